Source: an optimization exercise on an open RTL-to-GDS flow (aim: small area, a short achievable clock period and few clock cycles per item). Production flows keep margins and buffers that such runs may drop.
Where RTL was checked, it was by simulation tests only, not by an equivalence proof against the original.
The runs stand in the order in which they began. Some may have run side by side, so a run need not build on the results above it, and the first need not be the original design.
Not every run is shown, and edits may drop behaviour that the tests do not exercise.
The RTL of runs 2 to 5, 11, 18 to 20 and 25 was laid out without a check of its function.

### flow/run.sh
#!/bin/bash
# synth_recipe.tcl (not shown) runs the flow's synth.tcl, then flattens the netlist and writes it again
# the make line also repeats each setting of config.mk as NAME=value (left out here)
make -C /OpenROAD-flow-scripts/flow DESIGN_CONFIG=/design/flow/config.mk WORK_HOME=/design/flow/orfs CLKGATE_MAP_FILE= SYNTH_SCRIPT=/design/flow/synth_recipe.tcl finish
### flow/config.mk
export PLATFORM = sky130hd
export DESIGN_NAME = SNN
export DESIGN_NICKNAME = SNN
export VERILOG_FILES = /design/flow/design.v
export SDC_FILE = /design/flow/constraint.sdc
export NUM_CORES = 4
export LEC_CHECK = 0
export CAP_MARGIN = 20
export CORE_MARGIN = 2
export CORE_UTILIZATION = 40
export SLEW_MARGIN = 20
### flow/constraint.sdc
create_clock -name core_clock -period 16.0 [get_ports {clk}]
set_input_delay 3.2000 -clock core_clock [delete_from_list [all_inputs] [get_ports {clk}]]
set_output_delay 3.2000 -clock core_clock [all_outputs]
set_load 0.01 [all_outputs]
### flow/design.v
module SNN(
	clk,
	rst_n,
	in_valid,
	img,
	ker,
	weight,
	out_valid,
	out_data
);
input clk;
input rst_n;
input in_valid;
input [7:0] img;
input [7:0] ker;
input [7:0] weight;
output reg out_valid;
output reg [9:0] out_data;
reg[7:0] image[0:2][0:5];
reg[7:0] kernel[0:8];
reg[7:0] wgt[0:3];
reg[2:0] img_x;
reg[1:0] img_y;
reg[1:0] img_flag;
reg out_valid_conv;
reg[19:0] conv_data;
reg[7:0] mcand[0:8];
reg[15:0] product[0:8];
always @(posedge clk or negedge rst_n) begin
	if(!rst_n) img_x <= 3'b0;
	else if(in_valid) img_x <= (img_x[2] & img_x[0])? 3'b0:img_x + 1'b1;
	else img_x <= img_x;
end
always @(posedge clk or negedge rst_n) begin
	if(!rst_n) img_y <= 2'b0;
	else if(img_x[2] & img_x[0]) img_y <= (img_y[1])? 2'b0:img_y + 1'b1;
	else img_y <= img_y;
end
always @(posedge clk or negedge rst_n) begin
	if(!rst_n) img_flag <= 2'b0;
	else if(img_y[1] & img_x[2] & img_x[0]) img_flag <= img_flag + 1'b1;
	else img_flag <= img_flag;
end
generate
	for(genvar j = 0; j < 3; j = j + 1)begin
		for(genvar i = 0; i < 6; i = i + 1)begin
			always @(posedge clk) begin
				if(j == img_y && i == img_x) image[j][i] <= img;
				else image[j][i] <= image[j][i];
			end
		end
	end
endgenerate
generate
	for(genvar i = 1; i < 6; i = i + 1)begin
		always @(posedge clk) begin
			if(~|img_flag && ~|img_y && i == img_x) kernel[i] <= ker;
			else kernel[i] <= kernel[i];
		end
	end
endgenerate
always @(posedge clk) begin
	if(~|img_flag && img_y[0] && ~|img_x) kernel[6] <= ker;
	else kernel[6] <= kernel[6];
end
always @(posedge clk) begin
	if(~|img_flag && img_y[0] && img_x == 3'd1) kernel[7] <= ker;
	else kernel[7] <= kernel[7];
end
always @(posedge clk) begin
	if(~|img_flag & img_y[0] & img_x[1] & ~img_x[0]) kernel[8] <= ker;
	else kernel[8] <= kernel[8];
end
generate
	for(genvar i = 1; i < 4; i = i + 1)begin
		always @(posedge clk) begin
			if(~|img_flag && ~|img_y && i == img_x) wgt[i] <= weight;
			else wgt[i] <= wgt[i];
		end
	end
endgenerate
always @(posedge clk) begin
	if(in_valid && ~|img_flag && ~|img_y && ~|img_x)begin
		kernel[0] <= ker;
		wgt[0] <= weight;
	end
end
always @(posedge clk or negedge rst_n) begin
	if(!rst_n) out_valid_conv <= 1'b0;
	else out_valid_conv <= (img_x[2:1] && (img_flag[0] | img_y[1]));
end
always @(*) begin
	if(img_x[2:1] && (img_flag[0] | img_y[1]))begin
		mcand[0] = image[(1+img_y)%3][img_x-2];
		mcand[1] = image[(1+img_y)%3][img_x-1];
		mcand[2] = image[(1+img_y)%3][img_x];
		mcand[3] = image[(2+img_y)%3][img_x-2];
		mcand[4] = image[(2+img_y)%3][img_x-1];
		mcand[5] = image[(2+img_y)%3][img_x];
		mcand[6] = image[img_y][img_x-2];
		mcand[7] = image[img_y][img_x-1];
		mcand[8] = img;
	end else begin
		for(integer i = 0; i < 9; i = i + 1) mcand[i] = 8'b0;
	end
end
always @(*) begin
	for(integer i = 0; i < 9; i = i + 1)
		product[i] = mcand[i] * kernel[i];
end
always @(posedge clk) begin
	conv_data <= (product[0] + product[1] + product[2]) + (product[3] + product[4] + product[5]) + (product[6] + product[7] + product[8]);
end
wire[7:0]conv_q1 = conv_data / 12'd2295;
reg[2:0] cnt_mp;
reg[7:0] max[0:1];
reg[7:0] compare;
reg[7:0] opA, opB;
reg out_valid_mp;
always @(posedge clk or negedge rst_n) begin
	if(!rst_n) cnt_mp <= 3'b0;
	else if(out_valid_conv) cnt_mp <= cnt_mp + 1'b1;
end
always @(posedge clk) begin
	if(out_valid_conv)begin
		case (cnt_mp)
			3'd0: max[0] <= conv_q1;
			3'd1,3'd4,3'd5: max[0] <= compare;
			default:  max[0] <=  max[0];
		endcase
	end
end
always @(posedge clk) begin
	if(out_valid_conv)begin
		case (cnt_mp)
			3'd2: max[1] <= conv_q1;
			3'd3,3'd6,3'd7: max[1] <= compare;
			default: max[1] <=  max[1];
		endcase
	end
end
always @(*) begin
	opA = conv_q1;
end
always @(*) begin
	if(cnt_mp[1]) opB = max[1];
	else opB = max[0];
end
always @(*) begin
	if(opA < opB) compare = opB;
	else compare = opA;
end
always @(posedge clk or negedge rst_n) begin
	if(!rst_n) out_valid_mp <= 1'b0;
	else out_valid_mp <= cnt_mp[2] & cnt_mp[0];
end
reg cnt_fc;
reg[15:0] fc_data[0:1];
reg[15:0] product_fc[0:1];
reg [7:0] wgt_src[0:1];
reg [7:0] input_src;
always @(posedge clk or negedge rst_n) begin
	if(!rst_n) cnt_fc <= 1'b0;
	else if(out_valid_mp) cnt_fc <= ~cnt_fc;
end
always @(*) begin
	if(cnt_fc)begin
		input_src  = max[1];
		wgt_src[0] = wgt[2];
		wgt_src[1] = wgt[3];
	end else  begin
		input_src  = max[0];
		wgt_src[0] = wgt[0];
		wgt_src[1] = wgt[1];
	end
end
always @(*) begin
	product_fc[0] = input_src * wgt_src[0];
	product_fc[1] = input_src * wgt_src[1];
end
always @(posedge clk) begin
	if(out_valid_mp & ~cnt_fc)begin
		fc_data[0] <= product_fc[0];
		fc_data[1] <= product_fc[1];
	end
end
wire[16:0]  sum[0:1];
wire[7:0] fc_q2[0:1];
assign sum[0] = fc_data[0] + product_fc[0];
assign sum[1] = fc_data[1] + product_fc[1];
assign fc_q2[0] = sum[0] / 9'd510;
assign fc_q2[1] = sum[1] / 9'd510;
reg[1:0] cnt_L1;
reg[7:0] L1_data[0:3];
reg [9:0] out_data_reg;
reg [7:0] abs_add[0:1];
always @(posedge clk or negedge rst_n) begin
	if(!rst_n) cnt_L1 <= 2'b0;
	else if(out_valid_mp & cnt_fc) cnt_L1 <= cnt_L1 + 1'b1;
end
always @(posedge clk) begin
	if(out_valid_mp && cnt_fc && ~cnt_L1[0])begin
		L1_data[0] <= (cnt_L1[1])? abs_add[0]:fc_q2[0];
		L1_data[1] <= (cnt_L1[1])? abs_add[1]:fc_q2[1];
	end
end
always @(posedge clk) begin
	if(out_valid_mp && cnt_fc && cnt_L1[0])begin
		L1_data[2] <= (cnt_L1[1])? abs_add[0]:fc_q2[0];
		L1_data[3] <= (cnt_L1[1])? abs_add[1]:fc_q2[1];
	end
end
always @(*) begin
	if(cnt_L1[0])begin
		abs_add[0] = (L1_data[2] < fc_q2[0])? fc_q2[0] - L1_data[2]:L1_data[2] - fc_q2[0];
		abs_add[1] = (L1_data[3] < fc_q2[1])? fc_q2[1] - L1_data[3]:L1_data[3] - fc_q2[1];
	end else begin
		abs_add[0] = (L1_data[0] < fc_q2[0])? fc_q2[0] - L1_data[0]:L1_data[0] - fc_q2[0];
		abs_add[1] = (L1_data[1] < fc_q2[1])? fc_q2[1] - L1_data[1]:L1_data[1] - fc_q2[1];
	end
end
always @(*) begin
	out_data_reg = (L1_data[0] + L1_data[1]) + (L1_data[2] + L1_data[3]);
end
always @(posedge clk or negedge rst_n) begin
	if(!rst_n) out_valid <= 1'b0;
	else out_valid <= out_valid_mp && cnt_fc && cnt_L1 == 2'd3;
end
always @(*) begin
	if(out_valid && out_data_reg[9:4]) out_data = out_data_reg;
	else out_data = 10'b0;
end
endmodule
==> impl_metrics.csv, run 1 <==
group,metric,value,unit
status,status,"no timing/DRC/antenna violations",
global_routing,grt_max_degree,47,
cells_and_area,final_cell_mix,"inv_1 (874), fa_1 (649), ha_1 (494)",
route,viasPerCell,6.14,
synthesis,synth_seq_cells,364,
setup_path,startpoint_type,"register",
die,core-area,139000,µm²
route,dr.pass1.iters,10,
synthesis,syn_inst,6055,
sta,skew,33.3,ps
global_routing,grt_pass1_vias,49700,
route,wl,228000,µm
synthesis,synthesis.area,56100,µm²
sta,drv_slew,0,
setup_path,endpoint,"conv_data[19]$_DFF_P_",
synthesis,synthArstFlopShare,4.40,%
synthesis,seq_area_frac_synth,19.0,%
setup_path,crit_path_frequent_cell,"fa_1",
cts,cts_buffers,47,
placed_design,hpwl,172000,µm
placed_design,dp_slack,-320,ps
setup_path,crit_required,16490,ps
synthesis,yosys.area_share.simple,15.7,%
cells_and_area,layout_commonest_cell,"inv_1",
setup_path,r2r_end,"conv_data[19]$_DFF_P_",
cts,clock_sink_count,364,
route,ant_nets,0,
setup_path,crit_buf_inv,7,
synthesis,synth-edff-count,328,
cts,h-tree-depth,2,
setup_path,path_delay_family,"adder cells",
synthesis,synth_area_per_cell,9.26,µm²
job,cap_violations,0,
setup_path,crit_start,"img_y[0]$_DFFE_PN0P_",
sta,fin_ws,588,ps
cells_and_area,finalNonFillerCells,8040,
cts,clk_latency,660,ps
sta,relSlewSlack,15.6,%
setup_path,crit_arrival,15900,ps
cts,holdBufCountCts,0,
setup_path,critPathMaxStageDelay,880,ps
setup_path,reg2reg_depth,48,
cts,cts_buffer_depth,3,
cts,cts_tree,"done",
route,wire_per_inst,28.3,µm
synthesis,syn-num-nets,7225,
cells_and_area,drive_gt1_share,7.81,%
cells_and_area,final_nets,7280,
setup_path,r2r_start,"img_y[0]$_DFFE_PN0P_",
cts,cts_root_buf,"clkbuf_16",
die,die-area,143000,µm²
sta,fin_crit,15410,ps
setup_path,worstPathMaxFanout,18,
die,start_util,40.2,%
synthesis,synthAdderAreaFrac,34.3,%
global_routing,antenna_found_initial,22,
synthesis,synth_xor_area_share,2.97,%
placed_design,gp_congestion,1.06,
setup_path,endpoint_kind,"register",
route,drc,0,
setup_path,slowest_stage,"a31oi_1",
sta,fmax,0.0649,GHz
cells_and_area,syn_to_final_growth,9.52,%
die,rows,137,
synthesis,ys_types,123,
die,die_height,378,µm
cells_and_area,fill_cells,13500,
sta,worst_pin_slew,1270,ps
setup_path,crit_cells,48,
sta,finalHoldViolCount,0,
worst_hold_path,holdPathStages,1,
placed_design,placed_cells,7921,
sta,timing.final.crit_share,96.3,%
global_routing,grt-ovfl-total,0,
cells_and_area,final_util,44.1,%
route,vias,49400,
route,first_iter_violations,5435,
die,io_pins,38,
sta,setup_viol,0,
placed_design,port_buffers,37,
global_routing,grt_pass1_wl,333000,µm
synthesis,synthFlopType,"edfxtp_1",
global_routing,grt.total_usage,31.7,%
setup_path,reg2reg_slack,590,ps
die,dieWidth,378,µm
setup_path,path_class,"register to register",
synthesis,synth_top_family_by_area,"adder cells",
worst_hold_path,hp-class,"register to register",
synthesis,synth_mux_area_share,3.68,%
synthesis,yosysWarnings,12,
cts,cts.clk_slew.worst_paths,70,ps
synthesis,synth_compound_area_share,16.9,%
-- final cells by class --
| type | count | area, µm² | area share (%) |
|---|---|---|---|
| diodes | 16 | 40.0 | 0.0652 |
| clock inverters | 33 | 439 | 0.715 |
| inverters | 878 | 3300 | 5.38 |
| multi-input cells | 4575 | 41500 | 67.5 |
| clock buffers | 54 | 1220 | 1.99 |
| well taps | 1876 | 2350 | 3.82 |
| repair buffers | 244 | 1930 | 3.15 |
| flip-flops and latches | 364 | 10700 | 17.4 |
-- logic make-up after synthesis --
| logic type | Yosys count |
|---|---|
| xor+xnor | 190 |
| buf+inv | 1116 |
| compound gates | 1289 |
| flops | 364 |
| mux | 187 |
| simple gates | 1762 |
| fa+ha+maj | 1147 |
-- layer usage --
metal	wire, µm	global-route usage, %	vias up
met5	213	1.03	-
met4	13700	15.8	7
met3	21400	8.18	699
met2	100000	49.6	2534
met1	92100	40.4	24800
li1	-	-	21300
-- worst register-to-register path: cells and delay by family (launching register included) --
kind | cells | cell delay, ps
adders and majority gates | 13 | 6710
xor gates and xnor gates | 3 | 1470
and+or+nand+nor | 6 | 1540
DFF | 1 | 550
AOI/OAI and AO/OA | 19 | 4070
buffers and inverters | 7 | 910
-- cell usage after synthesis, types with 41 or more instances --
library cell / instances / area share, %
nand4_1: 51 / 0.57
or2_2: 45 / 0.50
fa_1: 649 / 23
a21o_1: 73 / 0.98
and2_1: 309 / 3.4
nand2_1: 488 / 3.3
a221oi_1: 102 / 1.6
a31oi_1: 56 / 0.62
mux2i_1: 148 / 2.6
a22oi_1: 142 / 1.9
ha_1: 494 / 11
nand3_1: 112 / 1.0
xor2_1: 51 / 0.80
clkbuf_1: 109 / 0.73
and3_1: 77 / 0.86
o21ai_0: 176 / 1.6
inv_1: 875 / 5.9
edfxtp_1: 328 / 18
a222oi_1: 73 / 1.3
nor2_1: 414 / 2.8
a22o_1: 75 / 1.2
a21oi_1: 210 / 1.9
nor3_1: 69 / 0.62
o21a_1: 41 / 0.55
xnor2_1: 139 / 2.2
buf_1: 111 / 0.74
-- repair_timing --
item	4_1_cts	5_1_grt
pin swaps	0	6
setup endpoints to repair	6	28
gates resized for setup	4	53
buffers inserted	0	14
-- through the flow --
stage	hold slack (ps)	cell area (µm²)	TNS, ps
floorplan	468	56100	0
global placement	492	59300	-163
detailed placement	517	59300	-1000
CTS	533	61000	0
global route	548	61400	-159
finish	526	61400	0
-- worst min path at each step --
stage	slack [ps]	from	endpoint
floorplan	470	img_flag[0]$_DFFE_PN0P_	img_flag[0]$_DFFE_PN0P_
global placement	490	img_flag[1]$_DFFE_PN0P_	img_flag[1]$_DFFE_PN0P_
detailed placement	520	img_flag[1]$_DFFE_PN0P_	img_flag[1]$_DFFE_PN0P_
CTS	530	img_flag[1]$_DFFE_PN0P_	img_flag[1]$_DFFE_PN0P_
global route	550	img_flag[0]$_DFFE_PN0P_	img_flag[0]$_DFFE_PN0P_
finish	530	img_flag[1]$_DFFE_PN0P_	img_flag[1]$_DFFE_PN0P_
-- registers in the layout, indices dropped and copies added, names as in the netlist, 2 cells and up --
register and flops:
max 16, img_x 3, cnt_L1 2, kernel 72, img_flag 2, img_y 2
conv_data 20, cnt_mp 3, L1_data 32, fc_data 32, wgt 32, image 144
Testbench counts, summed over its fixed seeds: cycles 36,000, items 480.
Power of run 1 is left out: the tool's default activity adds up to more than one toggle a clock period on the data nets, which glitch-free logic cannot reach.
==> run 2: too many edits to list; what changed since run 1 <==
flow/design.v: 233 -> 3559 lines; modules unchanged: 0
  SNN: edited, 233 -> 3559 lines, shown in part
==> module SNN, changes in run 2, first 62 of 3749 lines <==
@@ -16,218 +16,3544 @@
 input [7:0] weight;
 output reg out_valid;
 output reg [9:0] out_data;
-reg[7:0] image[0:2][0:5];
-reg[7:0] kernel[0:8];
-reg[7:0] wgt[0:3];
-reg[2:0] img_x;
-reg[1:0] img_y;
-reg[1:0] img_flag;
-reg out_valid_conv;
-reg[19:0] conv_data;
-reg[7:0] mcand[0:8];
-reg[15:0] product[0:8];
+reg v_r;
+reg [2:0] x, ym;
+reg im;
+reg [7:0] img_r, sr0, sr1, sr2, sr3, sr4, sr5, sr6, sr7, sr8, sr9, sr10, sr11, sr12;
+reg [7:0] k0, k1, k2, k3, k4, k5, k6, k7, k8;
+reg [7:0] w0, w1, w2, w3;
 always @(posedge clk or negedge rst_n) begin
-	if(!rst_n) img_x <= 3'b0;
-	else if(in_valid) img_x <= (img_x[2] & img_x[0])? 3'b0:img_x + 1'b1;
-	else img_x <= img_x;
-end
-always @(posedge clk or negedge rst_n) begin
-	if(!rst_n) img_y <= 2'b0;
-	else if(img_x[2] & img_x[0]) img_y <= (img_y[1])? 2'b0:img_y + 1'b1;
-	else img_y <= img_y;
-end
-always @(posedge clk or negedge rst_n) begin
-	if(!rst_n) img_flag <= 2'b0;
-	else if(img_y[1] & img_x[2] & img_x[0]) img_flag <= img_flag + 1'b1;
-	else img_flag <= img_flag;
-end
-generate
-	for(genvar j = 0; j < 3; j = j + 1)begin
-		for(genvar i = 0; i < 6; i = i + 1)begin
-			always @(posedge clk) begin
-				if(j == img_y && i == img_x) image[j][i] <= img;
-				else image[j][i] <= image[j][i];
-			end
-		end
-	end
-endgenerate
-generate
-	for(genvar i = 1; i < 6; i = i + 1)begin
-		always @(posedge clk) begin
-			if(~|img_flag && ~|img_y && i == img_x) kernel[i] <= ker;
-			else kernel[i] <= kernel[i];
-		end
-	end
-endgenerate
-always @(posedge clk) begin
-	if(~|img_flag && img_y[0] && ~|img_x) kernel[6] <= ker;
-	else kernel[6] <= kernel[6];
-end
-always @(posedge clk) begin
-	if(~|img_flag && img_y[0] && img_x == 3'd1) kernel[7] <= ker;
-	else kernel[7] <= kernel[7];
-end
-always @(posedge clk) begin
==> run 2 against run 1 <==
Compared with the run above:
- critical path type unchanged
- non-clock buffer count shrank 193
- largest cell class unchanged
- sequential share of layout area increased by 7.8 points
- critical endpoint is now acc0[16]$_DFFE_PP_
- die area decreased by 26%
- count of clock-buffer cells in the layout up 19
==> impl_metrics.csv, run 2 <==
group,metric,value,unit
status,status,"no timing/DRC/antenna violations",
worst_hold_path,holdPathStages,0,
route,wl,101000,µm
setup_path,crit_buf_inv,3,
cts,clk_latency,660,ps
synthesis,synth_top_area_share,35.9,%
synthesis,synth_most_common_cell,"inv_1",
cts,cts_resized,0,
placed_design,port_buffers,37,
cells_and_area,final_nets,4871,
cells_and_area,largest_reg_flops,20,
global_routing,antenna_found_initial,2,
setup_path,crit_start,"f2$_DFF_PN0_",
route,ant_nets,0,
cts,cts_buffer_depth,3,
setup_path,worstPathMaxFanout,40,
synthesis,syn_inst,3755,
global_routing,gr-usage-met3,3.18,%
setup_path,crit_required,16520,ps
die,io_pins,38,
cts,cts_tree,"done",
setup_path,crit_arrival,6260,ps
setup_path,startpoint_type,"register",
setup_path,crit_chain,"buf_4 > mux2i_1 > nor2_1 > ha_1 > fa_1 > inv_1 > fa_1 > inv_1 > fa_1 > ha_1 > and3_1 > a211oi_2 > o21bai_1 > or4_1 > nand3_1",
sta,relSlewSlack,28.5,%
setup_path,path_class,"register to register",
cells_and_area,layout_top_registers,"conv (20), acc0 (17), acc1 (17)",
job,cap_violations,0,
setup_path,crit_path_frequent_cell,"fa_1",
synthesis,synthArstFlopShare,3.92,%
die,rows,118,
global_routing,grt_pass1_wl,159000,µm
sta,rsz0062_at_grt,"false",
sta,finalHoldViolCount,0,
cells_and_area,syn_to_final_growth,9.88,%
route,dr.pass1.iters,5,
synthesis,synthTopCellsByArea,"fa_1 (36%), edfxtp_1 (16%), dfxtp_1 (11%), ha_1 (8.0%), inv_1 (7.8%)",
die,dieWidth,326,µm
cells_and_area,num_antenna_cells,0,
die,core-area,103000,µm²
placed_design,gp_congestion,0.884,
synthesis,synth_area_per_cell,11.0,µm²
synthesis,synth_common_cells,"inv_1 (867), fa_1 (744), and2_1 (459)",
setup_path,slowest_stage,"dfrtp_2",
synthesis,seq_area_frac_synth,27.6,%
route,viasPerCell,4.82,
global_routing,grt.total_usage,19.6,%
die,die_height,326,µm
synthesis,synthFlopType,"dfxtp_1",
sta,setup_viol,0,
setup_path,path_delay_family,"adder cells",
sta,timing.final.crit_share,35.9,%
placed_design,hpwl,83100,µm
setup_path,endpoint_kind,"register",
die,start_util,40.2,%
global_routing,busiest_layer,"met2",
sta,worst_pin_slew,1070,ps
synthesis,synth_seq_cells,459,
worst_hold_path,hp-class,"register to register",
cells_and_area,drive_gt1_share,4.22,%
synthesis,ys_types,68,
cells_and_area,fill_cells,9631,
cts,h-tree-depth,2,
synthesis,synth-edff-count,218,
setup_path,r2r_start,"f2$_DFF_PN0_",
cells_and_area,regMostFlops,"conv",
synthesis,yosysWarnings,1,
setup_path,reg2reg_slack,10260,ps
route,wire_per_inst,19.1,µm
sta,tns,0,ps
global_routing,grtUsageMet1,26.2,%
sta,skew,21.2,ps
global_routing,grt_pass1_vias,27500,
synthesis,synthesis.area,41500,µm²
cts,cts.clk_slew.worst_paths,60,ps
cts,cts_root_buf,"clkbuf_16",
synthesis,yosys.area.top_type,"fa_1",
worst_hold_path,min-delay-start,"sr9[4]$_DFF_P_",
setup_path,r2r_end,"acc0[16]$_DFFE_PP_",
sta,drv_slew,0,
cts,cts_buffers,55,
global_routing,grtUsageMet2,32.3,%
global_routing,grt_max_degree,41,
sta,fmax,0.174,GHz
setup_path,critPathMaxStageDelay,840,ps
route,first_iter_violations,1465,
setup_path,reg2reg_depth,15,
synthesis,syn-num-nets,4791,
cells_and_area,layout_commonest_cell,"inv_1",
global_routing,grt-ovfl-total,0,
route,vias,25400,
cells_and_area,final_cell_mix,"inv_1 (867), fa_1 (744), and2_1 (459)",
sta,fin_crit,5740,ps
cts,clock_sink_count,459,
worst_hold_path,hold_end,"sr10[4]$_DFF_P_",
cts,holdBufCountCts,0,
route,drc,0,
die,die-area,106000,µm²
cts,post_cts.repair.setup_buffers,0,
-- run 2: cell count changes after synthesis, sizes merged, moves of 141 or more --
cell   before  now
a22oi     142    1
ha        494  265
and2      312  460
nor2      416  143
nand2     490  194
dfxtp      20  223
-- run 2: logic make-up (layout without fill, tap and decap cells) --
logic type                 after synthesis  in the layout  share of synthesized area, %
and+or+nand+nor                        976            976                          12.7
DFF                                    459            459                          27.6
buffers and inverters                  895           1022                          8.13
muxes                                   55             55                          1.36
xor gates and xnor gates                99             99                          2.09
adders and majority gates             1009           1009                          43.9
AOI/OAI and AO/OA                      262            262                          4.19
-- run 2: worst max-delay path by stage --
stage / endpoint / slack [ps] / cells past startpoint
after global routing: acc1[16]$_DFFE_PP_ / 9930 / 18
after global placement: acc0[16]$_DFFE_PP_ / 10400 / 15
after floorplan: acc0[16]$_DFFE_PP_ / 10580 / 17
after CTS: acc0[16]$_DFFE_PP_ / 10280 / 15
after detailed placement: acc0[16]$_DFFE_PP_ / 10330 / 15
final: acc0[16]$_DFFE_PP_ / 10260 / 15
-- run 2: cell type report --
cell class	instances	area (µm²)	share of cell area [%]
clock inverter	31	425	0.934
sequential	459	11500	25.2
clock buffer	73	1570	3.44
tap	1380	1730	3.79
inverter	867	3250	7.14
multi-input combinational	2401	26600	58.5
timing repair buffer	51	475	1.04
-- run 2: routing by layer --
metal,vias up,wire length [µm]
li1,11600,-
met1,12900,43000
met2,641,48200
met3,162,5620
met4,2,3800
met5,-,7
-- run 2: stage by stage --
stage | std cells | hold WS, ps | area, µm² | utilization [%] | setup slack (ps)
after floorplan | 3755 | 310 | 41500 | - | 10580
after global placement | 5158 | 310 | 43600 | 42.2 | 10400
after detailed placement | 5158 | 312 | 43600 | 42.2 | 10330
after CTS | 5262 | 318 | 45600 | 44.1 | 10280
after global routing | 5262 | 325 | 45600 | 44.1 | 9930
final | 5262 | 317 | 45600 | 44.1 | 10260
Power of run 2 is not shown: the default activity estimate is doubtful for this run.
--- run 3: outline of the changes from run 2 ---
flow/design.v: 3559 -> 3271 lines; modules unchanged: 0
  SNN: edited, 3559 -> 3271 lines, shown in part
==> module SNN, changes in run 3, first 56 of 2329 lines <==
@@ -20,8 +20,9 @@
 reg [2:0] x, ym;
 reg im;
 reg [7:0] img_r, sr0, sr1, sr2, sr3, sr4, sr5, sr6, sr7, sr8, sr9, sr10, sr11, sr12;
+reg [7:0] img_b;
 reg [7:0] k0, k1, k2, k3, k4, k5, k6, k7, k8;
-reg [7:0] w0, w1, w2, w3;
+reg [7:0] w_in, wr0, wr1, wr2, wr3;
 always @(posedge clk or negedge rst_n) begin
   if (!rst_n) v_r <= 1'b0;
   else v_r <= in_valid;
@@ -36,8 +37,13 @@
     end else x <= x + 3'd1;
   end
 end
+always @(posedge clk or negedge rst_n) begin
+  if (!rst_n) img_b <= 8'd0;
+  else img_b <= img;
+end
 always @(posedge clk) begin
     img_r <= img;
+    w_in <= weight;
     sr0 <= img_r;
     sr1 <= sr0;
     sr2 <= sr1;
@@ -55,406 +61,414 @@
 wire first = in_valid & ~v_r;
 wire row0 = v_r & ~im & (ym == 3'd0);
 wire row1 = v_r & ~im & (ym == 3'd1);
+reg op0, op1, op2, op3, e2, e3, g;
+wire wshift = (row0 & (x <= 3'd3)) | op0 | op1 | op2 | op3;
 always @(posedge clk) begin
-  if (first) begin k0 <= ker; w0 <= weight; end
-  if (row0 && x == 3'd0) begin k1 <= ker; w1 <= weight; end
-  if (row0 && x == 3'd1) begin k2 <= ker; w2 <= weight; end
-  if (row0 && x == 3'd2) begin k3 <= ker; w3 <= weight; end
+  if (first) k0 <= ker;
+  if (row0 && x == 3'd0) k1 <= ker;
+  if (row0 && x == 3'd1) k2 <= ker;
+  if (row0 && x == 3'd2) k3 <= ker;
   if (row0 && x == 3'd3) k4 <= ker;
   if (row0 && x == 3'd4) k5 <= ker;
   if (row0 && x == 3'd5) k6 <= ker;
   if (row1 && x == 3'd0) k7 <= ker;
   if (row1 && x == 3'd1) k8 <= ker;
+  if (wshift) begin
+    wr0 <= wr1; wr1 <= wr2; wr2 <= wr3;
+    wr3 <= (op0 | op1 | op2 | op3) ? wr0 : w_in;
+  end
 end
-reg cv, qv, f1, f2, g3, g4;
+reg cv, qv;
 reg [1:0] cr, cc, qr, qc;
-reg cim, qim, fpr, fim, g3pr, g3im, g4pr;
+reg cim, qim, opr, oim, epr, eim, ek, gpr, gk;
 always @(posedge clk or negedge rst_n) begin
==> run 3 against run 2 <==
Compared with the run above:
- still clean
- critical path depth rose by 1
- maximum frequency rose by 1.6%
- count of clock-buffer cells in the layout rose by 6
- die area fell by 10%
- design area fell by 10%
- flip-flop and latch count rose by 13
- core utilization rose by 0.45 points
- synthesized cell count fell by 13%
- routed wire length fell by 10%
- hold slack improved by 5.0 ps
- critical endpoint is now mr[16]$_DFF_P_
==> impl_metrics.csv, run 3 <==
group,metric,value,unit
status,status,"no timing/DRC/antenna violations",
global_routing,antenna_found_initial,1,
setup_path,crit_path_frequent_cell,"fa_1",
cells_and_area,layout_top_registers,"conv (20), m2 (17), mr (17)",
synthesis,synth_area_per_cell,11.4,µm²
cts,holdBufCountCts,0,
route,viasPerCell,4.78,
worst_hold_path,hp-class,"register to register",
synthesis,synth_most_common_cell,"inv_1",
cts,cts_resized,0,
global_routing,grt_pass1_wl,144000,µm
synthesis,ys_types,60,
setup_path,crit_chain,"nor2_1 > mux2i_1 > nor2b_1 > fa_1 > inv_1 > fa_1 > fa_1 > inv_1 > fa_1 > ha_1 > a41oi_1 > o21ai_0 > a221oi_1 > o21ai_0 > a21oi_1 > xor2_1",
cells_and_area,drive_gt1_share,3.61,%
global_routing,grt_pass1_vias,24400,
route,first_iter_violations,1382,
synthesis,synthTopCellsByArea,"fa_1 (37%), dfxtp_1 (15%), edfxtp_1 (14%), inv_1 (7.4%), and2_1 (7.0%)",
synthesis,synthesis.area,37200,µm²
die,io_pins,38,
die,core-area,91900,µm²
job,cap_violations,0,
die,die-area,95400,µm²
placed_design,hpwl,74800,µm
cells_and_area,final_cell_mix,"inv_1 (729), fa_1 (684), and2_1 (416)",
die,rows,111,
route,ant_nets,0,
synthesis,synth-edff-count,171,
synthesis,synth_seq_cells,472,
setup_path,worstPathMaxFanout,10,
cells_and_area,regMostFlops,"conv",
setup_path,crit_start,"e2$_DFF_PN0_",
die,dieWidth,309,µm
sta,rsz0062_at_grt,"false",
cells_and_area,layout_commonest_cell,"inv_1",
setup_path,path_class,"register to register",
placed_design,port_buffers,37,
synthesis,syn_inst,3267,
route,wire_per_inst,19.5,µm
synthesis,synth_top_area_share,36.8,%
cts,cts_tree,"done",
die,start_util,40.4,%
setup_path,critPathMaxStageDelay,640,ps
sta,timing.final.crit_share,35.3,%
cells_and_area,num_antenna_cells,0,
setup_path,endpoint_kind,"register",
setup_path,endpoint,"mr[16]$_DFF_P_",
cts,cts_root_buf,"clkbuf_16",
setup_path,crit_arrival,6190,ps
placed_design,gp_congestion,0.940,
cts,clk_latency,630,ps
sta,skew,25.7,ps
sta,hold_ws,322,ps
global_routing,grt.total_usage,20.0,%
synthesis,seq_area_frac_synth,30.4,%
route,drc,0,
global_routing,grt_max_degree,34,
sta,relSlewSlack,37.0,%
sta,drv_slew,0,
setup_path,reg2reg_depth,16,
cells_and_area,largest_reg_flops,20,
setup_path,r2r_start,"e2$_DFF_PN0_",
setup_path,crit_required,16550,ps
setup_path,r2r_end,"mr[16]$_DFF_P_",
synthesis,synthFlopType,"dfxtp_1",
cts,cts_buffer_depth,3,
sta,setup_viol,0,
cts,h-tree-depth,2,
sta,worst_pin_slew,945,ps
cells_and_area,syn_to_final_growth,10.3,%
synthesis,yosys.area.top_type,"fa_1",
sta,finalHoldViolCount,0,
sta,tns,0,ps
route,dr.pass1.iters,5,
synthesis,syn-num-nets,4185,
cts,post_cts.repair.setup_buffers,0,
cts,clock_sink_count,472,
setup_path,slowest_stage,"mux2i_1",
route,wl,90600,µm
sta,fmax,0.177,GHz
synthesis,yosysWarnings,1,
setup_path,reg2reg_slack,10350,ps
setup_path,startpoint_type,"register",
die,die_height,309,µm
synthesis,synth_common_cells,"inv_1 (729), fa_1 (684), and2_1 (416)",
route,vias,22200,
global_routing,grt-ovfl-total,0,
sta,fin_crit,5650,ps
synthesis,synthArstFlopShare,5.93,%
cts,cts.clk_slew.worst_paths,60,ps
cells_and_area,final_nets,4276,
cts,cts_buffers,55,
run 3: cells by family (layout without fill, tap and decap cells):
logic type,after synthesis,in the layout,synth area share [%]
adder cells (fa/ha/maj),891,891,43.8
AND/OR/NAND/NOR,854,854,12.2
buffers and inverters,737,874,7.45
flip-flops,472,472,30.4
multiplexers,19,19,0.549
AO/OA/AOI/OAI,226,226,3.95
XOR/XNOR,68,68,1.60
run 3: cell type report:
cell class	count	area (µm²)
Clock buffer	79	1590
Clock inverter	24	302
Fill cell	8667	50900
Inverter	729	2740
Multi-Input combinational cell	2058	23100
Sequential cell	472	11300
Tap cell	1243	1560
Timing Repair Buffer	42	403
run 3: layer usage:
layer	wire length [µm]	part of all wire, %	vias up	global-route usage [%]
met5	0	0	-	0
met4	2140	2.4	0	4.99
met3	5380	5.9	152	3.85
met2	43200	48	544	33.6
met1	39900	44	11400	26.6
li1	-	-	10100	-
run 3: worst max-delay path: cells and delay by family, from the launching register on:
family,cells,cell delay (ps)
muxes,1,640
AOI/OAI and AO/OA,5,1260
xor gates and xnor gates,1,150
DFF,1,410
buffers and inverters,2,100
adders and majority gates,5,2330
and+or+nand+nor,2,670
run 3: stage by stage:
stage	setup WS (ps)	area [µm²]	utilization [%]	instances
6_report	10350	41000	44.6	4647
5_1_grt	9890	41000	44.6	4647
3_3_place_gp	10480	39100	42.5	4544
4_1_cts	10330	41000	44.6	4647
3_5_place_dp	10360	39100	42.5	4544
2_1_floorplan	10980	37200	-	3267
run 3: worst min-delay path by stage:
stage / start / to / slack (ps) / cells after the start
final: sr7[7]$_DFF_P_ / sr8[7]$_DFF_P_ / 320 / 0
after global routing: sr3[0]$_DFF_P_ / sr4[0]$_DFF_P_ / 330 / 0
after CTS: sr3[0]$_DFF_P_ / sr4[0]$_DFF_P_ / 320 / 0
after detailed placement: sr3[2]$_DFF_P_ / sr4[2]$_DFF_P_ / 310 / 0
after global placement: cim$_DFF_P_ / qim$_DFF_P_ / 310 / 0
after floorplan: ek$_DFF_P_ / gk$_DFF_P_ / 310 / 0
Power of run 3 is not shown: default switching activity piles up to over one toggle a cycle in this logic, so the estimate is an artifact.
==> run 4: too many edits to list; what changed since run 3 <==
flow/design.v: 3271 -> 3094 lines; modules unchanged: 0
  SNN: edited, 3271 -> 3094 lines, shown in part
==> module SNN, changes in run 4, first 59 of 1776 lines <==
@@ -20,7 +20,6 @@
 reg [2:0] x, ym;
 reg im;
 reg [7:0] img_r, sr0, sr1, sr2, sr3, sr4, sr5, sr6, sr7, sr8, sr9, sr10, sr11, sr12;
-reg [7:0] img_b;
 reg [7:0] k0, k1, k2, k3, k4, k5, k6, k7, k8;
 reg [7:0] w_in, wr0, wr1, wr2, wr3;
 always @(posedge clk or negedge rst_n) begin
@@ -37,10 +36,6 @@
     end else x <= x + 3'd1;
   end
 end
-always @(posedge clk or negedge rst_n) begin
-  if (!rst_n) img_b <= 8'd0;
-  else img_b <= img;
-end
 always @(posedge clk) begin
     img_r <= img;
     w_in <= weight;
@@ -61,8 +56,9 @@
 wire first = in_valid & ~v_r;
 wire row0 = v_r & ~im & (ym == 3'd0);
 wire row1 = v_r & ~im & (ym == 3'd1);
-reg op0, op1, op2, op3, e2, e3, g;
-wire wshift = (row0 & (x <= 3'd3)) | op0 | op1 | op2 | op3;
+reg op0, op1, op2, op3, e2, e3;
+wire opany = op0 | op1 | op2 | op3;
+wire wshift = (row0 & (x <= 3'd3)) | opany;
 always @(posedge clk) begin
   if (first) k0 <= ker;
   if (row0 && x == 3'd0) k1 <= ker;
@@ -75,15 +71,15 @@
   if (row1 && x == 3'd1) k8 <= ker;
   if (wshift) begin
     wr0 <= wr1; wr1 <= wr2; wr2 <= wr3;
-    wr3 <= (op0 | op1 | op2 | op3) ? wr0 : w_in;
+    wr3 <= opany ? wr0 : w_in;
   end
 end
 reg cv, qv;
 reg [1:0] cr, cc, qr, qc;
-reg cim, qim, opr, oim, epr, eim, ek, gpr, gk;
+reg cim, qim, opr, oim, epr, eim;
 always @(posedge clk or negedge rst_n) begin
   if (!rst_n) begin cv <= 1'b0; qv <= 1'b0; op0 <= 1'b0; op1 <= 1'b0; op2 <= 1'b0; op3 <= 1'b0;
-    e2 <= 1'b0; e3 <= 1'b0; g <= 1'b0; end
+    e2 <= 1'b0; e3 <= 1'b0; end
   else begin
     cv <= v_r & (x >= 3'd2) & (ym >= 3'd2);
     qv <= cv;
@@ -93,26 +89,20 @@
     op3 <= op2;
     e2 <= op2;
     e3 <= op3;
-    g <= (e2 | e3) & eim;
   end
 end
 always @(posedge clk) begin
   cr <= ym[1:0] - 2'd2; cc <= x[1:0] - 2'd2; cim <= im;
==> run 4 against run 3 <==
Compared with the run above:
- non-clock buffer count is the same
- highest routed layer is now met5
- maximum frequency grew 5.6%
- hold slack lost 8.2 ps
- area after synthesis shrank 2.7%
- die area shrank 2.7%
- critical path depth grew 8
- routed wire length shrank 2.6%
- critical endpoint is now out_data[0]$_DFF_PN0_
- still clean
- worst setup slack gained 300 ps
- first-iteration DRC count shrank 18%
- clock skew grew 2.2 ps
- core utilization shrank 0.19 points
- count of clock-buffer cells in the layout shrank 6
==> impl_metrics.csv, run 4 <==
group,metric,value,unit
cts,holdBufCountCts,0,
global_routing,grt_pass1_vias,23600,
placed_design,dp_slack,10610,ps
synthesis,syn-num-nets,3936,
sta,setup_viol,0,
cells_and_area,drive_gt1_share,3.75,%
sta,fin_crit,5350,ps
sta,drv_slew,0,
synthesis,synthFlopType,"dfxtp_1",
route,drc,0,
cells_and_area,final_cell_mix,"fa_1 (651), inv_1 (618), and2_1 (495)",
setup_path,r2r_end,"out_data[0]$_DFF_PN0_",
cells_and_area,final_nets,4022,
die,dieWidth,305,µm
route,wl,88300,µm
cts,cts_buffers,56,
worst_hold_path,hold_end,"sr3[2]$_DFF_P_",
setup_path,worstPathMaxFanout,9,
die,core-area,89900,µm²
cells_and_area,final_area,39900,µm²
synthesis,seq_area_frac_synth,32.7,%
cts,cts_tree,"done",
cells_and_area,regMostFlops,"conv",
setup_path,endpoint_kind,"register",
job,cap_violations,0,
synthesis,synth_common_cells,"fa_1 (651), inv_1 (618), and2_1 (495)",
global_routing,grt.total_usage,19.8,%
synthesis,synth_seq_cells,501,
global_routing,antenna_found_initial,2,
cells_and_area,largest_reg_flops,20,
cells_and_area,layout_commonest_cell,"fa_1",
placed_design,placed_area,38000,µm²
synthesis,synthTopCellsByArea,"fa_1 (36%), dfxtp_1 (17%), edfxtp_1 (14%), and2_1 (8.6%), inv_1 (6.4%)",
cells_and_area,multi_input_area,22000,µm²
placed_design,port_buffers,37,
sta,relSlewSlack,42.0,%
global_routing,grt_max_degree,34,
global_routing,grt_pass1_wl,139000,µm
synthesis,synthArstFlopShare,3.79,%
cts,cts_resized,0,
cells_and_area,syn_to_final_growth,10.3,%
cells_and_area,fill_cells,8329,
status,status,"no timing/DRC/antenna violations",
synthesis,synth_top_area_share,36.0,%
worst_hold_path,holdPathStages,0,
route,first_iter_violations,1132,
die,start_util,40.2,%
worst_hold_path,min-delay-start,"sr2[2]$_DFF_P_",
cts,cts.clk_slew.worst_paths,60,ps
die,die-area,92900,µm²
route,wire_per_inst,20.1,µm
cells_and_area,layout_top_registers,"conv (20), m2 (17), mr (17)",
cts,h-tree-depth,2,
die,rows,110,
route,vias,21200,
setup_path,path_class,"register to register",
worst_hold_path,hp-class,"register to register",
synthesis,yosys.area.top_type,"fa_1",
sta,skew,27.9,ps
setup_path,crit_arrival,5880,ps
synthesis,synth-edff-count,171,
sta,tns,0,ps
die,io_pins,38,
setup_path,reg2reg_depth,24,
die,die_height,305,µm
placed_design,gp_congestion,0.915,
cts,post_cts.repair.setup_buffers,0,
setup_path,reg2reg_slack,10650,ps
cts,clk_latency,660,ps
route,viasPerCell,4.82,
placed_design,hpwl,72100,µm
global_routing,grt-ovfl-total,0,
setup_path,crit_required,16540,ps
sta,fin_ws,10650,ps
route,ant_nets,0,
cts,cts_buffer_depth,3,
synthesis,synth_area_per_cell,11.7,µm²
sta,timing.final.crit_share,33.4,%
sta,rsz0062_at_grt,"false",
route,dr.pass1.iters,5,
setup_path,r2r_start,"mr[11]$_DFF_P_",
synthesis,ys_types,63,
synthesis,synthesis.area,36200,µm²
synthesis,synth_most_common_cell,"fa_1",
sta,hold_ws,314,ps
cells_and_area,register_area,11800,µm²
sta,worst_pin_slew,867,ps
synthesis,yosysWarnings,1,
sta,fmax,0.187,GHz
synthesis,syn_inst,3092,
sta,finalHoldViolCount,0,
setup_path,startpoint_type,"register",
cts,cts_root_buf,"clkbuf_16",
cts,clock_sink_count,501,
## run 4: changes by cell type in the layout (fill, tap and decap cells not counted), sizes merged, moves of 9 or more
| cell | previous run | this run |
|---|---|---|
| nand2 | 257 | 189 |
| and2 | 416 | 495 |
| dfxtp | 273 | 311 |
| a21o | 37 | 27 |
| ha | 207 | 166 |
| o211ai | 4 | 15 |
| clkinv | 10 | 19 |
| o21ai | 46 | 33 |
| inv | 735 | 624 |
| dfrtp | 28 | 19 |
| o21a | 6 | 19 |
| a21oi | 73 | 52 |
| fa | 684 | 651 |
| o21bai | 15 | 4 |
## run 4: routing by layer
layer | track usage (%) | part of all wire, % | vias to the layer above
met1 | 26.6 | 44 | 10900
met4 | 5.49 | 2.6 | 4
met5 | 0 | 0.028 | -
met3 | 4.14 | 6.2 | 159
met2 | 32.5 | 47 | 506
li1 | - | - | 9612
## run 4: stage by stage
| stage | instances | util (%) |
|---|---|---|
| CTS | 4399 | 44.4 |
| global route | 4400 | 44.4 |
| finish | 4401 | 44.4 |
| floorplan | 3092 | - |
| global placement | 4295 | 42.3 |
| detailed placement | 4295 | 42.3 |
## run 4: cell type report
class                   instances  area share (%)
diodes                          1         0.00627
clock inverters                31           0.815
inverters                     618            5.81
clock buffers                  73            3.91
multi-input cells            1959            55.1
well taps                    1176            3.69
repair buffers                 42            1.04
flip-flops and latches        501            29.7
## run 4: worst max-delay path: stages (launching register included)
cell and delay [ps]:
dfxtp_1 460, ha_1 290, a21oi_1 120, a21boi_0 100
a2111oi_2 390, nor2_1 80, o21ai_0 150, nand2b_1 110
xor2_1 170, ha_1 220, fa_1 400, nand3b_1 190
a21oi_1 240, o21ai_4 150, a211oi_1 230, a21oi_1 70
xor2_1 170, ha_1 350, o21ai_0 130, o21ai_0 260
nand2_1 90, a21oi_1 170, mux2i_1 280, and4b_1 330
nor2_1 70
## run 4: kinds of logic after synthesis
| group | after synthesis | synth area share, % |
|---|---|---|
| buffers and inverters | 632 | 6.56 |
| adders and majority gates | 817 | 41.8 |
| DFF | 501 | 32.7 |
| xor gates and xnor gates | 62 | 1.50 |
| and+or+nand+nor | 865 | 13.3 |
| AOI/OAI and AO/OA | 198 | 3.69 |
| muxes | 17 | 0.502 |
## run 4: worst max path at each step
stage | slack [ps] | end | startpoint
after floorplan | 11230 | out_data[0]$_DFF_PN0_ | mr[11]$_DFF_P_
after global placement | 10600 | out_data[0]$_DFF_PN0_ | mr[11]$_DFF_P_
after detailed placement | 10610 | out_data[2]$_DFF_PN0_ | mr[11]$_DFF_P_
after CTS | 10580 | out_data[0]$_DFF_PN0_ | mr[11]$_DFF_P_
after global routing | 10100 | out_data[0]$_DFF_PN0_ | mr[11]$_DFF_P_
final | 10650 | out_data[0]$_DFF_PN0_ | mr[11]$_DFF_P_
Power of run 4 is not shown: the default activity estimate is doubtful for this run.
==> run 5, diff against run 4 <==
--- a/flow/config.mk
+++ b/flow/config.mk
@@ -8,4 +8,5 @@
 export CAP_MARGIN = 20
 export CORE_MARGIN = 2
 export CORE_UTILIZATION = 40
+export CTS_BUF_LIST = sky130_fd_sc_hd__clkbuf_4 sky130_fd_sc_hd__clkbuf_8
 export SLEW_MARGIN = 20
==> run 5 against run 4 <==
Compared with the run above:
- synthesized cell count did not move
- critical path depth unchanged
- clock skew up 11 ps
- area after synthesis is the same
- flip-flop and latch count unchanged
- die area is the same
- sequential share of layout area down 0.12 points
- maximum frequency is essentially flat
- hold slack hardly changed
- count of clock-buffer cells in the layout increased by 55
- global-route usage is 0.14 points higher
- still clean on timing, DRC and antenna
==> impl_metrics.csv, run 5 <==
group,metric,value,unit
status,status,"no timing/DRC/antenna violations",
synthesis,yosys.area_share.simple,13.3,%
die,core-area,89900,µm²
cells_and_area,final_util,44.6,%
route,wire_per_inst,19.9,µm
cells_and_area,layout_top_registers,"conv (20), m2 (17), mr (17)",
synthesis,syn_inst,3092,
synthesis,synth_compound_area_share,3.69,%
sta,hold_ws,314,ps
sta,worst_pin_slew,867,ps
synthesis,synth-edff-count,171,
synthesis,synth_seq_cells,501,
sta,finalHoldViolCount,0,
placed_design,hpwl,72100,µm
sta,rsz0062_at_grt,"false",
cts,post_cts.repair.setup_buffers,0,
synthesis,synthTopCellsByArea,"fa_1 (36%), dfxtp_1 (17%), edfxtp_1 (14%), and2_1 (8.6%), inv_1 (6.4%)",
sta,relSlewSlack,42.0,%
worst_hold_path,hp-class,"register to register",
cts,h-tree-depth,3,
sta,fin_crit,5340,ps
route,vias,21500,
cells_and_area,finalNonFillerCells,4464,
cells_and_area,final_cell_mix,"fa_1 (651), inv_1 (618), and2_1 (495)",
route,ant_nets,0,
cts,cts_root_buf,"clkbuf_8",
synthesis,yosysWarnings,1,
sta,fmax,0.187,GHz
synthesis,synthesis.area,36200,µm²
synthesis,synth_area_per_cell,11.7,µm²
cts,cts_resized,0,
job,cap_violations,0,
global_routing,busiest_layer,"met2",
sta,timing.final.crit_share,33.4,%
global_routing,grtUsageMet1,26.7,%
global_routing,grt.total_usage,19.9,%
route,viasPerCell,4.81,
placed_design,port_buffers,37,
die,rows,110,
cells_and_area,drive_gt1_share,5.81,%
sta,skew,39.1,ps
setup_path,worstPathMaxFanout,9,
global_routing,gr-usage-met3,4.14,%
cts,cts.clk_slew.worst_paths,60,ps
cts,cts_tree,"done",
setup_path,startpoint_type,"register",
route,dr.pass1.iters,5,
synthesis,synthAdderAreaFrac,41.8,%
cts,holdBufCountCts,0,
die,io_pins,38,
cells_and_area,largest_reg_flops,20,
synthesis,synthFlopType,"dfxtp_1",
die,die_height,305,µm
setup_path,crit_required,16620,ps
synthesis,synth_mux_area_share,0.502,%
setup_path,crit_arrival,5960,ps
die,dieWidth,305,µm
cts,clk_latency,730,ps
cts,clock_sink_count,501,
synthesis,syn-num-nets,3936,
global_routing,grt_max_degree,34,
synthesis,synth_xor_area_share,1.50,%
setup_path,path_class,"register to register",
synthesis,synth_common_cells,"fa_1 (651), inv_1 (618), and2_1 (495)",
placed_design,placed_cells,4295,
sta,setup_viol,0,
synthesis,ys_types,63,
cells_and_area,layout_commonest_cell,"fa_1",
route,wl,89000,µm
global_routing,grt_pass1_wl,140000,µm
route,drc,0,
global_routing,grtUsageMet2,32.6,%
cells_and_area,syn_to_final_growth,10.8,%
cells_and_area,regMostFlops,"conv",
synthesis,yosys.area.top_type,"fa_1",
synthesis,seq_area_frac_synth,32.7,%
global_routing,grt_pass1_vias,23900,
cells_and_area,final_nets,4055,
synthesis,synthArstFlopShare,3.79,%
sta,tns,0,ps
die,start_util,40.2,%
synthesis,synth_top_family_by_area,"adder cells",
synthesis,synth_top_area_share,36.0,%
cts,cts_buffer_depth,3,
placed_design,gp_congestion,0.915,
global_routing,antenna_found_initial,2,
cts,cts_buffers,89,
global_routing,grt-ovfl-total,0,
setup_path,endpoint_kind,"register",
route,first_iter_violations,1084,
synthesis,synth_most_common_cell,"fa_1",
die,die-area,92900,µm²
sta,drv_slew,0,
## run 5: cell counts after synthesis
No cell type changed its count.
## run 5: cells by family (layout without fill, tap and decap cells)
family                     Yosys count  count (layout)
other                                0               3
and+or+nand+nor                    865             865
adders and majority gates          817             817
DFF                                501             501
AOI/OAI and AO/OA                  198             198
buffers and inverters              632             825
muxes                               17              17
xor gates and xnor gates            62              62
## run 5: worst paths after layout
| path | endpoint | startpoint | slack, ps | depth (start not counted) |
|---|---|---|---|---|
| setup / recovery | out_data[2]$_DFF_PN0_ | mr[11]$_DFF_P_ | 10660 | 24 |
| hold / removal | sr10[7]$_DFF_P_ | sr9[7]$_DFF_P_ | 310 | 0 |
| setup reg to reg | out_data[2]$_DFF_PN0_ | mr[11]$_DFF_P_ | 10660 | 24 |
| hold reg to reg | sr10[7]$_DFF_P_ | sr9[7]$_DFF_P_ | 310 | 0 |
| max in group asynchronous | out_data[7]$_DFF_PN0_ | rst_n | 12490 | 1 |
| min in group asynchronous | out_data[2]$_DFF_PN0_ | rst_n | 2960 | 1 |
## run 5: layout make-up
type	instances	area (µm²)
clock inverters	37	453
diodes	3	7.51
clock buffers	128	1590
repair buffers	42	414
multi-input cells	1959	22000
flip-flops and latches	501	11800
fillers	8362	49800
well taps	1176	1470
inverters	618	2320
## run 5: per-layer routing
metal | share of wire (%) | up-vias
li1 | - | 9701
met1 | 45 | 11100
met2 | 47 | 512
met3 | 5.4 | 187
met4 | 2.8 | 2
met5 | 0.011 | -
## run 5: critical path: stages, from the launching register on
cell       delay [ps]
dfxtp_1           470
ha_1              300
a21oi_1           120
a21boi_0          100
a2111oi_2         390
nor2_1             80
o21ai_0           150
nand2b_1          110
xor2_1            170
ha_1              220
fa_1              400
nand3b_1          190
a21oi_1           240
o21ai_4           150
a211oi_1          230
a21oi_1            70
xor2_1            170
ha_1              350
o21ai_0           130
o21ai_0           250
nand2_1            90
a21oi_1           170
mux2i_1           290
and4b_1           320
nor2_1             70
## run 5: per-stage QoR
stage                     cell area, µm²  setup WS (ps)
after detailed placement           38000          10610
after global placement             38000          10600
after CTS                          40000          10600
after global routing               40100          10110
final                              40100          10660
after floorplan                    36200          11230
Power of run 5 is not shown: the default activity estimate is doubtful for this run.
==> run 6, diff against run 5 <==
--- a/flow/design.v
+++ b/flow/design.v
@@ -56,7 +56,7 @@
 wire first = in_valid & ~v_r;
 wire row0 = v_r & ~im & (ym == 3'd0);
 wire row1 = v_r & ~im & (ym == 3'd1);
-reg op0, op1, op2, op3, e2, e3;
+reg op0, op1, op2, op3, e2, e3, h;
 wire opany = op0 | op1 | op2 | op3;
 wire wshift = (row0 & (x <= 3'd3)) | opany;
 always @(posedge clk) begin
@@ -76,10 +76,10 @@
 end
 reg cv, qv;
 reg [1:0] cr, cc, qr, qc;
-reg cim, qim, opr, oim, epr, eim;
+reg cim, qim, opr, oim, epr, eim, hk, hpr;
 always @(posedge clk or negedge rst_n) begin
   if (!rst_n) begin cv <= 1'b0; qv <= 1'b0; op0 <= 1'b0; op1 <= 1'b0; op2 <= 1'b0; op3 <= 1'b0;
-    e2 <= 1'b0; e3 <= 1'b0; end
+    e2 <= 1'b0; e3 <= 1'b0; h <= 1'b0; end
   else begin
     cv <= v_r & (x >= 3'd2) & (ym >= 3'd2);
     qv <= cv;
@@ -89,6 +89,7 @@
     op3 <= op2;
     e2 <= op2;
     e3 <= op3;
+    h <= (e2 | e3) & eim;
   end
 end
 always @(posedge clk) begin
@@ -96,6 +97,7 @@
   qr <= cr; qc <= cc; qim <= cim;
   if (op0) begin opr <= qr[1]; oim <= qim; end
   epr <= opr; eim <= oim;
+  hk <= e3; hpr <= epr;
 end
 reg [19:0] conv;
 reg [7:0] q;
@@ -103,6 +105,7 @@
 reg [16:0] mr, m2;
 reg [7:0] f0, f1, f2, f3;
 reg [9:0] dsum;
+reg [7:0] dif;
 wire hs_1;
 wire hc_2;
 assign hs_1 = ~(~(sr12[0] & k0[7]) ^ ~(sr12[1] & k0[6]));
@@ -3066,9 +3069,8 @@
 wire pfirst = !qr[0] && !qc[0];
 wire [16:0] fsum = {1'b0, mr[16:1]} + {9'd0, mr[16:9]} + 17'd1;
 wire [7:0] fcv = fsum[15:8];
-wire [7:0] dif = (f0 > fcv) ? f0 - fcv : fcv - f0;
-wire last = e3 & eim & epr;
-wire [9:0] tot = ((epr | e3) ? dsum : 10'd0) + {2'd0, dif};
+wire last = h & hpr & hk;
+wire [9:0] tot = ((hpr | hk) ? dsum : 10'd0) + {2'd0, dif};
 always @(posedge clk) begin
   conv <= conv_nx;
   q <= qn;
@@ -3082,7 +3084,8 @@
   if (e2 | e3) begin
     f0 <= f1; f1 <= f2; f2 <= f3; f3 <= fcv;
   end
-  if ((e2 | e3) & eim) dsum <= tot;
+  dif <= (f0 > fcv) ? f0 - fcv : fcv - f0;
+  if (h) dsum <= tot;
 end
 always @(posedge clk or negedge rst_n) begin
   if (!rst_n) begin out_valid <= 1'b0; out_data <= 10'd0; end
--- a/flow/config.mk
+++ b/flow/config.mk
@@ -8,5 +8,4 @@
 export CAP_MARGIN = 20
 export CORE_MARGIN = 2
 export CORE_UTILIZATION = 40
-export CTS_BUF_LIST = sky130_fd_sc_hd__clkbuf_4 sky130_fd_sc_hd__clkbuf_8
 export SLEW_MARGIN = 20
==> run 6 against run 5 <==
Compared with the run above:
- die area grew 1.4%
- still clean
- synthesized cell count is 2.8% higher
- largest cell class unchanged
- cell count increased by 0.85%
- design area increased by 1.4%
==> impl_metrics.csv, run 6 <==
group,metric,value,unit
global_routing,grt_max_degree,34,
route,wl,88600,µm
route,drc,0,
synthesis,seq_area_frac_synth,32.9,%
cts,cts.clk_slew.worst_paths,60,ps
setup_path,r2r_start,"k1[4]$_DFFE_PP_",
synthesis,syn_inst,3179,
sta,setup_viol,0,
setup_path,worstPathMaxFanout,8,
route,wire_per_inst,19.7,µm
synthesis,yosysWarnings,1,
cts,cts_buffer_depth,3,
cells_and_area,final_cell_mix,"inv_1 (689), fa_1 (651), and2_1 (476)",
cts,clk_latency,660,ps
cts,cts_tree,"done",
worst_hold_path,hp-class,"register to register",
die,core-area,91200,µm²
synthesis,synth-edff-count,171,
synthesis,synth_seq_cells,512,
setup_path,r2r_end,"sa_6_0$_DFF_P_",
cells_and_area,final_nets,4112,
sta,finalHoldViolCount,0,
cts,clock_sink_count,512,
cells_and_area,final_util,44.5,%
synthesis,synth_area_per_cell,11.5,µm²
synthesis,synth_top_area_share,35.5,%
sta,relSlewSlack,24.9,%
setup_path,reg2reg_depth,11,
cts,holdBufCountCts,0,
synthesis,syn-num-nets,4024,
sta,tns,0,ps
setup_path,reg2reg_slack,11240,ps
sta,fin_crit,4760,ps
synthesis,synthesis.area,36700,µm²
sta,timing.final.crit_share,29.7,%
synthesis,synthFlopType,"dfxtp_1",
cells_and_area,layout_top_registers,"conv (20), m2 (17), mr (17)",
cts,cts_resized,0,
synthesis,ys_types,64,
worst_hold_path,holdPathStages,0,
cts,cts_root_buf,"clkbuf_16",
cells_and_area,regMostFlops,"conv",
route,viasPerCell,4.81,
die,die_height,307,µm
cells_and_area,largest_reg_flops,20,
synthesis,synthArstFlopShare,3.91,%
sta,skew,42.3,ps
synthesis,yosys.area.top_type,"fa_1",
cells_and_area,layout_commonest_cell,"inv_1",
global_routing,grt_pass1_wl,140000,µm
global_routing,grt.total_usage,19.7,%
setup_path,crit_arrival,5290,ps
die,io_pins,38,
sta,drv_slew,0,
die,dieWidth,307,µm
setup_path,endpoint_kind,"register",
worst_hold_path,hold_end,"sr2[6]$_DFF_P_",
sta,worst_pin_slew,1120,ps
synthesis,synthTopCellsByArea,"fa_1 (36%), dfxtp_1 (18%), edfxtp_1 (14%), and2_1 (8.1%), inv_1 (7.1%)",
route,dr.pass1.iters,7,
cells_and_area,syn_to_final_growth,10.8,%
placed_design,dp_slack,10830,ps
synthesis,synth_common_cells,"inv_1 (689), fa_1 (651), and2_1 (476)",
sta,fin_ws,11240,ps
die,start_util,40.2,%
die,die-area,94100,µm²
sta,fmax,0.210,GHz
die,rows,111,
setup_path,path_class,"register to register",
cts,cts_buffers,58,
global_routing,antenna_found_initial,4,
cells_and_area,num_antenna_cells,0,
placed_design,hpwl,72600,µm
route,first_iter_violations,1301,
job,cap_violations,0,
worst_hold_path,min-delay-start,"sr1[6]$_DFF_P_",
placed_design,port_buffers,37,
cts,h-tree-depth,2,
setup_path,startpoint_type,"register",
route,vias,21700,
synthesis,synth_most_common_cell,"inv_1",
global_routing,grt_pass1_vias,23900,
global_routing,grt-ovfl-total,0,
cells_and_area,drive_gt1_share,4.22,%
setup_path,crit_required,16530,ps
route,ant_nets,0,
cts,post_cts.repair.setup_buffers,0,
placed_design,gp_congestion,0.900,
status,status,"no timing/DRC/antenna violations",
sta,rsz0062_at_grt,"false",
[run 6: per-stage QoR]
step	hold slack, ps	std cells	area (µm²)
floorplan	310	3179	36700
global placement	310	4392	38500
detailed placement	312	4393	38500
CTS	304	4502	40600
global route	314	4502	40600
finish	312	4502	40600
[run 6: worst max-delay path by stage]
stage                     startpoint        endpoint  slack [ps]  cells past startpoint
finish               k1[4]$_DFFE_PP_  sa_6_0$_DFF_P_       11240                     11
global route        conv[17]$_DFF_P_    q[6]$_DFF_P_       11060                     13
CTS                  k1[4]$_DFFE_PP_  sa_6_0$_DFF_P_       11210                     11
detailed placement            img[0]  pb_7_1$_DFF_P_       10830                      5
global placement              img[0]  pb_7_1$_DFF_P_       10850                      5
floorplan                     img[0]  pb_7_1$_DFF_P_       11510                      4
[run 6: metal layers]
layer	GRT usage (%)	share of wire (%)	routed length, µm
met1	25.5	41	36600
met2	33.1	49	43500
met3	3.67	6.2	5510
met4	6.66	3.3	2940
met5	0	0	0
[run 6: worst max-delay path, stage by stage, from the launching register on]
cell      delay [ps]
edfxtp_1         550
and2_1           230
fa_1             530
inv_1             60
fa_1             530
fa_1             550
inv_1             60
fa_1             530
fa_1             590
inv_1             60
fa_1             460
fa_1             480
[run 6: cells by family (layout without fill, tap and decap cells)]
logic type / after synthesis / in the layout / synth area share, %
AO/OA/AOI/OAI: 192 / 192 / 3.52
adder cells (fa/ha/maj): 818 / 818 / 41.2
XOR/XNOR: 60 / 60 / 1.43
flip-flops: 512 / 512 / 32.9
buffers and inverters: 702 / 839 / 7.19
AND/OR/NAND/NOR: 868 / 868 / 12.9
multiplexers: 27 / 27 / 0.798
[run 6: final cells by class]
type	instances	area, µm²
Sequential cell	512	12100
Tap cell	1186	1480
Clock buffer	75	1720
Timing Repair Buffer	40	393
Fill cell	8443	50600
Clock inverter	34	400
Inverter	690	2590
Multi-Input combinational cell	1965	22000
Testbench counts for the RTL of run 6, summed over its fixed seeds: cycles 38,400, items 480.
Power of run 6 is left out: the tool's default activity adds up to more than one toggle a clock period on the data nets, which glitch-free logic cannot reach.
==> run 7, diff against run 6 <==
==> flow/flow/run.sh (new file) <==
#!/bin/bash
# Standard ORFS layout; the only change is the cell used to buffer the ports.
set -euo pipefail
export BUFFER_PORTS_ARGS="-buffer_cell sky130_fd_sc_hd__buf_2"
bash standard.sh > standard.log 2>&1
==> flow/standard.sh (new file) <==
#!/bin/bash
# synth_recipe.tcl (not shown) runs the flow's synth.tcl, then flattens the netlist and writes it again
# the make line also repeats each setting of config.mk as NAME=value (left out here)
make -C /OpenROAD-flow-scripts/flow DESIGN_CONFIG=/design/flow/config.mk WORK_HOME=/design/flow/orfs CLKGATE_MAP_FILE= SYNTH_SCRIPT=/design/flow/synth_recipe.tcl "${@:-finish}"
removed: flow/run.sh
==> run 7 against run 6 <==
Compared with the run above:
- maximum frequency is 1.4% higher
- non-clock buffer count grew 2
- critical endpoint is now q[6]$_DFF_P_
- worst setup slack better by 67 ps
==> impl_metrics.csv, run 7 <==
group,metric,value,unit
route,drc,0,
synthesis,synth_common_cells,"inv_1 (689), fa_1 (651), and2_1 (476)",
cells_and_area,regMostFlops,"conv",
cts,cts_buffers,60,
sta,setup_viol,0,
die,rows,111,
sta,timing.final.crit_share,29.3,%
route,first_iter_violations,1187,
synthesis,synthFlopType,"dfxtp_1",
synthesis,synth_area_per_cell,11.5,µm²
global_routing,grt-ovfl-total,0,
synthesis,synthArstFlopShare,3.91,%
route,ant_nets,0,
status,status,"no timing/DRC/antenna violations",
sta,tns,0,ps
synthesis,synthAdderAreaFrac,41.2,%
global_routing,antenna_found_initial,3,
cts,holdBufCountCts,0,
synthesis,syn-num-nets,4024,
sta,drv_slew,0,
global_routing,grt.total_usage,19.9,%
cts,cts_buffer_depth,3,
cts,cts_resized,0,
synthesis,seq_area_frac_synth,32.9,%
die,die-area,94100,µm²
synthesis,synth_top_family_by_area,"adder cells",
cells_and_area,fill_cells,8436,
synthesis,synthTopCellsByArea,"fa_1 (36%), dfxtp_1 (18%), edfxtp_1 (14%), and2_1 (8.1%), inv_1 (7.1%)",
global_routing,grt_max_degree,34,
setup_path,reg2reg_slack,11310,ps
placed_design,port_buffers,37,
cts,cts.clk_slew.worst_paths,60,ps
cells_and_area,layout_commonest_cell,"inv_1",
worst_hold_path,hp-class,"register to register",
synthesis,synthesis.area,36700,µm²
route,wl,89700,µm
placed_design,gp_congestion,0.966,
cells_and_area,final_cell_mix,"inv_1 (689), fa_1 (651), and2_1 (476)",
synthesis,syn_inst,3179,
sta,fmax,0.213,GHz
synthesis,synth_top_area_share,35.5,%
synthesis,synth_seq_cells,512,
synthesis,yosys.area_share.simple,12.9,%
cts,h-tree-depth,2,
synthesis,synth_mux_area_share,0.798,%
cts,cts_tree,"done",
synthesis,yosys.area.top_type,"fa_1",
sta,finalHoldViolCount,0,
sta,skew,40.6,ps
synthesis,synth_most_common_cell,"inv_1",
cells_and_area,final_nets,4116,
die,die_height,307,µm
cts,cts_root_buf,"clkbuf_16",
synthesis,synth_compound_area_share,3.52,%
cells_and_area,largest_reg_flops,20,
cts,clock_sink_count,512,
setup_path,r2r_start,"conv[15]$_DFF_P_",
placed_design,hpwl,74100,µm
sta,relSlewSlack,44.9,%
synthesis,synth-edff-count,171,
global_routing,grt_pass1_wl,140000,µm
job,cap_violations,0,
setup_path,crit_required,16540,ps
route,viasPerCell,4.81,
cts,post_cts.repair.setup_buffers,0,
sta,fin_crit,4690,ps
synthesis,ys_types,64,
synthesis,synth_xor_area_share,1.43,%
cells_and_area,layout_top_registers,"conv (20), m2 (17), mr (17)",
cts,clk_latency,690,ps
setup_path,startpoint_type,"register",
cells_and_area,syn_to_final_growth,10.3,%
global_routing,grt_pass1_vias,23500,
setup_path,worstPathMaxFanout,4,
setup_path,crit_start,"conv[15]$_DFF_P_",
setup_path,path_class,"register to register",
route,dr.pass1.iters,5,
die,start_util,40.2,%
route,vias,21700,
route,wire_per_inst,19.9,µm
setup_path,endpoint_kind,"register",
die,dieWidth,307,µm
setup_path,crit_arrival,5230,ps
die,core-area,91200,µm²
synthesis,yosysWarnings,1,
cells_and_area,drive_gt1_share,5.33,%
sta,worst_pin_slew,827,ps
sta,rsz0062_at_grt,"false",
worst_hold_path,min-delay-start,"sr1[4]$_DFF_P_",
die,io_pins,38,
-- run 7: layout make-up --
cell class / instances / area [µm²] / area share (%)
multi-input cells: 1965 / 22000 / 54.3
flip-flops and latches: 512 / 12100 / 29.8
inverters: 690 / 2590 / 6.40
clock buffers: 90 / 1860 / 4.59
well taps: 1186 / 1480 / 3.67
clock inverters: 24 / 251 / 0.622
repair buffers: 42 / 223 / 0.551
diodes: 2 / 5.00 / 0.0124
-- run 7: through the flow --
step | hold WS, ps | worst slack [ps] | util (%) | instance area (µm²) | std cells
final | 320 | 11310 | 44.3 | 40500 | 4511
after global routing | 314 | 11100 | 44.3 | 40400 | 4509
after CTS | 313 | 11290 | 44.3 | 40400 | 4509
after detailed placement | 312 | 11290 | 42.0 | 38300 | 4395
after global placement | 310 | 11310 | 42.0 | 38300 | 4394
after floorplan | 310 | 11510 | - | 36700 | 3179
-- run 7: path summary, 6_finish.rpt --
check / endpoint / cells after the start
max in group asynchronous: qv$_DFF_PN0_ / 1
hold reg to reg: sr2[4]$_DFF_P_ / 0
setup reg to reg: q[6]$_DFF_P_ / 13
setup / recovery: q[6]$_DFF_P_ / 13
min in group asynchronous: out_data[3]$_DFF_PN0_ / 1
hold / removal: sr2[4]$_DFF_P_ / 0
-- run 7: per-layer routing --
layer  share of wire (%)  GRT usage [%]  wire, µm  vias up
li1                    -              -         -     9832
met1                  42           25.7     37400    11100
met2                  48           32.6     42900      550
met3                 6.0           4.20      5380      181
met4                 4.4           8.29      3950        2
met5               0.014              0        13        -
-- run 7: logic make-up after synthesis --
group,count (synthesis)
and+or+nand+nor,868
adders and majority gates,818
buffers and inverters,702
DFF,512
AOI/OAI and AO/OA,192
xor gates and xnor gates,60
muxes,27
-- run 7: worst max-delay path, stage by stage, from the launching register on --
cell and delay (ps):
dfxtp_1 450, inv_1 190, fa_1 570, fa_1 550, fa_1 520, inv_1 50
fa_1 450, ha_1 330, nand4_1 130, a211oi_1 320, o311ai_1 260, a211oi_1 430
mux2i_1 240, nand3_1 90
Power of run 7 is not shown: the default activity estimate is doubtful for this run.
==> run 8, diff against run 7 <==
==> flow/run.sh (new file) <==
#!/bin/bash
# synth_recipe.tcl (not shown) runs the flow's synth.tcl, then flattens the netlist and writes it again
# the make line also repeats each setting of config.mk as NAME=value (left out here)
make -C /OpenROAD-flow-scripts/flow DESIGN_CONFIG=/design/flow/config.mk WORK_HOME=/design/flow/orfs CLKGATE_MAP_FILE= SYNTH_SCRIPT=/design/flow/synth_recipe.tcl finish
--- a/flow/config.mk
+++ b/flow/config.mk
@@ -5,6 +5,7 @@
 export SDC_FILE = /design/flow/constraint.sdc
 export NUM_CORES = 4
 export LEC_CHECK = 0
+export ABC_AREA = 1
 export CAP_MARGIN = 20
 export CORE_MARGIN = 2
 export CORE_UTILIZATION = 40
removed: flow/flow/run.sh
removed: flow/standard.sh
==> run 8 against run 7 <==
Compared with the run above:
- critical path type is now register to primary output
- still clean on timing, DRC and antenna
- sequential share of layout area down 1.0 points
- cell count up 20%
- register-to-register slack worse by 30 ps
- count of clock-buffer cells in the layout is 13 lower
- first-iteration DRC count rose by 44%
- hold slack got worse by 3.6 ps
- maximum frequency shrank 0.74%
==> impl_metrics.csv, run 8 <==
group,metric,value,unit
cells_and_area,regMostFlops,"conv",
setup_path,crit_required,12800,ps
sta,relSlewSlack,22.7,%
cells_and_area,final_nets,4922,
synthesis,synth_top_area_share,33.8,%
die,core-area,95200,µm²
cells_and_area,layout_commonest_cell,"inv_1",
cts,clock_sink_count,512,
global_routing,grt_pass1_wl,156000,µm
sta,rsz0062_at_grt,"false",
cells_and_area,final_cell_mix,"inv_1 (1279), nand2_1 (923), fa_1 (651)",
route,ant_nets,0,
global_routing,antenna_found_initial,2,
global_routing,grt_max_degree,33,
global_routing,grt_pass1_vias,26900,
sta,skew,53.8,ps
cts,cts_buffers,58,
synthesis,synthArstFlopShare,3.91,%
global_routing,grt.total_usage,20.9,%
synthesis,synth_area_per_cell,9.30,µm²
cts,cts_buffer_depth,3,
cts,clk_latency,670,ps
setup_path,crit_arrival,1530,ps
route,drc,0,
synthesis,syn_inst,4141,
cts,cts_root_buf,"clkbuf_16",
die,rows,113,
setup_path,crit_chain,"clkdlybuf4s50_1",
synthesis,syn-num-nets,4986,
synthesis,synth_most_common_cell,"inv_1",
sta,finalHoldViolCount,0,
cells_and_area,syn_to_final_growth,8.71,%
cts,h-tree-depth,2,
synthesis,synthTopCellsByArea,"fa_1 (34%), dfxtp_1 (17%), edfxtp_1 (13%), inv_1 (12%), nand2_1 (9.0%)",
synthesis,seq_area_frac_synth,31.3,%
route,dr.pass1.iters,5,
placed_design,port_buffers,37,
cts,cts_resized,0,
die,start_util,40.5,%
synthesis,synth_common_cells,"inv_1 (1279), nand2_1 (923), fa_1 (651)",
route,vias,24800,
sta,fmax,0.212,GHz
sta,worst_pin_slew,1150,ps
route,wl,99400,µm
synthesis,yosys.area.top_type,"fa_1",
cells_and_area,drive_gt1_share,3.01,%
setup_path,endpoint_kind,"primary output",
placed_design,placed_cells,5282,
die,die_height,314,µm
cells_and_area,final_util,44.0,%
cts,cts.clk_slew.worst_paths,70,ps
die,io_pins,38,
placed_design,hpwl,81700,µm
synthesis,synthesis.area,38500,µm²
sta,timing.final.crit_share,29.5,%
worst_hold_path,hp-class,"register to register",
cts,post_cts.repair.setup_buffers,0,
route,wire_per_inst,18.4,µm
cells_and_area,finalNonFillerCells,5391,
setup_path,startpoint_type,"register",
synthesis,synth_seq_cells,512,
sta,fin_crit,4730,ps
global_routing,grt-ovfl-total,0,
setup_path,worstPathMaxFanout,1,
sta,tns,0,ps
cells_and_area,final_area,41900,µm²
synthesis,ys_types,40,
synthesis,synth-edff-count,171,
die,die-area,98800,µm²
synthesis,synthFlopType,"dfxtp_1",
placed_design,gp_congestion,0.954,
cells_and_area,layout_top_registers,"conv (20), m2 (17), mr (17)",
die,dieWidth,314,µm
setup_path,slowest_stage,"clkdlybuf4s50_1",
cts,holdBufCountCts,0,
status,status,"no timing/DRC/antenna violations",
route,first_iter_violations,1708,
job,cap_violations,0,
setup_path,path_delay_family,"buffers and inverters",
route,viasPerCell,4.60,
sta,setup_viol,0,
synthesis,yosysWarnings,1,
sta,drv_slew,0,
setup_path,critPathMaxStageDelay,550,ps
cells_and_area,largest_reg_flops,20,
placed_design,placed_area,39900,µm²
setup_path,crit_buf_inv,1,
cells_and_area,num_antenna_cells,0,
setup_path,path_class,"register to primary output",
cts,cts_tree,"done",
## run 8: cell families after synthesis
kind of cell             share of synthesized area, %
buffers and inverters                            14.2
adder cells (fa/ha/maj)                          39.3
flip-flops                                       31.3
XOR/XNOR                                         1.00
AO/OA/AOI/OAI                                    2.33
AND/OR/NAND/NOR                                  11.9
## run 8: cell type report
type	instances	area [µm²]
clock inverters	32	390
flip-flops and latches	512	12100
inverters	1280	4800
multi-input cells	2183	21000
clock buffers	77	1620
repair buffers	42	403
fillers	9110	53300
well taps	1265	1580
## run 8: final timing paths
kind | slack (ps) | from | to | depth (start not counted)
worst min-delay path | 320 | sr9[0]$_DFF_P_ | sr10[0]$_DFF_P_ | 0
min in group asynchronous | 2510 | rst_n | out_data[2]$_DFF_PN0_ | 1
worst min register to register | 320 | sr9[0]$_DFF_P_ | sr10[0]$_DFF_P_ | 0
worst max register to register | 11280 | sr4[4]$_DFF_P_ | sa_8_0$_DFF_P_ | 10
worst max-delay path | 11270 | out_data[3]$_DFF_PN0_ | out_data[3] | 1
max in group asynchronous | 13100 | rst_n | op2$_DFF_PN0_ | 1
## run 8: worst register-to-register path, delay by kind of cell (launching register included)
kind	cells	cell delay, ps
adder cells (fa/ha/maj)	7	3570
flip-flops	1	710
AND/OR/NAND/NOR	1	160
buffers and inverters	2	150
## run 8: routing by layer
metal  up-vias  global-route usage (%)  routed length, µm
li1      11600                       -                  -
met1     12300                    27.5              41800
met2       737                    35.0              47100
met3       201                    3.68               6940
met4         0                    6.92               3580
met5         -                       0                  0
## run 8: metrics by stage
step                setup WS, ps  hold WS, ps
floorplan                  11390          310
global placement           10830          310
detailed placement         10790          313
CTS                        11200          316
global route               11170          319
finish                     11270          316
Power of run 8 is left out: the tool's default activity adds up to more than one toggle a clock period on the data nets, which glitch-free logic cannot reach.
==> run 9, diff against run 8 <==
==> flow/flow/run.sh (new file) <==
#!/bin/bash
# Standard ORFS layout with two changes: the ports are buffered with buf_2, and
# after the standard synthesis the inverters that extract_fa leaves around
# full adders are removed by choosing each full adder's polarity (invopt.py).
set -euo pipefail
export BUFFER_PORTS_ARGS="-buffer_cell sky130_fd_sc_hd__buf_2"
bash standard.sh synth > synth.log 2>&1
NET=orfs/results/sky130hd/SNN/base/1_2_yosys.v
cp "$NET" synth_netlist_before_invopt.log
python3 flow/invopt.py "$NET" > invopt.log 2>&1
bash standard.sh > standard.log 2>&1
==> flow/flow/invopt.py (new file) <==
#!/usr/bin/env python3
"""Remove inverters around full adders in a flat gate-level netlist.

A full adder is self-dual: FA(~a,~b,~c) = (~cout, ~sum).  Yosys' extract_fa
leaves many inverters between full-adder cells.  This pass chooses, for each
fa cell, whether to implement it in complemented polarity so that the number
of inverters needed is minimal, then rewrites the netlist.  The logic
function of every port and register input is unchanged.

usage: invopt.py netlist.v [out.v]
"""
import re, sys, random, collections

CELL_RE = re.compile(r'^(\s*)(sky130_fd_sc_hd__\w+)\s+(\S+)\s*\((.*?)\);\n', re.M | re.S)
PIN_RE = re.compile(r'\.(\w+)\(\s*((?:\\\S+\s*)|[^()]*?)\s*\)')
OUTPINS = {'X', 'Y', 'Q', 'Q_N', 'SUM', 'COUT', 'HI', 'LO'}
INV_TYPES = {'sky130_fd_sc_hd__inv_1'}


def fmt(net):
    return net + ' ' if net.startswith('\\') else net


def main():
    src = sys.argv[1]
    dst = sys.argv[2] if len(sys.argv) > 2 else src
    txt = open(src).read()
    mod_end = txt.rindex('endmodule')
    ports = set()
    for m in re.finditer(r'^\s*(input|output)\s+(\[[^\]]*\]\s*)?(\S+);', txt, re.M):
        ports.add(m.group(3))

    cells = []   # [type, name, {pin: net}, indent]
    for m in CELL_RE.finditer(txt):
        pins = {p: n.strip() for p, n in PIN_RE.findall(m.group(4))}
        cells.append([m.group(2), m.group(3), pins, m.group(1)])

    def base(net):
        return net.split('[')[0].strip().lstrip('\\')

    drv = {}
    loads = collections.defaultdict(list)
    for i, (t, n, p, _) in enumerate(cells):
        for pin, net in p.items():
            if pin in OUTPINS:
                drv[net] = (i, pin)
            else:
                loads[net].append((i, pin))

    # removable inverters: input and output internal nets
    removable = set()
    for i, (t, n, p, _) in enumerate(cells):
        if t in INV_TYPES:
            a, y = p['A'], p['Y']
            if base(a) in ports or base(y) in ports:
                continue
            removable.add(i)

    # resolve every net to (root net, polarity) through removable inverters
    root = {}
    def resolve(net):
        if net in root:
            return root[net]
        d = drv.get(net)
        if d is not None and d[0] in removable:
            r, pol = resolve(cells[d[0]][2]['A'])
            root[net] = (r, pol ^ 1)
        else:
            root[net] = (net, 0)
        return root[net]

    # load pins (non-removable cells) grouped by root net
    pinreq = collections.defaultdict(list)  # root -> [(cell, pin, pol)]
    for i, (t, n, p, _) in enumerate(cells):
        if i in removable:
            continue
        for pin, net in p.items():
            if pin in OUTPINS:
                continue
            r, pol = resolve(net)
            pinreq[r].append((i, pin, pol))

    isfa = [c[0].startswith('sky130_fd_sc_hd__fa_') for c in cells]
    flip = [0] * len(cells)
    # root nets driven by fa cells
    rootdrv = {}
    for r in pinreq:
        d = drv.get(r)
        rootdrv[r] = d[0] if d is not None else None

    fa_roots = collections.defaultdict(set)   # fa cell -> root nets it touches
    for r, lst in pinreq.items():
        d = rootdrv[r]
        if d is not None and isfa[d]:
            fa_roots[d].add(r)
        for (i, pin, pol) in lst:
            if isfa[i]:
                fa_roots[i].add(r)

    def cost_root(r):
        d = rootdrv[r]
        fd = flip[d] if d is not None else 0
        need = 0
        for (i, pin, pol) in pinreq[r]:
            if pol ^ flip[i] ^ fd:
                need = 1
                break
        # a root whose driver was flipped but which feeds a port directly is handled
        # by the rewrite (it needs an inverter to the port); count it too
        return need

    fas = [i for i in range(len(cells)) if isfa[i]]
    total0 = sum(cost_root(r) for r in pinreq)
    best = total0
    random.seed(1)
    improved = True
    it = 0
    while improved and it < 50:
        improved = False
        it += 1
        random.shuffle(fas)
        for i in fas:
            rs = fa_roots[i]
            before = sum(cost_root(r) for r in rs)
            flip[i] ^= 1
            after = sum(cost_root(r) for r in rs)
            if after < before:
                improved = True
            elif after == before and random.random() < 0.3:
                pass
            else:
                flip[i] ^= 1
    total = sum(cost_root(r) for r in pinreq)

    # nets that are outputs of cells we keep and are connected to ports need care:
    # a flipped fa never drives a port net directly (check)
    for i in fas:
        if flip[i]:
            for pin in ('SUM', 'COUT'):
                net = cells[i][2].get(pin)
                if net is not None and base(net) in ports:
                    flip[i] = 0
    total = sum(cost_root(r) for r in pinreq)

    # rewrite: new inverter per root that needs one
    newcells = []
    newwires = []
    invnet = {}
    k = 0
    for r, lst in pinreq.items():
        d = rootdrv[r]
        fd = flip[d] if d is not None else 0
        for (i, pin, pol) in lst:
            if pol ^ flip[i] ^ fd:
                if r not in invnet:
                    k += 1
                    nn = f'_invopt_n{k}_'
                    invnet[r] = nn
                    newwires.append(nn)
                    newcells.append(('sky130_fd_sc_hd__inv_1', f'_invopt_i{k}_', {'A': r, 'Y': nn}))
                cells[i][2][pin] = invnet[r]
            else:
                cells[i][2][pin] = r
    # removed inverters: drop them
    out = []
    pos = 0
    idx = 0
    pieces = []
    last = 0
    for m, c in zip(CELL_RE.finditer(txt), cells):
        pieces.append(txt[last:m.start()])
        i = idx
        idx += 1
        last = m.end()
        if i in removable:
            continue
        t, n, p, ind = c
        body = ',\n'.join(f'{ind}  .{pin}({fmt(net)})' for pin, net in p.items())
        pieces.append(f'{ind}{t} {n} (\n{body}\n{ind});\n')
    tail = txt[last:]
    body = ''.join(pieces)
    # declare new wires right after the module header port declarations
    decl = ''.join(f'  wire {w};\n' for w in newwires)
    cellsrc = ''.join(f'  {t} {n} (\n' + ',\n'.join(f'    .{pin}({fmt(net)})' for pin, net in p.items()) + '\n  );\n' for t, n, p in newcells)
    ei = tail.rindex('endmodule')
    tail = tail[:ei] + cellsrc + tail[ei:]
    first_cell = body.find('sky130_fd_sc_hd__')
    # insert declarations before the first cell instance line
    line_start = body.rfind('\n', 0, first_cell) + 1
    body = body[:line_start] + decl + body[line_start:]
    open(dst, 'w').write(body + tail)
    print(f'invopt: fa cells {len(fas)}, flipped {sum(flip[i] for i in fas)}, '
          f'removable inverters {len(removable)}, inverters before {total0} after {total}')


if __name__ == '__main__':
    main()
==> flow/standard.sh (new file) <==
#!/bin/bash
# synth_recipe.tcl (not shown) runs the flow's synth.tcl, then flattens the netlist and writes it again
# the make line also repeats each setting of config.mk as NAME=value (left out here)
make -C /OpenROAD-flow-scripts/flow DESIGN_CONFIG=/design/flow/config.mk WORK_HOME=/design/flow/orfs CLKGATE_MAP_FILE= SYNTH_SCRIPT=/design/flow/synth_recipe.tcl "${@:-finish}"
--- a/flow/config.mk
+++ b/flow/config.mk
@@ -5,7 +5,6 @@
 export SDC_FILE = /design/flow/constraint.sdc
 export NUM_CORES = 4
 export LEC_CHECK = 0
-export ABC_AREA = 1
 export CAP_MARGIN = 20
 export CORE_MARGIN = 2
 export CORE_UTILIZATION = 40
removed: flow/run.sh
==> run 9 against run 8 <==
Compared with the run above:
- die area shrank 8.3%
- global-route usage shrank 1.3 points
- maximum frequency shrank 0.35%
- clock skew shrank 9.0 ps
- design area shrank 7.0%
- non-clock buffer count shrank 1
- via count shrank 19%
- core utilization grew 0.66 points
- sequential share of layout area grew 2.2 points
- critical path type is now register to register
- critical endpoint is now q[6]$_DFF_P_
==> impl_metrics.csv, run 9 <==
group,metric,value,unit
status,status,"no timing/DRC/antenna violations",
route,wl,85200,µm
cells_and_area,syn_to_final_growth,10.3,%
cells_and_area,final_cell_mix,"fa_1 (651), and2_1 (476), dfxtp_1 (321)",
cells_and_area,layout_top_registers,"conv (20), m2 (17), mr (17)",
sta,rsz0062_at_grt,"false",
global_routing,grt_max_degree,34,
sta,finalHoldViolCount,0,
sta,tns,0,ps
cts,cts_buffers,57,
route,ant_nets,0,
cts,cts_buffer_depth,3,
sta,setup_viol,0,
route,first_iter_violations,1169,
die,io_pins,38,
cells_and_area,drive_gt1_share,5.80,%
sta,timing.final.crit_share,29.6,%
cells_and_area,final_nets,3743,
setup_path,crit_chain,"inv_1 > fa_1 > fa_1 > inv_1 > fa_1 > fa_1 > inv_1 > ha_1 > nand4_1 > a211oi_1 > o311ai_1 > a211oi_1 > mux2i_1 > nand3_1",
route,drc,0,
sta,fin_crit,4740,ps
cts,cts_root_buf,"clkbuf_16",
route,dr.pass1.iters,5,
cells_and_area,largest_reg_flops,20,
synthesis,syn-num-nets,3655,
cells_and_area,layout_commonest_cell,"fa_1",
placed_design,dp_slack,11260,ps
cts,holdBufCountCts,0,
worst_hold_path,hp-class,"register to register",
synthesis,synthesis.area,35300,µm²
setup_path,crit_arrival,5290,ps
placed_design,hpwl,70400,µm
synthesis,syn_inst,2810,
cells_and_area,regMostFlops,"conv",
setup_path,crit_path_frequent_cell,"fa_1",
cells_and_area,fill_cells,8004,
die,start_util,40.5,%
setup_path,startpoint_type,"register",
die,die_height,301,µm
die,rows,108,
global_routing,grt_pass1_wl,133000,µm
cts,clock_sink_count,512,
placed_design,port_buffers,37,
sta,skew,44.9,ps
synthesis,yosysWarnings,1,
setup_path,crit_required,16550,ps
setup_path,endpoint_kind,"register",
route,viasPerCell,4.91,
sta,worst_pin_slew,1030,ps
sta,fmax,0.211,GHz
setup_path,worstPathMaxFanout,5,
cts,h-tree-depth,2,
cts,cts.clk_slew.worst_paths,60,ps
sta,relSlewSlack,31.1,%
global_routing,grt-ovfl-total,0,
setup_path,critPathMaxStageDelay,530,ps
job,cap_violations,0,
placed_design,gp_congestion,0.925,
setup_path,path_class,"register to register",
cts,cts_tree,"done",
cts,post_cts.repair.setup_buffers,0,
cts,cts_resized,0,
global_routing,grt_pass1_vias,22300,
die,die-area,90600,µm²
setup_path,path_delay_family,"adder cells",
sta,fin_ws,11260,ps
die,core-area,87200,µm²
die,dieWidth,301,µm
setup_path,crit_buf_inv,3,
global_routing,antenna_found_initial,3,
global_routing,grt.total_usage,19.6,%
synthesis,synth_area_per_cell,12.6,µm²
cts,clk_latency,680,ps
sta,drv_slew,0,
route,wire_per_inst,20.8,µm
setup_path,slowest_stage,"dfxtp_1",
route,vias,20200,
## run 9: worst reg2reg max path: cells and delay by family, from the launching register on
kind	cells	cell delay [ps]
multiplexers	1	240
AO/OA/AOI/OAI	3	940
AND/OR/NAND/NOR	2	230
buffers and inverters	3	310
adder cells (fa/ha/maj)	5	2390
flip-flops	1	530
## run 9: per-stage QoR
step,hold slack (ps),instance area (µm²),util (%),cells
after floorplan,310,35300,-,2810
after global placement,310,36900,42.3,3994
after detailed placement,312,36900,42.3,3994
after CTS,293,38900,44.6,4102
after global routing,293,38900,44.6,4102
final,300,38900,44.7,4103
## run 9: routing by layer
| metal | global-route usage, % | part of all wire [%] | vias to the layer above |
|---|---|---|---|
| met3 | 3.92 | 5.9 | 128 |
| met4 | 7.53 | 3.8 | 2 |
| met5 | 0 | 0.021 | - |
| li1 | - | - | 9074 |
| met1 | 25.4 | 42 | 10400 |
| met2 | 32.4 | 48 | 515 |
## run 9: worst paths after layout
path | startpoint | to | slack, ps | cells past startpoint
max in group asynchronous | rst_n | out_data[6]$_DFF_PN0_ | 13210 | 1
hold reg to reg | sr1[0]$_DFF_P_ | sr2[0]$_DFF_P_ | 300 | 0
min in group asynchronous | rst_n | out_data[2]$_DFF_PN0_ | 2470 | 1
setup reg to reg | conv[14]$_DFF_P_ | q[6]$_DFF_P_ | 11260 | 14
setup / recovery | conv[14]$_DFF_P_ | q[6]$_DFF_P_ | 11260 | 14
hold / removal | sr1[0]$_DFF_P_ | sr2[0]$_DFF_P_ | 300 | 0
## run 9: area by class of cell
type | instances | area, µm² | area share, %
Timing Repair Buffer | 41 | 215 | 0.553
Clock inverter | 40 | 438 | 1.13
Sequential cell | 512 | 12100 | 31.0
Tap cell | 1155 | 1450 | 3.71
Multi-Input combinational cell | 1965 | 22000 | 56.5
Antenna cell | 1 | 2.50 | 0.00643
Clock buffer | 68 | 1570 | 4.03
Inverter | 321 | 1200 | 3.10
Power of run 9 is left out for the same reason.
==> run 10, diff against run 9 <==
==> flow/run.sh (new file) <==
#!/bin/bash
# synth_recipe.tcl (not shown) runs the flow's synth.tcl, then flattens the netlist and writes it again
# the make line also repeats each setting of config.mk as NAME=value (left out here)
make -C /OpenROAD-flow-scripts/flow DESIGN_CONFIG=/design/flow/config.mk WORK_HOME=/design/flow/orfs CLKGATE_MAP_FILE= SYNTH_SCRIPT=/design/flow/synth_recipe.tcl finish
--- a/flow/config.mk
+++ b/flow/config.mk
@@ -8,4 +8,6 @@
 export CAP_MARGIN = 20
 export CORE_MARGIN = 2
 export CORE_UTILIZATION = 40
+export CTS_CLUSTER_DIAMETER = 120
+export CTS_CLUSTER_SIZE = 24
 export SLEW_MARGIN = 20
removed: flow/flow/run.sh
removed: flow/flow/invopt.py
removed: flow/standard.sh
==> run 10 against run 9 <==
Compared with the run above:
- die area increased by 3.9%
- routed wire length is 3.0% higher
- first-iteration DRC count grew 13%
- flip-flop and latch count unchanged
- critical endpoint is now sa_6_0$_DFF_P_
- count of clock-buffer cells in the layout decreased by 29
==> impl_metrics.csv, run 10 <==
group,metric,value,unit
status,status,"no timing/DRC/antenna violations",
cts,cts.clk_slew.worst_paths,100,ps
synthesis,yosys.area.top_type,"fa_1",
placed_design,placed_area,38500,µm²
cells_and_area,final_area,39300,µm²
sta,drv_slew,0,
cells_and_area,regMostFlops,"conv",
die,die-area,94100,µm²
sta,rsz0062_at_grt,"false",
global_routing,grt_pass1_vias,23500,
die,die_height,307,µm
cts,cts_resized,0,
setup_path,crit_arrival,5260,ps
route,vias,21400,
synthesis,syn_inst,3179,
sta,finalHoldViolCount,0,
placed_design,hpwl,72600,µm
synthesis,synth_most_common_cell,"inv_1",
placed_design,port_buffers,37,
synthesis,synth-edff-count,171,
route,drc,0,
global_routing,grt_pass1_wl,138000,µm
cts,cts_buffer_depth,3,
sta,relSlewSlack,23.4,%
synthesis,ys_types,64,
synthesis,synthArstFlopShare,3.91,%
die,start_util,40.2,%
cts,post_cts.repair.setup_buffers,0,
die,dieWidth,307,µm
route,wl,87700,µm
setup_path,worstPathMaxFanout,8,
global_routing,antenna_found_initial,4,
setup_path,endpoint_kind,"register",
placed_design,gp_congestion,0.900,
cells_and_area,largest_reg_flops,20,
cts,clock_sink_count,512,
die,core-area,91200,µm²
synthesis,synth_area_per_cell,11.5,µm²
setup_path,path_class,"register to register",
cts,clk_latency,640,ps
synthesis,synth_common_cells,"inv_1 (689), fa_1 (651), and2_1 (476)",
sta,tns,0,ps
cts,cts_tree,"done",
route,dr.pass1.iters,5,
worst_hold_path,hp-class,"register to register",
synthesis,seq_area_frac_synth,32.9,%
synthesis,synthFlopType,"dfxtp_1",
job,cap_violations,0,
cells_and_area,drive_gt1_share,2.21,%
cts,h-tree-depth,1,
synthesis,synthTopCellsByArea,"fa_1 (36%), dfxtp_1 (18%), edfxtp_1 (14%), and2_1 (8.1%), inv_1 (7.1%)",
cells_and_area,syn_to_final_growth,7.26,%
setup_path,startpoint_type,"register",
sta,timing.final.crit_share,29.6,%
setup_path,crit_required,16520,ps
cells_and_area,layout_commonest_cell,"inv_1",
global_routing,grt.total_usage,19.3,%
route,viasPerCell,4.81,
sta,skew,37.3,ps
cells_and_area,layout_top_registers,"conv (20), m2 (17), mr (17)",
cells_and_area,final_cell_mix,"inv_1 (689), fa_1 (651), and2_1 (476)",
sta,setup_viol,0,
die,io_pins,38,
sta,fmax,0.211,GHz
global_routing,grt-ovfl-total,0,
synthesis,synthesis.area,36700,µm²
route,ant_nets,0,
sta,worst_pin_slew,1140,ps
synthesis,synth_seq_cells,512,
route,wire_per_inst,19.7,µm
die,rows,111,
cts,cts_buffers,27,
synthesis,synth_top_area_share,35.5,%
synthesis,syn-num-nets,4024,
cts,cts_root_buf,"clkbuf_16",
cts,holdBufCountCts,0,
global_routing,grt_max_degree,34,
sta,fin_crit,4740,ps
cells_and_area,final_nets,4081,
synthesis,yosysWarnings,1,
route,first_iter_violations,1318,
-- run 10: cell families after synthesis --
family | after synthesis | share of synthesized area (%)
compound gates | 192 | 3.52
buf+inv | 702 | 7.19
fa+ha+maj | 818 | 41.2
simple gates | 868 | 12.9
flops | 512 | 32.9
mux | 27 | 0.798
xor+xnor | 60 | 1.43
-- run 10: per-stage QoR --
| step | std cells | hold slack (ps) | utilization (%) | worst slack (ps) |
|---|---|---|---|---|
| after detailed placement | 4393 | 312 | 42.2 | 10830 |
| after global placement | 4392 | 310 | 42.2 | 10850 |
| after floorplan | 3179 | 310 | - | 11510 |
| after global routing | 4443 | 326 | 43.1 | 11040 |
| final | 4445 | 305 | 43.1 | 11260 |
| after CTS | 4442 | 308 | 43.1 | 11240 |
-- run 10: layout make-up --
| type | instances | area (µm²) |
|---|---|---|
| Sequential cell | 512 | 12100 |
| Antenna cell | 3 | 7.51 |
| Multi-Input combinational cell | 1965 | 22000 |
| Inverter | 690 | 2590 |
| Fill cell | 8552 | 51900 |
| Tap cell | 1186 | 1480 |
| Clock buffer | 39 | 721 |
| Timing Repair Buffer | 40 | 393 |
| Clock inverter | 10 | 101 |
-- run 10: per-layer routing --
metal  share of wire (%)  GRT usage [%]  up-vias
met1                  41           25.1    11000
met3                 6.1           3.51      141
li1                    -              -     9717
met2                  49           32.6      516
met5               0.015              0        -
met4                 3.8           6.74        2
-- run 10: worst max-delay path, stage by stage, from the launching register on --
cell and delay (ps):
edfxtp_1 560, and2_1 230, fa_1 530, inv_1 60, fa_1 530, fa_1 550
inv_1 60, fa_1 530, fa_1 590, inv_1 60, fa_1 460, fa_1 480
-- run 10: worst paths after layout --
check                                     start        endpoint  slack, ps  cells past startpoint
worst min register to register   sr8[2]$_DFF_P_  sr9[2]$_DFF_P_        310                      0
worst max register to register  k1[4]$_DFFE_PP_  sa_6_0$_DFF_P_      11260                     11
worst max-delay path            k1[4]$_DFFE_PP_  sa_6_0$_DFF_P_      11260                     11
worst min-delay path             sr8[2]$_DFF_P_  sr9[2]$_DFF_P_        310                      0
min in group asynchronous                 rst_n    cv$_DFF_PN0_       3090                      1
max in group asynchronous                 rst_n    qv$_DFF_PN0_      12350                      1
Power of run 10 is left out for the same reason.
==> run 11, diff against run 10 <==
--- a/flow/design.v
+++ b/flow/design.v
@@ -21,7 +21,7 @@
 reg im;
 reg [7:0] img_r, sr0, sr1, sr2, sr3, sr4, sr5, sr6, sr7, sr8, sr9, sr10, sr11, sr12;
 reg [7:0] k0, k1, k2, k3, k4, k5, k6, k7, k8;
-reg [7:0] w_in, wr0, wr1, wr2, wr3;
+reg [7:0] wr0, wr1, wr2, wr3;
 always @(posedge clk or negedge rst_n) begin
   if (!rst_n) v_r <= 1'b0;
   else v_r <= in_valid;
@@ -38,7 +38,6 @@
 end
 always @(posedge clk) begin
     img_r <= img;
-    w_in <= weight;
     sr0 <= img_r;
     sr1 <= sr0;
     sr2 <= sr1;
@@ -56,9 +55,9 @@
 wire first = in_valid & ~v_r;
 wire row0 = v_r & ~im & (ym == 3'd0);
 wire row1 = v_r & ~im & (ym == 3'd1);
-reg op0, op1, op2, op3, e2, e3, h;
+reg op0, op1, op2, op3, e2, e3;
 wire opany = op0 | op1 | op2 | op3;
-wire wshift = (row0 & (x <= 3'd3)) | opany;
+wire wshift = first | (row0 & (x <= 3'd2)) | opany;
 always @(posedge clk) begin
   if (first) k0 <= ker;
   if (row0 && x == 3'd0) k1 <= ker;
@@ -71,15 +70,15 @@
   if (row1 && x == 3'd1) k8 <= ker;
   if (wshift) begin
     wr0 <= wr1; wr1 <= wr2; wr2 <= wr3;
-    wr3 <= opany ? wr0 : w_in;
+    wr3 <= opany ? wr0 : weight;
   end
 end
 reg cv, qv;
 reg [1:0] cr, cc, qr, qc;
-reg cim, qim, opr, oim, epr, eim, hk, hpr;
+reg cim, qim, opr, oim, epr, eim;
 always @(posedge clk or negedge rst_n) begin
   if (!rst_n) begin cv <= 1'b0; qv <= 1'b0; op0 <= 1'b0; op1 <= 1'b0; op2 <= 1'b0; op3 <= 1'b0;
-    e2 <= 1'b0; e3 <= 1'b0; h <= 1'b0; end
+    e2 <= 1'b0; e3 <= 1'b0; end
   else begin
     cv <= v_r & (x >= 3'd2) & (ym >= 3'd2);
     qv <= cv;
@@ -89,7 +88,6 @@
     op3 <= op2;
     e2 <= op2;
     e3 <= op3;
-    h <= (e2 | e3) & eim;
   end
 end
 always @(posedge clk) begin
@@ -97,7 +95,6 @@
   qr <= cr; qc <= cc; qim <= cim;
   if (op0) begin opr <= qr[1]; oim <= qim; end
   epr <= opr; eim <= oim;
-  hk <= e3; hpr <= epr;
 end
 reg [19:0] conv;
 reg [7:0] q;
@@ -105,7 +102,6 @@
 reg [16:0] mr, m2;
 reg [7:0] f0, f1, f2, f3;
 reg [9:0] dsum;
-reg [7:0] dif;
 wire hs_1;
 wire hc_2;
 assign hs_1 = ~(~(sr12[0] & k0[7]) ^ ~(sr12[1] & k0[6]));
@@ -3069,8 +3065,11 @@
 wire pfirst = !qr[0] && !qc[0];
 wire [16:0] fsum = {1'b0, mr[16:1]} + {9'd0, mr[16:9]} + 17'd1;
 wire [7:0] fcv = fsum[15:8];
-wire last = h & hpr & hk;
-wire [9:0] tot = ((hpr | hk) ? dsum : 10'd0) + {2'd0, dif};
+wire last = e3 & eim & epr;
+wire [9:0] dbase = (epr | e3) ? dsum : 10'd0;
+wire [9:0] tot_a = dbase + {2'd0, f0} - {2'd0, fcv};
+wire [9:0] tot_b = dbase + {2'd0, fcv} - {2'd0, f0};
+wire [9:0] tot = (f0 >= fcv) ? tot_a : tot_b;
 always @(posedge clk) begin
   conv <= conv_nx;
   q <= qn;
@@ -3084,8 +3083,7 @@
   if (e2 | e3) begin
     f0 <= f1; f1 <= f2; f2 <= f3; f3 <= fcv;
   end
-  dif <= (f0 > fcv) ? f0 - fcv : fcv - f0;
-  if (h) dsum <= tot;
+  if ((e2 | e3) & eim) dsum <= tot;
 end
 always @(posedge clk or negedge rst_n) begin
   if (!rst_n) begin out_valid <= 1'b0; out_data <= 10'd0; end
==> flow/flow/run.sh (new file) <==
#!/bin/bash
# Standard ORFS layout with two changes: the ports are buffered with buf_2, and
# after the standard synthesis the inverters that extract_fa leaves around
# full adders are removed by choosing each full adder's polarity (invopt.py).
set -euo pipefail
export BUFFER_PORTS_ARGS="-buffer_cell sky130_fd_sc_hd__buf_2"
bash standard.sh synth > synth.log 2>&1
NET=orfs/results/sky130hd/SNN/base/1_2_yosys.v
cp "$NET" synth_netlist_before_invopt.log
python3 flow/invopt.py "$NET" > invopt.log 2>&1
bash standard.sh > standard.log 2>&1
==> flow/flow/invopt.py (new file) <==
#!/usr/bin/env python3
"""Remove inverters around full adders in a flat gate-level netlist.

A full adder is self-dual: FA(~a,~b,~c) = (~cout, ~sum).  Yosys' extract_fa
leaves many inverters between full-adder cells.  This pass chooses, for each
fa cell, whether to implement it in complemented polarity so that the number
of inverters needed is minimal, then rewrites the netlist.  The logic
function of every port and register input is unchanged.

usage: invopt.py netlist.v [out.v]
"""
import re, sys, random, collections, os

CELL_RE = re.compile(r'^(\s*)(sky130_fd_sc_hd__\w+)\s+(\S+)\s*\((.*?)\);\n', re.M | re.S)
PIN_RE = re.compile(r'\.(\w+)\(\s*((?:\\\S+\s*)|[^()]*?)\s*\)')
OUTPINS = {'X', 'Y', 'Q', 'Q_N', 'SUM', 'COUT', 'HI', 'LO'}
INV_TYPES = {'sky130_fd_sc_hd__inv_1'}


def fmt(net):
    return net + ' ' if net.startswith('\\') else net


def main():
    src = sys.argv[1]
    dst = sys.argv[2] if len(sys.argv) > 2 else src
    txt = open(src).read()
    mod_end = txt.rindex('endmodule')
    ports = set()
    for m in re.finditer(r'^\s*(input|output)\s+(\[[^\]]*\]\s*)?(\S+);', txt, re.M):
        ports.add(m.group(3))

    cells = []   # [type, name, {pin: net}, indent]
    for m in CELL_RE.finditer(txt):
        pins = {p: n.strip() for p, n in PIN_RE.findall(m.group(4))}
        cells.append([m.group(2), m.group(3), pins, m.group(1)])

    def base(net):
        return net.split('[')[0].strip().lstrip('\\')

    drv = {}
    loads = collections.defaultdict(list)
    for i, (t, n, p, _) in enumerate(cells):
        for pin, net in p.items():
            if pin in OUTPINS:
                drv[net] = (i, pin)
            else:
                loads[net].append((i, pin))

    # removable inverters: input and output internal nets
    removable = set()
    for i, (t, n, p, _) in enumerate(cells):
        if t in INV_TYPES:
            a, y = p['A'], p['Y']
            if base(a) in ports or base(y) in ports:
                continue
            removable.add(i)

    # resolve every net to (root net, polarity) through removable inverters
    root = {}
    def resolve(net):
        if net in root:
            return root[net]
        d = drv.get(net)
        if d is not None and d[0] in removable:
            r, pol = resolve(cells[d[0]][2]['A'])
            root[net] = (r, pol ^ 1)
        else:
            root[net] = (net, 0)
        return root[net]

    # load pins (non-removable cells) grouped by root net
    pinreq = collections.defaultdict(list)  # root -> [(cell, pin, pol)]
    for i, (t, n, p, _) in enumerate(cells):
        if i in removable:
            continue
        for pin, net in p.items():
            if pin in OUTPINS:
                continue
            r, pol = resolve(net)
            pinreq[r].append((i, pin, pol))

    isfa = [c[0].startswith('sky130_fd_sc_hd__fa_') for c in cells]
    # gates whose output polarity may be chosen: type -> (complement type, output pin map)
    PAIRS = [('and2_1', 'nand2_1', 6.256, 3.754), ('or2_1', 'nor2_1', 6.256, 3.754),
             ('xor2_1', 'xnor2_1', 8.758, 8.758), ('a21o_1', 'a21oi_1', 7.507, 5.005),
             ('o21a_1', 'o21ai_0', 7.507, 5.005), ('and3_1', 'nand3_1', 6.256, 5.005),
             ('or3_1', 'nor3_1', 6.256, 5.005), ('a22o_1', 'a22oi_1', 8.758, 7.507),
             ('o22a_1', 'o22ai_1', 8.758, 6.256), ('and4_1', 'nand4_1', 8.758, 6.256),
             ('or4_1', 'nor4_1', 7.507, 6.256), ('a211o_1', 'a211oi_1', 8.758, 7.507),
             ('o211a_1', 'o211ai_1', 10.010, 7.507), ('a31o_1', 'a31oi_1', 8.758, 6.256),
             ('o31a_1', 'o31ai_1', 8.758, 7.507), ('mux2_1', 'mux2i_1', 11.261, 10.010),
             ('or2b_1', 'nor2b_1', 7.507, 6.256), ('and2b_1', 'nand2b_1', 7.507, 6.256)]
    DUAL = {}
    AREA = {}
    for pos, neg, apos, aneg in PAIRS:
        P = 'sky130_fd_sc_hd__' + pos
        N = 'sky130_fd_sc_hd__' + neg
        DUAL[P] = (N, {'X': 'Y'})
        DUAL[N] = (P, {'Y': 'X'})
        AREA[P] = apos
        AREA[N] = aneg
    # o21ai_1 is flipped to o21a_1 (o21a_1 flips back to o21ai_0)
    DUAL['sky130_fd_sc_hd__o21ai_1'] = ('sky130_fd_sc_hd__o21a_1', {'Y': 'X'})
    AREA['sky130_fd_sc_hd__o21ai_1'] = 5.005
    INV_AREA = 3.754
    isgate = [False] * len(cells)
    for i, c in enumerate(cells):
        if c[0] in DUAL and i not in removable:
            outnet = [n for pin, n in c[2].items() if pin in OUTPINS][0]
            if base(outnet) not in ports:
                isgate[i] = True
    flip = [0] * len(cells)
    # root nets driven by fa cells
    rootdrv = {}
    for r in pinreq:
        d = drv.get(r)
        rootdrv[r] = d[0] if d is not None else None

    fa_roots = collections.defaultdict(set)   # flippable cell -> root nets it touches
    for r, lst in pinreq.items():
        d = rootdrv[r]
        if d is not None and (isfa[d] or isgate[d]):
            fa_roots[d].add(r)
        for (i, pin, pol) in lst:
            if isfa[i]:
                fa_roots[i].add(r)

    def gate_area(i):
        t = cells[i][0]
        return AREA[DUAL[t][0]] if flip[i] else AREA[t]

    def cost_root(r):
        d = rootdrv[r]
        fd = flip[d] if d is not None else 0
        need = 0
        for (i, pin, pol) in pinreq[r]:
            if pol ^ (flip[i] if isfa[i] else 0) ^ fd:
                need = 1
                break
        # a root whose driver was flipped but which feeds a port directly is handled
        # by the rewrite (it needs an inverter to the port); count it too
        return need

    fas = [i for i in range(len(cells)) if isfa[i] or isgate[i]]
    def cell_cost(i):
        return gate_area(i) if isgate[i] else 0.0
    def total_cost():
        return INV_AREA * sum(cost_root(r) for r in pinreq) + sum(cell_cost(i) for i in fas)
    area0 = total_cost()
    total0 = sum(cost_root(r) for r in pinreq)
    best = total0
    random.seed(int(os.environ.get('INVOPT_SEED', '1')))
    import math
    def local(i):
        return INV_AREA * sum(cost_root(r) for r in fa_roots[i]) + cell_cost(i)
    if os.environ.get('INVOPT_INIT') == 'inv':
        for i in fas:
            if isfa[i] or cells[i][0] == 'sky130_fd_sc_hd__and2_1':
                flip[i] = 1
    cur = total_cost()
    best_cost = cur
    best_flip = list(flip)
    n = len(fas)
    iters = int(os.environ.get('INVOPT_ITERS', '3000')) * n
    T0, T1 = float(os.environ.get('INVOPT_T0', '3.0')), 0.01
    for k in range(iters):
        T = T0 * (T1 / T0) ** (k / iters)
        i = fas[random.randrange(n)]
        before = local(i)
        flip[i] ^= 1
        after = local(i)
        d = after - before
        if d <= 0 or random.random() < math.exp(-d / T):
            cur += d
            if cur < best_cost - 1e-9:
                best_cost = cur
                best_flip = list(flip)
        else:
            flip[i] ^= 1
    flip[:] = best_flip
    # final greedy clean-up
    improved = True
    while improved:
        improved = False
        for i in fas:
            before = local(i)
            flip[i] ^= 1
            if local(i) < before - 1e-9:
                improved = True
            else:
                flip[i] ^= 1
    total = sum(cost_root(r) for r in pinreq)

    # nets that are outputs of cells we keep and are connected to ports need care:
    # a flipped fa never drives a port net directly (check)
    for i in fas:
        if flip[i] and isfa[i]:
            for pin in ('SUM', 'COUT'):
                net = cells[i][2].get(pin)
                if net is not None and base(net) in ports:
                    flip[i] = 0
    total = sum(cost_root(r) for r in pinreq)

    # rewrite: new inverter per root that needs one
    newcells = []
    newwires = []
    invnet = {}
    k = 0
    for r, lst in pinreq.items():
        d = rootdrv[r]
        fd = flip[d] if d is not None else 0
        for (i, pin, pol) in lst:
            if pol ^ (flip[i] if isfa[i] else 0) ^ fd:
                if r not in invnet:
                    k += 1
                    nn = f'_invopt_n{k}_'
                    invnet[r] = nn
                    newwires.append(nn)
                    newcells.append(('sky130_fd_sc_hd__inv_1', f'_invopt_i{k}_', {'A': r, 'Y': nn}))
                cells[i][2][pin] = invnet[r]
            else:
                cells[i][2][pin] = r
    for i in fas:
        if isgate[i] and flip[i]:
            t = cells[i][0]
            nt, pm = DUAL[t]
            cells[i][0] = nt
            cells[i][2] = {pm.get(pin, pin): net for pin, net in cells[i][2].items()}
    # removed inverters: drop them
    out = []
    pos = 0
    idx = 0
    pieces = []
    last = 0
    for m, c in zip(CELL_RE.finditer(txt), cells):
        pieces.append(txt[last:m.start()])
        i = idx
        idx += 1
        last = m.end()
        if i in removable:
            continue
        t, n, p, ind = c
        body = ',\n'.join(f'{ind}  .{pin}({fmt(net)})' for pin, net in p.items())
        pieces.append(f'{ind}{t} {n} (\n{body}\n{ind});\n')
    tail = txt[last:]
    body = ''.join(pieces)
    # declare new wires right after the module header port declarations
    decl = ''.join(f'  wire {w};\n' for w in newwires)
    cellsrc = ''.join(f'  {t} {n} (\n' + ',\n'.join(f'    .{pin}({fmt(net)})' for pin, net in p.items()) + '\n  );\n' for t, n, p in newcells)
    ei = tail.rindex('endmodule')
    tail = tail[:ei] + cellsrc + tail[ei:]
    first_cell = body.find('sky130_fd_sc_hd__')
    # insert declarations before the first cell instance line
    line_start = body.rfind('\n', 0, first_cell) + 1
    body = body[:line_start] + decl + body[line_start:]
    open(dst, 'w').write(body + tail)
    print(f'invopt: flippable cells {len(fas)}, flipped {sum(flip[i] for i in fas)}, '
          f'removable inverters {len(removable)}, inverters before {total0} after {total}, '
          f'area of inverters+gates {area0:.1f} -> {total_cost():.1f}')


if __name__ == '__main__':
    main()
==> flow/standard.sh (new file) <==
#!/bin/bash
# synth_recipe.tcl (not shown) runs the flow's synth.tcl, then flattens the netlist and writes it again
# the make line also repeats each setting of config.mk as NAME=value (left out here)
make -C /OpenROAD-flow-scripts/flow DESIGN_CONFIG=/design/flow/config.mk WORK_HOME=/design/flow/orfs CLKGATE_MAP_FILE= SYNTH_SCRIPT=/design/flow/synth_recipe.tcl "${@:-finish}"
removed: flow/run.sh
==> run 11 against run 10 <==
Compared with the run above:
- worst setup slack got worse by 470 ps
- maximum frequency fell by 9.0%
- die area decreased by 8.5%
- via count down 8.1%
- cell count shrank 15%
- hold slack improved by 28 ps
- design area is 8.9% lower
- flip-flop and latch count is 19 lower
- non-clock buffer count shrank 1
- clock skew decreased by 11 ps
- highest routed layer is now met4
==> impl_metrics.csv, run 11 <==
group,metric,value,unit
cells_and_area,final_nets,3554,
synthesis,syn_inst,2630,
sta,fmax,0.192,GHz
synthesis,synthesis.area,33500,µm²
sta,setup_viol,0,
die,start_util,40.3,%
route,first_iter_violations,1409,
die,dieWidth,294,µm
setup_path,endpoint_kind,"register",
global_routing,grt_pass1_vias,22500,
route,vias,19700,
placed_design,hpwl,69900,µm
cts,post_cts.repair.setup_buffers,0,
die,core-area,83300,µm²
synthesis,yosysWarnings,1,
route,drc,0,
sta,tns,0,ps
cells_and_area,drive_gt1_share,3.85,%
cts,cts_buffer_depth,3,
cts,cts.clk_slew.worst_paths,100,ps
placed_design,placed_area,35000,µm²
global_routing,antenna_found_initial,2,
setup_path,startpoint_type,"register",
cts,cts_tree,"done",
placed_design,placed_cells,3739,
cells_and_area,largest_reg_flops,20,
global_routing,grt-ovfl-total,0,
cells_and_area,final_util,43.0,%
route,dr.pass1.iters,8,
cells_and_area,final_area,35800,µm²
synthesis,syn-num-nets,3498,
cts,cts_buffers,25,
die,io_pins,38,
cells_and_area,fill_cells,7658,
cts,clock_sink_count,493,
global_routing,grt.total_usage,20.2,%
route,ant_nets,0,
route,wire_per_inst,22.2,µm
cts,clk_latency,610,ps
die,die_height,294,µm
cells_and_area,multi_input_area,21000,µm²
cells_and_area,layout_commonest_cell,"fa_1",
sta,rsz0062_at_grt,"false",
setup_path,reg2reg_slack,10790,ps
sta,fin_crit,5210,ps
sta,worst_pin_slew,842,ps
cells_and_area,layout_top_registers,"conv (20), m2 (17), mr (17)",
cts,cts_root_buf,"clkbuf_16",
cts,holdBufCountCts,0,
job,cap_violations,0,
placed_design,port_buffers,37,
setup_path,worstPathMaxFanout,5,
sta,skew,26.8,ps
setup_path,crit_required,16460,ps
synthesis,synth_area_per_cell,12.7,µm²
sta,drv_slew,0,
route,wl,84000,µm
setup_path,critPathMaxStageDelay,550,ps
route,viasPerCell,5.19,
cts,cts_resized,0,
setup_path,slowest_stage,"or4_1",
global_routing,grt_pass1_wl,132000,µm
cells_and_area,finalNonFillerCells,3785,
global_routing,grt_max_degree,34,
worst_hold_path,hp-class,"register to register",
setup_path,path_class,"register to register",
cells_and_area,regMostFlops,"conv",
cells_and_area,syn_to_final_growth,6.85,%
cells_and_area,final_cell_mix,"fa_1 (663), nand2_1 (594), dfxtp_1 (303)",
sta,finalHoldViolCount,0,
die,die-area,86200,µm²
placed_design,gp_congestion,0.958,
cts,h-tree-depth,1,
sta,relSlewSlack,43.8,%
setup_path,path_delay_family,"simple AND/OR/NAND/NOR gates",
die,rows,106,
setup_path,crit_buf_inv,1,
setup_path,crit_chain,"ha_1 > o21ai_1 > a221oi_2 > o2111ai_2 > a21boi_2 > and2_1 > nand3_1 > nor2_1 > xor2_1 > inv_1 > fa_1 > ha_1 > or3_1 > o22ai_1 > xnor2_1 > or4_1 > nor3_1 > a211o_2 > a21boi_1",
status,status,"no timing/DRC/antenna violations",
cells_and_area,register_area,11700,µm²
setup_path,crit_path_frequent_cell,"ha_1",
sta,timing.final.crit_share,32.6,%
setup_path,crit_arrival,5680,ps
run 11: final cells by class:
class / instances / area share, %
sequential: 493 / 32.6
multi-input combinational: 1917 / 58.7
antenna: 1 / 0.00698
clock inverter: 7 / 0.286
clock buffer: 38 / 1.89
inverter: 210 / 2.20
tap: 1080 / 3.77
timing repair buffer: 39 / 0.559
run 11: routing by layer:
metal	track usage, %	share of wire [%]
met1	25.5	39
met2	35.1	51
met5	0	0
met3	2.66	5.7
met4	8.49	4.9
run 11: path summary, 6_finish.rpt:
| path | from | to | cells past startpoint |
|---|---|---|---|
| max | mr[11]$_DFF_P_ | out_data[0]$_DFF_PN0_ | 19 |
| min | sr2[4]$_DFF_P_ | sr3[4]$_DFF_P_ | 0 |
| max reg2reg | mr[11]$_DFF_P_ | out_data[0]$_DFF_PN0_ | 19 |
| min reg2reg | sr2[4]$_DFF_P_ | sr3[4]$_DFF_P_ | 0 |
| max in group asynchronous | rst_n | cv$_DFF_PN0_ | 1 |
| min in group asynchronous | rst_n | v_r$_DFF_PN0_ | 1 |
run 11: per-stage QoR:
step / hold WS, ps / worst slack [ps]
floorplan: 310 / 11080
global placement: 310 / 11070
detailed placement: 312 / 10820
CTS: 334 / 10790
global route: 340 / 10390
finish: 334 / 10790
run 11: worst reg2reg max path, stage by stage, from the launching register on:
cell	delay (ps)
dfxtp_1	370
ha_1	290
o21ai_1	80
a221oi_2	290
o2111ai_2	150
a21boi_2	250
and2_1	260
nand3_1	140
nor2_1	230
xor2_1	390
inv_1	150
fa_1	520
ha_1	260
or3_1	380
o22ai_1	230
xnor2_1	120
or4_1	550
nor3_1	190
a211o_2	180
a21boi_1	80
Power of run 11 is not shown: the default activity estimate is doubtful for this run.
==> run 12, diff against run 11 <==
==> flow/design.v: back to that of run 6 <==
==> run 12 against run 11 <==
Compared with the run above:
- sequential share of layout area increased by 0.54 points
- via count increased by 2.6%
- flip-flop and latch count increased by 19
- core utilization increased by 0.42 points
- area after synthesis increased by 1.0%
- worst setup slack improved by 450 ps
- hold slack got worse by 25 ps
- die area increased by 1.0%
- maximum frequency increased by 9.5%
- first-iteration DRC count increased by 5.7%
==> impl_metrics.csv, run 12 <==
group,metric,value,unit
setup_path,crit_path_frequent_cell,"fa_1",
status,status,"no timing/DRC/antenna violations",
sta,fin_crit,4760,ps
cts,cts.clk_slew.worst_paths,100,ps
sta,setup_viol,0,
cts,clock_sink_count,512,
route,wire_per_inst,22.4,µm
cells_and_area,regMostFlops,"conv",
route,first_iter_violations,1489,
cts,holdBufCountCts,0,
die,io_pins,38,
die,rows,106,
cells_and_area,drive_gt1_share,4.00,%
synthesis,syn-num-nets,3539,
die,core-area,83800,µm²
sta,finalHoldViolCount,0,
worst_hold_path,hp-class,"register to register",
setup_path,worstPathMaxFanout,7,
setup_path,endpoint_kind,"register",
route,wl,87500,µm
cells_and_area,layout_top_registers,"conv (20), m2 (17), mr (17)",
sta,rsz0062_at_grt,"false",
sta,drv_slew,0,
die,start_util,40.4,%
cells_and_area,final_nets,3598,
cells_and_area,fill_cells,7852,
setup_path,slowest_stage,"fa_1",
die,die-area,87000,µm²
global_routing,grt.total_usage,20.8,%
placed_design,gp_congestion,0.948,
job,cap_violations,0,
synthesis,synthesis.area,33900,µm²
die,die_height,295,µm
route,vias,20200,
sta,worst_pin_slew,897,ps
setup_path,critPathMaxStageDelay,720,ps
global_routing,grt-ovfl-total,0,
setup_path,crit_required,16540,ps
sta,timing.final.crit_share,29.8,%
placed_design,port_buffers,37,
cts,cts_root_buf,"clkbuf_16",
cts,post_cts.repair.setup_buffers,0,
setup_path,crit_chain,"inv_1 > fa_1 > fa_1 > fa_1 > fa_1 > ha_1 > nand4_1 > a211oi_1 > o311ai_1 > a211oi_1 > nor2_1 > mux2i_1",
cts,cts_resized,0,
route,viasPerCell,5.16,
route,dr.pass1.iters,7,
sta,relSlewSlack,40.1,%
cts,cts_buffer_depth,3,
global_routing,grt_max_degree,34,
placed_design,hpwl,72600,µm
setup_path,startpoint_type,"register",
cells_and_area,final_cell_mix,"fa_1 (651), nand2_1 (610), dfxtp_1 (321)",
cells_and_area,largest_reg_flops,20,
cells_and_area,syn_to_final_growth,7.46,%
sta,fmax,0.210,GHz
global_routing,grt_pass1_vias,22800,
setup_path,crit_arrival,5310,ps
sta,skew,51.3,ps
cts,cts_tree,"done",
sta,tns,0,ps
setup_path,path_class,"register to register",
route,ant_nets,0,
cts,clk_latency,650,ps
cts,cts_buffers,28,
synthesis,syn_inst,2694,
global_routing,antenna_found_initial,4,
cts,h-tree-depth,1,
route,drc,0,
cells_and_area,layout_commonest_cell,"fa_1",
die,dieWidth,295,µm
synthesis,yosysWarnings,1,
global_routing,grt_pass1_wl,135000,µm
synthesis,synth_area_per_cell,12.6,µm²
-- run 12: metrics by stage --
| step | utilization, % | hold WS [ps] | worst slack [ps] | cell area [µm²] | std cells |
|---|---|---|---|---|---|
| after floorplan | - | 310 | 11610 | 33900 | 2694 |
| after global placement | 42.3 | 310 | 11280 | 35500 | 3856 |
| after detailed placement | 42.3 | 312 | 11220 | 35500 | 3856 |
| after CTS | 43.4 | 311 | 11180 | 36400 | 3908 |
| after global routing | 43.4 | 311 | 10990 | 36400 | 3909 |
| final | 43.4 | 308 | 11240 | 36400 | 3911 |
-- run 12: path summary, 6_finish.rpt --
| check | cells past startpoint | endpoint | slack [ps] | startpoint |
|---|---|---|---|---|
| min reg2reg | 0 | sr2[4]$_DFF_P_ | 310 | sr1[4]$_DFF_P_ |
| min in group asynchronous | 1 | out_data[3]$_DFF_PN0_ | 2540 | rst_n |
| max | 12 | q[7]$_DFF_P_ | 11240 | conv[18]$_DFF_P_ |
| max in group asynchronous | 1 | h$_DFF_PN0_ | 13140 | rst_n |
| max reg2reg | 12 | q[7]$_DFF_P_ | 11240 | conv[18]$_DFF_P_ |
| min | 0 | sr2[4]$_DFF_P_ | 310 | sr1[4]$_DFF_P_ |
-- run 12: worst max-delay path: cells and delay by family, from the launching register on --
| kind | cells | cell delay, ps |
|---|---|---|
| buffers and inverters | 1 | 140 |
| AOI/OAI and AO/OA | 3 | 870 |
| muxes | 1 | 210 |
| DFF | 1 | 580 |
| adders and majority gates | 5 | 2520 |
| and+or+nand+nor | 2 | 380 |
-- run 12: cell type report --
type,count,area [µm²],share of cell area (%)
antenna,2,5.00,0.0137
timing repair buffer,41,215,0.591
sequential,512,12100,33.1
tap,1134,1420,3.90
inverter,205,769,2.11
clock inverter,8,126,0.347
clock buffer,44,803,2.21
multi-input combinational,1965,21000,57.7
-- run 12: per-layer routing --
metal  part of all wire (%)  global-route usage (%)
met1                     40                    26.8
met2                     48                    34.9
met3                    6.4                    2.93
met4                    5.5                    9.57
met5                      0                       0
Testbench counts for the RTL of run 12, summed over its fixed seeds: cycles 38,400, items 480.
Power of run 12 is not shown: default switching activity piles up to over one toggle a cycle in this logic, so the estimate is an artifact.
==> run 13, diff against run 12 <==
--- a/flow/flow/run.sh
+++ b/flow/flow/run.sh
@@ -4,6 +4,7 @@
 # full adders are removed by choosing each full adder's polarity (invopt.py).
 set -euo pipefail
 export BUFFER_PORTS_ARGS="-buffer_cell sky130_fd_sc_hd__buf_2"
+export SETUP_SLACK_MARGIN=11.6
 bash standard.sh synth > synth.log 2>&1
 NET=orfs/results/sky130hd/SNN/base/1_2_yosys.v
 cp "$NET" synth_netlist_before_invopt.log
==> run 13 against run 12 <==
Compared with the run above:
- still clean
- non-clock buffer count grew 126
- area after synthesis is the same
- register-to-register slack gained 340 ps
- global-route usage grew 0.56 points
- hold slack lost 6.3 ps
- via count grew 2.7%
- flip-flop and latch count is the same
- sequential share of layout area shrank 0.88 points
- critical path type unchanged
- largest cell class unchanged
- highest routed layer unchanged
==> impl_metrics.csv, run 13 <==
group,metric,value,unit
die,rows,106,
setup_path,crit_buf_inv,1,
cells_and_area,layout_commonest_cell,"fa_1",
setup_path,critPathMaxStageDelay,620,ps
job,cap_violations,0,
global_routing,antenna_found_initial,4,
cts,clock_sink_count,512,
cts,cts_tree,"done",
global_routing,grtUsageMet2,35.8,%
sta,timing.final.crit_share,27.6,%
global_routing,grt.total_usage,21.4,%
worst_hold_path,hp-class,"register to register",
setup_path,startpoint_type,"register",
die,dieWidth,295,µm
cells_and_area,regMostFlops,"conv",
cells_and_area,layout_top_registers,"conv (20), m2 (17), mr (17)",
sta,setup_viol,0,
cts,clk_latency,650,ps
synthesis,syn_inst,2694,
cells_and_area,syn_to_final_growth,11.2,%
global_routing,grt_max_degree,34,
sta,fmax,0.226,GHz
setup_path,worstPathMaxFanout,5,
global_routing,grtUsageMet1,27.3,%
sta,tns,0,ps
global_routing,grt_pass1_wl,139000,µm
cts,holdBufCountCts,0,
route,viasPerCell,5.13,
status,status,"no timing/DRC/antenna violations",
die,io_pins,38,
cells_and_area,multi_input_area,21200,µm²
die,core-area,83800,µm²
cells_and_area,drive_gt1_share,11.8,%
sta,relSlewSlack,40.4,%
route,dr.pass1.iters,5,
synthesis,synthesis.area,33900,µm²
sta,fin_crit,4420,ps
route,drc,0,
global_routing,gr-usage-met3,3.52,%
route,vias,20700,
setup_path,crit_chain,"buf_6 > nand2_4 > fa_2 > fa_1 > fa_1 > fa_1 > fa_1 > fa_1 > fa_2",
setup_path,crit_path_frequent_cell,"fa_1",
cts,h-tree-depth,1,
sta,drv_slew,0,
sta,worst_pin_slew,892,ps
route,wire_per_inst,22.4,µm
route,first_iter_violations,1564,
placed_design,port_buffers,37,
cells_and_area,fill_cells,7783,
cts,cts_root_buf,"clkbuf_16",
sta,rsz0062_at_grt,"true",
cts,cts_buffers,28,
setup_path,endpoint_kind,"register",
route,ant_nets,0,
cts,cts_buffer_depth,3,
die,die_height,295,µm
setup_path,crit_arrival,5010,ps
cells_and_area,final_cell_mix,"fa_1 (627), nand2_1 (603), dfxtp_1 (263)",
placed_design,gp_congestion,0.948,
setup_path,path_delay_family,"adder cells",
synthesis,yosysWarnings,1,
global_routing,grt-ovfl-total,0,
setup_path,path_class,"register to register",
die,start_util,40.4,%
cells_and_area,final_nets,3724,
sta,skew,53.1,ps
die,die-area,87000,µm²
cts,cts.clk_slew.worst_paths,110,ps
setup_path,slowest_stage,"fa_2",
cells_and_area,largest_reg_flops,20,
global_routing,grt_pass1_vias,23200,
sta,finalHoldViolCount,0,
setup_path,crit_required,16590,ps
synthesis,synth_area_per_cell,12.6,µm²
cells_and_area,register_area,12100,µm²
route,wl,90500,µm
placed_design,hpwl,72600,µm
global_routing,busiest_layer,"met2",
synthesis,syn-num-nets,3539,
[run 13: layout make-up]
type	count	area share [%]
antenna	3	0.0199
clock inverter	8	0.336
sequential	512	32.2
timing repair buffer	167	3.18
clock buffer	44	2.13
tap	1134	3.77
multi-input combinational	1965	56.3
inverter	205	2.04
[run 13: path summary, 6_finish.rpt]
check	startpoint	end	slack [ps]	cells after the start
max	k0[5]$_DFFE_PP_	sa_10_0$_DFF_P_	11580	9
min	sr3[5]$_DFF_P_	sr4[5]$_DFF_P_	300	0
max reg2reg	k0[5]$_DFFE_PP_	sa_10_0$_DFF_P_	11580	9
min reg2reg	sr3[5]$_DFF_P_	sr4[5]$_DFF_P_	300	0
max in group asynchronous	rst_n	h$_DFF_PN0_	13140	1
min in group asynchronous	rst_n	out_data[3]$_DFF_PN0_	2540	1
[run 13: worst register-to-register path, cell delays in order, from the launching register on]
cell and delay [ps]:
edfxtp_1 510, buf_6 170, nand2_4 50, fa_2 620
fa_1 470, fa_1 540, fa_1 440, fa_1 570
fa_1 460, fa_2 540
[run 13: routing by layer]
metal	wire length, µm	up-vias
met5	0	-
met4	4800	0
met3	6530	199
met2	43800	756
met1	35400	10800
li1	-	8992
[run 13: per-stage QoR]
| step | util, % | area [µm²] | std cells | worst slack, ps | hold slack [ps] |
|---|---|---|---|---|---|
| after floorplan | - | 33900 | 2694 | 11610 | 310 |
| after global placement | 42.3 | 35500 | 3856 | 11280 | 310 |
| after detailed placement | 42.3 | 35500 | 3856 | 11220 | 312 |
| after CTS | 44.3 | 37200 | 3995 | 11560 | 308 |
| after global routing | 44.9 | 37700 | 4035 | 11530 | 307 |
| final | 44.9 | 37700 | 4038 | 11580 | 302 |
[run 13: timing repair]
item / in CTS / in global routing
pin swaps: 16 / 52
resized for setup: 67 / 49
setup endpoints to repair: 33 / 33
buffers inserted: 87 / 39
Power of run 13 is left out for the same reason.
==> run 14, diff against run 13 <==
--- a/flow/flow/run.sh
+++ b/flow/flow/run.sh
@@ -4,7 +4,6 @@
 # full adders are removed by choosing each full adder's polarity (invopt.py).
 set -euo pipefail
 export BUFFER_PORTS_ARGS="-buffer_cell sky130_fd_sc_hd__buf_2"
-export SETUP_SLACK_MARGIN=11.6
 bash standard.sh synth > synth.log 2>&1
 NET=orfs/results/sky130hd/SNN/base/1_2_yosys.v
 cp "$NET" synth_netlist_before_invopt.log
--- a/flow/config.mk
+++ b/flow/config.mk
@@ -8,6 +8,6 @@
 export CAP_MARGIN = 20
 export CORE_MARGIN = 2
 export CORE_UTILIZATION = 40
-export CTS_CLUSTER_DIAMETER = 120
-export CTS_CLUSTER_SIZE = 24
+export CTS_CLUSTER_DIAMETER = 100
+export CTS_CLUSTER_SIZE = 30
 export SLEW_MARGIN = 20
==> run 14 against run 13 <==
Compared with the run above:
- via count fell by 2.8%
- synthesized cell count did not move
- die area did not move
- global-route usage fell by 0.62 points
- cell count fell by 3.1%
- routed wire length fell by 3.8%
- critical path type unchanged
- count of clock-buffer cells in the layout fell by 10
- non-clock buffer count fell by 126
- worst setup slack got worse by 320 ps
- register-to-register slack got worse by 320 ps
==> impl_metrics.csv, run 14 <==
group,metric,value,unit
status,status,"no timing/DRC/antenna violations",
synthesis,yosysWarnings,1,
cts,h-tree-depth,1,
cts,cts.clk_slew.worst_paths,110,ps
route,met3WireLength,5970,µm
sta,timing.final.crit_share,29.7,%
route,vias,20100,
synthesis,syn-num-nets,3539,
route,viasPerCell,5.15,
sta,worst_pin_slew,905,ps
setup_path,reg2reg_depth,12,
setup_path,worstPathMaxFanout,7,
die,die-area,87000,µm²
die,dieWidth,295,µm
route,wire_per_inst,22.3,µm
route,first_iter_violations,1338,
synthesis,synth_area_per_cell,12.6,µm²
cells_and_area,multi_input_area,21000,µm²
cells_and_area,final_nets,3598,
setup_path,endpoint_kind,"register",
cells_and_area,layout_commonest_cell,"fa_1",
cts,cts_buffer_depth,3,
cts,cts_tree,"done",
route,ant_nets,0,
sta,fmax,0.211,GHz
die,core-area,83800,µm²
setup_path,crit_arrival,5300,ps
die,io_pins,38,
route,wl_met1,34400,µm
synthesis,syn_inst,2694,
cts,holdBufCountCts,0,
cells_and_area,largest_reg_flops,20,
cells_and_area,register_area,12100,µm²
sta,fin_crit,4750,ps
cells_and_area,layout_top_registers,"conv (20), m2 (17), mr (17)",
placed_design,hpwl,72600,µm
route,wl_met2,42000,µm
global_routing,grt_pass1_vias,22500,
route,highest_layer,"met4",
die,rows,106,
die,die_height,295,µm
route,dr.pass1.iters,5,
cells_and_area,drive_gt1_share,4.36,%
sta,setup_viol,0,
job,cap_violations,0,
global_routing,grt.total_usage,20.7,%
route,drc,0,
cts,clk_latency,620,ps
global_routing,antenna_found_initial,4,
cts,cts_root_buf,"clkbuf_16",
cts,post_cts.repair.setup_buffers,0,
global_routing,grt_max_degree,34,
cells_and_area,fill_cells,7851,
setup_path,crit_required,16560,ps
sta,tns,0,ps
global_routing,grt_pass1_wl,135000,µm
cells_and_area,regMostFlops,"conv",
cts,clock_sink_count,512,
sta,relSlewSlack,39.5,%
cells_and_area,final_cell_mix,"fa_1 (651), nand2_1 (610), dfxtp_1 (321)",
sta,drv_slew,0,
synthesis,synthesis.area,33900,µm²
cells_and_area,syn_to_final_growth,7.88,%
worst_hold_path,holdPathStages,0,
setup_path,path_class,"register to register",
cts,cts_resized,0,
placed_design,port_buffers,37,
route,wl,87100,µm
setup_path,startpoint_type,"register",
global_routing,grt-ovfl-total,0,
sta,skew,35.7,ps
die,start_util,40.4,%
cts,cts_buffers,28,
cells_and_area,final_util,43.6,%
sta,rsz0062_at_grt,"false",
sta,finalHoldViolCount,0,
placed_design,gp_congestion,0.948,
worst_hold_path,hp-class,"register to register",
## run 14: cell count changes in the layout (fill, tap and decap cells not counted), moves of 4 or more
cell,delta
dfxtp_2,-53
fa_1,+24
nand2_2,-6
ha_1,+4
fa_2,-24
buf_4,-121
clkbuf_1,-10
a211oi_2,-4
dfxtp_4,-5
a211oi_1,+4
nand2_1,+7
dfxtp_1,+58
## run 14: worst paths after layout
kind	slack (ps)	from	end
setup / recovery	11250	conv[18]$_DFF_P_	q[7]$_DFF_P_
hold / removal	340	sr8[4]$_DFF_P_	sr9[4]$_DFF_P_
setup reg to reg	11250	conv[18]$_DFF_P_	q[7]$_DFF_P_
hold reg to reg	340	sr8[4]$_DFF_P_	sr9[4]$_DFF_P_
max in group asynchronous	13170	rst_n	op2$_DFF_PN0_
min in group asynchronous	2510	rst_n	op1$_DFF_PN0_
## run 14: layout make-up
class	instances	area share [%]
diodes	2	0.0137
clock buffers	34	2.09
clock inverters	18	0.845
inverters	205	2.11
multi-input cells	1965	57.5
flip-flops and latches	512	33.0
well taps	1134	3.88
repair buffers	41	0.589
## run 14: worst max-delay path, stage by stage (launching register included)
cell and delay [ps]:
dfxtp_1 580, inv_1 140, fa_1 730, fa_1 480
fa_1 540, fa_1 420, ha_1 340, nand4_1 130
a211oi_1 60, o311ai_1 570, a211oi_1 240, nor2_1 250
mux2i_1 210
## run 14: metal layers
layer  global-route usage (%)  vias up
met5                        0        -
met4                     9.58        0
met3                     3.07      185
met2                     34.5      749
met1                     26.8    10500
li1                         -     8730
## run 14: metrics by stage
stage | setup slack, ps | std cells | hold slack, ps | area, µm²
after floorplan | 11610 | 2694 | 310 | 33900
after global placement | 11280 | 3856 | 310 | 35500
after detailed placement | 11220 | 3856 | 312 | 35500
after CTS | 11190 | 3908 | 332 | 36500
after global routing | 11010 | 3909 | 341 | 36500
final | 11250 | 3911 | 335 | 36600
Power of run 14 is left out for the same reason.
==> run 15, diff against run 14 <==
--- a/flow/config.mk
+++ b/flow/config.mk
@@ -7,7 +7,7 @@
 export LEC_CHECK = 0
 export CAP_MARGIN = 20
 export CORE_MARGIN = 2
-export CORE_UTILIZATION = 40
-export CTS_CLUSTER_DIAMETER = 100
-export CTS_CLUSTER_SIZE = 30
+export CORE_UTILIZATION = 55
+export CTS_CLUSTER_DIAMETER = 120
+export CTS_CLUSTER_SIZE = 24
 export SLEW_MARGIN = 20
==> run 15 against run 14 <==
Compared with the run above:
- critical path depth unchanged
- cell count down 9.2%
- hold slack worse by 9.8 ps
- core utilization up 16 points
- register-to-register slack worse by 70 ps
- area after synthesis unchanged
- routed wire length up 0.47%
- still clean
- first-iteration DRC count up 6.1%
- worst setup slack worse by 67 ps
- count of clock-buffer cells in the layout up 10
- die area down 27%
- via count about the same
==> impl_metrics.csv, run 15 <==
group,metric,value,unit
route,wl,87500,µm
global_routing,grt_pass1_wl,136000,µm
route,drc,0,
sta,skew,39.9,ps
route,wire_per_inst,24.6,µm
cts,post_cts.repair.setup_buffers,0,
worst_hold_path,hold_end,"sr9[5]$_DFF_P_",
die,die-area,63600,µm²
sta,worst_pin_slew,1090,ps
synthesis,yosysWarnings,1,
cells_and_area,multi_input_area,21000,µm²
job,cap_violations,0,
synthesis,synthesis.area,33900,µm²
placed_design,port_buffers,37,
worst_hold_path,min-delay-start,"sr8[5]$_DFF_P_",
route,first_iter_violations,1420,
global_routing,grt.total_usage,29.1,%
global_routing,grt-ovfl-total,0,
setup_path,endpoint_kind,"register",
worst_hold_path,holdPathStages,0,
sta,setup_viol,0,
cells_and_area,largest_reg_flops,20,
sta,finalHoldViolCount,0,
setup_path,r2r_start,"conv[14]$_DFF_P_",
status,status,"no timing/DRC/antenna violations",
cells_and_area,syn_to_final_growth,5.69,%
sta,rsz0062_at_grt,"false",
placed_design,gp_congestion,0.960,
cts,cts.clk_slew.worst_paths,110,ps
cells_and_area,final_nets,3594,
cts,cts_buffer_depth,3,
cells_and_area,register_area,12100,µm²
global_routing,grt_pass1_vias,22500,
placed_design,hpwl,72200,µm
route,vias,20100,
cells_and_area,layout_commonest_cell,"fa_1",
cts,cts_root_buf,"clkbuf_16",
cts,cts_resized,0,
die,die_height,252,µm
cts,cts_buffers,26,
setup_path,crit_required,16480,ps
cts,h-tree-depth,1,
cells_and_area,final_cell_mix,"fa_1 (651), nand2_1 (610), dfxtp_1 (321)",
synthesis,synth_area_per_cell,12.6,µm²
die,dieWidth,252,µm
route,ant_nets,0,
setup_path,worstPathMaxFanout,5,
worst_hold_path,hp-class,"register to register",
sta,relSlewSlack,27.2,%
cts,clock_sink_count,512,
die,io_pins,38,
setup_path,startpoint_type,"register",
cells_and_area,num_antenna_cells,0,
sta,drv_slew,0,
synthesis,syn-num-nets,3539,
global_routing,antenna_found_initial,1,
cts,holdBufCountCts,0,
die,rows,90,
sta,tns,0,ps
setup_path,reg2reg_depth,12,
setup_path,path_class,"register to register",
cells_and_area,regMostFlops,"conv",
die,core-area,60600,µm²
sta,fmax,0.208,GHz
route,dr.pass1.iters,6,
setup_path,r2r_end,"q[7]$_DFF_P_",
global_routing,grt_max_degree,34,
setup_path,reg2reg_slack,11190,ps
setup_path,crit_arrival,5300,ps
cells_and_area,fill_cells,4991,
route,viasPerCell,5.67,
cells_and_area,drive_gt1_share,3.72,%
cts,clk_latency,620,ps
sta,fin_crit,4810,ps
sta,timing.final.crit_share,30.1,%
cts,cts_tree,"done",
synthesis,syn_inst,2694,
die,start_util,55.9,%
cells_and_area,layout_top_registers,"conv (20), m2 (17), mr (17)",
-- run 15: worst max-delay path: stages, from the launching register on --
cell and delay (ps):
dfxtp_1 560, inv_1 220, fa_1 590, fa_1 450, fa_1 590, fa_1 430, ha_1 360, nand4_1 140
a211oi_1 310, o311ai_1 240, a211oi_1 490, nor2_1 160, mux2i_1 150
-- run 15: how the worst max path moves through the flow --
stage	start	end	depth (start not counted)
2_1_floorplan	img[5]	pb_8_1$_DFF_P_	5
3_3_place_gp	conv[18]$_DFF_P_	q[7]$_DFF_P_	12
3_5_place_dp	conv[14]$_DFF_P_	q[7]$_DFF_P_	12
4_1_cts	conv[14]$_DFF_P_	q[7]$_DFF_P_	12
5_1_grt	conv[18]$_DFF_P_	q[7]$_DFF_P_	12
6_report	conv[14]$_DFF_P_	q[7]$_DFF_P_	12
-- run 15: through the flow --
step | std cells | util, % | area, µm² | setup WS, ps | hold slack [ps]
floorplan | 2694 | - | 33900 | 11610 | 310
global placement | 3503 | 57.8 | 35000 | 11210 | 310
detailed placement | 3503 | 57.8 | 35000 | 11200 | 312
CTS | 3550 | 59.1 | 35800 | 11160 | 329
global route | 3550 | 59.1 | 35800 | 10890 | 328
finish | 3550 | 59.1 | 35800 | 11190 | 325
-- run 15: final cells by class --
cell class / count / area share, %
Tap cell: 782 / 2.73
Sequential cell: 512 / 33.7
Clock buffer: 44 / 2.06
Multi-Input combinational cell: 1965 / 58.7
Inverter: 205 / 2.15
Clock inverter: 3 / 0.136
Timing Repair Buffer: 39 / 0.559
-- run 15: per-layer routing --
layer | vias to the layer above | part of all wire (%) | global-route usage (%) | wire, µm
li1 | 8722 | - | - | -
met1 | 10600 | 40 | 38.4 | 34900
met2 | 660 | 49 | 48.5 | 42800
met3 | 194 | 5.6 | 3.68 | 4890
met4 | 0 | 5.6 | 13.4 | 4910
met5 | - | 0 | 0 | 0
Power of run 15 is not shown: the default activity estimate is doubtful for this run.
==> run 16, diff against run 15 <==
--- a/flow/design.v
+++ b/flow/design.v
@@ -100,7 +100,8 @@
   hk <= e3; hpr <= epr;
 end
 reg [19:0] conv;
-reg [7:0] q;
+reg [7:0] qa, qb;
+reg qcin;
 reg [7:0] pm0, pm1;
 reg [16:0] mr, m2;
 reg [7:0] f0, f1, f2, f3;
@@ -2835,8 +2836,9 @@
 wire hc_1302;
 assign hs_1301 = conv[18] ^ 1'b1;
 assign hc_1302 = conv[18] & 1'b1;
-wire [21:0] divq;
-assign divq = {hs_1301, hs_1299, fs_1297, fs_1295, fs_1293, fs_1291, fs_1289, fs_1287, fs_1285, fs_1283, fs_1281, fs_1279, fs_1277, fs_1275, fs_1273, fs_1271, fs_1269, fs_1267, fs_1265, fs_1263, fs_1261, hs_1219} + {hc_1300, fc_1298, fc_1296, fc_1294, fc_1292, fc_1290, fc_1288, fc_1286, fc_1284, fc_1282, fc_1280, fc_1278, fc_1276, fc_1274, fc_1272, fc_1270, fc_1268, fc_1266, fc_1264, fc_1262, hc_1260, hs_1259};
+wire [21:0] dva = {hs_1301, hs_1299, fs_1297, fs_1295, fs_1293, fs_1291, fs_1289, fs_1287, fs_1285, fs_1283, fs_1281, fs_1279, fs_1277, fs_1275, fs_1273, fs_1271, fs_1269, fs_1267, fs_1265, fs_1263, fs_1261, hs_1219};
+wire [21:0] dvb = {hc_1300, fc_1298, fc_1296, fc_1294, fc_1292, fc_1290, fc_1288, fc_1286, fc_1284, fc_1282, fc_1280, fc_1278, fc_1276, fc_1274, fc_1272, fc_1270, fc_1268, fc_1266, fc_1264, fc_1262, hc_1260, hs_1259};
+wire [14:0] dvlow = {1'b0, dva[13:0]} + {1'b0, dvb[13:0]};
 wire hs_1303;
 wire hc_1304;
 assign hs_1303 = ~(~(pm0[0] & wr0[5]) ^ ~(pm0[1] & wr0[4]));
@@ -3063,7 +3065,7 @@
 assign fc_1414 = (~(pm0[7] & wr0[7]) & ~m2[14]) | (~(pm0[7] & wr0[7]) & fc_1386) | (~m2[14] & fc_1386);
 wire [16:0] mac_nx;
 assign mac_nx = {~(~m2[16]), ~(~m2[15]), ~(fs_1413), ~(fs_1411), ~(fs_1409), ~(fs_1407), ~(fs_1405), ~(fs_1403), ~(fs_1401), ~(fs_1399), ~(fs_1397), ~(fs_1395), ~(fs_1393), ~(fs_1391), ~(fs_1389), ~(~m2[1]), ~(~(pm0[0] & wr0[0]))} + {1'b0, ~(fc_1414), ~(fc_1412), ~(fc_1410), ~(fc_1408), ~(fc_1406), ~(fc_1404), ~(fc_1402), ~(fc_1400), ~(fc_1398), ~(fc_1396), ~(fc_1394), ~(fc_1392), ~(fc_1390), ~(hc_1388), ~(hs_1387), ~(~m2[0])};
-wire [7:0] qn = divq[21:14];
+wire [7:0] q = qa + qb + {7'd0, qcin};
 wire q_gt0 = q > pm0;
 wire q_gt1 = q > pm1;
 wire pfirst = !qr[0] && !qc[0];
@@ -3073,7 +3075,9 @@
 wire [9:0] tot = ((hpr | hk) ? dsum : 10'd0) + {2'd0, dif};
 always @(posedge clk) begin
   conv <= conv_nx;
-  q <= qn;
+  qa <= dva[21:14];
+  qb <= dvb[21:14];
+  qcin <= dvlow[14];
   if (qv) begin
     if (!qc[1]) pm0 <= (pfirst || q_gt0) ? q : pm0;
     else if (qr[0] && qc[0]) pm0 <= q_gt1 ? q : pm1;   
==> run 16 against run 15 <==
Compared with the run above:
- worst setup slack got worse by 120 ps
- sequential share of layout area increased by 0.86 points
- routed wire length decreased by 3.3%
- die area decreased by 0.86%
- hold slack improved by 7.8 ps
- critical path depth increased by 6
- area after synthesis decreased by 0.88%
- cell count decreased by 2.5%
- via count decreased by 2.8%
- clock skew decreased by 16 ps
- count of clock-buffer cells in the layout decreased by 3
- critical path type unchanged
- largest cell class unchanged
==> impl_metrics.csv, run 16 <==
group,metric,value,unit
status,status,"no timing/DRC/antenna violations",
route,viasPerCell,5.65,
cells_and_area,final_cell_mix,"fa_1 (653), nand2_1 (584), dfxtp_1 (330)",
sta,skew,24.3,ps
global_routing,grt_max_degree,34,
sta,rsz0062_at_grt,"false",
placed_design,placed_area,34700,µm²
placed_design,placed_cells,3420,
route,drc,0,
job,cap_violations,0,
cts,cts_root_buf,"clkbuf_16",
cts,cts_resized,0,
setup_path,slowest_stage,"o22ai_1",
cts,cts_tree,"done",
sta,finalHoldViolCount,0,
setup_path,worstPathMaxFanout,10,
die,die_height,251,µm
cts,holdBufCountCts,0,
cells_and_area,finalNonFillerCells,3463,
setup_path,critPathMaxStageDelay,780,ps
cells_and_area,layout_top_registers,"conv (20), m2 (17), mr (17)",
worst_hold_path,hp-class,"register to register",
die,die-area,63100,µm²
setup_path,crit_chain,"ha_1 > a21oi_1 > a21boi_1 > a2111oi_0 > nor2_1 > o21ai_0 > nand2b_1 > xor2_1 > ha_1 > inv_1 > fa_1 > a21o_1 > a21oi_1 > o22ai_1 > o22ai_1 > mux2_1 > a211oi_2 > xnor2_1",
setup_path,endpoint_kind,"register",
global_routing,grt_pass1_wl,131000,µm
global_routing,grt_pass1_vias,21600,
placed_design,hpwl,70500,µm
die,rows,90,
sta,worst_pin_slew,995,ps
cts,cts.clk_slew.worst_paths,100,ps
die,io_pins,38,
setup_path,path_class,"register to register",
cts,clock_sink_count,521,
route,wl,84700,µm
setup_path,crit_required,16520,ps
synthesis,syn_inst,2609,
cells_and_area,layout_commonest_cell,"fa_1",
cells_and_area,final_nets,3510,
worst_hold_path,holdPathStages,0,
cells_and_area,final_util,58.7,%
sta,drv_slew,0,
synthesis,yosysWarnings,1,
cells_and_area,regMostFlops,"conv",
sta,fmax,0.203,GHz
sta,timing.final.crit_share,30.8,%
synthesis,syn-num-nets,3454,
route,wire_per_inst,24.4,µm
cells_and_area,fill_cells,4913,
die,dieWidth,251,µm
sta,relSlewSlack,33.7,%
placed_design,port_buffers,37,
cts,h-tree-depth,1,
die,core-area,60400,µm²
cts,cts_buffer_depth,3,
global_routing,grt.total_usage,28.1,%
synthesis,synthesis.area,33600,µm²
cells_and_area,largest_reg_flops,20,
route,vias,19600,
sta,fin_crit,4930,ps
cts,cts_buffers,25,
sta,tns,0,ps
setup_path,reg2reg_depth,18,
setup_path,crit_arrival,5450,ps
route,dr.pass1.iters,7,
global_routing,antenna_found_initial,1,
setup_path,startpoint_type,"register",
cells_and_area,final_area,35400,µm²
synthesis,synth_area_per_cell,12.9,µm²
placed_design,gp_congestion,0.934,
cells_and_area,num_antenna_cells,0,
cells_and_area,drive_gt1_share,3.66,%
sta,setup_viol,0,
route,ant_nets,0,
cts,post_cts.repair.setup_buffers,0,
cells_and_area,syn_to_final_growth,5.53,%
cts,clk_latency,590,ps
global_routing,grt-ovfl-total,0,
die,start_util,55.6,%
route,first_iter_violations,1640,
==> run 16: final timing paths <==
| path | from | slack (ps) | to |
|---|---|---|---|
| max | mr[11]$_DFF_P_ | 11070 | dif[5]$_DFF_P_ |
| min | sr3[1]$_DFF_P_ | 330 | sr4[1]$_DFF_P_ |
| max reg2reg | mr[11]$_DFF_P_ | 11070 | dif[5]$_DFF_P_ |
| min reg2reg | sr3[1]$_DFF_P_ | 330 | sr4[1]$_DFF_P_ |
| max in group asynchronous | rst_n | 13020 | cv$_DFF_PN0_ |
| min in group asynchronous | rst_n | 2590 | out_data[8]$_DFF_PN0_ |
==> run 16: cell type report <==
type / instances / area, µm² / area share [%]
multi-input combinational: 1875 / 20500 / 58.0
clock buffer: 41 / 696 / 1.96
timing repair buffer: 41 / 215 / 0.607
clock inverter: 2 / 15.0 / 0.0424
inverter: 201 / 754 / 2.13
tap: 782 / 978 / 2.76
sequential: 521 / 12200 / 34.5
==> run 16: through the flow <==
step / setup slack, ps / hold slack (ps)
4_1_cts: 11090 / 333
3_3_place_gp: 11150 / 310
6_report: 11070 / 333
5_1_grt: 10690 / 332
3_5_place_dp: 11140 / 312
2_1_floorplan: 11610 / 310
==> run 16: metal layers <==
metal	global-route usage, %	vias up	share of wire, %
li1	-	8372	-
met1	41.4	10200	43
met2	43.6	802	46
met3	3.55	160	7.2
met4	9.85	0	4.1
met5	0	-	0
==> run 16: worst max-delay path: cells and delay by family (launching register included) <==
family,cells,cell delay (ps)
muxes,1,400
AOI/OAI and AO/OA,9,2490
adders and majority gates,3,890
and+or+nand+nor,2,230
xor gates and xnor gates,2,350
buffers and inverters,1,60
DFF,1,440
Testbench counts for the RTL of run 16, summed over its fixed seeds: cycles 38,400, items 480.
Power of run 16 is not shown: the default activity estimate is doubtful for this run.
==> run 17, diff against run 16 <==
--- a/flow/config.mk
+++ b/flow/config.mk
@@ -7,7 +7,7 @@
 export LEC_CHECK = 0
 export CAP_MARGIN = 20
 export CORE_MARGIN = 2
-export CORE_UTILIZATION = 55
+export CORE_UTILIZATION = 40
 export CTS_CLUSTER_DIAMETER = 120
 export CTS_CLUSTER_SIZE = 24
 export SLEW_MARGIN = 20
==> run 17 against run 16 <==
Compared with the run above:
- still clean on timing, DRC and antenna
- critical path depth decreased by 10
- via count decreased by 0.72%
- count of clock-buffer cells in the layout increased by 1
- global-route usage decreased by 8.4 points
- clock skew increased by 11 ps
- core utilization decreased by 16 points
- critical endpoint is now sa_7_0$_DFF_P_
==> impl_metrics.csv, run 17 <==
group,metric,value,unit
cells_and_area,fill_cells,7538,
route,first_iter_violations,1453,
cts,cts.clk_slew.worst_paths,100,ps
cells_and_area,register_area,12200,µm²
cts,clk_latency,630,ps
cells_and_area,drive_gt1_share,3.87,%
route,viasPerCell,5.16,
global_routing,grt_pass1_wl,129000,µm
setup_path,path_class,"register to register",
setup_path,crit_arrival,5150,ps
sta,worst_pin_slew,826,ps
job,cap_violations,0,
cts,post_cts.repair.setup_buffers,0,
die,die-area,86300,µm²
sta,fin_crit,4640,ps
synthesis,syn_inst,2609,
cells_and_area,final_cell_mix,"fa_1 (653), nand2_1 (584), dfxtp_1 (330)",
placed_design,port_buffers,37,
route,drc,0,
cells_and_area,multi_input_area,20500,µm²
global_routing,grt_pass1_vias,22000,
cts,cts_tree,"done",
setup_path,crit_path_frequent_cell,"fa_1",
cts,holdBufCountCts,0,
route,vias,19400,
cells_and_area,largest_reg_flops,20,
setup_path,worstPathMaxFanout,8,
global_routing,grt.total_usage,19.7,%
synthesis,synthesis.area,33600,µm²
synthesis,synth_area_per_cell,12.9,µm²
setup_path,crit_chain,"nand2_1 > fa_1 > fa_1 > fa_1 > fa_1 > fa_1 > fa_1 > fa_1",
sta,tns,0,ps
sta,timing.final.crit_share,29.0,%
setup_path,crit_start,"k1[4]$_DFFE_PP_",
status,status,"no timing/DRC/antenna violations",
placed_design,hpwl,68500,µm
die,die_height,294,µm
cells_and_area,regMostFlops,"conv",
die,start_util,40.3,%
setup_path,startpoint_type,"register",
setup_path,slowest_stage,"fa_1",
die,io_pins,38,
worst_hold_path,min-delay-start,"sr9[4]$_DFF_P_",
synthesis,syn-num-nets,3454,
cts,h-tree-depth,1,
placed_design,gp_congestion,0.946,
cts,cts_resized,0,
cts,clock_sink_count,521,
die,dieWidth,294,µm
setup_path,path_delay_family,"adder cells",
die,core-area,83400,µm²
global_routing,grt-ovfl-total,0,
setup_path,endpoint_kind,"register",
synthesis,yosysWarnings,1,
cells_and_area,syn_to_final_growth,6.96,%
cts,cts_root_buf,"clkbuf_16",
global_routing,grt_max_degree,34,
route,dr.pass1.iters,5,
sta,rsz0062_at_grt,"false",
route,wire_per_inst,21.8,µm
sta,finalHoldViolCount,0,
route,ant_nets,0,
cts,cts_buffers,27,
sta,skew,35.3,ps
global_routing,antenna_found_initial,2,
cells_and_area,layout_top_registers,"conv (20), m2 (17), mr (17)",
setup_path,r2r_start,"k1[4]$_DFFE_PP_",
route,wl,82000,µm
worst_hold_path,hp-class,"register to register",
cells_and_area,final_nets,3511,
setup_path,critPathMaxStageDelay,670,ps
setup_path,crit_required,16510,ps
sta,setup_viol,0,
sta,drv_slew,0,
setup_path,crit_buf_inv,0,
cells_and_area,layout_commonest_cell,"fa_1",
die,rows,106,
sta,relSlewSlack,44.8,%
cts,cts_buffer_depth,3,
sta,fmax,0.216,GHz
## run 17: cell types whose count changed in the layout (fill, tap and decap cells not counted), sizes merged
cell / previous run / this run
buf: 41 / 40
clkbuf: 41 / 42
clkinv: 0 / 1
diode: 0 / 1
inv: 203 / 206
## run 17: layout make-up
| type | instances | area share, % |
|---|---|---|
| multi-input cells | 1875 | 57.2 |
| flip-flops and latches | 521 | 34.1 |
| well taps | 1080 | 3.76 |
| inverters | 201 | 2.10 |
| clock buffers | 42 | 2.04 |
| repair buffers | 40 | 0.578 |
| clock inverters | 6 | 0.233 |
| diodes | 1 | 0.00697 |
## run 17: worst reg2reg max path, delay by kind of cell (launching register included)
family | cells | cell delay [ps]
fa+ha+maj | 7 | 3760
flops | 1 | 620
simple gates | 1 | 150
## run 17: routing by layer
| metal | track usage, % | routed length (µm) |
|---|---|---|
| met4 | 9.33 | 4420 |
| met2 | 33.6 | 40600 |
| met3 | 2.13 | 4580 |
| met5 | 0 | 0 |
| met1 | 25.3 | 32300 |
## run 17: metrics by stage
| step | hold WS, ps | worst slack [ps] | instances | cell area (µm²) | utilization (%) |
|---|---|---|---|---|---|
| 5_1_grt | 325 | 10980 | 3766 | 35900 | 43.1 |
| 6_report | 315 | 11360 | 3766 | 35900 | 43.1 |
| 4_1_cts | 318 | 11060 | 3765 | 35900 | 43.0 |
| 3_3_place_gp | 311 | 11210 | 3717 | 35100 | 42.1 |
| 2_1_floorplan | 310 | 11610 | 2609 | 33600 | - |
| 3_5_place_dp | 312 | 11090 | 3717 | 35100 | 42.1 |
## run 17: final timing paths
kind / cells after the start / slack, ps / end
setup / recovery: 8 / 11360 / sa_7_0$_DFF_P_
hold / removal: 0 / 310 / sr10[4]$_DFF_P_
setup reg to reg: 8 / 11360 / sa_7_0$_DFF_P_
hold reg to reg: 0 / 310 / sr10[4]$_DFF_P_
max in group asynchronous: 1 / 13130 / e3$_DFF_PN0_
min in group asynchronous: 1 / 2520 / v_r$_DFF_PN0_
Power of run 17 is not shown: the default activity estimate is doubtful for this run.
==> run 18, diff against run 17 <==
--- a/flow/design.v
+++ b/flow/design.v
@@ -3071,6 +3071,8 @@
 wire pfirst = !qr[0] && !qc[0];
 wire [16:0] fsum = {1'b0, mr[16:1]} + {9'd0, mr[16:9]} + 17'd1;
 wire [7:0] fcv = fsum[15:8];
+wire [8:0] dfa = {1'b0, f0} - {1'b0, fcv};
+wire [7:0] dfb = fcv - f0;
 wire last = h & hpr & hk;
 wire [9:0] tot = ((hpr | hk) ? dsum : 10'd0) + {2'd0, dif};
 always @(posedge clk) begin
@@ -3088,7 +3090,7 @@
   if (e2 | e3) begin
     f0 <= f1; f1 <= f2; f2 <= f3; f3 <= fcv;
   end
-  dif <= (f0 > fcv) ? f0 - fcv : fcv - f0;
+  dif <= dfa[8] ? dfb : dfa[7:0];
   if (h) dsum <= tot;
 end
 always @(posedge clk or negedge rst_n) begin
--- a/flow/flow/invopt.py
+++ b/flow/flow/invopt.py
@@ -108,7 +108,8 @@
     for i, c in enumerate(cells):
         if c[0] in DUAL and i not in removable:
             outnet = [n for pin, n in c[2].items() if pin in OUTPINS][0]
-            if base(outnet) not in ports:
+            # weak inverting gates are kept off high-fanout nets
+            if base(outnet) not in ports and len(loads.get(outnet, [])) <= 3:
                 isgate[i] = True
     flip = [0] * len(cells)
     # root nets driven by fa cells
==> run 18 against run 17 <==
Compared with the run above:
- routed wire length increased by 1.3%
- area after synthesis increased by 0.26%
- clock skew decreased by 8.6 ps
- count of clock-buffer cells in the layout increased by 1
- non-clock buffer count unchanged
- via count increased by 1.1%
- synthesized cell count increased by 0.57%
- worst setup slack got worse by 23 ps
- first-iteration DRC count decreased by 7.9%
- design area about the same
- critical path type unchanged
- maximum frequency decreased by 0.50%
- register-to-register slack got worse by 20 ps
==> impl_metrics.csv, run 18 <==
group,metric,value,unit
status,status,"no timing/DRC/antenna violations",
synthesis,syn-num-nets,3469,
cts,h-tree-depth,1,
synthesis,syn_inst,2624,
global_routing,grt_max_degree,34,
die,die-area,86500,µm²
route,wire_per_inst,22.0,µm
setup_path,startpoint_type,"register",
setup_path,path_class,"register to register",
cts,holdBufCountCts,0,
sta,relSlewSlack,40.7,%
sta,setup_viol,0,
cts,cts_buffer_depth,3,
cells_and_area,fill_cells,7750,
die,start_util,40.3,%
cells_and_area,drive_gt1_share,4.08,%
cts,cts_resized,0,
route,first_iter_violations,1338,
cells_and_area,final_nets,3523,
placed_design,gp_congestion,0.947,
die,dieWidth,294,µm
setup_path,worstPathMaxFanout,9,
synthesis,synth_area_per_cell,12.8,µm²
sta,skew,26.7,ps
route,viasPerCell,5.20,
cts,clock_sink_count,521,
setup_path,crit_required,16540,ps
setup_path,endpoint_kind,"register",
synthesis,yosysWarnings,1,
route,dr.pass1.iters,5,
global_routing,grt.total_usage,19.9,%
cts,cts_tree,"done",
die,rows,106,
route,wl,83100,µm
sta,tns,0,ps
cells_and_area,num_antenna_cells,0,
sta,hold_ws,328,ps
global_routing,grt_pass1_vias,22300,
placed_design,hpwl,69500,µm
die,core-area,83600,µm²
cts,cts_buffers,26,
die,die_height,294,µm
cells_and_area,layout_top_registers,"conv (20), m2 (17), mr (17)",
sta,rsz0062_at_grt,"false",
cts,post_cts.repair.setup_buffers,0,
die,io_pins,38,
route,ant_nets,0,
worst_hold_path,hp-class,"register to register",
placed_design,port_buffers,37,
cells_and_area,regMostFlops,"conv",
cells_and_area,largest_reg_flops,20,
sta,timing.final.crit_share,29.1,%
cts,cts.clk_slew.worst_paths,90,ps
global_routing,antenna_found_initial,1,
sta,fin_crit,4660,ps
placed_design,dp_slack,11320,ps
cells_and_area,final_cell_mix,"fa_1 (653), nand2_1 (585), dfxtp_1 (330)",
global_routing,grt_pass1_wl,130000,µm
sta,drv_slew,0,
cts,clk_latency,620,ps
global_routing,grt-ovfl-total,0,
cells_and_area,syn_to_final_growth,6.78,%
job,cap_violations,0,
sta,fmax,0.215,GHz
route,drc,0,
setup_path,crit_arrival,5200,ps
route,vias,19600,
cells_and_area,layout_commonest_cell,"fa_1",
synthesis,synthesis.area,33700,µm²
cts,cts_root_buf,"clkbuf_16",
sta,worst_pin_slew,887,ps
sta,fin_ws,11340,ps
sta,finalHoldViolCount,0,
run 18: metal layers:
metal,part of all wire (%),global-route usage [%]
met1,38,24.4
met2,52,35.5
met3,5.3,2.25
met4,4.9,8.04
met5,0,0
run 18: layout make-up:
type,instances,area [µm²],area share (%)
Timing Repair Buffer,40,208,0.578
Tap cell,1080,1350,3.76
Clock inverter,5,55.1,0.153
Inverter,198,743,2.07
Multi-Input combinational cell,1891,20600,57.4
Clock buffer,43,714,1.99
Sequential cell,521,12200,34.0
run 18: final timing paths:
| check | end | slack (ps) | from | cells past startpoint |
|---|---|---|---|---|
| hold reg to reg | sr3[4]$_DFF_P_ | 330 | sr2[4]$_DFF_P_ | 0 |
| setup / recovery | mr[14]$_DFF_P_ | 11340 | pm0[0]$_DFFE_PP_ | 13 |
| max in group asynchronous | op2$_DFF_PN0_ | 13110 | rst_n | 1 |
| hold / removal | sr3[4]$_DFF_P_ | 330 | sr2[4]$_DFF_P_ | 0 |
| setup reg to reg | mr[14]$_DFF_P_ | 11340 | pm0[0]$_DFFE_PP_ | 13 |
| min in group asynchronous | out_data[2]$_DFF_PN0_ | 2540 | rst_n | 1 |
run 18: critical path, cell delays in order, from the launching register on:
cell and delay (ps):
edfxtp_1 570, and2_1 240, fa_1 570, fa_1 450
fa_1 580, fa_1 430, ha_1 360, a21oi_1 150
o21ai_0 110, nor2b_1 150, a2111oi_2 500, o21bai_1 150
a21oi_1 200, xnor2_1 130
run 18: stage by stage:
stage               area [µm²]  cells  utilization [%]
finish                   36000   3778             43.0
floorplan                33700   2624                -
CTS                      36000   3778             43.0
detailed placement       35200   3730             42.1
global route             36000   3778             43.0
global placement         35200   3730             42.1
Power of run 18 is not shown: the default activity estimate is doubtful for this run.
==> run 19, diff against run 18 <==
--- a/flow/config.mk
+++ b/flow/config.mk
@@ -5,6 +5,7 @@
 export SDC_FILE = /design/flow/constraint.sdc
 export NUM_CORES = 4
 export LEC_CHECK = 0
+export ABC_CLOCK_PERIOD_IN_PS = 4500
 export CAP_MARGIN = 20
 export CORE_MARGIN = 2
 export CORE_UTILIZATION = 40
==> run 19 against run 18 <==
Compared with the run above:
- still clean
- flip-flop and latch count unchanged
- maximum frequency did not move
- die area unchanged
==> impl_metrics.csv, run 19 <==
group,metric,value,unit
cells_and_area,layout_commonest_cell,"fa_1",
sta,finalHoldViolCount,0,
synthesis,synth_area_per_cell,12.8,µm²
cells_and_area,final_nets,3523,
global_routing,grt-ovfl-total,0,
cts,cts_resized,0,
cts,cts_tree,"done",
route,dr.pass1.iters,5,
synthesis,synthesis.area,33700,µm²
sta,fin_crit,4660,ps
sta,relSlewSlack,40.7,%
setup_path,r2r_start,"pm0[0]$_DFFE_PP_",
cts,cts_buffer_depth,3,
global_routing,grtUsageMet1,24.4,%
global_routing,grt_pass1_vias,22300,
placed_design,gp_congestion,0.947,
cts,cts.clk_slew.worst_paths,90,ps
die,dieWidth,294,µm
sta,drv_slew,0,
die,die_height,294,µm
route,wire_per_inst,22.0,µm
worst_hold_path,min-delay-start,"sr2[4]$_DFF_P_",
global_routing,grtUsageMet2,35.5,%
sta,skew,26.7,ps
die,io_pins,38,
sta,rsz0062_at_grt,"false",
setup_path,endpoint_kind,"register",
worst_hold_path,hp-class,"register to register",
cts,post_cts.repair.setup_buffers,0,
placed_design,hpwl,69500,µm
global_routing,grt_max_degree,34,
sta,tns,0,ps
route,drc,0,
job,cap_violations,0,
global_routing,grt.total_usage,19.9,%
cells_and_area,regMostFlops,"conv",
sta,worst_pin_slew,887,ps
global_routing,busiest_layer,"met2",
global_routing,gr-usage-met3,2.25,%
route,wl,83100,µm
setup_path,slowest_stage,"fa_1",
setup_path,worstPathMaxFanout,9,
setup_path,crit_path_frequent_cell,"fa_1",
global_routing,grt_pass1_wl,130000,µm
status,status,"no timing/DRC/antenna violations",
setup_path,crit_required,16540,ps
cells_and_area,syn_to_final_growth,6.78,%
setup_path,crit_buf_inv,0,
cts,cts_buffers,26,
cts,clock_sink_count,521,
cells_and_area,drive_gt1_share,4.08,%
cells_and_area,final_cell_mix,"fa_1 (653), nand2_1 (585), dfxtp_1 (330)",
synthesis,syn-num-nets,3469,
route,first_iter_violations,1338,
setup_path,path_class,"register to register",
sta,fmax,0.215,GHz
route,vias,19600,
setup_path,path_delay_family,"adder cells",
cells_and_area,layout_top_registers,"conv (20), m2 (17), mr (17)",
placed_design,port_buffers,37,
synthesis,yosysWarnings,1,
route,ant_nets,0,
synthesis,syn_inst,2624,
cts,clk_latency,620,ps
sta,timing.final.crit_share,29.1,%
setup_path,crit_arrival,5200,ps
setup_path,crit_chain,"and2_1 > fa_1 > fa_1 > fa_1 > fa_1 > ha_1 > a21oi_1 > o21ai_0 > nor2b_1 > a2111oi_2 > o21bai_1 > a21oi_1 > xnor2_1",
die,die-area,86500,µm²
route,viasPerCell,5.20,
die,core-area,83600,µm²
setup_path,critPathMaxStageDelay,580,ps
cells_and_area,largest_reg_flops,20,
cts,holdBufCountCts,0,
setup_path,startpoint_type,"register",
sta,setup_viol,0,
die,start_util,40.3,%
setup_path,crit_start,"pm0[0]$_DFFE_PP_",
die,rows,106,
cts,cts_root_buf,"clkbuf_16",
cells_and_area,num_antenna_cells,0,
cts,h-tree-depth,1,
global_routing,antenna_found_initial,1,
==> run 19: worst paths after layout <==
| path | end | slack, ps | cells after the start |
|---|---|---|---|
| min in group asynchronous | out_data[2]$_DFF_PN0_ | 2540 | 1 |
| max in group asynchronous | op2$_DFF_PN0_ | 13110 | 1 |
| setup / recovery | mr[14]$_DFF_P_ | 11340 | 13 |
| hold / removal | sr3[4]$_DFF_P_ | 330 | 0 |
| hold reg to reg | sr3[4]$_DFF_P_ | 330 | 0 |
| setup reg to reg | mr[14]$_DFF_P_ | 11340 | 13 |
==> run 19: area by class of cell <==
type                       instances  area, µm²
multi-input combinational       1891      20600
inverter                         198        743
tap                             1080       1350
fill                            7750      47600
timing repair buffer              40        208
sequential                       521      12200
clock buffer                      43        714
clock inverter                     5       55.1
==> run 19: per-stage QoR <==
| stage | std cells | setup slack, ps | hold WS (ps) | cell area [µm²] | util [%] |
|---|---|---|---|---|---|
| after floorplan | 2624 | 11610 | 310 | 33700 | - |
| after CTS | 3778 | 11290 | 316 | 36000 | 43.0 |
| after global routing | 3778 | 11050 | 323 | 36000 | 43.0 |
| final | 3778 | 11340 | 328 | 36000 | 43.0 |
| after detailed placement | 3730 | 11320 | 312 | 35200 | 42.1 |
| after global placement | 3730 | 11380 | 310 | 35200 | 42.1 |
==> run 19: per-layer routing <==
layer  share of wire, %  routed length [µm]
met1                 38               31500
met2                 52               43000
met3                5.3                4440
met4                4.9                4040
met5                  0                   0
==> run 19: worst reg2reg max path: stages, from the launching register on <==
cell and delay [ps]:
edfxtp_1 570, and2_1 240, fa_1 570, fa_1 450, fa_1 580, fa_1 430, ha_1 360, a21oi_1 150
o21ai_0 110, nor2b_1 150, a2111oi_2 500, o21bai_1 150, a21oi_1 200, xnor2_1 130
Power of run 19 is not shown: the default activity estimate is doubtful for this run.
==> run 20: too many edits to list; what changed since run 19 <==
flow/design.v: 3103 -> 3114 lines; modules unchanged: 0
  SNN: edited, 3103 -> 3114 lines, shown in part
==> module SNN, changes in run 20, first 60 of 4789 lines <==
@@ -56,7 +56,7 @@
 wire first = in_valid & ~v_r;
 wire row0 = v_r & ~im & (ym == 3'd0);
 wire row1 = v_r & ~im & (ym == 3'd1);
-reg op0, op1, op2, op3, e2, e3, h;
+reg op0, op1, op2, op3, n2, n3, e2, e3, h;
 wire opany = op0 | op1 | op2 | op3;
 wire wshift = (row0 & (x <= 3'd3)) | opany;
 always @(posedge clk) begin
@@ -76,10 +76,10 @@
 end
 reg cv, qv;
 reg [1:0] cr, cc, qr, qc;
-reg cim, qim, opr, oim, epr, eim, hk, hpr;
+reg cim, qim, opr, oim, epr, eim;
 always @(posedge clk or negedge rst_n) begin
   if (!rst_n) begin cv <= 1'b0; qv <= 1'b0; op0 <= 1'b0; op1 <= 1'b0; op2 <= 1'b0; op3 <= 1'b0;
-    e2 <= 1'b0; e3 <= 1'b0; h <= 1'b0; end
+    n2 <= 1'b0; n3 <= 1'b0; e2 <= 1'b0; e3 <= 1'b0; end
   else begin
     cv <= v_r & (x >= 3'd2) & (ym >= 3'd2);
     qv <= cv;
@@ -87,9 +87,10 @@
     op1 <= op0;
     op2 <= qv & qr[0] & (qc == 2'd3);
     op3 <= op2;
-    e2 <= op2;
-    e3 <= op3;
-    h <= (e2 | e3) & eim;
+    n2 <= op2;
+    n3 <= op3;
+    e2 <= n2;
+    e3 <= n3;
   end
 end
 always @(posedge clk) begin
@@ -97,2984 +98,2995 @@
   qr <= cr; qc <= cc; qim <= cim;
   if (op0) begin opr <= qr[1]; oim <= qim; end
   epr <= opr; eim <= oim;
-  hk <= e3; hpr <= epr;
 end
 reg [19:0] conv;
 reg [7:0] qa, qb;
 reg qcin;
 reg [7:0] pm0, pm1;
-reg [16:0] mr, m2;
+reg [16:0] mr;
+wire [16:0] madd = (op2 | op3) ? mr : 17'd0;
 reg [7:0] f0, f1, f2, f3;
 reg [9:0] dsum;
-reg [7:0] dif;
-wire hs_1;
-wire hc_2;
-assign hs_1 = ~(~(sr12[0] & k0[7]) ^ ~(sr12[1] & k0[6]));
-assign hc_2 = ~(sr12[0] & k0[7]) | ~(sr12[1] & k0[6]);
-wire fs_3;
-wire fc_4;
-assign fs_3 = ~(sr12[0] & k0[5]) ^ ~(sr12[1] & k0[4]) ^ ~(sr12[2] & k0[3]);
-assign fc_4 = (~(sr12[0] & k0[5]) & ~(sr12[1] & k0[4])) | (~(sr12[0] & k0[5]) & ~(sr12[2] & k0[3])) | (~(sr12[1] & k0[4]) & ~(sr12[2] & k0[3]));
--- a/flow/config.mk
+++ b/flow/config.mk
@@ -5,7 +5,6 @@
 export SDC_FILE = /design/flow/constraint.sdc
 export NUM_CORES = 4
 export LEC_CHECK = 0
-export ABC_CLOCK_PERIOD_IN_PS = 4500
 export CAP_MARGIN = 20
 export CORE_MARGIN = 2
 export CORE_UTILIZATION = 40
==> run 20 against run 19 <==
Compared with the run above:
- maximum frequency shrank 5.0%
- count of clock-buffer cells in the layout grew 2
- critical path depth grew 7
- design area grew 1.9%
- global-route usage grew 0.27 points
- die area grew 1.5%
- cell count grew 3.3%
- critical endpoint is now out_data[1]$_DFF_PN0_
- largest cell class unchanged
==> impl_metrics.csv, run 20 <==
group,metric,value,unit
global_routing,grt_max_degree,34,
sta,drv_slew,0,
synthesis,synthesis.area,34200,µm²
cells_and_area,largest_reg_flops,20,
cells_and_area,fill_cells,7836,
route,ant_nets,0,
cts,cts_resized,0,
route,wire_per_inst,21.7,µm
route,drc,0,
placed_design,hpwl,70600,µm
sta,fin_crit,4910,ps
placed_design,port_buffers,37,
global_routing,grt.total_usage,20.1,%
route,dr.pass1.iters,6,
cells_and_area,layout_top_registers,"conv (20), mr (17)",
synthesis,syn-num-nets,3516,
die,start_util,40.2,%
setup_path,crit_arrival,5420,ps
placed_design,gp_congestion,0.953,
setup_path,startpoint_type,"register",
cells_and_area,multi_input_area,20400,µm²
route,vias,19900,
cts,clk_latency,630,ps
sta,setup_viol,0,
cts,holdBufCountCts,0,
cells_and_area,drive_gt1_share,4.46,%
setup_path,endpoint_kind,"register",
cells_and_area,final_nets,3572,
cts,cts.clk_slew.worst_paths,100,ps
die,die-area,87900,µm²
route,wl,84700,µm
cts,cts_tree,"done",
cts,clock_sink_count,550,
sta,finalHoldViolCount,0,
setup_path,crit_required,16520,ps
cells_and_area,regMostFlops,"conv",
die,dieWidth,296,µm
die,core-area,85000,µm²
setup_path,worstPathMaxFanout,5,
sta,rsz0062_at_grt,"false",
cts,h-tree-depth,1,
synthesis,yosysWarnings,1,
sta,skew,18.8,ps
global_routing,antenna_found_initial,1,
sta,relSlewSlack,38.1,%
cells_and_area,final_util,43.1,%
die,die_height,296,µm
cts,post_cts.repair.setup_buffers,0,
synthesis,syn_inst,2681,
global_routing,grt_pass1_vias,22700,
cells_and_area,layout_commonest_cell,"nand2_1",
cells_and_area,syn_to_final_growth,7.16,%
synthesis,synth_area_per_cell,12.8,µm²
route,viasPerCell,5.10,
die,io_pins,38,
worst_hold_path,hp-class,"register to register",
sta,tns,0,ps
cts,cts_root_buf,"clkbuf_16",
cells_and_area,register_area,12800,µm²
cts,cts_buffers,28,
cts,cts_buffer_depth,3,
cells_and_area,final_cell_mix,"nand2_1 (666), fa_1 (653), dfxtp_1 (359)",
setup_path,path_class,"register to register",
status,status,"no timing/DRC/antenna violations",
sta,worst_pin_slew,926,ps
sta,fmax,0.204,GHz
global_routing,grt_pass1_wl,133000,µm
global_routing,grt-ovfl-total,0,
sta,timing.final.crit_share,30.7,%
die,rows,107,
route,first_iter_violations,1506,
job,cap_violations,0,
## run 20: per-layer routing
metal | wire length (µm) | vias to the layer above | GRT usage, %
li1 | - | 8604 | -
met4 | 3790 | 0 | 7.60
met2 | 43100 | 744 | 35.1
met5 | 0 | - | 0
met3 | 5600 | 171 | 3.17
met1 | 32100 | 10400 | 25.2
## run 20: cell type report
| cell class | count | share of cell area, % |
|---|---|---|
| antenna | 1 | 0.00683 |
| clock buffer | 45 | 2.14 |
| clock inverter | 6 | 0.242 |
| inverter | 233 | 2.39 |
| multi-input combinational | 1885 | 55.8 |
| sequential | 550 | 35.0 |
| tap | 1144 | 3.91 |
| timing repair buffer | 39 | 0.546 |
## run 20: per-stage QoR
stage	cells	setup WS, ps	instance area, µm²	hold slack (ps)
2_1_floorplan	2681	11510	34200	310
3_3_place_gp	3851	11110	35800	310
3_5_place_dp	3851	11090	35800	312
4_1_cts	3902	11070	36600	327
5_1_grt	3903	10750	36600	330
6_report	3903	11090	36600	325
## run 20: path summary, 6_finish.rpt
check	start	to	slack [ps]	depth (start not counted)
worst min-delay path	sr2[3]$_DFF_P_	sr3[3]$_DFF_P_	330	0
worst min register to register	sr2[3]$_DFF_P_	sr3[3]$_DFF_P_	330	0
min in group asynchronous	rst_n	out_data[5]$_DFF_PN0_	2530	1
worst max-delay path	f0[0]$_DFFE_PN_	out_data[1]$_DFF_PN0_	11090	20
worst max register to register	f0[0]$_DFFE_PN_	out_data[1]$_DFF_PN0_	11090	20
max in group asynchronous	rst_n	cv$_DFF_PN0_	13110	1
## run 20: worst max-delay path, stage by stage (launching register included)
cell and delay, ps:
edfxtp_1 410, inv_1 70, ha_1 140, inv_1 60
fa_1 370, a21o_1 190, a21o_1 190, a21o_1 220
a221o_1 330, a21oi_2 290, mux2_1 410, fa_1 430
inv_1 90, nor2b_1 40, o21ai_0 200, a21boi_1 130
o21a_1 210, or3_1 350, a211oi_1 280, o2111a_1 280
nor3_1 70
Power of run 20 is not shown: the default activity estimate is doubtful for this run.
==> run 21, diff against run 20 <==
--- a/flow/design.v
+++ b/flow/design.v
@@ -76,10 +76,10 @@
 end
 reg cv, qv;
 reg [1:0] cr, cc, qr, qc;
-reg cim, qim, opr, oim, epr, eim;
+reg cim, qim, opr, oim, epr, eim, hk, hpr;
 always @(posedge clk or negedge rst_n) begin
   if (!rst_n) begin cv <= 1'b0; qv <= 1'b0; op0 <= 1'b0; op1 <= 1'b0; op2 <= 1'b0; op3 <= 1'b0;
-    n2 <= 1'b0; n3 <= 1'b0; e2 <= 1'b0; e3 <= 1'b0; end
+    n2 <= 1'b0; n3 <= 1'b0; e2 <= 1'b0; e3 <= 1'b0; h <= 1'b0; end
   else begin
     cv <= v_r & (x >= 3'd2) & (ym >= 3'd2);
     qv <= cv;
@@ -91,6 +91,7 @@
     n3 <= op3;
     e2 <= n2;
     e3 <= n3;
+    h <= (e2 | e3) & eim;
   end
 end
 always @(posedge clk) begin
@@ -98,6 +99,7 @@
   qr <= cr; qc <= cc; qim <= cim;
   if (op0) begin opr <= qr[1]; oim <= qim; end
   epr <= opr; eim <= oim;
+  hk <= e3; hpr <= epr;
 end
 reg [19:0] conv;
 reg [7:0] qa, qb;
@@ -107,7 +109,7 @@
 wire [16:0] madd = (op2 | op3) ? mr : 17'd0;
 reg [7:0] f0, f1, f2, f3;
 reg [9:0] dsum;
-reg [7:0] fcv;
+reg [7:0] dif;
 wire fs_1;
 wire fc_2;
 assign fs_1 = ~(sr12[0] & k0[0]) ^ ~(sr11[0] & k1[0]) ^ ~(sr10[0] & k2[0]);
@@ -3081,12 +3083,12 @@
 wire q_gt0 = q > pm0;
 wire q_gt1 = q > pm1;
 wire pfirst = !qr[0] && !qc[0];
-wire [16:0] fsum = {1'b0, mac_nx[16:1]} + {9'd0, mac_nx[16:9]} + 17'd1;
+wire [16:0] fsum = {1'b0, mr[16:1]} + {9'd0, mr[16:9]} + 17'd1;
+wire [7:0] fcv = fsum[15:8];
 wire [8:0] dfa = {1'b0, f0} - {1'b0, fcv};
 wire [7:0] dfb = fcv - f0;
-wire [7:0] dif = dfa[8] ? dfb : dfa[7:0];
-wire last = e3 & eim & epr;
-wire [9:0] tot = ((epr | e3) ? dsum : 10'd0) + {2'd0, dif};
+wire last = h & hpr & hk;
+wire [9:0] tot = ((hpr | hk) ? dsum : 10'd0) + {2'd0, dif};
 always @(posedge clk) begin
   conv <= conv_nx;
   qa <= dva[21:14];
@@ -3098,11 +3100,11 @@
     else        pm1 <= (pfirst || q_gt1) ? q : pm1;
   end
   mr <= mac_nx;
-  fcv <= fsum[15:8];
   if (e2 | e3) begin
     f0 <= f1; f1 <= f2; f2 <= f3; f3 <= fcv;
   end
-  if ((e2 | e3) & eim) dsum <= tot;
+  dif <= dfa[8] ? dfb : dfa[7:0];
+  if (h) dsum <= tot;
 end
 always @(posedge clk or negedge rst_n) begin
   if (!rst_n) begin out_valid <= 1'b0; out_data <= 10'd0; end
==> run 21 against run 20 <==
Compared with the run above:
- sequential share of layout area is 0.15 points higher
- routed wire length is 2.1% higher
- critical path depth is 19 lower
==> impl_metrics.csv, run 21 <==
group,metric,value,unit
cells_and_area,regMostFlops,"conv",
sta,worst_pin_slew,1000,ps
cts,clock_sink_count,553,
cts,cts_tree,"done",
worst_hold_path,min-delay-start,"sr1[1]$_DFF_P_",
synthesis,syn_inst,2685,
die,die-area,87800,µm²
synthesis,syn-num-nets,3520,
cts,holdBufCountCts,0,
cts,post_cts.repair.setup_buffers,0,
cts,cts_resized,0,
cts,cts_buffers,29,
cts,cts_buffer_depth,3,
cells_and_area,layout_commonest_cell,"nand2_1",
cells_and_area,largest_reg_flops,20,
die,rows,107,
setup_path,crit_chain,"buf_2",
route,vias,20000,
setup_path,endpoint_kind,"primary output",
sta,fin_crit,4360,ps
die,die_height,296,µm
cells_and_area,syn_to_final_growth,7.32,%
job,cap_violations,0,
sta,timing.final.crit_share,27.3,%
placed_design,gp_congestion,0.943,
cts,clk_latency,640,ps
cells_and_area,num_antenna_cells,0,
cells_and_area,layout_top_registers,"conv (20), mr (17)",
global_routing,grt_max_degree,34,
setup_path,slowest_stage,"dfrtp_1",
placed_design,hpwl,71100,µm
sta,rsz0062_at_grt,"false",
sta,tns,0,ps
global_routing,antenna_found_initial,0,
route,ant_nets,0,
synthesis,synth_area_per_cell,12.7,µm²
sta,relSlewSlack,32.9,%
route,viasPerCell,5.11,
route,first_iter_violations,1458,
global_routing,grt_pass1_vias,22500,
status,status,"no timing/DRC/antenna violations",
setup_path,critPathMaxStageDelay,390,ps
setup_path,startpoint_type,"register",
cells_and_area,drive_gt1_share,4.13,%
route,drc,0,
cells_and_area,fill_cells,7853,
setup_path,crit_buf_inv,1,
cells_and_area,final_cell_mix,"nand2_1 (666), fa_1 (653), dfxtp_1 (361)",
cells_and_area,multi_input_area,20400,µm²
die,core-area,84900,µm²
cells_and_area,register_area,12900,µm²
cts,h-tree-depth,1,
global_routing,grt.total_usage,20.4,%
synthesis,yosysWarnings,1,
die,dieWidth,296,µm
cells_and_area,final_nets,3575,
route,wire_per_inst,22.1,µm
setup_path,r2r_start,"sa_2_0$_DFF_P_",
placed_design,port_buffers,37,
die,io_pins,38,
setup_path,path_delay_family,"flip-flops",
sta,fmax,0.229,GHz
setup_path,path_class,"register to primary output",
route,wl,86500,µm
cts,cts_root_buf,"clkbuf_16",
sta,finalHoldViolCount,0,
setup_path,worstPathMaxFanout,1,
route,dr.pass1.iters,7,
setup_path,crit_arrival,1160,ps
global_routing,grt_pass1_wl,134000,µm
sta,setup_viol,0,
die,start_util,40.3,%
worst_hold_path,hp-class,"register to register",
global_routing,grt-ovfl-total,0,
cts,cts.clk_slew.worst_paths,110,ps
synthesis,synthesis.area,34200,µm²
setup_path,crit_required,12800,ps
setup_path,crit_start,"out_data[3]$_DFF_PN0_",
sta,drv_slew,0,
sta,skew,24.3,ps
-- run 21: worst paths after layout --
kind,end,slack [ps],depth (start not counted)
hold reg to reg,sr2[1]$_DFF_P_,330,0
hold / removal,sr2[1]$_DFF_P_,330,0
min in group asynchronous,out_data[9]$_DFF_PN0_,2520,1
setup / recovery,out_data[3],11640,1
setup reg to reg,conv[15]$_DFF_P_,11710,12
max in group asynchronous,cv$_DFF_PN0_,13150,1
-- run 21: routing by layer --
layer | part of all wire (%) | wire length, µm | global-route usage [%] | up-vias
met5 | 0.069 | 60 | 0.499 | -
met4 | 6.0 | 5180 | 10.3 | 2
met3 | 5.9 | 5090 | 2.95 | 221
met2 | 51 | 44100 | 35.6 | 755
met1 | 37 | 32100 | 24.7 | 10400
li1 | - | - | - | 8614
-- run 21: final cells by class --
cell class / instances / share of cell area [%]
sequential: 553 / 35.1
tap: 1144 / 3.90
clock inverter: 8 / 0.338
multi-input combinational: 1889 / 55.6
inverter: 229 / 2.34
clock buffer: 45 / 2.20
timing repair buffer: 38 / 0.525
-- run 21: through the flow --
step	instances	util [%]	hold slack, ps	area (µm²)	setup slack (ps)
after floorplan	2685	-	310	34200	11610
after global placement	3853	42.1	310	35700	11380
after detailed placement	3853	42.1	312	35700	11360
after CTS	3906	43.2	326	36700	11600
after global routing	3906	43.2	330	36700	11520
final	3906	43.2	326	36700	11640
Testbench counts for the RTL of run 21, summed over its fixed seeds: cycles 38,880, items 480.
Power of run 21 is not shown: the default activity estimate is doubtful for this run.
==> run 22, diff against run 21 <==
--- a/flow/config.mk
+++ b/flow/config.mk
@@ -8,6 +8,7 @@
 export CAP_MARGIN = 20
 export CORE_MARGIN = 2
 export CORE_UTILIZATION = 40
-export CTS_CLUSTER_DIAMETER = 120
-export CTS_CLUSTER_SIZE = 24
+export CTS_BUF_LIST = sky130_fd_sc_hd__clkbuf_8
+export CTS_CLUSTER_DIAMETER = 80
+export CTS_CLUSTER_SIZE = 16
 export SLEW_MARGIN = 20
==> run 22 against run 21 <==
Compared with the run above:
- still clean on timing, DRC and antenna
- die area unchanged
- synthesized cell count unchanged
- non-clock buffer count unchanged
- critical path type unchanged
==> impl_metrics.csv, run 22 <==
group,metric,value,unit
setup_path,path_delay_family,"flip-flops",
sta,rsz0062_at_grt,"false",
cts,cts_root_buf,"clkbuf_8",
route,ant_nets,0,
die,die-area,87800,µm²
cells_and_area,largest_reg_flops,20,
cells_and_area,layout_top_registers,"conv (20), mr (17)",
cts,cts_buffer_depth,3,
die,die_height,296,µm
cells_and_area,final_cell_mix,"nand2_1 (666), fa_1 (653), dfxtp_1 (361)",
sta,timing.final.crit_share,27.4,%
setup_path,startpoint_type,"register",
cts,clk_latency,660,ps
synthesis,yosysWarnings,1,
die,core-area,84900,µm²
route,wl,86900,µm
die,io_pins,38,
cells_and_area,layout_commonest_cell,"nand2_1",
cts,clock_sink_count,553,
route,vias,20100,
setup_path,critPathMaxStageDelay,390,ps
setup_path,slowest_stage,"dfrtp_1",
sta,tns,0,ps
cts,post_cts.repair.setup_buffers,0,
cells_and_area,multi_input_area,20400,µm²
route,wire_per_inst,22.1,µm
cts,h-tree-depth,2,
setup_path,endpoint_kind,"primary output",
die,rows,107,
worst_hold_path,hp-class,"register to register",
cts,cts.clk_slew.worst_paths,110,ps
cells_and_area,register_area,12900,µm²
placed_design,gp_congestion,0.943,
global_routing,antenna_found_initial,1,
cts,cts_resized,0,
synthesis,syn-num-nets,3520,
setup_path,crit_required,12800,ps
sta,relSlewSlack,34.3,%
route,first_iter_violations,1658,
setup_path,worstPathMaxFanout,1,
cts,holdBufCountCts,0,
sta,fmax,0.228,GHz
cells_and_area,syn_to_final_growth,7.22,%
placed_design,port_buffers,37,
route,dr.pass1.iters,6,
die,dieWidth,296,µm
cells_and_area,regMostFlops,"conv",
setup_path,crit_chain,"buf_2",
die,start_util,40.3,%
global_routing,grt_pass1_wl,135000,µm
setup_path,crit_buf_inv,1,
job,cap_violations,0,
global_routing,grt.total_usage,20.7,%
cts,cts_buffers,46,
sta,drv_slew,0,
cells_and_area,final_nets,3592,
cts,cts_tree,"done",
synthesis,synth_area_per_cell,12.7,µm²
status,status,"no timing/DRC/antenna violations",
route,drc,0,
sta,fin_crit,4380,ps
synthesis,syn_inst,2685,
route,viasPerCell,5.10,
sta,skew,43.5,ps
sta,worst_pin_slew,980,ps
setup_path,path_class,"register to primary output",
sta,finalHoldViolCount,0,
global_routing,grt-ovfl-total,0,
setup_path,crit_arrival,1180,ps
global_routing,grt_max_degree,34,
cells_and_area,drive_gt1_share,4.87,%
placed_design,hpwl,71100,µm
sta,setup_viol,0,
cells_and_area,fill_cells,7902,
synthesis,synthesis.area,34200,µm²
global_routing,grt_pass1_vias,22700,
## run 22: worst paths after layout
path | slack [ps] | start | cells past startpoint | to
setup / recovery | 11620 | out_data[3]$_DFF_PN0_ | 1 | out_data[3]
hold / removal | 320 | sr7[0]$_DFF_P_ | 0 | sr8[0]$_DFF_P_
setup reg to reg | 11710 | pb_4_1$_DFF_P_ | 12 | conv[15]$_DFF_P_
hold reg to reg | 320 | sr7[0]$_DFF_P_ | 0 | sr8[0]$_DFF_P_
max in group asynchronous | 13170 | rst_n | 1 | op2$_DFF_PN0_
min in group asynchronous | 2490 | rst_n | 1 | out_data[5]$_DFF_PN0_
## run 22: stage by stage
stage,hold slack [ps],util (%),setup slack [ps],area [µm²],cells
CTS,329,43.2,11540,36600,3938
global route,333,43.2,11500,36600,3939
floorplan,310,-,11610,34200,2685
finish,321,43.2,11620,36600,3939
detailed placement,312,42.1,11360,35700,3853
global placement,310,42.1,11380,35700,3853
## run 22: final cells by class
class | count | share of cell area (%)
Inverter | 229 | 2.35
Antenna cell | 1 | 0.00683
Sequential cell | 553 | 35.2
Timing Repair Buffer | 38 | 0.526
Multi-Input combinational cell | 1889 | 55.6
Tap cell | 1144 | 3.91
Clock inverter | 39 | 0.717
Clock buffer | 46 | 1.73
## run 22: routing by layer
metal,global-route usage [%],vias up,routed length [µm],part of all wire (%)
met5,0.499,-,60,0.069
met4,10.7,2,5050,5.8
met3,3.09,226,5220,6.0
met2,35.9,787,44400,51
met1,24.8,10400,32200,37
li1,-,8663,-,-
Power of run 22 is not shown: the default activity estimate is doubtful for this run.
==> run 23, diff against run 22 <==
--- a/flow/config.mk
+++ b/flow/config.mk
@@ -8,7 +8,7 @@
 export CAP_MARGIN = 20
 export CORE_MARGIN = 2
 export CORE_UTILIZATION = 40
-export CTS_BUF_LIST = sky130_fd_sc_hd__clkbuf_8
-export CTS_CLUSTER_DIAMETER = 80
-export CTS_CLUSTER_SIZE = 16
+export CTS_CLUSTER_DIAMETER = 120
+export CTS_CLUSTER_SIZE = 24
+export GPL_TIMING_DRIVEN = 1
 export SLEW_MARGIN = 20
==> run 23 against run 22 <==
Compared with the run above:
- critical path depth is the same
- critical path type unchanged
- first-iteration DRC count shrank 12%
- sequential share of layout area is essentially flat
- clock skew shrank 19 ps
- maximum frequency grew 0.49%
- worst setup slack gained 22 ps
==> impl_metrics.csv, run 23 <==
group,metric,value,unit
status,status,"no timing/DRC/antenna violations",
cts,cts_buffers,29,
cts,h-tree-depth,1,
sta,relSlewSlack,32.9,%
sta,fin_ws,11640,ps
global_routing,grt_pass1_vias,22500,
setup_path,endpoint_kind,"primary output",
sta,timing.final.crit_share,27.3,%
cts,post_cts.repair.setup_buffers,0,
synthesis,synthesis.area,34200,µm²
die,start_util,40.3,%
cts,clk_latency,640,ps
cts,cts.clk_slew.worst_paths,110,ps
synthesis,synth_area_per_cell,12.7,µm²
die,core-area,84900,µm²
route,drc,0,
global_routing,antenna_found_initial,0,
die,rows,107,
sta,drv_slew,0,
cts,clock_sink_count,553,
route,vias,20000,
cells_and_area,regMostFlops,"conv",
cts,cts_root_buf,"clkbuf_16",
setup_path,path_class,"register to primary output",
route,wl,86500,µm
cells_and_area,layout_commonest_cell,"nand2_1",
setup_path,worstPathMaxFanout,1,
cells_and_area,final_cell_mix,"nand2_1 (666), fa_1 (653), dfxtp_1 (361)",
global_routing,grt_pass1_wl,134000,µm
sta,fin_crit,4360,ps
placed_design,dp_slack,11360,ps
worst_hold_path,hp-class,"register to register",
placed_design,hpwl,71100,µm
sta,fmax,0.229,GHz
die,die_height,296,µm
route,first_iter_violations,1458,
setup_path,slowest_stage,"dfrtp_1",
route,dr.pass1.iters,7,
setup_path,crit_buf_inv,1,
route,wire_per_inst,22.1,µm
global_routing,grt.total_usage,20.4,%
route,viasPerCell,5.11,
sta,tns,0,ps
setup_path,path_delay_family,"flip-flops",
sta,worst_pin_slew,1000,ps
synthesis,yosysWarnings,1,
job,cap_violations,0,
placed_design,gp_congestion,0.943,
cells_and_area,fill_cells,7853,
cells_and_area,layout_top_registers,"conv (20), mr (17)",
placed_design,port_buffers,37,
cts,cts_tree,"done",
setup_path,startpoint_type,"register",
cells_and_area,num_antenna_cells,0,
die,dieWidth,296,µm
setup_path,crit_required,12800,ps
cells_and_area,syn_to_final_growth,7.32,%
route,ant_nets,0,
cells_and_area,drive_gt1_share,4.13,%
cells_and_area,final_nets,3575,
cts,cts_resized,0,
setup_path,crit_chain,"buf_2",
sta,finalHoldViolCount,0,
cts,holdBufCountCts,0,
setup_path,crit_arrival,1160,ps
die,die-area,87800,µm²
setup_path,critPathMaxStageDelay,390,ps
synthesis,syn-num-nets,3520,
global_routing,grt-ovfl-total,0,
cells_and_area,largest_reg_flops,20,
sta,rsz0062_at_grt,"false",
sta,setup_viol,0,
global_routing,grt_max_degree,34,
sta,skew,24.3,ps
cts,cts_buffer_depth,3,
die,io_pins,38,
synthesis,syn_inst,2685,
-- run 23: cell count changes in the layout (fill, tap and decap cells not counted), sizes merged --
cell    previous run  this run
clkinv             4         2
clkbuf            46        45
diode              1         0
inv              263       234
-- run 23: final timing paths --
check | from | end | slack (ps) | cells after the start
min in group asynchronous | rst_n | out_data[9]$_DFF_PN0_ | 2520 | 1
min reg2reg | sr1[1]$_DFF_P_ | sr2[1]$_DFF_P_ | 330 | 0
max in group asynchronous | rst_n | cv$_DFF_PN0_ | 13150 | 1
max reg2reg | sa_2_0$_DFF_P_ | conv[15]$_DFF_P_ | 11710 | 12
min | sr1[1]$_DFF_P_ | sr2[1]$_DFF_P_ | 330 | 0
max | out_data[3]$_DFF_PN0_ | out_data[3] | 11640 | 1
-- run 23: layout make-up --
class	count	area, µm²	share of cell area (%)
Clock buffer	45	807	2.20
Sequential cell	553	12900	35.1
Inverter	229	860	2.34
Tap cell	1144	1430	3.90
Timing Repair Buffer	38	193	0.525
Multi-Input combinational cell	1889	20400	55.6
Clock inverter	8	124	0.338
-- run 23: through the flow --
stage               hold slack [ps]  instance area [µm²]  util [%]  instances
finish                          326                36700      43.2       3906
global route                    330                36700      43.2       3906
CTS                             326                36700      43.2       3906
detailed placement              312                35700      42.1       3853
global placement                310                35700      42.1       3853
floorplan                       310                34200         -       2685
-- run 23: layer usage --
| metal | global-route usage [%] | part of all wire [%] | vias up |
|---|---|---|---|
| li1 | - | - | 8614 |
| met1 | 24.7 | 37 | 10400 |
| met2 | 35.6 | 51 | 755 |
| met3 | 2.95 | 5.9 | 221 |
| met4 | 10.3 | 6.0 | 2 |
| met5 | 0.499 | 0.069 | - |
Power of run 23 is not shown: the default activity estimate is doubtful for this run.
## Run 24: large edit since run 23, in outline
flow/design.v: 3116 -> 3104 lines; modules unchanged: 0
  SNN: edited, 3116 -> 3104 lines, shown in part
==> module SNN, changes in run 24, first 42 of 4538 lines <==
@@ -114,10 +114,10 @@
 wire fc_2;
 assign fs_1 = ~(sr12[0] & k0[0]) ^ ~(sr11[0] & k1[0]) ^ ~(sr10[0] & k2[0]);
 assign fc_2 = (~(sr12[0] & k0[0]) & ~(sr11[0] & k1[0])) | (~(sr12[0] & k0[0]) & ~(sr10[0] & k2[0])) | (~(sr11[0] & k1[0]) & ~(sr10[0] & k2[0]));
-wire hs_3;
-wire hc_4;
-assign hs_3 = ~(~(sr6[0] & k3[0]) ^ ~(sr5[0] & k4[0]));
-assign hc_4 = ~(sr6[0] & k3[0]) | ~(sr5[0] & k4[0]);
+wire fs_3;
+wire fc_4;
+assign fs_3 = ~(sr6[0] & k3[0]) ^ ~(sr5[0] & k4[0]) ^ ~(sr4[0] & k5[0]);
+assign fc_4 = (~(sr6[0] & k3[0]) & ~(sr5[0] & k4[0])) | (~(sr6[0] & k3[0]) & ~(sr4[0] & k5[0])) | (~(sr5[0] & k4[0]) & ~(sr4[0] & k5[0]));
 wire fs_5;
 wire fc_6;
 assign fs_5 = ~(sr12[0] & k0[1]) ^ ~(sr12[1] & k0[0]) ^ ~(sr11[0] & k1[1]);
@@ -140,12 +140,12 @@
 assign fc_14 = (~(sr0[0] & k6[1]) & ~(sr0[1] & k6[0])) | (~(sr0[0] & k6[1]) & ~(img_r[0] & k7[1])) | (~(sr0[1] & k6[0]) & ~(img_r[0] & k7[1]));
 wire fs_15;
 wire fc_16;
-assign fs_15 = ~(img_r[1] & k7[0]) ^ hc_4 ^ fc_2;
-assign fc_16 = (~(img_r[1] & k7[0]) & hc_4) | (~(img_r[1] & k7[0]) & fc_2) | (hc_4 & fc_2);
-wire hs_17;
-wire hc_18;
-assign hs_17 = ~(fs_5 ^ fs_7);
-assign hc_18 = fs_5 | fs_7;
+assign fs_15 = ~(img_r[1] & k7[0]) ^ fc_2 ^ fc_4;
+assign fc_16 = (~(img_r[1] & k7[0]) & fc_2) | (~(img_r[1] & k7[0]) & fc_4) | (fc_2 & fc_4);
+wire fs_17;
+wire fc_18;
+assign fs_17 = fs_5 ^ fs_7 ^ fs_9;
+assign fc_18 = (fs_5 & fs_7) | (fs_5 & fs_9) | (fs_7 & fs_9);
 wire fs_19;
 wire fc_20;
 assign fs_19 = ~(sr12[0] & k0[2]) ^ ~(sr12[1] & k0[1]) ^ ~(sr12[2] & k0[0]);
@@ -196,1842 +196,1858 @@
 assign fc_42 = (fs_27 & fs_29) | (fs_27 & fs_31) | (fs_29 & fs_31);
 wire fs_43;
 wire fc_44;
-assign fs_43 = fs_33 ^ hc_18 ^ fc_16;
-assign fc_44 = (fs_33 & hc_18) | (fs_33 & fc_16) | (hc_18 & fc_16);
-wire fs_45;
-wire fc_46;
--- a/flow/config.mk
+++ b/flow/config.mk
@@ -10,5 +10,4 @@
 export CORE_UTILIZATION = 40
 export CTS_CLUSTER_DIAMETER = 120
 export CTS_CLUSTER_SIZE = 24
-export GPL_TIMING_DRIVEN = 1
 export SLEW_MARGIN = 20
==> run 24 against run 23 <==
Compared with the run above:
- still clean
- core utilization hardly changed
- clock skew is 5.7 ps higher
- first-iteration DRC count up 5.5%
- non-clock buffer count did not move
- maximum frequency rose by 0.42%
- routed wire length about the same
- die area grew 0.26%
- design area increased by 0.14%
- hold slack improved by 0.78 ps
- critical endpoint is now out_data[5]
==> impl_metrics.csv, run 24 <==
group,metric,value,unit
synthesis,synthesis.area,34300,µm²
setup_path,crit_chain,"buf_2",
status,status,"no timing/DRC/antenna violations",
cts,cts_buffer_depth,3,
sta,fin_crit,4340,ps
global_routing,antenna_found_initial,1,
global_routing,grt.total_usage,20.5,%
die,dieWidth,297,µm
synthesis,yosysWarnings,1,
placed_design,dp_slack,11350,ps
setup_path,slowest_stage,"dfrtp_1",
setup_path,endpoint,"out_data[5]",
route,ant_nets,0,
cts,cts_tree,"done",
route,vias,20300,
global_routing,grtUsageMet1,25.4,%
synthesis,syn-num-nets,3549,
route,viasPerCell,5.17,
die,core-area,85000,µm²
setup_path,path_delay_family,"flip-flops",
cells_and_area,final_cell_mix,"nand2_1 (675), fa_1 (653), dfxtp_1 (353)",
setup_path,critPathMaxStageDelay,390,ps
setup_path,crit_buf_inv,1,
cts,clk_latency,640,ps
setup_path,crit_arrival,1140,ps
setup_path,crit_start,"out_data[5]$_DFF_PN0_",
sta,timing.final.crit_share,27.1,%
cells_and_area,largest_reg_flops,20,
cells_and_area,register_area,12700,µm²
route,drc,0,
global_routing,grt_max_degree,34,
placed_design,hpwl,71400,µm
global_routing,gr-usage-met3,2.34,%
cts,cts_buffers,29,
cts,h-tree-depth,1,
cts,clock_sink_count,545,
setup_path,worstPathMaxFanout,1,
setup_path,reg2reg_slack,11770,ps
sta,finalHoldViolCount,0,
placed_design,port_buffers,37,
route,wl,86400,µm
sta,relSlewSlack,36.2,%
cts,cts.clk_slew.worst_paths,100,ps
job,cap_violations,0,
cells_and_area,regMostFlops,"conv",
cells_and_area,num_antenna_cells,0,
setup_path,reg2reg_depth,11,
setup_path,r2r_start,"sa_6_0$_DFF_P_",
setup_path,crit_required,12800,ps
setup_path,r2r_end,"conv[12]$_DFF_P_",
sta,fmax,0.230,GHz
cts,cts_root_buf,"clkbuf_16",
sta,fin_ws,11660,ps
route,first_iter_violations,1538,
cts,holdBufCountCts,0,
sta,rsz0062_at_grt,"false",
die,rows,107,
setup_path,endpoint_kind,"primary output",
setup_path,startpoint_type,"register",
cells_and_area,fill_cells,7834,
cts,cts_resized,0,
sta,skew,30.0,ps
die,die-area,88000,µm²
synthesis,syn_inst,2714,
global_routing,grtUsageMet2,35.3,%
placed_design,gp_congestion,0.956,
cts,post_cts.repair.setup_buffers,0,
global_routing,busiest_layer,"met2",
worst_hold_path,hp-class,"register to register",
synthesis,synth_area_per_cell,12.6,µm²
global_routing,grt_pass1_vias,22700,
sta,drv_slew,0,
sta,setup_viol,0,
cells_and_area,layout_commonest_cell,"nand2_1",
sta,tns,0,ps
cells_and_area,syn_to_final_growth,7.19,%
cells_and_area,multi_input_area,20600,µm²
die,die_height,297,µm
sta,worst_pin_slew,952,ps
die,start_util,40.3,%
global_routing,grt-ovfl-total,0,
setup_path,crit_cells,1,
cells_and_area,layout_top_registers,"conv (20), mr (17)",
cells_and_area,drive_gt1_share,4.52,%
die,io_pins,38,
route,dr.pass1.iters,5,
route,wire_per_inst,22.0,µm
setup_path,path_class,"register to primary output",
cells_and_area,final_nets,3600,
global_routing,grt_pass1_wl,135000,µm
-- run 24: cell count changes in the layout (fill, tap and decap cells not counted), sizes merged, moves of 6 or more --
| cell | change |
|---|---|
| a21oi | +8 |
| inv | -9 |
| nand2 | +11 |
| dfxtp | -8 |
| and2 | -7 |
| nor2 | +12 |
| o21a | +6 |
-- run 24: area by class of cell --
type / instances / share of cell area (%)
clock buffers: 46 / 2.18
multi-input cells: 1931 / 56.2
well taps: 1144 / 3.90
inverters: 220 / 2.25
clock inverters: 7 / 0.286
flip-flops and latches: 545 / 34.7
repair buffers: 38 / 0.525
-- run 24: per-stage QoR --
step           utilization (%)  std cells  area, µm²  hold WS (ps)
2_1_floorplan                -       2714      34300           310
4_1_cts                   43.2       3931      36700           330
3_3_place_gp              42.1       3878      35800           310
3_5_place_dp              42.1       3878      35800           312
6_report                  43.2       3931      36700           327
5_1_grt                   43.2       3931      36700           332
-- run 24: worst min-delay path by stage --
stage                        start              to  slack [ps]  cells past startpoint
floorplan              epr$_DFF_P_     hpr$_DFF_P_         310                      0
global placement    sr7[2]$_DFF_P_  sr8[2]$_DFF_P_         310                      0
detailed placement  sr1[4]$_DFF_P_  sr2[4]$_DFF_P_         310                      0
CTS                 sr2[3]$_DFF_P_  sr3[3]$_DFF_P_         330                      0
global route        sr2[3]$_DFF_P_  sr3[3]$_DFF_P_         330                      0
finish               cr[1]$_DFF_P_   qr[1]$_DFF_P_         330                      0
-- run 24: layer usage --
metal | part of all wire (%) | wire length (µm)
met1 | 38 | 32800
met2 | 50 | 43600
met3 | 5.3 | 4600
met4 | 6.4 | 5490
met5 | 0 | 0
Testbench counts for the RTL of run 24, summed over its fixed seeds: cycles 38,880, items 480.
Power of run 24 is not shown: the default activity estimate is doubtful for this run.
==> run 25, diff against run 24 <==
--- a/flow/design.v
+++ b/flow/design.v
@@ -21,7 +21,7 @@
 reg im;
 reg [7:0] img_r, sr0, sr1, sr2, sr3, sr4, sr5, sr6, sr7, sr8, sr9, sr10, sr11, sr12;
 reg [7:0] k0, k1, k2, k3, k4, k5, k6, k7, k8;
-reg [7:0] w_in, wr0, wr1, wr2, wr3;
+reg [7:0] wr0, wr1, wr2, wr3;
 always @(posedge clk or negedge rst_n) begin
   if (!rst_n) v_r <= 1'b0;
   else v_r <= in_valid;
@@ -38,7 +38,6 @@
 end
 always @(posedge clk) begin
     img_r <= img;
-    w_in <= weight;
     sr0 <= img_r;
     sr1 <= sr0;
     sr2 <= sr1;
@@ -58,7 +57,7 @@
 wire row1 = v_r & ~im & (ym == 3'd1);
 reg op0, op1, op2, op3, n2, n3, e2, e3, h;
 wire opany = op0 | op1 | op2 | op3;
-wire wshift = (row0 & (x <= 3'd3)) | opany;
+wire wshift = first | (row0 & (x <= 3'd2)) | opany;
 always @(posedge clk) begin
   if (first) k0 <= ker;
   if (row0 && x == 3'd0) k1 <= ker;
@@ -71,7 +70,7 @@
   if (row1 && x == 3'd1) k8 <= ker;
   if (wshift) begin
     wr0 <= wr1; wr1 <= wr2; wr2 <= wr3;
-    wr3 <= opany ? wr0 : w_in;
+    wr3 <= opany ? wr0 : weight;
   end
 end
 reg cv, qv;
==> run 25 against run 24 <==
Compared with the run above:
- non-clock buffer count unchanged
- synthesized cell count down 2.1%
- die area down 1.7%
- area after synthesis down 1.7%
- sequential share of layout area up 0.19 points
- maximum frequency down 1.6%
- core utilization about the same
- worst setup slack worse by 71 ps
- design area down 1.8%
- first-iteration DRC count up 8.3%
- critical path type is now input pin to register
- critical endpoint is now wr0[0]$_DFFE_PP_
- largest cell class unchanged
==> impl_metrics.csv, run 25 <==
group,metric,value,unit
route,ant_nets,0,
setup_path,path_class,"input pin to register",
global_routing,grt.total_usage,19.8,%
cells_and_area,final_cell_mix,"nand2_1 (676), fa_1 (653), dfxtp_1 (345)",
cts,cts_resized,0,
cts,holdBufCountCts,0,
sta,relSlewSlack,41.2,%
setup_path,worstPathMaxFanout,32,
synthesis,syn_inst,2658,
die,die-area,86500,µm²
sta,fin_crit,4410,ps
sta,setup_viol,0,
route,wl,82400,µm
sta,rsz0062_at_grt,"false",
setup_path,crit_buf_inv,2,
global_routing,grt-ovfl-total,0,
setup_path,path_delay_family,"simple AND/OR/NAND/NOR gates",
route,wire_per_inst,21.6,µm
placed_design,hpwl,68500,µm
global_routing,grt_pass1_vias,22100,
placed_design,gp_congestion,0.965,
placed_design,port_buffers,37,
cells_and_area,syn_to_final_growth,7.14,%
global_routing,antenna_found_initial,1,
setup_path,slowest_stage,"nor2b_1",
setup_path,crit_required,16260,ps
sta,fmax,0.227,GHz
cells_and_area,layout_top_registers,"conv (20), mr (17)",
die,start_util,40.3,%
worst_hold_path,min-delay-start,"sr9[6]$_DFF_P_",
setup_path,r2r_start,"conv[17]$_DFF_P_",
sta,timing.final.crit_share,27.6,%
die,dieWidth,294,µm
cells_and_area,layout_commonest_cell,"nand2_1",
cells_and_area,drive_gt1_share,3.84,%
setup_path,r2r_end,"qcin$_DFF_P_",
worst_hold_path,holdPathStages,0,
setup_path,reg2reg_slack,11680,ps
cts,cts.clk_slew.worst_paths,100,ps
synthesis,synth_area_per_cell,12.7,µm²
sta,skew,27.3,ps
status,status,"no timing/DRC/antenna violations",
setup_path,crit_chain,"buf_2 > nor2b_1 > nand3b_1 > buf_4",
cts,clk_latency,630,ps
worst_hold_path,hp-class,"register to register",
cells_and_area,fill_cells,7685,
setup_path,startpoint_type,"input pin",
die,core-area,83600,µm²
setup_path,endpoint_kind,"register",
sta,finalHoldViolCount,0,
route,dr.pass1.iters,6,
setup_path,crit_arrival,4670,ps
route,vias,19700,
cts,clock_sink_count,537,
cts,cts_root_buf,"clkbuf_16",
route,viasPerCell,5.15,
setup_path,reg2reg_depth,12,
route,first_iter_violations,1665,
global_routing,grt_max_degree,34,
setup_path,critPathMaxStageDelay,720,ps
setup_path,crit_start,"in_valid",
cells_and_area,num_antenna_cells,0,
cts,cts_tree,"done",
job,cap_violations,0,
sta,tns,0,ps
global_routing,grt_pass1_wl,130000,µm
placed_design,placed_cells,3764,
die,io_pins,38,
cells_and_area,finalNonFillerCells,3816,
synthesis,yosysWarnings,1,
route,drc,0,
cts,cts_buffers,29,
cts,h-tree-depth,1,
cells_and_area,final_nets,3550,
sta,drv_slew,0,
cells_and_area,largest_reg_flops,20,
worst_hold_path,hold_end,"sr10[6]$_DFF_P_",
cells_and_area,regMostFlops,"conv",
die,die_height,294,µm
cts,cts_buffer_depth,3,
synthesis,synthesis.area,33700,µm²
die,rows,106,
sta,worst_pin_slew,880,ps
synthesis,syn-num-nets,3493,
cts,post_cts.repair.setup_buffers,0,
## run 25: cell types whose count changed in the layout (fill, tap and decap cells not counted), sizes merged, moves of 6 or more
cell	previous run	this run
nor3b	7	1
xor2	17	23
a21o	16	27
o21ai	29	39
and2	32	21
nand3	17	9
dfxtp	353	345
## run 25: worst max path at each step
stage / to / cells past startpoint
after CTS: out_data[0] / 1
after detailed placement: wr2[2]$_DFFE_PP_ / 4
after global placement: wr0[2]$_DFFE_PP_ / 4
after floorplan: wr0[0]$_DFFE_PP_ / 2
after global routing: pm1[1]$_DFFE_PP_ / 15
final: wr0[0]$_DFFE_PP_ / 4
## run 25: area by class of cell
type / instances / area (µm²) / area share [%]
Tap cell: 1080 / 1350 / 3.75
Sequential cell: 537 / 12600 / 34.8
Clock inverter: 8 / 120 / 0.333
Multi-Input combinational cell: 1888 / 20200 / 56.1
Timing Repair Buffer: 38 / 193 / 0.534
Inverter: 221 / 830 / 2.30
Clock buffer: 44 / 782 / 2.17
## run 25: layer usage
metal | up-vias | global-route usage [%] | routed length [µm]
met3 | 178 | 2.50 | 4600
met2 | 692 | 34.0 | 41600
li1 | 8511 | - | -
met4 | 0 | 9.42 | 4650
met5 | - | 0 | 0
met1 | 10300 | 25.0 | 31600
## run 25: worst reg2reg max path, stage by stage (launching register included)
cell and delay, ps:
dfxtp_1 690, fa_1 540, ha_1 300, fa_1 510, fa_1 430, ha_1 300, a31o_2 190, a21o_1 170
a21o_1 170, a21o_1 170, a21oi_1 270, nor3_1 80, or3_1 350
## run 25: through the flow
stage	util [%]	setup slack (ps)	hold WS, ps	area, µm²
global placement	42.1	11110	310	35200
global route	43.2	11470	322	36100
finish	43.2	11590	311	36100
floorplan	-	11080	310	33700
CTS	43.2	11610	315	36100
detailed placement	42.1	11000	312	35200
Power of run 25 is not shown: the default activity estimate is doubtful for this run.

static timing again, ports no longer ideal:
The flow's constraints put no driver on any port. The routed layouts listed below were extracted and timed again, unchanged, in two steps. Step 1 sets driving cells, clkbuf_16 on the clock port and buf_2 on the other inputs (assumed; they add their load-dependent delay and slew). Step 2 moves the port delays by t, midway between the first and last clock arrival at a register: inputs arrive t later, outputs are due t later. That takes back most of the time a late clock gives input paths. Slacks: no drivers / after step 1 / after step 2; pairs: no drivers / after step 1.
run | t (ns) | slack for setup (ns) | hold WS [ns] | latest minus earliest clock arrival (ns)
run 1 | 0.713 | 0.588 / 0.588 / 0.588 | 0.526 / 0.526 / 0.526 | 0.042 / 0.042
run 2 | 0.710 | 10.261 / 10.261 / 10.261 | 0.317 / 0.317 / 0.317 | 0.023 / 0.023
run 3 | 0.681 | 10.354 / 10.354 / 10.354 | 0.322 / 0.322 / 0.322 | 0.029 / 0.029
run 4 | 0.711 | 10.654 / 10.654 / 10.654 | 0.314 / 0.314 / 0.314 | 0.035 / 0.034
run 5 | 0.776 | 10.657 / 10.657 / 10.657 | 0.314 / 0.314 / 0.314 | 0.042 / 0.043
run 6 | 0.703 | 11.243 / 11.232 / 10.831 | 0.312 / 0.312 / 0.312 | 0.043 / 0.043
run 7 | 0.730 | 11.310 / 11.310 / 11.294 | 0.320 / 0.320 / 0.320 | 0.040 / 0.041
run 8 | 0.709 | 11.275 / 11.210 / 10.809 | 0.316 / 0.316 / 0.316 | 0.055 / 0.055
run 9 | 0.716 | 11.258 / 11.258 / 11.248 | 0.300 / 0.300 / 0.300 | 0.046 / 0.046
run 10 | 0.690 | 11.260 / 11.251 / 10.831 | 0.305 / 0.305 / 0.305 | 0.041 / 0.041
run 11 | 0.661 | 10.788 / 10.788 / 10.788 | 0.334 / 0.334 / 0.334 | 0.029 / 0.029
run 12 | 0.672 | 11.240 / 11.240 / 11.240 | 0.308 / 0.308 / 0.308 | 0.071 / 0.071
run 13 | 0.675 | 11.579 / 11.579 / 11.349 | 0.302 / 0.302 / 0.302 | 0.075 / 0.075
run 14 | 0.668 | 11.255 / 11.255 / 11.255 | 0.335 / 0.335 / 0.335 | 0.048 / 0.048
run 15 | 0.665 | 11.188 / 11.188 / 11.188 | 0.325 / 0.325 / 0.325 | 0.043 / 0.043
run 16 | 0.646 | 11.072 / 11.072 / 11.072 | 0.333 / 0.333 / 0.333 | 0.024 / 0.024
run 17 | 0.679 | 11.362 / 11.362 / 11.362 | 0.315 / 0.315 / 0.315 | 0.049 / 0.049
run 18 | 0.665 | 11.339 / 11.339 / 11.339 | 0.328 / 0.328 / 0.328 | 0.027 / 0.027
run 19 | 0.665 | 11.339 / 11.339 / 11.339 | 0.328 / 0.328 / 0.328 | 0.027 / 0.027
run 20 | 0.689 | 11.091 / 11.091 / 11.091 | 0.325 / 0.325 / 0.325 | 0.021 / 0.021
run 21 | 0.692 | 11.639 / 11.576 / 11.378 | 0.326 / 0.326 / 0.326 | 0.025 / 0.024
run 22 | 0.711 | 11.617 / 11.554 / 11.396 | 0.321 / 0.321 / 0.321 | 0.061 / 0.061
run 23 | 0.692 | 11.639 / 11.576 / 11.378 | 0.326 / 0.326 / 0.326 | 0.025 / 0.024
run 24 | 0.682 | 11.657 / 11.592 / 11.364 | 0.327 / 0.327 / 0.327 | 0.047 / 0.047
run 25 | 0.675 | 11.586 / 11.566 / 10.891 | 0.311 / 0.311 / 0.311 | 0.037 / 0.038
After both steps setup and hold are still met in every run listed. For run 25, which loses most, drivers alone change the setup slack by -0.020 ns; drivers and shift together by -0.695 ns.
